From an optimization exercise on the open Yosys and OpenROAD flow, aimed at small area; shortcuts taken in it are not production practice. RTL that was checked went through simulation tests only; none was proved equivalent to the original. The runs stand in the order in which they began. Some may have run side by side, so a run need not build on the results above it, and the first need not be the original design. Not every run is shown, and edits may drop behaviour that the tests do not exercise. No functional check of the RTL was part of runs 1 and 2.

===== config.mk =====
export PLATFORM = sky130hd
export DESIGN_NAME = data_shifter
export DESIGN_NICKNAME = data_shifter
export VERILOG_FILES = /design/flow/design.v
export SDC_FILE = /design/flow/constraint.sdc
export NUM_CORES = 4
export LEC_CHECK = 0
export CAP_MARGIN = 20
export CORE_MARGIN = 2
export CORE_UTILIZATION = 40
export PLACE_DENSITY = 0.6
export SLEW_MARGIN = 20

===== constraint.sdc =====
create_clock -name core_clock -period 6.0 [get_ports {mem_clk}]
set_input_delay 1.2000 -clock core_clock [delete_from_list [all_inputs] [get_ports {mem_clk}]]
set_output_delay 1.2000 -clock core_clock [all_outputs]
set_load 0.01 [all_outputs]

===== design.v =====
`timescale 1ns/1ps
module data_shifter
   (
   mem_clk,
   rst_n,
   mem_mr_xfer_valid,
   mem_mr_error,
   cont_wr_rd_req,
   mem_mr_xfer_wr_rd,
   mem_mr_xfer_btype,
   mem_mr_xfer_addr,
   mem_mr_xfer_len,
   mem_mr_wdata_valid,
   mem_mr_wdata,
   mem_mr_wlast,
   mem_mr_wstrb,
   mr8_bsize,
   xmittr_ack,
   mem_mr_xfer_ack,
   xmit_engn_wdata_ack,
   mem_mr_wdata_ack,
   spl_dpd_entry_valid,
   spl_dpd_exit_valid,
   spl_hs_entry_valid,
   spl_hs_exit_valid,
   spl_glbl_reset_valid,
   mem_spl_xfer_in_prgrs,
   mr_access_reg,
   mr_access,
   dpd_exit_cycle_cnt,
   hs_exit_cycle_cnt,
   mem_base_addr,
   mem_top_addr,
   cmd,
   mr8_btype,
   start_track,  
   wr_rd,        
   first_addr,   
   xfer_btype,
   xfer_mem_len,
   wr_tcem_pg_bndry_expired,
   wr_last_addr,
  mr8_rbx,
  prev_cmd,
  rd_done_reg,
  rd_pg_bndry_expired_sync,
  rd_last_addr,
  rd_cnt_sync,
  min_dqs_cnt_rch,
   rd_done,
   rd_stretch,
   dqs_timeout,
   almost_full_reg,
   pending_xfer,
   rcv_dq_fifo_flush_en,
   rcv_dq_fifo_flush_done,
   spl_instrn_dpd_exit_prgrs,
   spl_instrn_hs_exit_prgrs,
   spl_instrn_glbl_rst_prgrs,
   tcem_expired,
   tcph_expired,
   trc_expired,
   trst_expired,
   txhs_expired,
   txdpd_expired,
   sclk_en,
   ce_n_ip,
   dq_out_ip,
   dm_ip,
   dq_oe_ip,
   dm_oe_ip
   );
parameter AXI_DATA_WIDTH = 32;  
parameter FIFO_ADDR_WIDTH = 4;
localparam DQS_CNT_WIDTH = (AXI_DATA_WIDTH==32) ? 10: ((AXI_DATA_WIDTH==64) ? 11 : 12);
localparam INCR = 2'b01;
localparam WRAP = 2'b10;
parameter IDLE               = 4'd0;
parameter SEND_CMD                = 4'd1;
parameter ADDR               = 4'd2;
parameter TX_LATENCY         = 4'd3;
parameter TX_DATA            = 4'd4; 
parameter WAIT_TR_EXPIRY     = 4'd5;
parameter HS_EXIT            = 4'd6;
parameter DPD_EXIT           = 4'd7;
parameter RD_DATA            = 4'd8;
parameter RD_ERR_FINISH      = 4'd9;
parameter WR_ERR_FINISH      = 4'd10;
parameter WAIT_RCV_DQ_FIFO_FLUSH = 4'd11;
input                      mem_clk;
input                      rst_n;
input                      mem_mr_xfer_valid;
input [1:0]                mem_mr_error;
input                      cont_wr_rd_req;
input                      mem_mr_xfer_wr_rd;
input [1:0]                mem_mr_xfer_btype;
input [31:0]               mem_mr_xfer_addr;
input [DQS_CNT_WIDTH-1:0]  mem_mr_xfer_len;
input                      mem_mr_wdata_valid;
input [31:0]               mem_mr_wdata;
input [3:0]                mem_mr_wstrb;
input                      mem_mr_wlast;
output [1:0]               mr8_bsize;
output                     xmittr_ack;
input                      mem_mr_xfer_ack;
output                     xmit_engn_wdata_ack;
input                      mem_mr_wdata_ack;
input                      spl_dpd_entry_valid;
input                      spl_dpd_exit_valid;
input                      spl_hs_entry_valid;
input                      spl_hs_exit_valid;
input                      spl_glbl_reset_valid;
output                     mem_spl_xfer_in_prgrs;
output                     mr_access_reg;
input                      mr_access;
input [3:0]                dpd_exit_cycle_cnt;
input [3:0]                hs_exit_cycle_cnt;
input [24:0]               mem_base_addr;
input [24:0]               mem_top_addr;
input   [7:0]              cmd;
output                     start_track;  
output                     wr_rd;        
output  [31:0]             first_addr;   
output [1:0]               xfer_btype;
output [DQS_CNT_WIDTH-1:0] xfer_mem_len;
input                      wr_tcem_pg_bndry_expired;
input   [31:0]             wr_last_addr;
output                     mr8_rbx;
output  [7:0]              prev_cmd;
output                     rd_done_reg;
input                      rd_pg_bndry_expired_sync;
input  [31:0]              rd_last_addr;
input                      rd_cnt_sync;
input                      min_dqs_cnt_rch;
input tcem_expired;
input                      rd_done;
input                      rd_stretch;
input                      dqs_timeout;
input                      almost_full_reg;
output                     pending_xfer;
output                     rcv_dq_fifo_flush_en;
input                      rcv_dq_fifo_flush_done;
output                     mr8_btype;
output                     spl_instrn_dpd_exit_prgrs;
output                     spl_instrn_hs_exit_prgrs;
output                     spl_instrn_glbl_rst_prgrs;
input                      tcph_expired;
input                      trc_expired;
input                      trst_expired;
input                      txhs_expired;
input                      txdpd_expired;
output                     sclk_en;
output                     ce_n_ip;
output   [15:0]            dq_out_ip;
output   [1:0]             dm_ip;
output                     dq_oe_ip;
output                     dm_oe_ip;
reg [3:0]               pres_state, next_state;
reg [1:0]               mr8_bsize, next_mr8_bsize;                     
reg                     xmittr_ack, next_xmittr_ack;
reg                     xmit_engn_wdata_ack_int, next_xmit_engn_wdata_ack_int;
reg                     mem_spl_xfer_in_prgrs, next_mem_spl_xfer_in_prgrs;
reg                     rcv_dq_fifo_flush_en, next_rcv_dq_fifo_flush_en;
reg                     mr8_btype, next_mr8_btype;
reg                     cmd_ack, next_cmd_ack;
reg                     start_track, next_start_track;
reg                     wr_rd, next_wr_rd;
reg [31:0]              first_addr, next_first_addr;
reg [1:0]               xfer_btype, next_xfer_btype;
reg [DQS_CNT_WIDTH-1:0] xfer_mem_len, next_xfer_mem_len;
reg                     mr8_rbx, next_mr8_rbx;
reg                     sclk_en, next_sclk_en;
reg                     ce_n_ip, next_ce_n_ip;
reg [15:0]              dq_out_ip, next_dq_out_ip;
reg [1:0]               dm_ip, next_dm_ip;
reg                     dq_oe_ip, next_dq_oe_ip;
reg                     dm_oe_ip, next_dm_oe_ip;
reg                     rd_done_reg, next_rd_done_reg; 
reg [3:0]               ce_low_to_low_cntr, next_ce_low_to_low_cntr;
reg                     success_xfer, next_success_xfer;
reg [2:0]               mr4_wr_lat , next_mr4_wr_lat;
reg [7:0]               next_prev_cmd       , prev_cmd;
reg                     next_addr_cycle_cnt , addr_cycle_cnt;
reg [2:0]               next_wait_cntr      , wait_cntr;
reg [1:0]               next_addr_cntr             , addr_cntr             ;
reg                     tcem_expired_reg, next_tcem_expired_reg;
reg                     next_pending_xfer          , pending_xfer          ;
reg                     next_reg_1                  , reg_1                  ;
reg                     next_cnt                   , cnt                   ;
reg [36:0]              next_wr_data_reg0          , wr_data_reg0          ;
reg [36:0]              next_wr_data_reg1          , wr_data_reg1          ;
reg [1:0]               next_wdata_avail_cnt       , wdata_avail_cnt       ;
reg                     next_trc_expired_reg       , trc_expired_reg       ;
reg                     next_tcph_expired_reg      , tcph_expired_reg      ;
reg                     spl_instrn_hs_exit_prgrs, next_spl_instrn_hs_exit_prgrs;
reg                     spl_instrn_dpd_exit_prgrs, next_spl_instrn_dpd_exit_prgrs;
reg                     spl_instrn_glbl_rst_prgrs, next_spl_instrn_glbl_rst_prgrs;
reg                     wr_tcem_pg_bndry_expired_reg, next_wr_tcem_pg_bndry_expired_reg;
reg                     min_one_wr_xfer_cmplt, next_min_one_wr_xfer_cmplt;
reg odd_wrap_wr_xfer, next_odd_wrap_wr_xfer;
reg odd_wrap_wr_rem, next_odd_wrap_wr_rem;
reg [8:0] rem_wr_data, next_rem_wr_data;
reg mr_access_reg, next_mr_access_reg;
reg next_spl_dpd_exit_valid_reg     , spl_dpd_exit_valid_reg   ; 
reg next_spl_dpd_entry_valid_reg    , spl_dpd_entry_valid_reg   ;
reg next_spl_hs_exit_valid_reg      , spl_hs_exit_valid_reg     ;
reg next_spl_hs_entry_valid_reg     , spl_hs_entry_valid_reg    ;
reg next_spl_glbl_reset_valid_reg , spl_glbl_reset_valid_reg;
reg [31:0] wrap_wr_addr; 
reg pending_mr8_wr, next_pending_mr8_wr;
reg mr8_wr_complete, next_mr8_wr_complete;
wire [31:0]              first_addr_dur_rd_tcem_expiry;
wire last_xfer;
wire cont_wr_xfer_valid;
wire last_xfer_lsb;
wire [3:0]                mem_mr_wmask;
wire mem_boundary_cross;
assign first_addr_dur_rd_tcem_expiry = rd_last_addr + 1;
assign mem_boundary_cross = tcem_expired_reg ? ((first_addr_dur_rd_tcem_expiry < mem_base_addr) || (first_addr_dur_rd_tcem_expiry > mem_top_addr)) : 
                             ((first_addr < mem_base_addr) || (first_addr > mem_top_addr));
assign last_xfer          = reg_1 ? wr_data_reg1[36] : wr_data_reg0 [36];
assign cont_wr_xfer_valid = cont_wr_rd_req & mem_mr_xfer_valid & (!(|mem_mr_error)) & mem_mr_xfer_wr_rd;
assign last_xfer_lsb      = last_xfer && (reg_1 ? (&wr_data_reg1[35:34]) : (&wr_data_reg0[35:34]));
assign mem_mr_wmask = {!mem_mr_wstrb[3],!mem_mr_wstrb[2], !mem_mr_wstrb[1], !mem_mr_wstrb[0]};
assign xmit_engn_wdata_ack = wdata_avail_cnt==2 ? 1'b0 : xmit_engn_wdata_ack_int;
wire 			[6:0] 	req_in_wrap_size;
wire 			[6:0] 	ap_mem_wrap_size;
assign ap_mem_wrap_size= ('b10000) << mr8_bsize;
assign req_in_wrap_size  = mem_mr_xfer_len << 1;
always @ (posedge mem_clk or negedge rst_n)
begin
if(~rst_n)
begin
   pres_state                   <= IDLE;
   mr8_bsize                    <= 2'b01;
   xmittr_ack                   <= 1'b0;
   xmit_engn_wdata_ack_int      <= 1'b0;
   mem_spl_xfer_in_prgrs        <= 1'b0;
   mr8_btype                    <= 1'b1;
   rcv_dq_fifo_flush_en         <= 1'b0;
   cmd_ack                      <= 1'b0;
   start_track                  <= 1'b0;
   wr_rd                        <= 1'b0;
   first_addr                   <= 32'd0;
   xfer_btype                   <= 2'd0;
   xfer_mem_len                 <= {DQS_CNT_WIDTH{1'b0}};
   mr8_rbx                      <= 1'b0;  
   sclk_en                      <= 1'b0;
   ce_n_ip                      <= 1'b1;
   dq_out_ip                    <= 16'd0;
   dm_ip                        <= 2'd0;
   dq_oe_ip                     <= 1'b0;
   dm_oe_ip                     <= 1'b0; 
   rd_done_reg                  <= 1'b0;
   ce_low_to_low_cntr           <= 4'd0;
   success_xfer                 <= 1'b0;
   mr4_wr_lat                   <= 3'd5;
   prev_cmd                     <= 8'd0; 
   addr_cycle_cnt               <= 1'b0;
   wait_cntr                    <= 3'd0;
   addr_cntr                    <= 2'd0;
   tcem_expired_reg             <= 1'b0;
   pending_xfer                 <= 1'b0;
   reg_1                        <= 1'b0;
   cnt                          <= 1'b0;
   wr_data_reg0                 <= 37'd0;
   wr_data_reg1                 <= 37'd0;
   wdata_avail_cnt              <= 2'd0;
   trc_expired_reg              <= 1'b0;
   tcph_expired_reg             <= 1'b0;
   spl_instrn_hs_exit_prgrs     <= 1'b0; 
   spl_instrn_dpd_exit_prgrs    <= 1'b0; 
   spl_instrn_glbl_rst_prgrs    <= 1'b0;
   wr_tcem_pg_bndry_expired_reg <= 1'b0;
   min_one_wr_xfer_cmplt        <= 1'b0;
   odd_wrap_wr_xfer             <= 1'b0; 
   odd_wrap_wr_rem              <= 1'b0; 
   rem_wr_data                  <= 9'd0;
   mr_access_reg                <= 1'b1;
   spl_dpd_exit_valid_reg       <= 1'b0; 
   spl_dpd_entry_valid_reg      <= 1'b0;
   spl_hs_exit_valid_reg        <= 1'b0;
   spl_hs_entry_valid_reg       <= 1'b0;
   spl_glbl_reset_valid_reg     <= 1'b0;
pending_mr8_wr  <= 1'b0; 
mr8_wr_complete <= 1'b0; 
end
else
begin
   pres_state                <= next_state;
   mr8_bsize                 <= next_mr8_bsize;
   xmittr_ack                <= next_xmittr_ack           ;
   xmit_engn_wdata_ack_int   <= next_xmit_engn_wdata_ack_int  ;
   mem_spl_xfer_in_prgrs     <= next_mem_spl_xfer_in_prgrs;
   mr8_btype                 <= next_mr8_btype            ;
   rcv_dq_fifo_flush_en      <= next_rcv_dq_fifo_flush_en;
   cmd_ack                   <= next_cmd_ack              ;
   start_track               <= next_start_track          ;
   wr_rd                     <= next_wr_rd                ;
   first_addr                <= next_first_addr           ;
   xfer_btype                <= next_xfer_btype;
   xfer_mem_len              <= next_xfer_mem_len;
   mr8_rbx                   <= next_mr8_rbx              ;
   sclk_en                   <= next_sclk_en              ;
   ce_n_ip                   <= next_ce_n_ip              ;
   dq_out_ip                 <= next_dq_out_ip            ;
   dm_ip                     <= next_dm_ip                ;
   dq_oe_ip                  <= next_dq_oe_ip          ;
   dm_oe_ip                  <= next_dm_oe_ip          ;
   rd_done_reg                  <= next_rd_done_reg;
   ce_low_to_low_cntr           <= next_ce_low_to_low_cntr   ;
   success_xfer                 <= next_success_xfer         ;
   mr4_wr_lat                   <= next_mr4_wr_lat;
   prev_cmd                     <= next_prev_cmd;
   addr_cycle_cnt               <= next_addr_cycle_cnt;
   wait_cntr                    <= next_wait_cntr;     
   addr_cntr                    <= next_addr_cntr              ;
   tcem_expired_reg             <= next_tcem_expired_reg;
   pending_xfer                 <= next_pending_xfer           ;
   reg_1                        <= next_reg_1                   ;
   cnt                          <= next_cnt                    ;
   wr_data_reg0                 <= next_wr_data_reg0           ;
   wr_data_reg1                 <= next_wr_data_reg1           ;
   wdata_avail_cnt              <= next_wdata_avail_cnt        ;
   trc_expired_reg              <= next_trc_expired_reg        ;
   tcph_expired_reg             <= next_tcph_expired_reg       ;
   spl_instrn_hs_exit_prgrs     <= next_spl_instrn_hs_exit_prgrs;
   spl_instrn_dpd_exit_prgrs    <= next_spl_instrn_dpd_exit_prgrs;
   spl_instrn_glbl_rst_prgrs    <=  next_spl_instrn_glbl_rst_prgrs;
   wr_tcem_pg_bndry_expired_reg <= next_wr_tcem_pg_bndry_expired_reg;
   min_one_wr_xfer_cmplt        <= next_min_one_wr_xfer_cmplt;
   odd_wrap_wr_xfer             <= next_odd_wrap_wr_xfer;
   odd_wrap_wr_rem              <= next_odd_wrap_wr_rem;
   rem_wr_data                  <= next_rem_wr_data;     
   mr_access_reg                <= next_mr_access_reg;
   spl_dpd_exit_valid_reg       <= next_spl_dpd_exit_valid_reg   ; 
   spl_dpd_entry_valid_reg      <= next_spl_dpd_entry_valid_reg   ;
   spl_hs_exit_valid_reg        <= next_spl_hs_exit_valid_reg     ;
   spl_hs_entry_valid_reg       <= next_spl_hs_entry_valid_reg    ;
   spl_glbl_reset_valid_reg     <= next_spl_glbl_reset_valid_reg;
pending_mr8_wr  <=  next_pending_mr8_wr  ;
mr8_wr_complete <=  next_mr8_wr_complete ;
end                                                       
end                                                      
always @ *
begin
   case(mr8_bsize)
   'b00: wrap_wr_addr = &mem_mr_xfer_addr[3:0] ? {mem_mr_xfer_addr[31:4],4'd0} : mem_mr_xfer_addr + 32'd1;  
   'b01: wrap_wr_addr = &mem_mr_xfer_addr[4:0] ? {mem_mr_xfer_addr[31:5],5'd0} : mem_mr_xfer_addr + 32'd1;  
   'b10: wrap_wr_addr = &mem_mr_xfer_addr[5:0] ? {mem_mr_xfer_addr[31:6],6'd0} : mem_mr_xfer_addr + 32'd1;  
    default : wrap_wr_addr = mem_mr_xfer_addr;
   endcase
end
always @ *
begin
next_state                   = pres_state;
next_mr8_bsize               = mr8_bsize;            
next_xmittr_ack              = 1'b0;
next_mem_spl_xfer_in_prgrs   = mem_spl_xfer_in_prgrs;
next_mr8_btype               = mr8_btype;            
next_rcv_dq_fifo_flush_en    = 1'b0;
next_cmd_ack                 = 1'b0;
next_start_track             = wr_rd ? 1'b0 : start_track;
next_wr_rd                   = wr_rd;     
next_first_addr              = first_addr;
next_xfer_btype              = xfer_btype;
next_xfer_mem_len            = xfer_mem_len;
next_mr8_rbx                 = mr8_rbx;              
next_sclk_en                 = sclk_en;              
next_ce_n_ip                 = ce_n_ip;              
next_dq_out_ip               = dq_out_ip;
next_dm_ip                   = dm_ip;   
next_dq_oe_ip                = dq_oe_ip;          
next_dm_oe_ip                = dm_oe_ip;          
next_rd_done_reg             = rd_done ? 1'b1 : rd_done_reg;
next_ce_low_to_low_cntr      = ce_low_to_low_cntr;   
next_success_xfer            = success_xfer;
next_mr4_wr_lat              = mr4_wr_lat;           
next_prev_cmd                = prev_cmd;
next_addr_cycle_cnt          = addr_cycle_cnt;
next_wait_cntr               = wait_cntr;
next_addr_cntr               = addr_cntr; 
next_tcem_expired_reg        = tcem_expired_reg;
next_pending_xfer            = pending_xfer;
next_reg_1                   = reg_1;
next_cnt                     = cnt==0 && mem_mr_wdata_valid && xmit_engn_wdata_ack ? 1'b1 : cnt;
next_wr_data_reg0            = cnt==0 && mem_mr_wdata_valid && xmit_engn_wdata_ack ?{mem_mr_wlast,mem_mr_wmask,mem_mr_wdata} :wr_data_reg0;
next_wr_data_reg1            = cnt==1 && mem_mr_wdata_valid && xmit_engn_wdata_ack ?{mem_mr_wlast,mem_mr_wmask,mem_mr_wdata} :wr_data_reg1;
next_wdata_avail_cnt         = mem_mr_wdata_valid && xmit_engn_wdata_ack && success_xfer ? wdata_avail_cnt + 1 : wdata_avail_cnt;
next_xmit_engn_wdata_ack_int = cnt==0 && success_xfer ? 1'b1:
                               cnt==1 && success_xfer && (!reg_1) && mem_mr_wdata_valid ? 1'b0 : xmit_engn_wdata_ack_int && success_xfer; 
next_trc_expired_reg           = trc_expired ? 1'b1 : trc_expired_reg  ;
next_tcph_expired_reg          = tcph_expired ? 1'b1 : tcph_expired_reg;
next_spl_instrn_hs_exit_prgrs  = spl_instrn_hs_exit_prgrs;
next_spl_instrn_dpd_exit_prgrs = spl_instrn_dpd_exit_prgrs;
next_spl_instrn_glbl_rst_prgrs = spl_instrn_glbl_rst_prgrs;
next_wr_tcem_pg_bndry_expired_reg = wr_tcem_pg_bndry_expired ? 1'b1 : wr_tcem_pg_bndry_expired_reg;
next_min_one_wr_xfer_cmplt     = min_one_wr_xfer_cmplt;
next_xfer_btype                = mem_mr_xfer_ack ? mem_mr_xfer_btype : xfer_btype;
next_xfer_mem_len              = mem_mr_xfer_ack ? mem_mr_xfer_len : xfer_mem_len;
next_odd_wrap_wr_xfer          = odd_wrap_wr_xfer;
next_odd_wrap_wr_rem           = odd_wrap_wr_rem;
next_rem_wr_data               = rem_wr_data;
next_mr_access_reg             = mr_access_reg; 
next_spl_dpd_exit_valid_reg    = spl_dpd_exit_valid ? 1'b1 : spl_dpd_exit_valid_reg  ;
next_spl_dpd_entry_valid_reg   = spl_dpd_entry_valid ? 1'b1 : spl_dpd_entry_valid_reg ;
next_spl_hs_exit_valid_reg     = spl_hs_exit_valid ? 1'b1 : spl_hs_exit_valid_reg   ;
next_spl_hs_entry_valid_reg    = spl_hs_entry_valid? 1'b1 : spl_hs_entry_valid_reg  ;
next_spl_glbl_reset_valid_reg  = spl_glbl_reset_valid ? 1'b1 : spl_glbl_reset_valid_reg  ;
next_pending_mr8_wr  = pending_mr8_wr;
next_mr8_wr_complete = mr8_wr_complete;
case(pres_state)
IDLE:
begin
next_sclk_en = 1'b0;
next_ce_n_ip = 1'b1;
next_mem_spl_xfer_in_prgrs = 1'b0;
next_dq_oe_ip      = 1'b0;
next_dm_oe_ip         = 1'b0;
next_trc_expired_reg   = 1'b0;  
next_tcph_expired_reg  = 1'b0;  
   if(mem_mr_xfer_valid)
   begin
      if(|mem_mr_error)
      begin
         next_success_xfer = 1'b0; 
         next_xmittr_ack   = 1'b1;
         next_state        = mem_mr_xfer_wr_rd ? WR_ERR_FINISH : RD_ERR_FINISH;
      end
      else
      begin
        if(mem_mr_xfer_btype==WRAP && (|(req_in_wrap_size^ap_mem_wrap_size)) && (!pending_mr8_wr)) 
         begin
	 next_pending_mr8_wr = 1'b1;    
         next_mr8_btype     = 1'b1; 
         next_mr8_bsize     = (mem_mr_xfer_len[3] ? 2'b00 : mem_mr_xfer_len[4] ? 2'b01 : 2'b10);
         next_success_xfer  = 1'b0; 
         next_xmittr_ack    = 1'b0;
         next_mr_access_reg = 1'b1;
         next_start_track   = 1'b0;
         next_wr_rd         = 1'b1;
         next_first_addr    = {24'd0, 8'd8};  
         next_addr_cntr     = addr_cntr;  
         next_ce_n_ip       = 1'b0;
         next_state         = SEND_CMD;
         end
         else
         begin
         next_mr8_wr_complete = 1'b0;
         next_success_xfer  = 1'b1; 
         next_xmittr_ack    = 1'b1;
         next_mr_access_reg = mr_access ? 1'b1 : 1'b0;
         next_start_track   = mr_access ? 1'b0 : (mem_mr_xfer_wr_rd ? 1'b0: 1'b1) ;
         next_wr_rd         = mem_mr_xfer_wr_rd;         
         next_first_addr    = mr_access ? {mem_mr_xfer_addr[31:1],1'b0} : (mem_mr_xfer_btype==WRAP && mem_mr_xfer_wr_rd && mem_mr_xfer_addr[0]) ? 				  wrap_wr_addr : {mem_mr_xfer_addr[31:1],1'b0};
         next_addr_cntr        = {mem_mr_xfer_addr[1],1'b0};  
         next_odd_wrap_wr_xfer = mem_mr_xfer_btype==WRAP && mem_mr_xfer_wr_rd && mem_mr_xfer_addr[0];  
         next_ce_n_ip       = 1'b0;
         next_state         = SEND_CMD;
         end
      end
   end
   else if (spl_dpd_entry_valid || spl_hs_entry_valid || spl_glbl_reset_valid || 
            spl_dpd_entry_valid_reg || spl_hs_entry_valid_reg || spl_glbl_reset_valid_reg ) 
   begin
      next_mr_access_reg             = 1'b1;
      next_spl_dpd_entry_valid_reg   = 1'b0 ;
      next_spl_hs_entry_valid_reg    = 1'b0 ;
      next_spl_glbl_reset_valid_reg  = 1'b0 ;
      next_ce_n_ip                   = 1'b0;
      next_state                     = SEND_CMD;
      next_wr_rd                     = 1'b1;     
      next_mem_spl_xfer_in_prgrs     = 1'b1;
      next_first_addr                = {24'd0, 8'd6};  
      next_wr_data_reg0              = spl_dpd_entry_valid || spl_dpd_entry_valid_reg ? {wr_data_reg0 [36:8],8'hC0} : 
                                       spl_hs_entry_valid || spl_hs_entry_valid_reg ? {wr_data_reg0 [36:8],8'hF0} : wr_data_reg0;
      next_mr8_btype                 = spl_hs_entry_valid || spl_hs_entry_valid_reg ? mr8_btype  : 1'b1;   
      next_mr8_bsize                 = spl_hs_entry_valid || spl_hs_entry_valid_reg ? mr8_bsize  : 2'b01;
      next_mr8_rbx                   = spl_hs_entry_valid || spl_hs_entry_valid_reg ? mr8_rbx    : 1'b0; 
      next_mr4_wr_lat                = spl_hs_entry_valid || spl_hs_entry_valid_reg ? mr4_wr_lat : 3'd5;
      next_spl_instrn_glbl_rst_prgrs = spl_glbl_reset_valid || spl_glbl_reset_valid_reg ? 1'b1 : spl_instrn_glbl_rst_prgrs;
   end
   else if (spl_dpd_exit_valid || spl_dpd_exit_valid_reg)
   begin
      next_spl_dpd_exit_valid_reg    = 1'b0;
      next_ce_n_ip                   = 1'b0;
      next_state                     = DPD_EXIT;
      next_mem_spl_xfer_in_prgrs     = 1'b1;
      next_ce_low_to_low_cntr        = dpd_exit_cycle_cnt;
      next_spl_instrn_dpd_exit_prgrs = 1'b1;
   end
   else if(spl_hs_exit_valid || spl_hs_exit_valid_reg)
   begin
      next_spl_hs_exit_valid_reg    = 1'b0;
      next_ce_n_ip                  = 1'b0;
      next_state                    = HS_EXIT;
      next_mem_spl_xfer_in_prgrs    = 1'b1;
      next_ce_low_to_low_cntr       = hs_exit_cycle_cnt;
      next_spl_instrn_hs_exit_prgrs = 1'b1;
   end
   else
   begin
      next_state        = pres_state;
   end
end
SEND_CMD:
begin
next_addr_cycle_cnt    = 1'b0;
   if(pending_xfer)  
   begin
      next_pending_xfer = 1'b0; 
      next_sclk_en     = 1'b1;
      next_dq_oe_ip    = 1'b1;
      next_dm_oe_ip    = wr_rd ? 1'b1 : 1'b0;
      next_dq_out_ip   = (wr_rd ? {8'hA0,8'hA0} : {8'h20,8'h20});  
      next_dm_ip     = 2'b00;
      next_state     = ADDR;
      next_prev_cmd  =  wr_rd ? 8'hA0 : 8'h20;  
   end
   else
   begin
      next_sclk_en     = 1'b1;
      next_dq_oe_ip = 1'b1;
      next_dm_oe_ip    = wr_rd ? 1'b1 : 1'b0;
      next_cmd_ack   = pending_mr8_wr ? 1'b0 : 1'b1;
      next_dq_out_ip = pending_mr8_wr ? { 8'hC0, 8'hC0} : {cmd, cmd};
      next_dm_ip     = 2'b00;
      next_state     = ADDR;
      next_prev_cmd  = cmd;
   end
end
ADDR:
begin
   if(|addr_cycle_cnt)  
   begin
      next_addr_cycle_cnt = 1'b0;
      next_dq_out_ip      = {first_addr[7:0],first_addr[15:8]};
      next_dm_ip          = 2'b00;
      next_state          = mr_access_reg ? (wr_rd ? TX_DATA : RD_DATA) : (wr_rd ? TX_LATENCY : RD_DATA);
      next_wait_cntr      = (!mr_access_reg) && wr_rd ? mr4_wr_lat - 3'd1 : wait_cntr;
      next_start_track    = mr_access_reg ? 1'b0 : start_track;
   end
   else  
   begin
      next_addr_cycle_cnt = 1'b1;
      next_dq_out_ip      = {first_addr[23:16],first_addr[31:24]};
      next_dm_ip          = 2'b00;
      next_state          = pres_state;
   end
end
TX_LATENCY:
begin
   next_start_track = (wait_cntr==3'd2);  
   if(wait_cntr==3'd0)
   begin
      next_wait_cntr = 3'd0;
      if (|wdata_avail_cnt)
      begin
      next_min_one_wr_xfer_cmplt = 1'b1;
      next_sclk_en = odd_wrap_wr_xfer ? 1'b0 : 1'b1;
      next_rem_wr_data  = odd_wrap_wr_xfer ? (addr_cntr[1]   ? {wr_data_reg0[35],wr_data_reg0[31:24]} : 
                          {wr_data_reg0[33],wr_data_reg0[15:8]} ) : rem_wr_data;
      next_odd_wrap_wr_xfer = 1'b0;
      next_odd_wrap_wr_rem  = odd_wrap_wr_xfer ? 1'b1 : odd_wrap_wr_rem ;
         case(addr_cntr)       
            2'b00:
            begin
               next_dq_out_ip       = reg_1 ?  wr_data_reg1[15:0] : wr_data_reg0[15:0];
               next_dm_ip           = reg_1 ?  wr_data_reg1[33:32] : wr_data_reg0[33:32];
               next_addr_cntr       = last_xfer_lsb & cont_wr_xfer_valid ? {mem_mr_xfer_addr[1],1'b0} : 2'd2;
               next_state           = last_xfer_lsb ? 
			              (cont_wr_xfer_valid ? TX_DATA : WAIT_TR_EXPIRY) : pres_state;
               next_xmittr_ack      = last_xfer_lsb ? 
                                      cont_wr_xfer_valid : 1'b0;
               next_reg_1           = last_xfer_lsb ? 1'b0 : reg_1;
               next_cnt             = last_xfer_lsb ? 1'b0 : (cnt==0 && mem_mr_wdata_valid && xmit_engn_wdata_ack) || cnt;
               next_wdata_avail_cnt = last_xfer_lsb ? 2'd0 : (mem_mr_wdata_valid && xmit_engn_wdata_ack ?wdata_avail_cnt+1 : wdata_avail_cnt);
               next_pending_xfer  = last_xfer_lsb ? cont_wr_xfer_valid : 1'b1;
            end
            2'b10: 
            begin
               next_dq_out_ip       = reg_1 ?  wr_data_reg1[31:16] : wr_data_reg0[31:16];
               next_dm_ip           = reg_1 ?  wr_data_reg1[35:34] : wr_data_reg0[35:34];
               next_addr_cntr       = last_xfer & cont_wr_xfer_valid ? {mem_mr_xfer_addr[1],1'b0} : 2'd0;
               next_state           = last_xfer ? (cont_wr_xfer_valid ? TX_DATA : WAIT_TR_EXPIRY) : TX_DATA;
               next_xmittr_ack      = last_xfer ? cont_wr_xfer_valid : 1'b0;
               next_reg_1           = last_xfer ? 1'b0 : (reg_1 ? 1'b0: 1'b1);
               next_cnt             = last_xfer ? 1'b0 : (reg_1 ? ((cnt==0 && mem_mr_wdata_valid  && xmit_engn_wdata_ack) || cnt) : 1'b0);
               next_wdata_avail_cnt = last_xfer ? 2'd0 : (mem_mr_wdata_valid && xmit_engn_wdata_ack ? wdata_avail_cnt : wdata_avail_cnt-1); 
               next_pending_xfer  = last_xfer ? cont_wr_xfer_valid : 1'b1;
            end
         endcase
      end
      else
      begin
         next_state        = TX_DATA;
         next_reg_1        = 1'b0;  
         next_sclk_en      = 1'b0;
      end
   end
   else
   begin
      next_wait_cntr = wait_cntr - 3'd1;
      next_state     = pres_state;
   end
end
TX_DATA:
begin
   if(mem_spl_xfer_in_prgrs)  
   begin
      next_dq_out_ip = wr_data_reg0[15:0];  
      next_dm_ip         = 2'b10;
      next_state         = spl_instrn_glbl_rst_prgrs ? WAIT_TR_EXPIRY : IDLE;
   end
   else if(mr_access_reg)  
   begin
      if(|wdata_avail_cnt || pending_mr8_wr)
      begin
         next_pending_mr8_wr  = 1'b0;
         next_mr8_wr_complete = pending_mr8_wr;
         next_sclk_en         = 1'b1;
         next_addr_cntr       = 2'd0;
         next_state           = WAIT_TR_EXPIRY;
         next_reg_1            = 1'b0;
         next_cnt             = 1'b0;
         next_wdata_avail_cnt = 2'd0;
         next_dq_out_ip       = pending_mr8_wr ? {2{4'd0,mr8_rbx, mr8_btype, mr8_bsize}} : 
                                |first_addr[1:0]   ? wr_data_reg0[31:16] : {8'd0,wr_data_reg0[7:0]};
         next_dm_ip           = pending_mr8_wr ? 2'b00 : |first_addr[1:0]   ? wr_data_reg0[35:34] : {1'b1,wr_data_reg0[32]};
         case(first_addr[3:0])
         4'd8: 
         begin
            next_mr8_bsize  = pending_mr8_wr ? mr8_bsize: wr_data_reg0[1:0]; 
            next_mr8_btype  = pending_mr8_wr ? mr8_btype: wr_data_reg0[2]; 
            next_mr8_rbx    = pending_mr8_wr ? mr8_rbx  : wr_data_reg0[3]; 
         end
         4'd4:
         begin
            next_mr4_wr_lat = wr_data_reg0[7:5] ==3'd0 ? 3'd3 :
	          	      wr_data_reg0[7:5] ==3'd4 ? 3'd4 :
	          	      wr_data_reg0[7:5] ==3'd2 ? 3'd5 :
	          	      wr_data_reg0[7:5] ==3'd6 ? 3'd6 :
	          	      wr_data_reg0[7:5] ==3'd1 ? 3'd7 : 3'd5;
         end
         default;
         endcase
      end
      else
      begin
         next_state   = pres_state;
         next_sclk_en = 1'b0;
      end 
   end
   else  
   begin
      if(wr_tcem_pg_bndry_expired && ((xfer_btype==WRAP && sclk_en) || xfer_btype==INCR))
      begin
         next_sclk_en    = 1'b0;
         next_first_addr = sclk_en ? wr_last_addr : wr_last_addr-2;
         next_reg_1      = |wdata_avail_cnt ? reg_1 : 1'b0;  
         next_state      = WAIT_TR_EXPIRY; 
         next_pending_xfer  = min_one_wr_xfer_cmplt ? pending_xfer : 1'b1;
      end
      else if(|wdata_avail_cnt)
      begin
         next_sclk_en          = odd_wrap_wr_xfer ? 1'b0 : 1'b1;
         next_rem_wr_data      = odd_wrap_wr_xfer ? (addr_cntr[1]   ? {wr_data_reg0[35],wr_data_reg0[31:24]} : 
                                 {wr_data_reg0[33],wr_data_reg0[15:8]} ) : rem_wr_data;
         next_odd_wrap_wr_xfer = 1'b0;
         case(addr_cntr[1:0])
         2'b00:
         begin
         next_odd_wrap_wr_rem  = last_xfer_lsb ? 1'b0 : (odd_wrap_wr_xfer ? 1'b1 : odd_wrap_wr_rem);
         next_dq_out_ip    = last_xfer_lsb && odd_wrap_wr_rem ? 
                             (reg_1 ? {rem_wr_data[7:0],wr_data_reg1[7:0]} : {rem_wr_data[7:0],wr_data_reg0[7:0]}) :
			     (reg_1 ? wr_data_reg1[15:0] : wr_data_reg0[15:0]);
         next_dm_ip        = last_xfer_lsb && odd_wrap_wr_rem ?
                             (reg_1 ? {rem_wr_data[8],wr_data_reg1[32]} : {rem_wr_data[8],wr_data_reg0[32]}) :
   			     (reg_1 ? wr_data_reg1[33:32] : wr_data_reg0[33:32]); 
         next_addr_cntr    = last_xfer_lsb & cont_wr_xfer_valid ? {mem_mr_xfer_addr[1],1'b0} : 2'd2;
         next_state        = last_xfer_lsb ? 
	  	             (cont_wr_xfer_valid ? pres_state : WAIT_TR_EXPIRY) : pres_state;
         next_xmittr_ack   = last_xfer_lsb ? 
                                cont_wr_xfer_valid : 1'b0;
         next_reg_1        = last_xfer_lsb ? 1'b0 : reg_1;
         next_cnt          = last_xfer_lsb ? 1'b0 : (cnt==0 && mem_mr_wdata_valid && xmit_engn_wdata_ack) || cnt;
         next_wdata_avail_cnt = last_xfer_lsb ? 2'd0 : (mem_mr_wdata_valid && xmit_engn_wdata_ack ? wdata_avail_cnt+1 : wdata_avail_cnt);
         next_pending_xfer  = last_xfer_lsb ? cont_wr_xfer_valid : 1'b1;
         end
         2'b10:
         begin
         next_odd_wrap_wr_rem  = last_xfer ? 1'b0 : (odd_wrap_wr_xfer ? 1'b1 : odd_wrap_wr_rem);
         next_dq_out_ip    = last_xfer && odd_wrap_wr_rem ? 
                             (reg_1 ? {rem_wr_data[7:0],wr_data_reg1[23:16]} : {rem_wr_data[7:0],wr_data_reg0[23:16]}) :
			     (reg_1 ? wr_data_reg1[31:16] : wr_data_reg0[31:16]);
         next_dm_ip        = last_xfer && odd_wrap_wr_rem ?
                             (reg_1 ? {rem_wr_data[8],wr_data_reg1[34]} : {rem_wr_data[8],wr_data_reg0[34]}) :
   			     (reg_1 ? wr_data_reg1[35:34] : wr_data_reg0[35:34]); 
         next_addr_cntr    = last_xfer & cont_wr_xfer_valid ? {mem_mr_xfer_addr[1],1'b0} : 2'd0;
         next_state        = last_xfer ? (cont_wr_xfer_valid ? pres_state : WAIT_TR_EXPIRY) : pres_state;
         next_xmittr_ack   = last_xfer ? cont_wr_xfer_valid : 1'b0;
         next_reg_1        = last_xfer ? 1'b0 : (reg_1 ? 1'b0: 1'b1);
         next_cnt          = last_xfer ? 1'b0 : (reg_1 ? ((cnt==0 && mem_mr_wdata_valid  && xmit_engn_wdata_ack) || cnt) : 1'b0);
         next_wdata_avail_cnt = last_xfer ? 2'd0 : (mem_mr_wdata_valid && xmit_engn_wdata_ack ? wdata_avail_cnt : wdata_avail_cnt-1); 
         next_pending_xfer  = last_xfer ? cont_wr_xfer_valid : 1'b1;
         end
         default;
         endcase
      end
      else
      begin
         next_state   = pres_state;
         next_sclk_en = 1'b0;
         next_reg_1   = 1'b0;  
      end 
   end
end
HS_EXIT:
begin
   if(|ce_low_to_low_cntr)
   begin
      next_ce_low_to_low_cntr = ce_low_to_low_cntr - 1;
      next_state              = pres_state;      
   end
   else 
   begin
      next_ce_n_ip               = 1'b1;
      next_mem_spl_xfer_in_prgrs = txhs_expired ? 1'b0 : mem_spl_xfer_in_prgrs;
      next_spl_instrn_hs_exit_prgrs = txhs_expired ? 1'b0 : spl_instrn_hs_exit_prgrs;
      next_state                 = txhs_expired ? IDLE : pres_state;
   end
end
DPD_EXIT:
begin
   if(|ce_low_to_low_cntr)
   begin
      next_ce_low_to_low_cntr = ce_low_to_low_cntr - 1;
      next_state              = pres_state;      
   end
   else 
   begin
      next_ce_n_ip               = 1'b1;
      next_mem_spl_xfer_in_prgrs = txdpd_expired ? 1'b0 : mem_spl_xfer_in_prgrs;
      next_state                 = txdpd_expired ? IDLE : pres_state;
      next_spl_instrn_dpd_exit_prgrs = txdpd_expired ? 1'b0 : spl_instrn_dpd_exit_prgrs;
   end
end
RD_DATA:
begin
next_dq_oe_ip = 1'b0;
next_dm_oe_ip    = 1'b0;  
   if(dqs_timeout)  
   begin
      next_pending_xfer      = 1'b0;
      next_start_track       = 1'b0;
      next_rd_done_reg       = 1'b0;      
      next_state             = WAIT_RCV_DQ_FIFO_FLUSH;
      next_wait_cntr         = 3'd3;  
   end
   else if(rd_done || rd_done_reg) 
   begin
      next_sclk_en           = 1'b1;
      next_state             = start_track ? pres_state : (rd_cnt_sync ? pres_state : (rd_pg_bndry_expired_sync ? pres_state : WAIT_RCV_DQ_FIFO_FLUSH)) ; 
      next_start_track       = min_dqs_cnt_rch ? 1'b0 : start_track;
      next_rd_done_reg      = rd_done ? 1'b1 : rd_done_reg; 
      next_wait_cntr        = 3'd3;  
   end
   else if( tcem_expired || rd_pg_bndry_expired_sync) 
   begin
      next_tcem_expired_reg       = tcem_expired ? 1'b1 : tcem_expired_reg;
      next_pending_xfer           = 1'b1;
      next_first_addr             = tcem_expired ? first_addr :rd_last_addr + 1;  
      next_state                  = WAIT_TR_EXPIRY;         
      next_start_track            = min_dqs_cnt_rch ? 1'b0 : start_track;
      next_sclk_en                = 1'b1;
   end
   else if (rd_stretch)  
   begin
      next_sclk_en  = 1'b0;
      next_state    = pres_state;
   end
   else
   begin
      next_sclk_en              = 1'b1;
      next_state                = pres_state;
   end
end
WAIT_TR_EXPIRY:
begin
   if(spl_instrn_glbl_rst_prgrs)  
   begin
      next_mem_spl_xfer_in_prgrs = trst_expired ? 1'b0 : mem_spl_xfer_in_prgrs;
      next_sclk_en          = 1'b0;
      next_ce_n_ip          = sclk_en ? ce_n_ip : 1'b1;
      next_dq_oe_ip      = 1'b0;
      next_dm_oe_ip      = 1'b0;
      next_dm_ip         = 2'd0;
      next_spl_instrn_glbl_rst_prgrs = trst_expired ? 1'b0 : spl_instrn_glbl_rst_prgrs;
      next_state            = trst_expired ? IDLE : pres_state;
   end
   else  
   begin
      next_min_one_wr_xfer_cmplt = 1'b0;
      next_wr_tcem_pg_bndry_expired_reg = 1'b0;
      next_sclk_en       = wr_rd ? 1'b0 : (start_track ? sclk_en : (rd_cnt_sync ? 1'b1 : (rd_pg_bndry_expired_sync ? 1'b1 : 1'b0)));  
      next_ce_n_ip       = sclk_en ? ce_n_ip : 1'b1;
      next_dq_oe_ip      = 1'b0;
      next_dm_oe_ip      = 1'b0;
      next_dm_ip         = 2'd0;
      next_start_track   = min_dqs_cnt_rch ? 1'b0 : start_track;
      if(rd_done || rd_done_reg)
      begin
      next_pending_xfer  = 1'b0;
      next_state         = start_track ? pres_state : (rd_cnt_sync ? pres_state : (rd_pg_bndry_expired_sync ? pres_state : WAIT_RCV_DQ_FIFO_FLUSH)) ; 
      next_rd_done_reg   = 1'b1;
      next_wait_cntr     = 3'd3;  
      end
      else if((trc_expired || trc_expired_reg) && (tcph_expired || tcph_expired_reg) && (!almost_full_reg))
      begin
         next_trc_expired_reg  = 1'b0;
         next_tcph_expired_reg = 1'b0;
         next_tcem_expired_reg = 1'b0;
         next_first_addr       = mem_boundary_cross ? {7'd0,mem_base_addr} : wr_rd ? first_addr : rd_last_addr + 1;
         if(pending_xfer && ((!rd_done_reg) || (!rd_done)) )
         begin
            next_success_xfer    = success_xfer;  
            next_state           = SEND_CMD; 
            next_ce_n_ip         = 1'b0;
            next_start_track     = (wr_rd ? 1'b0: 1'b1) ;
            next_xfer_btype      = 2'd1;  
         end
         else
         begin
            next_rd_done_reg     = rd_done_reg || rd_done ? 1'b0 : rd_done_reg;
            next_success_xfer    = 1'b0;  
            next_state           = IDLE;
            next_ce_n_ip         = 1'b1;  
            next_cnt             = 1'b0;
            next_reg_1           = 1'b0;
            next_wdata_avail_cnt = 2'd0;
         end
      end      
      else
      begin
            next_state         = pres_state;
      end
   end
end
RD_ERR_FINISH:
begin
 next_rd_done_reg = 1'b0;
 next_state = rd_done ? IDLE : pres_state;  
end
WR_ERR_FINISH:
begin
 next_state = mem_mr_wdata_valid && mem_mr_wlast && mem_mr_wdata_ack ? IDLE : pres_state;
end
WAIT_RCV_DQ_FIFO_FLUSH:
begin
   next_sclk_en   = 1'b0;
   next_ce_n_ip   = sclk_en ? ce_n_ip : 1'b1;
   next_wait_cntr  = |wait_cntr ? wait_cntr-1 : wait_cntr; 
   next_rd_done_reg = wait_cntr==1 ? 1'b0 : rd_done_reg;
   next_rcv_dq_fifo_flush_en = wait_cntr==1 ? 1'b1 : 1'b0;
   next_state     = rcv_dq_fifo_flush_done ? WAIT_TR_EXPIRY :pres_state; 
end
endcase
end
endmodule

===== run.sh =====
#!/bin/bash
# synth_recipe.tcl (not shown) runs the flow's synth.tcl, then flattens the netlist and writes it again
# the make line also repeats each setting of config.mk as NAME=value (left out here)
make -C /OpenROAD-flow-scripts/flow DESIGN_CONFIG=/design/flow/config.mk WORK_HOME=/design/flow/orfs CLKGATE_MAP_FILE= SYNTH_SCRIPT=/design/flow/synth_recipe.tcl finish

==> results of run 1 <==
==> critical path: stages <==
cell and delay, ps:
clkdlybuf4s50_1 510, nand3_1 120, or4_1 600, nor2_1 210
and4_1 250, and3_1 180, xor2_1 280, ha_1 190
nand3_1 90, nor4_1 390, buf_4 180, a21oi_1 50
a211oi_1 170, o21ai_0 160, a2111oi_4 330, buf_4 190
o21ai_2 60, o21a_2 330, buf_4 230, nor2_1 100
a21oi_1 50
==> logic make-up (layout without fill, tap and decap cells) <==
kind of cell,Yosys count,after routing
AND/OR/NAND/NOR,732,732
AO/OA/AOI/OAI,541,541
flip-flops,207,207
buffers and inverters,190,541
multiplexers,123,123
adder cells (fa/ha/maj),110,110
XOR/XNOR,80,80
other,0,2
==> path summary, 6_finish.rpt <==
check | end | slack, ps
min | wr_data_reg1[32] | 480
max in group asynchronous | first_addr[25] | 3900
max | first_addr[31] | 520
max reg2reg | dq_out_ip[9] | 1890
min in group asynchronous | wr_data_reg1[21] | 760
min reg2reg | wr_data_reg1[32] | 480
==> per-layer routing <==
layer  share of wire [%]  up-vias  track usage, %
li1                    -     7974               -
met1                  42     8412            45.2
met5               0.018        -               0
met4                 4.6        2            14.2
met2                  46      850            55.4
met3                 7.4      155            3.82
==> stage by stage <==
stage,worst slack [ps],instance area (um2),hold slack [ps],instances,utilization (%)
global placement,100,20600,461,2822,50.6
finish,523,21500,482,2868,52.8
global route,166,21500,516,2868,52.8
detailed placement,19.8,20600,473,2822,50.6
CTS,559,21400,487,2866,52.8
floorplan,1100,16400,445,1983,-
==> placed cells by master (no fill, tap or decap), types with 7 or more instances in the layout <==
cell type / Yosys / final
nor4_1: 17 / 17
or3_1: 15 / 15
clkdlybuf4s50_1: 0 / 330
o221ai_1: 9 / 9
nor3_1: 49 / 47
nand2b_1: 23 / 23
a31oi_1: 33 / 33
and3_1: 19 / 19
a22oi_1: 7 / 7
mux2i_1: 51 / 51
nand2_1: 249 / 249
and2_1: 11 / 11
o31ai_1: 8 / 8
a221oi_1: 29 / 29
o211ai_1: 20 / 20
a222oi_1: 7 / 7
mux2_2: 54 / 54
nor2b_1: 14 / 13
dfrtp_1: 201 / 201
buf_4: 0 / 70
o21ai_0: 126 / 126
nand3b_1: 8 / 8
xor2_1: 40 / 40
a21o_1: 10 / 10
mux4_2: 18 / 18
a21oi_1: 154 / 153
a22o_1: 9 / 9
nand3_1: 68 / 68
inv_1: 93 / 93
a2111oi_0: 7 / 7
xnor2_1: 40 / 40
nor2_1: 202 / 202
o22ai_1: 29 / 29
o21a_1: 14 / 13
nand4_1: 25 / 25
ha_1: 110 / 110
a211oi_1: 22 / 22
clkbuf_16: 0 / 25
==> cell type report <==
type,instances,area (um2),share of cell area [%]
multi-input cells,1586,10500,48.8
clock inverters,13,204,0.951
clock buffers,31,688,3.21
flip-flops and latches,207,5190,24.2
inverters,94,353,1.64
well taps,532,666,3.10
repair buffers,403,3880,18.1
diodes,2,5.00,0.0233
==> flow_summary_export.csv, run 1 <==
group,metric,value,unit
cts,clock-sinks,207,
timing,grt_setup_unrepaired,"no",
global_routing,grt_pass1_vias,16800,
timing,setup_violations,0,
yosys,synth_xor_area_share,4.28,%
timing,slew_violations,0,
yosys,syn_nets,2335,
yosys,synth_area_leaders,"dfrtp_1 31%, ha_1 8.4%, nand2_1 5.7%, a21oi_1 4.7%, nor2_1 4.6%",
setup_path,setup.worst_path.class,"input port to flop",
floorplan,row_count,74,
cts,cts_setup_buffers,0,
timing,post-route-min-period,5480,ps
cts,clkTransAtPathRegs,60,ps
timing,fmax,183,MHz
drt,firstDrtPassIters,6,
yosys,synthAdderAreaFrac,8.41,%
drt,ant_nets,0,
timing,period_share,91.3,%
drt,wl_per_cell,25.5,um
drt,wirelength,73.0,mm
yosys,muxShareOfSynthArea,9.31,%
cts,cts_inserted_buffers,24,
global_routing,grt_pass1_wl,107,mm
yosys,synth_edf_count,0,
final_layout,nets,2668,
cts,cts_resized,0,
global_routing,track_usage,33.8,%
drt,drc,0,
place,io_buffers,331,
global_routing,antenna_found_initial,3,
yosys,async_flop_share,100,%
yosys,ys_types,80,
final_layout,area_delta_synth_final,31.0,%
setup_path,reg2regPathDepth,7,
yosys,ys_seq_area_share,31.7,%
floorplan,dieArea,42600,um2
cts,htreeDepth,1,
setup_path,cp-startpoint,"rd_last_addr[1]",
setup_path,worstPathArrival,5890,ps
timing,finalHoldViolCount,0,
final_layout,drive_gt1_share,9.13,%
place,place_hpwl,58.3,mm
worst_hold_path,hold_depth,2,
drt,drt_iter0_drc,1806,
final_layout,top_regs,"wr_data_reg0 (37), wr_data_reg1 (37), first_addr (32)",
timing,max_slew_margin,25.9,%
global_routing,grt_overflow,0,
yosys,yosysMostFrequentCell,"nand2_1",
yosys,synth_cells,1983,
drt,via_per_inst,6.06,
global_routing,grt_start_max_net_pins,116,
yosys,synth-simple-area-share,20.6,%
timing,finalSetupTns,0,ps
floorplan,core_area,40600,um2
place,routabilityCongestion,0.954,
yosys,syn_avg_cell_area,8.26,um2
yosys,netlist.top_cell.by_area,"dfrtp_1",
setup_path,cp-end-kind,"flop",
timing,tightestPinTransition,1110,ps
flow_run,drv_cap,0,
cts,cts_max_path_buffers,3,
setup_path,worstPathRequired,6410,ps
floorplan,initial_utilization,40.3,%
final_layout,fillers,3867,
timing,clock_skew,18.7,ps
cts,cts_tree,"done",
yosys,synth_top_area_share,30.7,%
floorplan,die_y,206,um
outcome,status,"finished clean",
floorplan,die_w,206,um
worst_hold_path,hold_path_class,"flop to flop",
setup_path,startpoint_type,"input port",
worst_hold_path,hold_start,"wr_data_reg1[32]",
yosys,synth_top_family_by_area,"compound AO/OA/AOI/OAI gates",
yosys,synth_ff_type,"dfrtp_1",
setup_path,crit-reg2reg-launch,"pres_state[1]",
drt,num_vias,17400,
cts,clock_latency,540,ps
yosys,syn_area,16400,um2
floorplan,io_pins,332,
setup_path,crit_fanout,20,
yosys,ys_seq_elements,207,
yosys,synth_compound_area_share,21.2,%
yosys,ys_warn_count,1,
cts,root_buffer,"clkbuf_16",
cts,hold_buffers,0,
yosys,synth_common_cells,"249 x nand2_1, 202 x nor2_1, 201 x dfrtp_1, 154 x a21oi_1, 126 x o21ai_0",
Power of run 1 is not shown: the default activity estimate is doubtful for this run.
==> run 2: changes to the inputs <==
==> flow/run.sh (new file) <==
#!/bin/bash
# Standard ORFS layout (standard.sh, unchanged synthesis) with port buffers
# made from the smallest buffer cell instead of the resizer's default choice.
set -euo pipefail
bash standard.sh "BUFFER_PORTS_ARGS=-buffer_cell sky130_fd_sc_hd__buf_1" finish > orfs_flow.log 2>&1
==> standard.sh (new file) <==
#!/bin/bash
# synth_recipe.tcl (not shown) runs the flow's synth.tcl, then flattens the netlist and writes it again
# the make line also repeats each setting of config.mk as NAME=value (left out here)
make -C /OpenROAD-flow-scripts/flow DESIGN_CONFIG=/design/flow/config.mk WORK_HOME=/design/flow/orfs CLKGATE_MAP_FILE= SYNTH_SCRIPT=/design/flow/synth_recipe.tcl "${@:-finish}"
--- a/config.mk
+++ b/config.mk
@@ -7,6 +7,9 @@
 export LEC_CHECK = 0
+export ABC_AREA = 1
 export CAP_MARGIN = 20
 export CORE_MARGIN = 2
-export CORE_UTILIZATION = 40
-export PLACE_DENSITY = 0.6
+export CORE_UTILIZATION = 60
+export CTS_BUF_LIST = sky130_fd_sc_hd__clkbuf_4 sky130_fd_sc_hd__clkbuf_8
+export GPL_TIMING_DRIVEN = 0
+export PLACE_DENSITY = 0.75
 export SLEW_MARGIN = 20
removed: run.sh
==> run 2 against run 1 <==
  * Still clean
  * Cell count increased by 21%
  * Register-to-register slack better by 410 ps
  * Sequential cell count unchanged
  * Core utilization rose by 18 points
  * Die area fell by 27%
  * Via count grew 25%
  * Hold slack worse by 8.3 ps
  * Area after synthesis is 8.1% higher
  * Clock-buffer cell count grew 25
  * First-iteration DRC count up 74%
  * Clock skew grew 10 ps
  * Maximum frequency rose by 5.7%
  * Critical path type unchanged
  * Critical endpoint is now first_addr[0]
  * Largest cell class unchanged
==> flow_summary_export.csv, run 2 <==
group,metric,value,unit
setup_path,slowest_stage,"nor4_1",
yosys,synth_area_leaders,"dfrtp_1 28%, nand2_1 12%, inv_1 7.9%, nor2_1 7.8%, ha_1 7.8%",
final_layout,nets,3425,
setup_path,cp-end-kind,"flop",
floorplan,initial_utilization,61.3,%
yosys,synth_top_area_share,28.4,%
final_layout,area_delta_synth_final,14.7,%
setup_path,setup.worst_path.class,"input port to flop",
setup_path,worstPathArrival,5620,ps
worst_hold_path,hold_path_class,"flop to flop",
setup_path,startpoint_type,"input port",
final_layout,final_common_cell,"nand2_1",
drt,wirelength,74.0,mm
drt,wl_per_cell,21.3,um
place,place_area,19500,um2
yosys,ys_seq_elements,207,
final_layout,finalNonFillerCells,3482,
cts,hold_buffers,0,
drt,drc,0,
global_routing,grt_overflow,0,
timing,setup_violations,0,
timing,post-route-min-period,5180,ps
setup_path,critPathBufInv,4,
drt,drt_iter0_drc,3137,
yosys,synth_edf_count,0,
cts,cts_resized,0,
cts,clock-sinks,207,
setup_path,worstPathRequired,6440,ps
outcome,status,"finished clean",
setup_path,path_cells,"buf_1 > ha_1 > nand2_1 > nor2_2 > nand2_1 > nor4_1 > nand2_1 > xor2_1 > inv_1 > ha_1 > nand4_1 > or3_1 > inv_1 > nand4_1 > nand2_1 > nand2_2 > nand3_4 > nand2_4 > nand3_2 > buf_2 > nand3_1 > nor2_1 > nor2_1",
drt,ant_nets,0,
flow_run,drv_cap,0,
global_routing,grt_pass1_wl,113,mm
yosys,synth_cells,2699,
floorplan,core_area,28900,um2
drt,firstDrtPassIters,8,
yosys,ys_types,63,
floorplan,io_pins,332,
yosys,async_flop_share,100,%
setup_path,crit_path_max_incr_delay,550,ps
timing,clock_skew,29.1,ps
yosys,yosysMostFrequentCell,"nand2_1",
timing,finalHoldViolCount,0,
timing,fmax,193,MHz
floorplan,dieArea,30900,um2
yosys,syn_area,17700,um2
cts,cts_inserted_buffers,36,
timing,tightestPinTransition,1250,ps
place,routabilityCongestion,1.07,
cts,htreeDepth,2,
timing,grt_setup_unrepaired,"no",
final_layout,layout_common_cells,"572 x nand2_1, 371 x inv_1, 368 x nor2_1",
yosys,synth_common_cells,"572 x nand2_1, 371 x inv_1, 368 x nor2_1, 242 x o21ai_0, 209 x nand3_1",
global_routing,grt_start_max_net_pins,35,
place,place_hpwl,59.6,mm
cts,cts_max_path_buffers,3,
drt,num_vias,21800,
setup_path,crit_fanout,10,
global_routing,antenna_found_initial,1,
place,dp.cells,3419,
global_routing,track_usage,47.1,%
floorplan,die_y,176,um
final_layout,stdcell_area,20300,um2
setup_path,path_delay_family,"simple AND/OR/NAND/NOR gates",
cts,cts_setup_buffers,0,
cts,clkTransAtPathRegs,60,ps
setup_path,cpMostUsedCell,"nand2_1",
yosys,ys_warn_count,1,
drt,via_per_inst,6.27,
cts,root_buffer,"clkbuf_8",
final_layout,postLayoutCoreUtil,70.3,%
timing,period_share,86.3,%
yosys,syn_nets,3051,
timing,finalSetupTns,0,ps
cts,cts_tree,"done",
yosys,netlist.top_cell.by_area,"dfrtp_1",
final_layout,fillers,2542,
cts,clock_latency,580,ps
floorplan,row_count,62,
place,io_buffers,330,
final_layout,top_regs,"wr_data_reg0 (37), wr_data_reg1 (37), first_addr (32)",
yosys,syn_avg_cell_area,6.55,um2
yosys,ys_seq_area_share,29.3,%
global_routing,grt_pass1_vias,20300,
timing,slew_violations,0,
yosys,synth_ff_type,"dfrtp_1",
timing,max_slew_margin,16.1,%
floorplan,die_w,176,um
final_layout,drive_gt1_share,4.75,%
-- run 2: final timing paths --
path / from / end / slack, ps / depth (start not counted)
worst max-delay path: rd_last_addr[0] / first_addr[0] / 820 / 23
worst min-delay path: xfer_mem_len[1] / xfer_mem_len[1] / 470 / 2
worst max register to register: addr_cntr[1] / dq_out_ip[0] / 2300 / 10
worst min register to register: xfer_mem_len[1] / xfer_mem_len[1] / 470 / 2
max in group asynchronous: rst_n / wr_data_reg0[10] / 4020 / 5
min in group asynchronous: rst_n / spl_instrn_glbl_rst_prgrs / 630 / 1
-- run 2: per-stage QoR --
| step | setup slack, ps | hold WS, ps |
|---|---|---|
| 2_1_floorplan | 1840 | 448 |
| 3_3_place_gp | -6150 | 454 |
| 3_5_place_dp | 422 | 459 |
| 4_1_cts | 956 | 474 |
| 5_1_grt | 503 | 503 |
| 6_report | 821 | 474 |
-- run 2: final cells by class --
cell class	count	area, um2	share of cell area [%]
diodes	1	2.50	0.0123
plain buffers	82	347	1.71
clock buffers	56	702	3.46
clock inverters	6	51.3	0.253
inverters	385	1450	7.14
multi-input cells	2025	10700	52.8
flip-flops and latches	207	5190	25.6
well taps	384	480	2.37
repair buffers	336	1360	6.70
-- run 2: worst register-to-register path, stage by stage (launching register included) --
cell,delay (ps)
dfrtp_1,320
clkbuf_1,380
clkinv_1,430
nor2_1,410
clkinv_1,330
o21ai_0,370
a211oi_1,130
o21ai_0,190
o22ai_1,130
a221oi_1,700
a31oi_1,150
-- run 2: kinds of logic (layout without fill, tap and decap cells) --
family	count (synthesis)	count (layout)	share of synthesized area, %
buffers and inverters	467	865	10.1
AO/OA/AOI/OAI	569	569	18.8
multiplexers	25	25	1.56
other	0	1	0
AND/OR/NAND/NOR	1284	1284	30.6
XOR/XNOR	37	37	1.83
flip-flops	207	207	29.3
adder cells (fa/ha/maj)	110	110	7.78
-- run 2: routing by layer --
layer  GRT usage, %  part of all wire [%]  up-vias
li1               -                     -     9792
met1           62.7                    37     9888
met2           69.8                    41     1783
met3           12.3                    15      350
met4           26.0                   6.6        2
met5              0                 0.018        -
Power of run 2 is not shown: the default activity estimate is doubtful for this run.
==> run 3: changes to the inputs <==
==> design.v (replaced) <==
`timescale 1ns/1ps
module data_shifter
   (
   mem_clk,
   rst_n,
   mem_mr_xfer_valid,
   mem_mr_error,
   cont_wr_rd_req,
   mem_mr_xfer_wr_rd,
   mem_mr_xfer_btype,
   mem_mr_xfer_addr,
   mem_mr_xfer_len,
   mem_mr_wdata_valid,
   mem_mr_wdata,
   mem_mr_wlast,
   mem_mr_wstrb,
   mr8_bsize,
   xmittr_ack,
   mem_mr_xfer_ack,
   xmit_engn_wdata_ack,
   mem_mr_wdata_ack,
   spl_dpd_entry_valid,
   spl_dpd_exit_valid,
   spl_hs_entry_valid,
   spl_hs_exit_valid,
   spl_glbl_reset_valid,
   mem_spl_xfer_in_prgrs,
   mr_access_reg,
   mr_access,
   dpd_exit_cycle_cnt,
   hs_exit_cycle_cnt,
   mem_base_addr,
   mem_top_addr,
   cmd,
   mr8_btype,
   start_track,  
   wr_rd,        
   first_addr,   
   xfer_btype,
   xfer_mem_len,
   wr_tcem_pg_bndry_expired,
   wr_last_addr,
  mr8_rbx,
  prev_cmd,
  rd_done_reg,
  rd_pg_bndry_expired_sync,
  rd_last_addr,
  rd_cnt_sync,
  min_dqs_cnt_rch,
   rd_done,
   rd_stretch,
   dqs_timeout,
   almost_full_reg,
   pending_xfer,
   rcv_dq_fifo_flush_en,
   rcv_dq_fifo_flush_done,
   spl_instrn_dpd_exit_prgrs,
   spl_instrn_hs_exit_prgrs,
   spl_instrn_glbl_rst_prgrs,
   tcem_expired,
   tcph_expired,
   trc_expired,
   trst_expired,
   txhs_expired,
   txdpd_expired,
   sclk_en,
   ce_n_ip,
   dq_out_ip,
   dm_ip,
   dq_oe_ip,
   dm_oe_ip
   );
parameter AXI_DATA_WIDTH = 32;  
parameter FIFO_ADDR_WIDTH = 4;
localparam DQS_CNT_WIDTH = (AXI_DATA_WIDTH==32) ? 10: ((AXI_DATA_WIDTH==64) ? 11 : 12);
localparam INCR = 2'b01;
localparam WRAP = 2'b10;
input                      mem_clk;
input                      rst_n;
input                      mem_mr_xfer_valid;
input [1:0]                mem_mr_error;
input                      cont_wr_rd_req;
input                      mem_mr_xfer_wr_rd;
input [1:0]                mem_mr_xfer_btype;
input [31:0]               mem_mr_xfer_addr;
input [DQS_CNT_WIDTH-1:0]  mem_mr_xfer_len;
input                      mem_mr_wdata_valid;
input [31:0]               mem_mr_wdata;
input [3:0]                mem_mr_wstrb;
input                      mem_mr_wlast;
output [1:0]               mr8_bsize;
output                     xmittr_ack;
input                      mem_mr_xfer_ack;
output                     xmit_engn_wdata_ack;
input                      mem_mr_wdata_ack;
input                      spl_dpd_entry_valid;
input                      spl_dpd_exit_valid;
input                      spl_hs_entry_valid;
input                      spl_hs_exit_valid;
input                      spl_glbl_reset_valid;
output                     mem_spl_xfer_in_prgrs;
output                     mr_access_reg;
input                      mr_access;
input [3:0]                dpd_exit_cycle_cnt;
input [3:0]                hs_exit_cycle_cnt;
input [24:0]               mem_base_addr;
input [24:0]               mem_top_addr;
input   [7:0]              cmd;
output                     start_track;  
output                     wr_rd;        
output  [31:0]             first_addr;   
output [1:0]               xfer_btype;
output [DQS_CNT_WIDTH-1:0] xfer_mem_len;
input                      wr_tcem_pg_bndry_expired;
input   [31:0]             wr_last_addr;
output                     mr8_rbx;
output  [7:0]              prev_cmd;
output                     rd_done_reg;
input                      rd_pg_bndry_expired_sync;
input  [31:0]              rd_last_addr;
input                      rd_cnt_sync;
input                      min_dqs_cnt_rch;
input tcem_expired;
input                      rd_done;
input                      rd_stretch;
input                      dqs_timeout;
input                      almost_full_reg;
output                     pending_xfer;
output                     rcv_dq_fifo_flush_en;
input                      rcv_dq_fifo_flush_done;
output                     mr8_btype;
output                     spl_instrn_dpd_exit_prgrs;
output                     spl_instrn_hs_exit_prgrs;
output                     spl_instrn_glbl_rst_prgrs;
input                      tcph_expired;
input                      trc_expired;
input                      trst_expired;
input                      txhs_expired;
input                      txdpd_expired;
output                     sclk_en;
output                     ce_n_ip;
output   [15:0]            dq_out_ip;
output   [1:0]             dm_ip;
output                     dq_oe_ip;
output                     dm_oe_ip;
localparam [3:0] IDLE                   = 4'd0;
localparam [3:0] SEND_CMD               = 4'd1;
localparam [3:0] ADDR                   = 4'd2;
localparam [3:0] TX_LATENCY             = 4'd3;
localparam [3:0] TX_DATA                = 4'd4;
localparam [3:0] WAIT_TR_EXPIRY         = 4'd5;
localparam [3:0] HS_EXIT                = 4'd6;
localparam [3:0] DPD_EXIT               = 4'd7;
localparam [3:0] RD_DATA                = 4'd8;
localparam [3:0] RD_ERR_FINISH          = 4'd9;
localparam [3:0] WR_ERR_FINISH          = 4'd10;
localparam [3:0] WAIT_RCV_DQ_FIFO_FLUSH = 4'd11;
localparam [3:0] ADDR2                  = 4'd12;  
reg [3:0]               pres_state, next_state;
reg [1:0]               mr8_bsize, next_mr8_bsize;
reg                     xmittr_ack, next_xmittr_ack;
reg                     xmit_engn_wdata_ack_int, next_xmit_engn_wdata_ack_int;
reg                     mem_spl_xfer_in_prgrs, next_mem_spl_xfer_in_prgrs;
reg                     rcv_dq_fifo_flush_en, next_rcv_dq_fifo_flush_en;
reg                     mr8_btype, next_mr8_btype;
reg                     start_track, next_start_track;
reg                     wr_rd, next_wr_rd;
reg [31:0]              first_addr, next_first_addr;
reg [1:0]               xfer_btype, next_xfer_btype;
reg [DQS_CNT_WIDTH-1:0] xfer_mem_len, next_xfer_mem_len;
reg                     mr8_rbx, next_mr8_rbx;
reg                     sclk_en, next_sclk_en;
reg                     ce_n_ip, next_ce_n_ip;
reg [15:0]              dq_out_ip, next_dq_out_ip;
reg [1:0]               dm_ip, next_dm_ip;
reg                     dq_oe_ip, next_dq_oe_ip;
reg                     rd_done_reg, next_rd_done_reg;
reg [3:0]               cntr, next_cntr;
reg                     success_xfer, next_success_xfer;
reg [2:0]               wr_lat_m1, next_wr_lat_m1;  
reg [7:0]               prev_cmd, next_prev_cmd;
reg [1:0]               addr_cntr, next_addr_cntr;
reg                     tcem_expired_reg, next_tcem_expired_reg;
reg                     pending_xfer, next_pending_xfer;
reg                     reg_1, next_reg_1;
reg                     cnt, next_cnt;
reg [36:0]              wr_data_reg0, next_wr_data_reg0;
reg [36:0]              wr_data_reg1, next_wr_data_reg1;
reg [1:0]               wdata_avail_cnt, next_wdata_avail_cnt;
reg                     trc_expired_reg, next_trc_expired_reg;
reg                     tcph_expired_reg, next_tcph_expired_reg;
reg                     spl_instrn_glbl_rst_prgrs, next_spl_instrn_glbl_rst_prgrs;
reg                     min_one_wr_xfer_cmplt, next_min_one_wr_xfer_cmplt;
reg                     odd_wrap_wr_xfer, next_odd_wrap_wr_xfer;
reg                     odd_wrap_wr_rem, next_odd_wrap_wr_rem;
reg [8:0]               rem_wr_data, next_rem_wr_data;
reg                     mr_access_reg, next_mr_access_reg;
reg                     spl_dpd_exit_valid_reg, next_spl_dpd_exit_valid_reg;
reg                     spl_dpd_entry_valid_reg, next_spl_dpd_entry_valid_reg;
reg                     spl_hs_exit_valid_reg, next_spl_hs_exit_valid_reg;
reg                     spl_hs_entry_valid_reg, next_spl_hs_entry_valid_reg;
reg                     spl_glbl_reset_valid_reg, next_spl_glbl_reset_valid_reg;
reg                     pending_mr8_wr, next_pending_mr8_wr;
assign dm_oe_ip = dq_oe_ip & wr_rd;
assign spl_instrn_hs_exit_prgrs  = (pres_state == HS_EXIT);
assign spl_instrn_dpd_exit_prgrs = (pres_state == DPD_EXIT);
wire [31:0] first_addr_dur_rd_tcem_expiry = rd_last_addr + 32'd1;
wire [31:0] bndry_chk_addr = tcem_expired_reg ? first_addr_dur_rd_tcem_expiry : first_addr;
wire mem_boundary_cross = (bndry_chk_addr < {7'd0, mem_base_addr}) || (bndry_chk_addr > {7'd0, mem_top_addr});
wire [36:0] sel_data      = reg_1 ? wr_data_reg1 : wr_data_reg0;
wire        last_xfer     = sel_data[36];
wire        last_xfer_lsb = last_xfer && (&sel_data[35:34]);
wire        cont_wr_xfer_valid = cont_wr_rd_req & mem_mr_xfer_valid & (!(|mem_mr_error)) & mem_mr_xfer_wr_rd;
wire [36:0] wbeat = {mem_mr_wlast, ~mem_mr_wstrb, mem_mr_wdata};
assign xmit_engn_wdata_ack = wdata_avail_cnt==2 ? 1'b0 : xmit_engn_wdata_ack_int;
wire        wr_acc = mem_mr_wdata_valid && xmit_engn_wdata_ack;
wire [6:0] req_in_wrap_size = mem_mr_xfer_len << 1;
wire [6:0] ap_mem_wrap_size = 7'b10000 << mr8_bsize;
wire [5:1] wa = mem_mr_xfer_addr[5:1];
wire [5:1] wa_inc = wa + 5'd1;
reg  [5:0] wrap_lo;
always @ *
begin
   case(mr8_bsize)
   2'b00: wrap_lo = {wa[5:4], wa_inc[3:1], 1'b0};
   2'b01: wrap_lo = {wa[5], wa_inc[4:1], 1'b0};
   2'b10: wrap_lo = {wa_inc[5:1], 1'b0};
   default: wrap_lo = {wa[5:1], 1'b1};
   endcase
end
wire odd_wrap_wr = mem_mr_xfer_btype==WRAP && mem_mr_xfer_wr_rd && mem_mr_xfer_addr[0];
wire [31:0] idle_first_addr = {mem_mr_xfer_addr[31:6], (odd_wrap_wr && !mr_access) ? wrap_lo : {mem_mr_xfer_addr[5:1], 1'b0}};
always @ (posedge mem_clk or negedge rst_n)
begin
if(~rst_n)
begin
   pres_state                   <= IDLE;
   mr8_bsize                    <= 2'b01;
   xmittr_ack                   <= 1'b0;
   xmit_engn_wdata_ack_int      <= 1'b0;
   mem_spl_xfer_in_prgrs        <= 1'b0;
   mr8_btype                    <= 1'b1;
   rcv_dq_fifo_flush_en         <= 1'b0;
   start_track                  <= 1'b0;
   wr_rd                        <= 1'b0;
   first_addr                   <= 32'd0;
   xfer_btype                   <= 2'd0;
   xfer_mem_len                 <= {DQS_CNT_WIDTH{1'b0}};
   mr8_rbx                      <= 1'b0;
   sclk_en                      <= 1'b0;
   ce_n_ip                      <= 1'b1;
   dq_out_ip                    <= 16'd0;
   dm_ip                        <= 2'd0;
   dq_oe_ip                     <= 1'b0;
   rd_done_reg                  <= 1'b0;
   cntr                         <= 4'd0;
   success_xfer                 <= 1'b0;
   wr_lat_m1                    <= 3'd4;
   prev_cmd                     <= 8'd0;
   addr_cntr                    <= 2'd0;
   tcem_expired_reg             <= 1'b0;
   pending_xfer                 <= 1'b0;
   reg_1                        <= 1'b0;
   cnt                          <= 1'b0;
   wr_data_reg0                 <= 37'd0;
   wr_data_reg1                 <= 37'd0;
   wdata_avail_cnt              <= 2'd0;
   trc_expired_reg              <= 1'b0;
   tcph_expired_reg             <= 1'b0;
   spl_instrn_glbl_rst_prgrs    <= 1'b0;
   min_one_wr_xfer_cmplt        <= 1'b0;
   odd_wrap_wr_xfer             <= 1'b0;
   odd_wrap_wr_rem              <= 1'b0;
   rem_wr_data                  <= 9'd0;
   mr_access_reg                <= 1'b1;
   spl_dpd_exit_valid_reg       <= 1'b0;
   spl_dpd_entry_valid_reg      <= 1'b0;
   spl_hs_exit_valid_reg        <= 1'b0;
   spl_hs_entry_valid_reg       <= 1'b0;
   spl_glbl_reset_valid_reg     <= 1'b0;
   pending_mr8_wr               <= 1'b0;
end
else
begin
   pres_state                   <= next_state;
   mr8_bsize                    <= next_mr8_bsize;
   xmittr_ack                   <= next_xmittr_ack;
   xmit_engn_wdata_ack_int      <= next_xmit_engn_wdata_ack_int;
   mem_spl_xfer_in_prgrs        <= next_mem_spl_xfer_in_prgrs;
   mr8_btype                    <= next_mr8_btype;
   rcv_dq_fifo_flush_en         <= next_rcv_dq_fifo_flush_en;
   start_track                  <= next_start_track;
   wr_rd                        <= next_wr_rd;
   first_addr                   <= next_first_addr;
   xfer_btype                   <= next_xfer_btype;
   xfer_mem_len                 <= next_xfer_mem_len;
   mr8_rbx                      <= next_mr8_rbx;
   sclk_en                      <= next_sclk_en;
   ce_n_ip                      <= next_ce_n_ip;
   dq_out_ip                    <= next_dq_out_ip;
   dm_ip                        <= next_dm_ip;
   dq_oe_ip                     <= next_dq_oe_ip;
   rd_done_reg                  <= next_rd_done_reg;
   cntr                         <= next_cntr;
   success_xfer                 <= next_success_xfer;
   wr_lat_m1                    <= next_wr_lat_m1;
   prev_cmd                     <= next_prev_cmd;
   addr_cntr                    <= next_addr_cntr;
   tcem_expired_reg             <= next_tcem_expired_reg;
   pending_xfer                 <= next_pending_xfer;
   reg_1                        <= next_reg_1;
   cnt                          <= next_cnt;
   wr_data_reg0                 <= next_wr_data_reg0;
   wr_data_reg1                 <= next_wr_data_reg1;
   wdata_avail_cnt              <= next_wdata_avail_cnt;
   trc_expired_reg              <= next_trc_expired_reg;
   tcph_expired_reg             <= next_tcph_expired_reg;
   spl_instrn_glbl_rst_prgrs    <= next_spl_instrn_glbl_rst_prgrs;
   min_one_wr_xfer_cmplt        <= next_min_one_wr_xfer_cmplt;
   odd_wrap_wr_xfer             <= next_odd_wrap_wr_xfer;
   odd_wrap_wr_rem              <= next_odd_wrap_wr_rem;
   rem_wr_data                  <= next_rem_wr_data;
   mr_access_reg                <= next_mr_access_reg;
   spl_dpd_exit_valid_reg       <= next_spl_dpd_exit_valid_reg;
   spl_dpd_entry_valid_reg      <= next_spl_dpd_entry_valid_reg;
   spl_hs_exit_valid_reg        <= next_spl_hs_exit_valid_reg;
   spl_hs_entry_valid_reg       <= next_spl_hs_entry_valid_reg;
   spl_glbl_reset_valid_reg     <= next_spl_glbl_reset_valid_reg;
   pending_mr8_wr               <= next_pending_mr8_wr;
end
end
always @ *
begin
next_state                   = pres_state;
next_mr8_bsize               = mr8_bsize;
next_xmittr_ack              = 1'b0;
next_mem_spl_xfer_in_prgrs   = mem_spl_xfer_in_prgrs;
next_mr8_btype               = mr8_btype;
next_rcv_dq_fifo_flush_en    = 1'b0;
next_start_track             = wr_rd ? 1'b0 : start_track;
next_wr_rd                   = wr_rd;
next_first_addr              = first_addr;
next_mr8_rbx                 = mr8_rbx;
next_sclk_en                 = sclk_en;
next_ce_n_ip                 = ce_n_ip;
next_dq_out_ip               = dq_out_ip;
next_dm_ip                   = dm_ip;
next_dq_oe_ip                = dq_oe_ip;
next_rd_done_reg             = rd_done ? 1'b1 : rd_done_reg;
next_cntr                    = |cntr ? cntr - 4'd1 : cntr;
next_success_xfer            = success_xfer;
next_wr_lat_m1               = wr_lat_m1;
next_prev_cmd                = prev_cmd;
next_addr_cntr               = addr_cntr;
next_tcem_expired_reg        = tcem_expired_reg;
next_pending_xfer            = pending_xfer;
next_reg_1                   = reg_1;
next_cnt                     = cnt==0 && wr_acc ? 1'b1 : cnt;
next_wr_data_reg0            = cnt==0 && wr_acc ? wbeat : wr_data_reg0;
next_wr_data_reg1            = cnt==1 && wr_acc ? wbeat : wr_data_reg1;
next_wdata_avail_cnt         = wr_acc && success_xfer ? wdata_avail_cnt + 2'd1 : wdata_avail_cnt;
next_xmit_engn_wdata_ack_int = cnt==0 && success_xfer ? 1'b1 :
                               cnt==1 && success_xfer && (!reg_1) && mem_mr_wdata_valid ? 1'b0 : xmit_engn_wdata_ack_int && success_xfer;
next_trc_expired_reg           = trc_expired ? 1'b1 : trc_expired_reg;
next_tcph_expired_reg          = tcph_expired ? 1'b1 : tcph_expired_reg;
next_spl_instrn_glbl_rst_prgrs = spl_instrn_glbl_rst_prgrs;
next_min_one_wr_xfer_cmplt     = min_one_wr_xfer_cmplt;
next_xfer_btype                = mem_mr_xfer_ack ? mem_mr_xfer_btype : xfer_btype;
next_xfer_mem_len              = mem_mr_xfer_ack ? mem_mr_xfer_len : xfer_mem_len;
next_odd_wrap_wr_xfer          = odd_wrap_wr_xfer;
next_odd_wrap_wr_rem           = odd_wrap_wr_rem;
next_rem_wr_data               = rem_wr_data;
next_mr_access_reg             = mr_access_reg;
next_spl_dpd_exit_valid_reg    = spl_dpd_exit_valid ? 1'b1 : spl_dpd_exit_valid_reg;
next_spl_dpd_entry_valid_reg   = spl_dpd_entry_valid ? 1'b1 : spl_dpd_entry_valid_reg;
next_spl_hs_exit_valid_reg     = spl_hs_exit_valid ? 1'b1 : spl_hs_exit_valid_reg;
next_spl_hs_entry_valid_reg    = spl_hs_entry_valid ? 1'b1 : spl_hs_entry_valid_reg;
next_spl_glbl_reset_valid_reg  = spl_glbl_reset_valid ? 1'b1 : spl_glbl_reset_valid_reg;
next_pending_mr8_wr            = pending_mr8_wr;
case(pres_state)
IDLE:
begin
next_sclk_en           = 1'b0;
next_ce_n_ip           = 1'b1;
next_mem_spl_xfer_in_prgrs = 1'b0;
next_dq_oe_ip          = 1'b0;
next_trc_expired_reg   = 1'b0;
next_tcph_expired_reg  = 1'b0;
next_cntr              = (spl_dpd_exit_valid || spl_dpd_exit_valid_reg) ? dpd_exit_cycle_cnt : hs_exit_cycle_cnt;
   if(mem_mr_xfer_valid)
   begin
      if(|mem_mr_error)
      begin
         next_success_xfer = 1'b0;
         next_xmittr_ack   = 1'b1;
         next_state        = mem_mr_xfer_wr_rd ? WR_ERR_FINISH : RD_ERR_FINISH;
      end
      else
      begin
        if(mem_mr_xfer_btype==WRAP && (|(req_in_wrap_size^ap_mem_wrap_size)) && (!pending_mr8_wr))
         begin
         next_pending_mr8_wr = 1'b1;
         next_mr8_btype     = 1'b1;
         next_mr8_bsize     = (mem_mr_xfer_len[3] ? 2'b00 : mem_mr_xfer_len[4] ? 2'b01 : 2'b10);
         next_success_xfer  = 1'b0;
         next_mr_access_reg = 1'b1;
         next_start_track   = 1'b0;
         next_wr_rd         = 1'b1;
         next_first_addr    = {24'd0, 8'd8};  
         next_ce_n_ip       = 1'b0;
         next_state         = SEND_CMD;
         end
         else
         begin
         next_success_xfer  = 1'b1;
         next_xmittr_ack    = 1'b1;
         next_mr_access_reg = mr_access;
         next_start_track   = !mr_access && !mem_mr_xfer_wr_rd;
         next_wr_rd         = mem_mr_xfer_wr_rd;
         next_first_addr    = idle_first_addr;
         next_addr_cntr     = {mem_mr_xfer_addr[1],1'b0};
         next_odd_wrap_wr_xfer = odd_wrap_wr;
         next_ce_n_ip       = 1'b0;
         next_state         = SEND_CMD;
         end
      end
   end
   else if (spl_dpd_entry_valid || spl_hs_entry_valid || spl_glbl_reset_valid ||
            spl_dpd_entry_valid_reg || spl_hs_entry_valid_reg || spl_glbl_reset_valid_reg )
   begin
      next_mr_access_reg             = 1'b1;
      next_spl_dpd_entry_valid_reg   = 1'b0 ;
      next_spl_hs_entry_valid_reg    = 1'b0 ;
      next_spl_glbl_reset_valid_reg  = 1'b0 ;
      next_ce_n_ip                   = 1'b0;
      next_state                     = SEND_CMD;
      next_wr_rd                     = 1'b1;
      next_mem_spl_xfer_in_prgrs     = 1'b1;
      next_first_addr                = {24'd0, 8'd6};  
      next_wr_data_reg0              = spl_dpd_entry_valid || spl_dpd_entry_valid_reg ? {wr_data_reg0 [36:8],8'hC0} :
                                       spl_hs_entry_valid || spl_hs_entry_valid_reg ? {wr_data_reg0 [36:8],8'hF0} : wr_data_reg0;
      next_mr8_btype                 = spl_hs_entry_valid || spl_hs_entry_valid_reg ? mr8_btype  : 1'b1;
      next_mr8_bsize                 = spl_hs_entry_valid || spl_hs_entry_valid_reg ? mr8_bsize  : 2'b01;
      next_mr8_rbx                   = spl_hs_entry_valid || spl_hs_entry_valid_reg ? mr8_rbx    : 1'b0;
      next_wr_lat_m1                 = spl_hs_entry_valid || spl_hs_entry_valid_reg ? wr_lat_m1  : 3'd4;
      next_spl_instrn_glbl_rst_prgrs = spl_glbl_reset_valid || spl_glbl_reset_valid_reg ? 1'b1 : spl_instrn_glbl_rst_prgrs;
   end
   else if (spl_dpd_exit_valid || spl_dpd_exit_valid_reg)
   begin
      next_spl_dpd_exit_valid_reg    = 1'b0;
      next_ce_n_ip                   = 1'b0;
      next_state                     = DPD_EXIT;
      next_mem_spl_xfer_in_prgrs     = 1'b1;
   end
   else if(spl_hs_exit_valid || spl_hs_exit_valid_reg)
   begin
      next_spl_hs_exit_valid_reg    = 1'b0;
      next_ce_n_ip                  = 1'b0;
      next_state                    = HS_EXIT;
      next_mem_spl_xfer_in_prgrs    = 1'b1;
   end
end
SEND_CMD:
begin
   next_sclk_en     = 1'b1;
   next_dq_oe_ip    = 1'b1;
   next_dm_ip       = 2'b00;
   next_state       = ADDR;
   if(pending_xfer)
   begin
      next_pending_xfer = 1'b0;
      next_dq_out_ip   = (wr_rd ? {8'hA0,8'hA0} : {8'h20,8'h20});
      next_prev_cmd    = wr_rd ? 8'hA0 : 8'h20;
   end
   else
   begin
      next_dq_out_ip = pending_mr8_wr ? { 8'hC0, 8'hC0} : {cmd, cmd};
      next_prev_cmd  = cmd;
   end
end
ADDR:  
begin
   next_cntr       = {1'b0, wr_lat_m1};
   next_dq_out_ip  = {first_addr[23:16],first_addr[31:24]};
   next_dm_ip      = 2'b00;
   next_state      = ADDR2;
end
ADDR2:  
begin
   next_cntr        = {1'b0, wr_lat_m1};
   next_dq_out_ip   = {first_addr[7:0],first_addr[15:8]};
   next_dm_ip       = 2'b00;
   next_state       = mr_access_reg ? (wr_rd ? TX_DATA : RD_DATA) : (wr_rd ? TX_LATENCY : RD_DATA);
   next_start_track = mr_access_reg ? 1'b0 : start_track;
end
TX_LATENCY:
begin
   next_start_track = (cntr==4'd2);
   if(cntr==4'd0)
   begin
      if (|wdata_avail_cnt)
      begin
      next_min_one_wr_xfer_cmplt = 1'b1;
      next_sclk_en = odd_wrap_wr_xfer ? 1'b0 : 1'b1;
      next_rem_wr_data  = odd_wrap_wr_xfer ? (addr_cntr[1] ? {wr_data_reg0[35],wr_data_reg0[31:24]} :
                          {wr_data_reg0[33],wr_data_reg0[15:8]} ) : rem_wr_data;
      next_odd_wrap_wr_xfer = 1'b0;
      next_odd_wrap_wr_rem  = odd_wrap_wr_xfer ? 1'b1 : odd_wrap_wr_rem ;
         case(addr_cntr)
            2'b00:
            begin
               next_dq_out_ip       = sel_data[15:0];
               next_dm_ip           = sel_data[33:32];
               next_addr_cntr       = last_xfer_lsb & cont_wr_xfer_valid ? {mem_mr_xfer_addr[1],1'b0} : 2'd2;
               next_state           = last_xfer_lsb ? (cont_wr_xfer_valid ? TX_DATA : WAIT_TR_EXPIRY) : pres_state;
               next_xmittr_ack      = last_xfer_lsb ? cont_wr_xfer_valid : 1'b0;
               next_reg_1           = last_xfer_lsb ? 1'b0 : reg_1;
               next_cnt             = last_xfer_lsb ? 1'b0 : (cnt==0 && wr_acc) || cnt;
               next_wdata_avail_cnt = last_xfer_lsb ? 2'd0 : (wr_acc ? wdata_avail_cnt+2'd1 : wdata_avail_cnt);
               next_pending_xfer    = last_xfer_lsb ? cont_wr_xfer_valid : 1'b1;
            end
            2'b10:
            begin
               next_dq_out_ip       = sel_data[31:16];
               next_dm_ip           = sel_data[35:34];
               next_addr_cntr       = last_xfer & cont_wr_xfer_valid ? {mem_mr_xfer_addr[1],1'b0} : 2'd0;
               next_state           = last_xfer ? (cont_wr_xfer_valid ? TX_DATA : WAIT_TR_EXPIRY) : TX_DATA;
               next_xmittr_ack      = last_xfer ? cont_wr_xfer_valid : 1'b0;
               next_reg_1           = last_xfer ? 1'b0 : !reg_1;
               next_cnt             = last_xfer ? 1'b0 : (reg_1 ? ((cnt==0 && wr_acc) || cnt) : 1'b0);
               next_wdata_avail_cnt = last_xfer ? 2'd0 : (wr_acc ? wdata_avail_cnt : wdata_avail_cnt-2'd1);
               next_pending_xfer    = last_xfer ? cont_wr_xfer_valid : 1'b1;
            end
            default;
         endcase
      end
      else
      begin
         next_state        = TX_DATA;
         next_reg_1        = 1'b0;
         next_sclk_en      = 1'b0;
      end
   end
end
TX_DATA:
begin
   if(mem_spl_xfer_in_prgrs)  
   begin
      next_dq_out_ip     = wr_data_reg0[15:0];
      next_dm_ip         = 2'b10;
      next_state         = spl_instrn_glbl_rst_prgrs ? WAIT_TR_EXPIRY : IDLE;
   end
   else if(mr_access_reg)  
   begin
      if(|wdata_avail_cnt || pending_mr8_wr)
      begin
         next_pending_mr8_wr  = 1'b0;
         next_sclk_en         = 1'b1;
         next_addr_cntr       = 2'd0;
         next_state           = WAIT_TR_EXPIRY;
         next_reg_1           = 1'b0;
         next_cnt             = 1'b0;
         next_wdata_avail_cnt = 2'd0;
         next_dq_out_ip       = pending_mr8_wr ? {2{4'd0,mr8_rbx, mr8_btype, mr8_bsize}} :
                                |first_addr[1:0] ? wr_data_reg0[31:16] : {8'd0,wr_data_reg0[7:0]};
         next_dm_ip           = pending_mr8_wr ? 2'b00 : |first_addr[1:0] ? wr_data_reg0[35:34] : {1'b1,wr_data_reg0[32]};
         case(first_addr[3:0])
         4'd8:
         begin
            next_mr8_bsize  = pending_mr8_wr ? mr8_bsize: wr_data_reg0[1:0];
            next_mr8_btype  = pending_mr8_wr ? mr8_btype: wr_data_reg0[2];
            next_mr8_rbx    = pending_mr8_wr ? mr8_rbx  : wr_data_reg0[3];
         end
         4'd4:
         begin
            next_wr_lat_m1 = wr_data_reg0[7:5] ==3'd0 ? 3'd2 :
                             wr_data_reg0[7:5] ==3'd4 ? 3'd3 :
                             wr_data_reg0[7:5] ==3'd2 ? 3'd4 :
                             wr_data_reg0[7:5] ==3'd6 ? 3'd5 :
                             wr_data_reg0[7:5] ==3'd1 ? 3'd6 : 3'd4;
         end
         default;
         endcase
      end
      else
      begin
         next_sclk_en = 1'b0;
      end
   end
   else  
   begin
      if(wr_tcem_pg_bndry_expired && ((xfer_btype==WRAP && sclk_en) || xfer_btype==INCR))
      begin
         next_sclk_en    = 1'b0;
         next_first_addr = sclk_en ? wr_last_addr : wr_last_addr-32'd2;
         next_reg_1      = |wdata_avail_cnt ? reg_1 : 1'b0;
         next_state      = WAIT_TR_EXPIRY;
         next_pending_xfer  = min_one_wr_xfer_cmplt ? pending_xfer : 1'b1;
      end
      else if(|wdata_avail_cnt)
      begin
         next_sclk_en          = odd_wrap_wr_xfer ? 1'b0 : 1'b1;
         next_rem_wr_data      = odd_wrap_wr_xfer ? (addr_cntr[1] ? {wr_data_reg0[35],wr_data_reg0[31:24]} :
                                 {wr_data_reg0[33],wr_data_reg0[15:8]} ) : rem_wr_data;
         next_odd_wrap_wr_xfer = 1'b0;
         case(addr_cntr[1:0])
         2'b00:
         begin
         next_odd_wrap_wr_rem  = last_xfer_lsb ? 1'b0 : (odd_wrap_wr_xfer ? 1'b1 : odd_wrap_wr_rem);
         next_dq_out_ip    = last_xfer_lsb && odd_wrap_wr_rem ? {rem_wr_data[7:0],sel_data[7:0]} : sel_data[15:0];
         next_dm_ip        = last_xfer_lsb && odd_wrap_wr_rem ? {rem_wr_data[8],sel_data[32]} : sel_data[33:32];
         next_addr_cntr    = last_xfer_lsb & cont_wr_xfer_valid ? {mem_mr_xfer_addr[1],1'b0} : 2'd2;
         next_state        = last_xfer_lsb ? (cont_wr_xfer_valid ? pres_state : WAIT_TR_EXPIRY) : pres_state;
         next_xmittr_ack   = last_xfer_lsb ? cont_wr_xfer_valid : 1'b0;
         next_reg_1        = last_xfer_lsb ? 1'b0 : reg_1;
         next_cnt          = last_xfer_lsb ? 1'b0 : (cnt==0 && wr_acc) || cnt;
         next_wdata_avail_cnt = last_xfer_lsb ? 2'd0 : (wr_acc ? wdata_avail_cnt+2'd1 : wdata_avail_cnt);
         next_pending_xfer  = last_xfer_lsb ? cont_wr_xfer_valid : 1'b1;
         end
         2'b10:
         begin
         next_odd_wrap_wr_rem  = last_xfer ? 1'b0 : (odd_wrap_wr_xfer ? 1'b1 : odd_wrap_wr_rem);
         next_dq_out_ip    = last_xfer && odd_wrap_wr_rem ? {rem_wr_data[7:0],sel_data[23:16]} : sel_data[31:16];
         next_dm_ip        = last_xfer && odd_wrap_wr_rem ? {rem_wr_data[8],sel_data[34]} : sel_data[35:34];
         next_addr_cntr    = last_xfer & cont_wr_xfer_valid ? {mem_mr_xfer_addr[1],1'b0} : 2'd0;
         next_state        = last_xfer ? (cont_wr_xfer_valid ? pres_state : WAIT_TR_EXPIRY) : pres_state;
         next_xmittr_ack   = last_xfer ? cont_wr_xfer_valid : 1'b0;
         next_reg_1        = last_xfer ? 1'b0 : !reg_1;
         next_cnt          = last_xfer ? 1'b0 : (reg_1 ? ((cnt==0 && wr_acc) || cnt) : 1'b0);
         next_wdata_avail_cnt = last_xfer ? 2'd0 : (wr_acc ? wdata_avail_cnt : wdata_avail_cnt-2'd1);
         next_pending_xfer  = last_xfer ? cont_wr_xfer_valid : 1'b1;
         end
         default;
         endcase
      end
      else
      begin
         next_sclk_en = 1'b0;
         next_reg_1   = 1'b0;
      end
   end
end
HS_EXIT:
begin
   if(~|cntr)
   begin
      next_ce_n_ip               = 1'b1;
      next_mem_spl_xfer_in_prgrs = txhs_expired ? 1'b0 : mem_spl_xfer_in_prgrs;
      next_state                 = txhs_expired ? IDLE : pres_state;
   end
end
DPD_EXIT:
begin
   if(~|cntr)
   begin
      next_ce_n_ip               = 1'b1;
      next_mem_spl_xfer_in_prgrs = txdpd_expired ? 1'b0 : mem_spl_xfer_in_prgrs;
      next_state                 = txdpd_expired ? IDLE : pres_state;
   end
end
RD_DATA:
begin
next_dq_oe_ip = 1'b0;
next_cntr     = 4'd3;
   if(dqs_timeout)
   begin
      next_pending_xfer      = 1'b0;
      next_start_track       = 1'b0;
      next_rd_done_reg       = 1'b0;
      next_state             = WAIT_RCV_DQ_FIFO_FLUSH;
   end
   else if(rd_done || rd_done_reg)
   begin
      next_sclk_en           = 1'b1;
      next_state             = start_track ? pres_state : (rd_cnt_sync ? pres_state : (rd_pg_bndry_expired_sync ? pres_state : WAIT_RCV_DQ_FIFO_FLUSH)) ;
      next_start_track       = min_dqs_cnt_rch ? 1'b0 : start_track;
   end
   else if( tcem_expired || rd_pg_bndry_expired_sync)
   begin
      next_tcem_expired_reg       = tcem_expired ? 1'b1 : tcem_expired_reg;
      next_pending_xfer           = 1'b1;
      next_first_addr             = tcem_expired ? first_addr : first_addr_dur_rd_tcem_expiry;
      next_state                  = WAIT_TR_EXPIRY;
      next_start_track            = min_dqs_cnt_rch ? 1'b0 : start_track;
      next_sclk_en                = 1'b1;
   end
   else
   begin
      next_sclk_en              = !rd_stretch;
   end
end
WAIT_TR_EXPIRY:
begin
   next_sclk_en          = 1'b0;
   next_dq_oe_ip         = 1'b0;
   next_dm_ip            = 2'd0;
   next_ce_n_ip          = sclk_en ? ce_n_ip : 1'b1;
   next_cntr             = 4'd3;
   if(spl_instrn_glbl_rst_prgrs)  
   begin
      next_mem_spl_xfer_in_prgrs = trst_expired ? 1'b0 : mem_spl_xfer_in_prgrs;
      next_spl_instrn_glbl_rst_prgrs = trst_expired ? 1'b0 : spl_instrn_glbl_rst_prgrs;
      next_state            = trst_expired ? IDLE : pres_state;
   end
   else
   begin
      next_min_one_wr_xfer_cmplt = 1'b0;
      next_sclk_en       = wr_rd ? 1'b0 : (start_track ? sclk_en : (rd_cnt_sync ? 1'b1 : (rd_pg_bndry_expired_sync ? 1'b1 : 1'b0)));
      next_start_track   = min_dqs_cnt_rch ? 1'b0 : start_track;
      if(rd_done || rd_done_reg)
      begin
      next_pending_xfer  = 1'b0;
      next_state         = start_track ? pres_state : (rd_cnt_sync ? pres_state : (rd_pg_bndry_expired_sync ? pres_state : WAIT_RCV_DQ_FIFO_FLUSH)) ;
      next_rd_done_reg   = 1'b1;
      end
      else if((trc_expired || trc_expired_reg) && (tcph_expired || tcph_expired_reg) && (!almost_full_reg))
      begin
         next_trc_expired_reg  = 1'b0;
         next_tcph_expired_reg = 1'b0;
         next_tcem_expired_reg = 1'b0;
         next_first_addr       = mem_boundary_cross ? {7'd0,mem_base_addr} : wr_rd ? first_addr : first_addr_dur_rd_tcem_expiry;
         if(pending_xfer)
         begin
            next_state           = SEND_CMD;
            next_ce_n_ip         = 1'b0;
            next_start_track     = !wr_rd;
            next_xfer_btype      = 2'd1;
         end
         else
         begin
            next_success_xfer    = 1'b0;
            next_state           = IDLE;
            next_ce_n_ip         = 1'b1;
            next_cnt             = 1'b0;
            next_reg_1           = 1'b0;
            next_wdata_avail_cnt = 2'd0;
         end
      end
   end
end
RD_ERR_FINISH:
begin
 next_rd_done_reg = 1'b0;
 next_state = rd_done ? IDLE : pres_state;
end
WR_ERR_FINISH:
begin
 next_state = mem_mr_wdata_valid && mem_mr_wlast && mem_mr_wdata_ack ? IDLE : pres_state;
end
WAIT_RCV_DQ_FIFO_FLUSH:
begin
   next_sclk_en   = 1'b0;
   next_ce_n_ip   = sclk_en ? ce_n_ip : 1'b1;
   next_rd_done_reg = cntr==4'd1 ? 1'b0 : rd_done_reg;
   next_rcv_dq_fifo_flush_en = cntr==4'd1;
   next_state     = rcv_dq_fifo_flush_done ? WAIT_TR_EXPIRY : pres_state;
end
default: ;
endcase
end
endmodule
==> flow/run.sh (replaced) <==
#!/bin/bash
# Layout flow: the standard ORFS flow (standard.sh) with two changes:
#  - synthesis is the standard flow's own script, except that the one technology-mapping
#    call to ABC uses the area-oriented ABC script flow/abc_area.script
#    (registers are not touched by ABC, so they are the standard synthesis's);
#  - port buffers use the smallest buffer cell.
# Each tool's output goes to a log file in the folder the flow runs in.
set -euo pipefail
W=$PWD
export MY_ABC_SCRIPT=$W/flow/abc_area.script
{
  cat <<'TCL'
proc abc {args} {
  set i [lsearch -exact $args -script]
  if { $i >= 0 } { lset args [expr {$i + 1}] $::env(MY_ABC_SCRIPT) }
  yosys abc {*}$args
}
TCL
  cat $W/synth_recipe.tcl
} > $W/area_synth.tcl
bash standard.sh "SYNTH_SCRIPT=$W/area_synth.tcl" "BUFFER_PORTS_ARGS=-buffer_cell sky130_fd_sc_hd__buf_1" finish > orfs_flow.log 2>&1
==> flow/abc_area.script (new file) <==
strash
&get -n
&deepsyn -T 90
&put
dch -f
amap
buffer -c
upsize -D 4800
dnsize -D 4800
topo
stime -c
--- a/config.mk
+++ b/config.mk
@@ -7,3 +7,2 @@
 export LEC_CHECK = 0
-export ABC_AREA = 1
 export CAP_MARGIN = 20
==> run 3 against run 2 <==
  * The run now fails in 5_1_grt
  * Synthesized cell count is 40% lower
  * Area after synthesis is 28% lower
==> flow_summary_export.csv, run 3 <==
group,metric,value,unit
outcome,status,"aborted with a tool error",
outcome,haltStage,"5_1_grt",
outcome,stop_error,"[ERROR GRT-0232] Routing congestion too high. Check the congestion heatmap in the GUI.",
yosys,ys_seq_area_share,39.3,%
yosys,synth_ff_type,"dfrtp_1",
floorplan,initial_utilization,60.8,%
yosys,syn_avg_cell_area,7.90,um2
cts,cts_max_path_buffers,2,
cts,cts_inserted_buffers,17,
yosys,synth_common_cells,"261 x inv_1, 256 x nor2_1, 195 x dfrtp_1, 121 x a21oi_1",
floorplan,die_w,150,um
place,place_hpwl,42.7,mm
yosys,synth_area_leaders,"dfrtp_1 38%, inv_1 7.7%, nor2_1 7.5%, ha_1 5.6%, a21oi_1 4.7%",
global_routing,track_usage,68.6,%
yosys,syn_nets,1914,
floorplan,die_y,150,um
cts,clock-sinks,200,
yosys,netlist.top_cell.by_area,"dfrtp_1",
yosys,ys_warn_count,1,
cts,htreeDepth,4,
floorplan,io_pins,332,
global_routing,grt_overflow,11,
yosys,syn_area,12800,um2
place,routabilityCongestion,1.06,
yosys,yosysMostFrequentCell,"inv_1",
yosys,ys_types,59,
yosys,async_flop_share,100,%
yosys,ys_seq_elements,200,
global_routing,grt_start_max_net_pins,34,
place,io_buffers,331,
cts,root_buffer,"clkbuf_8",
floorplan,row_count,53,
yosys,synth_top_area_share,38.3,%
yosys,synth_edf_count,0,
yosys,synth_cells,1615,
-- run 3: changes by cell type after synthesis, sizes merged, moves of 51 or more --
cell	before	now
nand2	577	91
ha	110	57
o22ai	22	91
inv	377	262
o21ai	243	83
nor2	382	256
nand3	211	24
o22a	0	51
-- run 3: worst min-delay path by stage --
stage | startpoint | to | slack, ps | cells after the start
after floorplan | spl_hs_exit_valid_reg | spl_hs_exit_valid_reg | 450 | 2
after global placement | spl_hs_exit_valid_reg | spl_hs_exit_valid_reg | 460 | 2
after detailed placement | dq_out_ip[6] | dq_out_ip[6] | 470 | 2
after CTS | dq_out_ip[8] | dq_out_ip[8] | 500 | 2
-- run 3: metrics by stage --
step                      cells  hold WS, ps  area, um2  TNS [ps]  setup slack [ps]
after floorplan            1615          450      13200    -18720              -564
after global placement     2221          463      14800  -1288430             -6140
after detailed placement   2228          473      14900    -87260             -2310
after CTS                  2378          500      16800    -32510              -845
-- run 3: cells by family after synthesis --
group,count (synthesis),share of synthesized area [%]
buffers and inverters,321,9.62
adders and majority gates,57,5.59
AOI/OAI and AO/OA,514,27.1
DFF,200,39.3
and+or+nand+nor,523,18.4
-- run 3: repair_timing --
item / CTS
gates resized for setup: 107
hold endpoints to repair: 0
setup buffers: 115
pin swaps: 24
gates cloned: 4
endpoints found under the setup margin: 43
hold buffers: 0
-- run 3: routing by layer --
| metal | GRT usage [%] | GRT overflow |
|---|---|---|
| met1 | 72.7 | 0 |
| met2 | 86.2 | 9 |
| met3 | 50.1 | 0 |
| met4 | 60.9 | 2 |
| met5 | 23.4 | 0 |
==> run 4: changes to the inputs <==
==> flow/run.sh (replaced) <==
#!/bin/bash
# Standard ORFS layout (standard.sh, unchanged synthesis) with port buffers
# made from the smallest buffer cell instead of the resizer's default choice.
set -euo pipefail
bash standard.sh "BUFFER_PORTS_ARGS=-buffer_cell sky130_fd_sc_hd__buf_1" finish > orfs_flow.log 2>&1
--- a/config.mk
+++ b/config.mk
@@ -9,6 +9,4 @@
 export CORE_MARGIN = 2
-export CORE_UTILIZATION = 60
-export CTS_BUF_LIST = sky130_fd_sc_hd__clkbuf_4 sky130_fd_sc_hd__clkbuf_8
-export GPL_TIMING_DRIVEN = 0
-export PLACE_DENSITY = 0.75
+export CORE_UTILIZATION = 55
+export PLACE_DENSITY = 0.7
 export SLEW_MARGIN = 20
removed: flow/abc_area.script
==> run 4 against run 3 <==
  * The run now finishes clean
  * Synthesized cell count grew 13%
  * Area after synthesis increased by 16%
==> flow_summary_export.csv, run 4 <==
group,metric,value,unit
global_routing,grt_overflow,0,
global_routing,met1_usage,57.3,%
cts,cts_setup_buffers,0,
yosys,ys_seq_elements,200,
cts,hold_buffers,0,
yosys,async_flop_share,100,%
cts,clock-sinks,200,
timing,max_slew_margin,24.3,%
setup_path,critPathBufInv,2,
outcome,status,"finished clean",
drt,firstDrtPassIters,9,
timing,post-route-min-period,5380,ps
drt,wl_per_cell,24.2,um
final_layout,multi_input_area,9110,um2
setup_path,worstPathArrival,5720,ps
yosys,netlist.top_cell.by_area,"dfrtp_1",
setup_path,path_delay_family,"simple AND/OR/NAND/NOR gates",
floorplan,core_area,26700,um2
cts,cts_resized,0,
final_layout,top_regs,"wr_data_reg0 (37), wr_data_reg1 (37), first_addr (32)",
drt,drt_iter0_drc,2042,
timing,grt_setup_unrepaired,"no",
yosys,syn_area,14800,um2
cts,clkTransAtPathRegs,80,ps
global_routing,use_met2,62.5,%
yosys,synth_cells,1820,
drt,drc,0,
timing,tightestPinTransition,1130,ps
setup_path,cp-end-kind,"flop",
timing,finalSetupTns,0,ps
floorplan,initial_utilization,55.4,%
yosys,synth_area_leaders,"dfrtp_1 33%, nand2_1 5.9%, nor2_1 5.6%, ha_1 4.8%, o21ai_0 4.3%",
setup_path,slowest_stage,"or3_1",
yosys,ys_types,82,
final_layout,layout_common_cells,"330 x buf_1, 234 x nand2_1, 217 x nor2_1",
timing,clock_skew,19.5,ps
yosys,synth_edf_count,0,
yosys,syn_nets,2119,
setup_path,crit_fanout,7,
timing,setup_violations,0,
flow_run,drv_cap,0,
final_layout,drive_gt1_share,7.50,%
cts,cts_tree,"done",
final_layout,area_delta_synth_final,14.7,%
cts,htreeDepth,4,
floorplan,die_y,168,um
timing,period_share,89.7,%
setup_path,cpMostUsedCell,"nor2_1",
setup_path,worstPathRequired,6340,ps
place,place_hpwl,45.7,mm
cts,root_buffer,"clkbuf_16",
floorplan,dieArea,28300,um2
global_routing,grt_pass1_wl,89.4,mm
yosys,yosysMostFrequentCell,"nand2_1",
timing,finalHoldViolCount,0,
drt,via_per_inst,6.57,
global_routing,grt_start_max_net_pins,93,
yosys,synth_ff_type,"dfrtp_1",
yosys,synth_common_cells,"234 x nand2_1, 220 x nor2_1, 195 x dfrtp_1, 126 x o21ai_0, 120 x a21oi_1",
final_layout,seq_area,5010,um2
cts,clock_latency,470,ps
global_routing,antenna_found_initial,1,
setup_path,startpoint_type,"input port",
drt,wirelength,59.3,mm
timing,slew_violations,0,
floorplan,die_w,168,um
timing,fmax,186,MHz
final_layout,diodes,0,
drt,ant_nets,0,
drt,num_vias,16100,
floorplan,io_pins,332,
final_layout,fillers,2457,
place,io_buffers,331,
cts,cts_inserted_buffers,17,
floorplan,row_count,60,
setup_path,crit_path_max_incr_delay,470,ps
final_layout,nets,2394,
place,routabilityCongestion,1.02,
final_layout,final_common_cell,"buf_1",
global_routing,grtUsageMet3,9.52,%
cts,cts_max_path_buffers,2,
global_routing,grt_pass1_vias,15000,
global_routing,gr-max-usage-layer,"met2",
worst_hold_path,hold_path_class,"flop to flop",
yosys,ys_seq_area_share,33.8,%
yosys,syn_avg_cell_area,8.14,um2
setup_path,path_cells,"buf_1 > nand3_2 > or3_1 > nor2_1 > nand3_1 > nor3_1 > xor2_1 > nor2_1 > nor2_1 > ha_1 > nand4_1 > a21oi_1 > o31ai_1 > nand3_1 > o221ai_1 > nand3_1 > nor2_1 > buf_4 > nor3_1 > o32a_1",
setup_path,setup.worst_path.class,"input port to flop",
yosys,ys_warn_count,1,
yosys,synth_top_area_share,32.9,%
global_routing,track_usage,41.4,%
run 4: cell count changes after synthesis, sizes merged, moves of 52 or more:
| cell | before | now |
|---|---|---|
| mux2 | 0 | 52 |
| nand2 | 91 | 235 |
| inv | 262 | 71 |
| o21ai | 83 | 136 |
| o22ai | 91 | 18 |
run 4: routing by layer:
metal | routed length [um] | part of all wire (%)
met2 | 25200 | 42
met3 | 7150 | 12
met5 | 14 | 0.024
met1 | 23900 | 40
met4 | 3050 | 5.1
run 4: path summary, 6_finish.rpt:
path	start	end	slack, ps	depth (start not counted)
worst max-delay path	rd_last_addr[0]	first_addr[14]	620	20
worst min-delay path	dq_out_ip[7]	dq_out_ip[7]	480	1
worst max register to register	tcem_expired_reg	first_addr[23]	1950	13
worst min register to register	dq_out_ip[7]	dq_out_ip[7]	480	1
max in group asynchronous	rst_n	first_addr[15]	3830	2
min in group asynchronous	rst_n	xfer_mem_len[7]	880	1
run 4: cell families after synthesis:
logic type                 count (synthesis)  share of synthesized area, %
adders and majority gates                 57                          4.81
AOI/OAI and AO/OA                        498                          21.8
xor gates and xnor gates                  66                          3.90
buffers and inverters                    180                          4.87
muxes                                    107                          8.51
and+or+nand+nor                          712                          22.2
DFF                                      200                          33.8
run 4: area by class of cell:
cell class                 instances  share of cell area, %
timing repair buffer             364                   8.98
tap                              341                   2.51
inverter                          72                   1.59
clock buffer                      17                   2.50
multi-input combinational       1440                   53.6
sequential                       200                   29.5
clock inverter                    15                   1.34
run 4: per-stage QoR:
stage	utilization [%]	instances	setup WS [ps]	hold WS [ps]	area [um2]
3_3_place_gp	61.1	2416	385	462	16300
4_1_cts	63.6	2449	689	486	17000
3_5_place_dp	61.2	2417	246	468	16300
6_report	63.6	2449	616	481	17000
2_1_floorplan	-	1820	1250	445	14800
5_1_grt	63.6	2449	303	511	17000
Power of run 4 is not shown: the default activity estimate is doubtful for this run.
==> run 5: changes to the inputs <==
==> flow/run.sh (replaced) <==
#!/bin/bash
# Layout flow: the standard ORFS flow (standard.sh) with these changes:
#  - synthesis is the standard flow's own script, except that the one technology-mapping
#    call to ABC uses the area-oriented ABC script flow/abc_area.script
#    (registers are not touched by ABC, so they are the standard synthesis's);
#  - port buffers use the smallest buffer cell.
# Each tool's output goes to a log file in the folder the flow runs in.
set -euo pipefail
W=$PWD
export MY_ABC_SCRIPT=$W/flow/abc_area.script
{
  cat <<'TCL'
proc abc {args} {
  set i [lsearch -exact $args -script]
  if { $i >= 0 } { lset args [expr {$i + 1}] $::env(MY_ABC_SCRIPT) }
  yosys abc {*}$args
}
TCL
  cat $W/synth_recipe.tcl
} > $W/area_synth.tcl
bash standard.sh "SYNTH_SCRIPT=$W/area_synth.tcl" "BUFFER_PORTS_ARGS=-buffer_cell sky130_fd_sc_hd__buf_1" finish > orfs_flow.log 2>&1
==> flow/abc_area.script (new file) <==
strash
&get -n
&deepsyn -T 60
&st
&syn2
&if -g -K 6
&synch2
&nf
&st
&syn2
&if -g -K 6
&synch2
&nf
&put
buffer -c
upsize -D 3500
dnsize -D 3500
topo
stime -c
==> run 5 against run 4 <==
  * Hold slack improved by 3.2 ps
  * Routed wire length decreased by 9.6%
  * Via count decreased by 9.6%
  * Synthesized cell count decreased by 12%
  * First-iteration DRC count decreased by 24%
  * Register-to-register slack got worse by 520 ps
  * Sequential share of layout area increased by 2.4 points
  * Global-route usage decreased by 0.13 points
  * Critical path depth decreased by 3
  * Worst setup slack improved by 13 ps
  * Die area decreased by 9.3%
  * Critical endpoint is now first_addr[27]
==> flow_summary_export.csv, run 5 <==
group,metric,value,unit
setup_path,r2r_slack,1430,ps
yosys,netlist.top_cell.by_area,"dfrtp_1",
setup_path,cp-end-kind,"flop",
yosys,syn_nets,1892,
yosys,muxShareOfSynthArea,6.31,%
setup_path,worstPathRequired,6310,ps
setup_path,reg2regPathDepth,9,
floorplan,initial_utilization,55.6,%
yosys,synth_cells,1593,
setup_path,critPathBufInv,1,
worst_hold_path,hold_end,"prev_cmd[7]",
global_routing,grt_pass1_wl,81.4,mm
timing,fmax,186,MHz
yosys,ys_seq_elements,200,
place,routabilityCongestion,1.00,
floorplan,die_y,160,um
drt,via_per_inst,6.52,
yosys,synth_top_area_share,36.4,%
setup_path,startpoint_type,"input port",
timing,setup_violations,0,
floorplan,io_pins,332,
timing,max_slew_margin,30.5,%
global_routing,grt_overflow,0,
yosys,synth_compound_area_share,20.9,%
yosys,ys_types,68,
timing,slew_violations,0,
yosys,syn_area,13400,um2
final_layout,final_common_cell,"buf_1",
setup_path,rr_endpoint,"rem_wr_data[1]",
yosys,ys_warn_count,1,
cts,cts_setup_buffers,0,
floorplan,dieArea,25600,um2
flow_run,drv_cap,0,
timing,finalSetupTns,0,ps
cts,clock_latency,470,ps
timing,finalHoldViolCount,0,
final_layout,nets,2192,
cts,cts_tree,"done",
global_routing,grt_start_max_net_pins,142,
final_layout,top_regs,"wr_data_reg0 (37), wr_data_reg1 (37), first_addr (32)",
timing,period_share,89.5,%
global_routing,antenna_found_initial,2,
cts,cts_inserted_buffers,17,
yosys,synth_xor_area_share,4.51,%
cts,clkTransAtPathRegs,90,ps
final_layout,fillers,2157,
cts,cts_resized,0,
yosys,async_flop_share,100,%
setup_path,crit-reg2reg-launch,"pres_state[3]",
setup_path,worstPathArrival,5680,ps
worst_hold_path,hold_start,"prev_cmd[7]",
yosys,synth_ff_type,"dfrtp_1",
setup_path,crit_fanout,25,
setup_path,crit_path_max_incr_delay,740,ps
worst_hold_path,hold_path_class,"flop to flop",
cts,cts_max_path_buffers,2,
final_layout,area_delta_synth_final,17.2,%
setup_path,path_cells,"buf_1 > nand4_1 > or4b_2 > nor2_1 > nand2_1 > xor2_1 > a21oi_1 > ha_1 > a211oi_1 > o21ai_0 > o211a_1 > o31ai_1 > a21oi_1 > o41ai_1 > nor4_1 > o21ai_4 > o21ai_0",
worst_hold_path,hold_depth,2,
outcome,status,"finished clean",
drt,firstDrtPassIters,8,
global_routing,grt_pass1_vias,14100,
yosys,synth_edf_count,0,
final_layout,layout_common_cells,"329 x buf_1, 248 x nand2_1, 195 x dfrtp_1",
yosys,synth_area_leaders,"dfrtp_1 36%, nand2_1 6.9%, ha_1 5.3%, mux2_2 4.2%, nor2_1 3.8%",
timing,post-route-min-period,5370,ps
place,io_buffers,331,
drt,num_vias,14500,
floorplan,die_w,160,um
place,place_hpwl,41.0,mm
yosys,yosysMostFrequentCell,"nand2_1",
cts,htreeDepth,4,
timing,grt_setup_unrepaired,"no",
floorplan,core_area,24100,um2
final_layout,drive_gt1_share,7.35,%
yosys,synth_common_cells,"248 x nand2_1, 195 x dfrtp_1, 137 x nor2_1, 95 x o21ai_0, 93 x a21oi_1",
setup_path,slowest_stage,"or4b_2",
yosys,syn_avg_cell_area,8.41,um2
drt,drt_iter0_drc,1556,
yosys,synthAdderAreaFrac,5.32,%
setup_path,path_delay_family,"compound AO/OA/AOI/OAI gates",
cts,root_buffer,"clkbuf_16",
setup_path,setup.worst_path.class,"input port to flop",
cts,hold_buffers,0,
drt,wl_per_cell,24.0,um
yosys,synth-simple-area-share,21.1,%
timing,tightestPinTransition,1040,ps
timing,clock_skew,22.5,ps
global_routing,track_usage,41.3,%
yosys,ys_seq_area_share,37.4,%
yosys,synth_top_family_by_area,"simple AND/OR/NAND/NOR gates",
drt,ant_nets,0,
cts,clock-sinks,200,
drt,wirelength,53.6,mm
floorplan,row_count,57,
drt,drc,0,
[run 5: changes by cell type after synthesis, sizes merged, moves of 14 or more]
| cell | change |
|---|---|
| o211ai | +16 |
| o21ai | -39 |
| mux2i | -19 |
| clkbuf | -14 |
| a222oi | +14 |
| nor2 | -83 |
| a21oi | -29 |
[run 5: metrics by stage]
stage | hold slack [ps] | instance area, um2 | instances | util (%) | setup WS [ps]
after floorplan | 445 | 13400 | 1593 | - | 931
after global routing | 498 | 15700 | 2231 | 65.1 | 249
after CTS | 489 | 15700 | 2230 | 65.1 | 704
after detailed placement | 467 | 15000 | 2198 | 62.3 | 261
final | 485 | 15700 | 2231 | 65.1 | 629
after global placement | 458 | 15000 | 2198 | 62.3 | 91.5
[run 5: worst max path at each step]
stage                    start        endpoint  slack, ps  cells after the start
2_1_floorplan  rd_last_addr[0]   first_addr[3]        930                     17
3_3_place_gp   rd_last_addr[5]  first_addr[29]         90                     17
3_5_place_dp   rd_last_addr[6]  first_addr[27]        260                     17
4_1_cts        rd_last_addr[6]  first_addr[29]        700                     17
5_1_grt        rd_last_addr[6]  first_addr[25]        250                     17
6_report       rd_last_addr[6]  first_addr[27]        630                     17
[run 5: final cells by class]
class | count | area [um2] | share of cell area (%)
multi-input combinational | 1235 | 7830 | 49.9
sequential | 200 | 5010 | 31.9
timing repair buffer | 362 | 1490 | 9.51
clock buffer | 17 | 425 | 2.71
tap | 324 | 405 | 2.58
inverter | 77 | 289 | 1.84
clock inverter | 15 | 241 | 1.54
antenna | 1 | 2.50 | 0.0159
[run 5: routing by layer]
metal  vias up  track usage, %  wire length, um
met5         -               0               13
met3       206            8.62             5370
met2       965            67.0            24600
li1       6397               -                -
met4         2            20.1             2980
met1      6968            52.8            20600
[run 5: logic make-up after synthesis]
family / Yosys count
XOR/XNOR: 69
multiplexers: 77
AND/OR/NAND/NOR: 614
adder cells (fa/ha/maj): 57
buffers and inverters: 158
flip-flops: 200
AO/OA/AOI/OAI: 418
[run 5: worst min-delay path: stages, from the launching register on]
cell	delay, ps
dfrtp_1	350
nand2_1	40
o21ai_0	60
Power of run 5 is not shown: the default activity estimate is doubtful for this run.
==> run 6: changes to the inputs <==
--- a/flow/run.sh
+++ b/flow/run.sh
@@ -5,3 +5,4 @@
 #    (registers are not touched by ABC, so they are the standard synthesis's);
-#  - port buffers use the smallest buffer cell.
+#  - port buffers use the smallest buffer cell;
+#  - clock tree synthesis inserts no dummy loads and uses larger sink clusters.
 # Each tool's output goes to a log file in the folder the flow runs in.
@@ -20,2 +21,4 @@
 } > $W/area_synth.tcl
-bash standard.sh "SYNTH_SCRIPT=$W/area_synth.tcl" "BUFFER_PORTS_ARGS=-buffer_cell sky130_fd_sc_hd__buf_1" finish > orfs_flow.log 2>&1
+bash standard.sh "SYNTH_SCRIPT=$W/area_synth.tcl" "BUFFER_PORTS_ARGS=-buffer_cell sky130_fd_sc_hd__buf_1" \
+  "CTS_ARGS=-sink_clustering_enable -repair_clock_nets -dont_use_dummy_load -sink_clustering_size 40 -sink_clustering_max_diameter 100" \
+  finish > orfs_flow.log 2>&1
==> run 6 against run 5 <==
  * Still clean on timing, DRC and antenna
  * Area after synthesis unchanged
  * Via count down 0.43%
  * Clock skew up 29 ps
  * Largest cell class unchanged
==> flow_summary_export.csv, run 6 <==
group,metric,value,unit
outcome,status,"finished clean",
yosys,syn_avg_cell_area,8.41,um2
yosys,synth_cells,1593,
worst_hold_path,hold_depth,2,
drt,drt_iter0_drc,1658,
yosys,synth_top_area_share,36.4,%
setup_path,worstPathArrival,5640,ps
floorplan,die_w,160,um
yosys,synth_ff_type,"dfrtp_1",
timing,slew_violations,0,
drt,wl_per_cell,24.1,um
cts,hold_buffers,0,
cts,root_buffer,"clkbuf_16",
yosys,synth_compound_area_share,20.9,%
yosys,synth_xor_area_share,4.51,%
timing,setup_violations,0,
place,routabilityCongestion,1.00,
setup_path,startpoint_type,"input port",
cts,clock_latency,460,ps
yosys,netlist.top_cell.by_area,"dfrtp_1",
place,place_hpwl,41.0,mm
setup_path,path_cells,"buf_1 > nand4_1 > or4b_2 > nor2_1 > nand2_1 > xor2_1 > a21oi_1 > ha_1 > a211oi_1 > o21ai_0 > o211a_1 > o31ai_1 > a21oi_1 > o41ai_1 > nor4_1 > o21ai_4 > o21ai_0",
timing,grt_setup_unrepaired,"no",
timing,fmax,187,MHz
yosys,synth_area_leaders,"dfrtp_1 36%, nand2_1 6.9%, ha_1 5.3%, mux2_2 4.2%, nor2_1 3.8%",
timing,layout_setup_ws,654,ps
final_layout,drive_gt1_share,6.61,%
floorplan,row_count,57,
yosys,yosysMostFrequentCell,"nand2_1",
cts,clkTransAtPathRegs,80,ps
setup_path,crit_path_max_incr_delay,740,ps
worst_hold_path,hold_path_class,"flop to flop",
floorplan,initial_utilization,55.6,%
yosys,ys_seq_elements,200,
timing,clock_skew,51.3,ps
yosys,synth_common_cells,"248 x nand2_1, 195 x dfrtp_1, 137 x nor2_1, 95 x o21ai_0, 93 x a21oi_1",
final_layout,layout_common_cells,"329 x buf_1, 248 x nand2_1, 195 x dfrtp_1",
cts,clock-sinks,200,
flow_run,drv_cap,0,
cts,cts_setup_buffers,0,
place,dpl_worst_slack,261,ps
drt,firstDrtPassIters,9,
global_routing,grt_pass1_wl,81.0,mm
yosys,synthAdderAreaFrac,5.32,%
global_routing,grt_pass1_vias,14000,
timing,hold_slack,477,ps
final_layout,final_common_cell,"buf_1",
setup_path,critPathBufInv,1,
global_routing,antenna_found_initial,2,
timing,finalHoldViolCount,0,
drt,wirelength,53.4,mm
drt,drc,0,
final_layout,multi_input_area,7830,um2
global_routing,track_usage,41.1,%
drt,via_per_inst,6.53,
yosys,muxShareOfSynthArea,6.31,%
yosys,synth_top_family_by_area,"simple AND/OR/NAND/NOR gates",
timing,post-route-min-period,5350,ps
floorplan,io_pins,332,
timing,finalSetupTns,0,ps
cts,cts_inserted_buffers,17,
place,io_buffers,331,
drt,num_vias,14500,
setup_path,setup.worst_path.class,"input port to flop",
global_routing,grt_start_max_net_pins,142,
floorplan,dieArea,25600,um2
final_layout,fillers,2200,
yosys,ys_warn_count,1,
cts,cts_tree,"done",
final_layout,postLayoutCoreUtil,64.1,%
setup_path,worstSetupPathDepth,17,
setup_path,crit_fanout,25,
cts,cts_max_path_buffers,2,
yosys,syn_area,13400,um2
setup_path,reg2regPathDepth,9,
setup_path,path_delay_family,"compound AO/OA/AOI/OAI gates",
timing,period_share,89.1,%
final_layout,seq_area,5010,um2
drt,ant_nets,0,
timing,tightestPinTransition,1100,ps
final_layout,nets,2192,
yosys,synth-simple-area-share,21.1,%
cts,cts_resized,0,
yosys,async_flop_share,100,%
setup_path,slowest_stage,"or4b_2",
setup_path,cp-end-kind,"flop",
cts,htreeDepth,4,
setup_path,worstPathRequired,6300,ps
floorplan,core_area,24100,um2
final_layout,area_delta_synth_final,15.4,%
final_layout,top_regs,"wr_data_reg0 (37), wr_data_reg1 (37), first_addr (32)",
timing,max_slew_margin,26.6,%
yosys,ys_seq_area_share,37.4,%
global_routing,grt_overflow,0,
floorplan,die_y,160,um
yosys,syn_nets,1892,
yosys,ys_types,68,
yosys,synth_edf_count,0,
## run 6: tightest hold or removal path, cell delays in order, from the launching register on
cell,delay [ps]
dfrtp_1,340
nand2_1,50
o21ai_0,60
## run 6: kinds of logic after synthesis
kind of cell / Yosys count
adders and majority gates: 57
DFF: 200
and+or+nand+nor: 614
AOI/OAI and AO/OA: 418
muxes: 77
buffers and inverters: 158
xor gates and xnor gates: 69
## run 6: through the flow
stage,instance area (um2),std cells
3_5_place_dp,15000,2198
6_report,15500,2216
3_3_place_gp,15000,2198
2_1_floorplan,13400,1593
4_1_cts,15500,2215
5_1_grt,15500,2216
## run 6: final timing paths
kind                       slack, ps            start              end
max                              650  rd_last_addr[6]   first_addr[27]
min                              480      prev_cmd[2]      prev_cmd[2]
max reg2reg                     1370    pres_state[3]   rem_wr_data[1]
min reg2reg                      480      prev_cmd[2]      prev_cmd[2]
max in group asynchronous       3800            rst_n  wr_data_reg0[3]
min in group asynchronous        890            rst_n          cntr[0]
## run 6: cell type report
cell class              count  area share, %
flip-flops and latches    200           32.4
clock buffers              17           2.75
diodes                      1         0.0162
repair buffers            362           9.66
well taps                 324           2.62
inverters                  77           1.87
multi-input cells        1235           50.7
## run 6: layer usage
layer  up-vias  track usage (%)  part of all wire, %
met5         -                0                0.024
met4         2             18.7                  5.1
met1      6958             52.9                   39
met3       184             8.83                   10
met2       950             66.7                   46
li1       6381                -                    -
Power of run 6 is not shown: the default activity estimate is doubtful for this run.
==> run 7: changes to the inputs <==
--- a/design.v
+++ b/design.v
@@ -208,3 +208,15 @@
 wire [31:0] bndry_chk_addr = tcem_expired_reg ? first_addr_dur_rd_tcem_expiry : first_addr;
-wire mem_boundary_cross = (bndry_chk_addr < {7'd0, mem_base_addr}) || (bndry_chk_addr > {7'd0, mem_top_addr});
+reg bc_lt, bc_gt;
+integer k;
+always @ *
+begin
+   bc_lt = 1'b0;
+   bc_gt = 1'b0;
+   for (k = 0; k < 25; k = k + 1)
+   begin
+      bc_lt = (~bndry_chk_addr[k] & mem_base_addr[k]) | (~bndry_chk_addr[k] & bc_lt) | (mem_base_addr[k] & bc_lt);
+      bc_gt = (bndry_chk_addr[k] & ~mem_top_addr[k]) | (bndry_chk_addr[k] & bc_gt) | (~mem_top_addr[k] & bc_gt);
+   end
+end
+wire mem_boundary_cross = (|bndry_chk_addr[31:25]) | bc_lt | bc_gt;
 wire [36:0] sel_data      = reg_1 ? wr_data_reg1 : wr_data_reg0;
--- a/flow/run.sh
+++ b/flow/run.sh
@@ -6,3 +6,3 @@
 #  - port buffers use the smallest buffer cell;
-#  - clock tree synthesis inserts no dummy loads and uses larger sink clusters.
+#  - clock tree synthesis inserts no dummy loads.
 # Each tool's output goes to a log file in the folder the flow runs in.
@@ -22,3 +22,3 @@
 bash standard.sh "SYNTH_SCRIPT=$W/area_synth.tcl" "BUFFER_PORTS_ARGS=-buffer_cell sky130_fd_sc_hd__buf_1" \
-  "CTS_ARGS=-sink_clustering_enable -repair_clock_nets -dont_use_dummy_load -sink_clustering_size 40 -sink_clustering_max_diameter 100" \
+  "CTS_ARGS=-sink_clustering_enable -repair_clock_nets -dont_use_dummy_load" \
   finish > orfs_flow.log 2>&1
==> flow/abc_area.script (replaced) <==
strash
&get -n
&deepsyn -T 180
&put
dch -f
map -D 3500
buffer -c
upsize -D 3500
dnsize -D 3500
topo
stime -c
==> run 7 against run 6 <==
  * Global-route usage shrank 2.1 points
  * Still clean
  * Critical path depth up 11
  * Worst setup slack worse by 210 ps
  * Sequential share of layout area rose by 2.0 points
  * Sequential cell count unchanged
  * Area after synthesis is 7.2% lower
  * Largest cell class unchanged
  * Via count down 4.1%
  * Register-to-register slack got worse by 280 ps
  * Design area down 5.9%
  * First-iteration DRC count shrank 3.1%
  * Synthesized cell count grew 3.8%
==> flow_summary_export.csv, run 7 <==
group,metric,value,unit
yosys,netlist.top_cell.by_area,"dfrtp_1",
setup_path,cp-startpoint,"rd_last_addr[0]",
floorplan,dieArea,23800,um2
drt,num_vias,13900,
place,io_buffers,331,
outcome,status,"finished clean",
flow_run,drv_cap,0,
timing,clock_skew,46.6,ps
place,routabilityCongestion,1.01,
final_layout,stdcell_area,14500,um2
drt,firstDrtPassIters,6,
yosys,synth_area_leaders,"dfrtp_1 39%, nand2_1 8.8%, inv_1 6.9%, o21ai_0 6.7%, nor2_1 6.5%",
final_layout,top_regs,"wr_data_reg0 (37), wr_data_reg1 (37), first_addr (32)",
drt,wirelength,47.2,mm
yosys,syn_avg_cell_area,7.52,um2
drt,drt_iter0_drc,1606,
floorplan,die_w,154,um
yosys,ys_warn_count,1,
timing,finalSetupTns,0,ps
final_layout,nets,2232,
cts,clkTransAtPathRegs,60,ps
drt,drc,0,
yosys,async_flop_share,100,%
setup_path,startpoint_type,"input port",
global_routing,grt_pass1_wl,72.3,mm
setup_path,reg2regPathDepth,23,
final_layout,multi_input_area,6360,um2
place,dpl_worst_slack,-68.8,ps
yosys,yosysMostFrequentCell,"nand2_1",
cts,htreeDepth,4,
floorplan,io_pins,332,
cts,cts_tree,"done",
yosys,ys_seq_elements,200,
yosys,synth_top_area_share,39.3,%
timing,period_share,92.5,%
drt,wl_per_cell,20.8,um
yosys,synth_common_cells,"291 x nand2_1, 229 x inv_1, 216 x nor2_1, 195 x dfrtp_1, 167 x o21ai_0",
final_layout,diodes,0,
timing,tightestPinTransition,1090,ps
floorplan,row_count,55,
worst_hold_path,hold_depth,2,
yosys,ys_seq_area_share,40.3,%
cts,root_buffer,"clkbuf_16",
cts,cts_inserted_buffers,17,
setup_path,crit_fanout,28,
floorplan,core_area,22400,um2
setup_path,crit-reg2reg-launch,"sclk_en",
yosys,synth_cells,1653,
global_routing,grt_start_max_net_pins,178,
global_routing,track_usage,39.0,%
final_layout,layout_common_cells,"330 x buf_1, 290 x nand2_1, 229 x inv_1",
yosys,ys_types,72,
final_layout,fillers,2096,
cts,clock_latency,450,ps
timing,layout_setup_ws,447,ps
yosys,syn_area,12400,um2
cts,cts_max_path_buffers,2,
yosys,synth_ff_type,"dfrtp_1",
drt,ant_nets,0,
final_layout,seq_area,5010,um2
cts,hold_buffers,0,
floorplan,die_y,154,um
timing,post-route-min-period,5550,ps
setup_path,rr_endpoint,"first_addr[31]",
timing,setup_violations,0,
timing,grt_setup_unrepaired,"no",
worst_hold_path,hold_start,"wr_data_reg1[5]",
setup_path,r2r_slack,1090,ps
setup_path,cp-end-kind,"flop",
worst_hold_path,hold_path_class,"flop to flop",
timing,finalHoldViolCount,0,
setup_path,worstPathRequired,6320,ps
place,place_area,14100,um2
yosys,synth_edf_count,0,
worst_hold_path,hold_end,"wr_data_reg1[5]",
floorplan,initial_utilization,55.4,%
setup_path,setup.worst_path.class,"input port to flop",
place,place_hpwl,36.9,mm
setup_path,worstPathArrival,5870,ps
timing,max_slew_margin,27.6,%
yosys,syn_nets,1903,
global_routing,antenna_found_initial,0,
timing,fmax,180,MHz
final_layout,area_delta_synth_final,17.0,%
timing,slew_violations,0,
global_routing,grt_pass1_vias,13000,
final_layout,drive_gt1_share,5.05,%
global_routing,grt_overflow,0,
cts,clock-sinks,200,
final_layout,final_common_cell,"buf_1",
drt,via_per_inst,6.13,
run 7: cell count changes after synthesis, moves of 25 or more:
cell and change:
mux2i_1 -25, nor2_1 +79, ha_1 -49, inv_1 +152, xnor2_1 -26, o21ai_0 +72
a21oi_1 -33, nand2_1 +43, a22oi_1 +62, nor3_1 -26, mux2_2 -41, clkbuf_1 -38
run 7: how the worst max path moves through the flow:
stage | to | slack [ps] | cells after the start
5_1_grt | first_addr[30] | 10 | 29
2_1_floorplan | mr8_bsize[1] | 1100 | 29
3_5_place_dp | first_addr[25] | -70 | 29
3_3_place_gp | first_addr[25] | 160 | 29
4_1_cts | first_addr[25] | 360 | 29
6_report | first_addr[26] | 450 | 28
run 7: kinds of logic (layout without fill, tap and decap cells):
logic type	after synthesis	in the layout	synth area share, %
simple gates	646	646	22.0
compound gates	470	470	24.6
buf+inv	283	610	8.86
flops	200	200	40.3
xor+xnor	35	35	2.47
mux	10	10	0.896
fa+ha+maj	9	9	0.886
run 7: layout make-up:
type,instances,share of cell area (%)
Multi-Input combinational cell,1170,43.7
Sequential cell,200,34.5
Timing Repair Buffer,361,10.4
Inverter,232,6.04
Clock buffer,17,2.93
Tap cell,285,2.45
run 7: metrics by stage:
step | std cells | util (%) | hold slack [ps]
6_report | 2265 | 64.8 | 487
3_5_place_dp | 2246 | 62.7 | 473
3_3_place_gp | 2246 | 62.7 | 467
4_1_cts | 2263 | 64.6 | 488
5_1_grt | 2265 | 64.8 | 508
2_1_floorplan | 1653 | - | 436
run 7: critical path, stage by stage:
cell and delay, ps:
buf_1 180, ha_1 200, nand3_1 130, nor3_2 180
nand3_1 220, xor2_1 220, nand2_1 70, o21ai_0 170
a22oi_1 180, o21ai_0 110, a21oi_1 150, a211oi_1 70
a221oi_1 260, nor2_1 90, a221oi_1 230, o22ai_1 100
a21oi_1 140, a221oi_1 60, o21ai_0 220, a21oi_1 100
o221a_2 260, o2111ai_4 300, nor2_2 70, nand2_2 90
nand2_4 150, inv_8 250, nand2_4 170, o311ai_0 300
run 7: per-layer routing:
metal | up-vias | wire (um) | global-route usage [%]
li1 | 6338 | - | -
met1 | 6523 | 19700 | 54.4
met2 | 899 | 21100 | 60.8
met3 | 124 | 4790 | 8.55
met4 | 0 | 1650 | 13.3
met5 | - | 0 | 0
run 7: repair_timing:
item,CTS,global route
resized for setup,0,9
setup endpoints to repair,0,22
endpoints found under the hold margin,0,0
setup buffers,0,2
Power of run 7 is not shown: the default activity estimate is doubtful for this run.
==> run 8: changes to the inputs <==
--- a/config.mk
+++ b/config.mk
@@ -9,4 +9,4 @@
 export CORE_MARGIN = 2
-export CORE_UTILIZATION = 55
-export PLACE_DENSITY = 0.7
+export CORE_UTILIZATION = 62
+export PLACE_DENSITY = 0.75
 export SLEW_MARGIN = 20
==> run 8 against run 7 <==
  * Global-route usage up 5.2 points
  * Register-to-register slack worse by 160 ps
  * Die area decreased by 11%
  * Area after synthesis did not move
  * Clock skew decreased by 3.6 ps
  * Design area barely moved
  * Non-clock buffer count rose by 1
  * Core utilization up 9.5 points
  * Critical endpoint is now first_addr[0]
==> flow_summary_export.csv, run 8 <==
group,metric,value,unit
cts,cts_tree,"done",
yosys,synth-simple-area-share,22.0,%
yosys,ys_types,72,
global_routing,gr-max-usage-layer,"met2",
final_layout,stdcell_area,14600,um2
timing,clock_skew,42.9,ps
place,place_area,14000,um2
yosys,synth_common_cells,"291 x nand2_1, 229 x inv_1, 216 x nor2_1, 195 x dfrtp_1, 167 x o21ai_0",
yosys,synth_compound_area_share,24.6,%
cts,cts_max_path_buffers,2,
yosys,synth_area_leaders,"dfrtp_1 39%, nand2_1 8.8%, inv_1 6.9%, o21ai_0 6.7%, nor2_1 6.5%",
timing,slew_violations,0,
setup_path,startpoint_type,"input port",
timing,finalHoldViolCount,0,
floorplan,initial_utilization,63.4,%
cts,clock_latency,460,ps
place,routabilityCongestion,1.01,
global_routing,grt_pass1_vias,13500,
final_layout,area_delta_synth_final,17.1,%
timing,period_share,94.1,%
setup_path,setup.worst_path.class,"input port to flop",
cts,clock-sinks,200,
outcome,status,"finished clean",
setup_path,slowest_stage,"a221oi_2",
final_layout,diodes,0,
final_layout,top_regs,"wr_data_reg0 (37), wr_data_reg1 (37), first_addr (32)",
floorplan,die_w,146,um
cts,clkTransAtPathRegs,60,ps
yosys,ys_seq_elements,200,
worst_hold_path,hold_depth,2,
drt,firstDrtPassIters,8,
timing,setup_violations,0,
final_layout,drive_gt1_share,5.50,%
yosys,synthAdderAreaFrac,0.886,%
yosys,netlist.top_cell.by_area,"dfrtp_1",
drt,ant_nets,0,
cts,root_buffer,"clkbuf_16",
yosys,synth_top_family_by_area,"compound AO/OA/AOI/OAI gates",
final_layout,nets,2233,
yosys,synth_top_area_share,39.3,%
global_routing,antenna_found_initial,0,
worst_hold_path,hold_path_class,"flop to flop",
global_routing,grt_overflow,0,
timing,post-route-min-period,5640,ps
yosys,muxShareOfSynthArea,0.896,%
place,place_hpwl,37.2,mm
setup_path,worstPathArrival,5980,ps
yosys,synth_xor_area_share,2.47,%
setup_path,crit_fanout,6,
floorplan,core_area,19600,um2
global_routing,grt_pass1_wl,73.4,mm
global_routing,use_met2,69.4,%
yosys,synth_cells,1653,
timing,fmax,177,MHz
yosys,yosysMostFrequentCell,"nand2_1",
yosys,syn_avg_cell_area,7.52,um2
setup_path,crit_path_max_incr_delay,330,ps
drt,num_vias,14500,
final_layout,fillers,1562,
drt,drt_iter0_drc,2079,
yosys,ys_seq_area_share,40.3,%
final_layout,layout_common_cells,"329 x buf_1, 290 x nand2_1, 229 x inv_1",
floorplan,row_count,51,
yosys,ys_warn_count,1,
drt,wl_per_cell,21.5,um
final_layout,final_common_cell,"buf_1",
floorplan,die_y,146,um
global_routing,met1_usage,59.4,%
global_routing,grtUsageMet3,9.18,%
global_routing,track_usage,44.3,%
drt,wirelength,48.4,mm
yosys,synth_edf_count,0,
setup_path,reg2regPathDepth,26,
setup_path,cp-end-kind,"flop",
floorplan,io_pins,332,
floorplan,dieArea,21200,um2
flow_run,drv_cap,0,
yosys,synth_ff_type,"dfrtp_1",
yosys,async_flop_share,100,%
yosys,syn_area,12400,um2
timing,tightestPinTransition,1180,ps
cts,hold_buffers,0,
timing,max_slew_margin,20.4,%
drt,drc,0,
cts,htreeDepth,4,
setup_path,worstPathRequired,6340,ps
place,io_buffers,331,
global_routing,grt_start_max_net_pins,174,
drt,via_per_inst,6.45,
yosys,syn_nets,1903,
cts,cts_inserted_buffers,17,
## run 8: cells by family (layout without fill, tap and decap cells)
group	count (synthesis)	in the layout
simple gates	646	646
compound gates	470	470
buf+inv	283	611
flops	200	200
xor+xnor	35	35
mux	10	10
fa+ha+maj	9	9
## run 8: what timing repair did
| action | 4_1_cts | 5_1_grt |
|---|---|---|
| setup endpoints to repair | 0 | 36 |
| hold endpoints to repair | 0 | 0 |
| gates resized for setup | 0 | 23 |
| setup buffers | 0 | 6 |
## run 8: path summary, 6_finish.rpt
check                                         to              from  slack [ps]
max                                first_addr[0]   rd_last_addr[2]         360
min                              wr_data_reg1[6]   wr_data_reg1[6]         490
max reg2reg                        first_addr[0]  tcem_expired_reg         930
min reg2reg                      wr_data_reg1[6]   wr_data_reg1[6]         490
max in group asynchronous  mem_spl_xfer_in_prgrs             rst_n        3870
min in group asynchronous         first_addr[17]             rst_n         750
## run 8: cell type report
type	count	area, um2	area share [%]
Inverter	232	881	6.05
Tap cell	265	332	2.28
Clock buffer	17	425	2.92
Multi-Input combinational cell	1170	6410	44.0
Timing Repair Buffer	362	1500	10.3
Sequential cell	200	5010	34.4
## run 8: critical path, delay by kind of cell
kind | cells | cell delay [ps]
buf+inv | 3 | 590
xor+xnor | 1 | 230
compound gates | 12 | 1930
simple gates | 13 | 2020
## run 8: stage by stage
| stage | hold WS [ps] | util, % | instances | setup WS, ps | TNS (ps) |
|---|---|---|---|---|---|
| finish | 490 | 74.3 | 2246 | 356 | 0 |
| global route | 511 | 74.3 | 2246 | -13.0 | -14.2 |
| CTS | 491 | 73.6 | 2240 | 350 | 0 |
| detailed placement | 474 | 71.4 | 2223 | -75.2 | -442 |
| global placement | 466 | 71.4 | 2223 | 84.8 | 0 |
| floorplan | 436 | - | 1653 | 1100 | 0 |
## run 8: metal layers
metal / up-vias / part of all wire, %
met3: 227 / 13
met4: 0 / 5.7
met2: 1228 / 44
met1: 6689 / 37
met5: - / 0
li1: 6348 / -
Power of run 8 is not shown: the default activity estimate is doubtful for this run.
==> run 9: changes to the inputs <==
==> flow/abc_area.script (replaced) <==
strash
&get -n
&deepsyn -T 300
&put
dch -f
map -D 3500
buffer -c
dnsize -D 3500
topo
stime -c
--- a/config.mk
+++ b/config.mk
@@ -9,4 +9,4 @@
 export CORE_MARGIN = 2
-export CORE_UTILIZATION = 62
-export PLACE_DENSITY = 0.75
+export CORE_UTILIZATION = 55
+export PLACE_DENSITY = 0.7
 export SLEW_MARGIN = 20
==> run 9 against run 8 <==
  * Still clean
  * Area after synthesis shrank 2.0%
  * First-iteration DRC count shrank 22%
  * Routed wire length grew 4.0%
  * Maximum frequency shrank 0.57%
  * Global-route usage shrank 2.2 points
  * Via count shrank 1.9%
  * Design area grew 1.7%
  * Die area grew 10%
  * Core utilization shrank 6.2 points
  * Critical path type unchanged
  * Highest routed layer is now met5
==> flow_summary_export.csv, run 9 <==
group,metric,value,unit
outcome,status,"finished clean",
setup_path,setup.worst_path.class,"input port to flop",
setup_path,worstPathRequired,6290,ps
timing,tightestPinTransition,1010,ps
global_routing,grt_pass1_wl,76.3,mm
drt,num_vias,14200,
cts,clkTransAtPathRegs,60,ps
yosys,yosysMostFrequentCell,"nand2_1",
final_layout,fillers,1970,
yosys,synth_ff_type,"dfrtp_1",
global_routing,grt_overflow,0,
setup_path,cp-end-kind,"flop",
worst_hold_path,hold_end,"prev_cmd[7]",
cts,clock-sinks,200,
drt,wirelength,50.3,mm
timing,max_slew_margin,32.4,%
yosys,ys_types,48,
cts,htreeDepth,4,
worst_hold_path,hold_start,"prev_cmd[7]",
timing,setup_violations,0,
drt,wl_per_cell,22.0,um
final_layout,layout_common_cells,"329 x buf_1, 290 x nand2_1, 245 x inv_1",
cts,clock_latency,450,ps
cts,root_buffer,"clkbuf_16",
global_routing,track_usage,42.0,%
global_routing,grt_start_max_net_pins,157,
drt,wl_met2,23.0,mm
yosys,synth_area_leaders,"dfrtp_1 40%, nand2_1 9.0%, inv_1 7.6%, nor2_1 6.6%, o21ai_0 6.5%",
final_layout,top_regs,"wr_data_reg0 (37), wr_data_reg1 (37), first_addr (32)",
final_layout,nets,2260,
setup_path,crit-reg2reg-launch,"tcem_expired_reg",
yosys,synth_cells,1638,
setup_path,worstPathArrival,5970,ps
floorplan,initial_utilization,56.0,%
yosys,async_flop_share,100,%
final_layout,area_delta_synth_final,21.5,%
setup_path,slowest_stage,"or2_2",
setup_path,reg2regPathDepth,26,
floorplan,core_area,21800,um2
drt,drc,0,
cts,cts_inserted_buffers,17,
drt,via_per_inst,6.21,
timing,fmax,176,MHz
timing,period_share,94.6,%
timing,post-route-min-period,5680,ps
setup_path,rr_endpoint,"first_addr[27]",
yosys,synth_common_cells,"293 x nand2_1, 247 x inv_1, 213 x nor2_1, 195 x dfrtp_1, 159 x o21ai_0",
drt,ant_nets,0,
yosys,synth_edf_count,0,
place,routabilityCongestion,1.03,
drt,firstDrtPassIters,6,
place,io_buffers,331,
setup_path,crit_path_max_incr_delay,310,ps
cts,cts_max_path_buffers,2,
setup_path,crit_fanout,28,
timing,slew_violations,0,
setup_path,critPathBufInv,6,
worst_hold_path,hold_path_class,"flop to flop",
floorplan,row_count,54,
setup_path,r2r_slack,450,ps
global_routing,grt_pass1_vias,13800,
floorplan,dieArea,23400,um2
floorplan,die_y,153,um
timing,layout_setup_ws,323,ps
cts,hold_buffers,0,
yosys,ys_seq_elements,200,
timing,clock_skew,36.6,ps
drt,wl_met1,18.3,mm
flow_run,drv_cap,0,
place,place_hpwl,39.2,mm
timing,finalHoldViolCount,0,
floorplan,die_w,153,um
floorplan,io_pins,332,
yosys,syn_area,12200,um2
cts,cts_tree,"done",
yosys,syn_nets,1888,
setup_path,startpoint_type,"input port",
setup_path,path_delay_family,"simple AND/OR/NAND/NOR gates",
final_layout,diodes,0,
yosys,syn_avg_cell_area,7.44,um2
drt,drt_iter0_drc,1627,
yosys,ys_seq_area_share,41.1,%
yosys,synth_top_area_share,40.0,%
setup_path,cpMostUsedCell,"nand2_1",
yosys,netlist.top_cell.by_area,"dfrtp_1",
drt,highest_layer,"met5",
global_routing,antenna_found_initial,1,
yosys,ys_warn_count,1,
final_layout,drive_gt1_share,7.62,%
place,dpl_worst_slack,-316,ps
drt,wl_met3,5.92,mm
worst_hold_path,hold_depth,2,
final_layout,final_common_cell,"buf_1",
run 9: worst max-delay path by stage:
stage	startpoint	to	slack [ps]	cells after the start
floorplan	rd_last_addr[0]	first_addr[21]	240	30
global placement	rd_last_addr[0]	first_addr[25]	-90	33
detailed placement	rd_last_addr[0]	first_addr[25]	-320	33
CTS	rd_last_addr[0]	first_addr[25]	110	33
global route	rd_last_addr[1]	first_addr[7]	-30	31
finish	rd_last_addr[1]	first_addr[27]	320	33
run 9: final cells by class:
cell class	count	area (um2)	area share [%]
clock buffers	17	425	2.87
inverters	249	935	6.31
multi-input cells	1142	6260	42.3
flip-flops and latches	200	5010	33.8
well taps	280	350	2.37
repair buffers	400	1830	12.3
run 9: logic make-up after synthesis:
family	count (synthesis)	share of synthesized area (%)
simple gates	610	20.3
compound gates	479	25.2
buf+inv	296	9.14
flops	200	41.1
xor+xnor	36	2.59
mux	9	0.832
fa+ha+maj	8	0.821
run 9: metrics by stage:
step	utilization [%]	cells	cell area [um2]	setup TNS (ps)	hold slack, ps
after detailed placement	65.2	2269	14200	-6970	467
final	68.1	2288	14800	0	484
after floorplan	-	1638	12200	0	449
after CTS	67.1	2286	14600	0	480
after global placement	65.2	2269	14200	-977	463
after global routing	68.1	2288	14800	-155	508
run 9: per-layer routing:
metal,global-route usage (%),vias to the layer above
li1,-,6348
met1,52.7,6599
met2,67.3,1045
met3,10.0,220
met4,23.2,2
met5,0,-
run 9: timing repair:
| action | 4_1_cts | 5_1_grt |
|---|---|---|
| resized for setup | 0 | 51 |
| setup endpoints to repair | 0 | 43 |
| buffers inserted | 0 | 2 |
| hold endpoints to repair | 0 | 0 |
run 9: worst register-to-register path: cells and delay by family, from the launching register on:
| family | cells | cell delay [ps] |
|---|---|---|
| compound gates | 18 | 2970 |
| simple gates | 5 | 780 |
| flops | 1 | 910 |
| buf+inv | 3 | 770 |
Power of run 9 is not shown: the default activity estimate is doubtful for this run.
==> run 10: changes to the inputs <==
==> flow/abc_area.script (replaced) <==
strash
&get -n
&deepsyn -T 300
&put
dch -f
map -D 3500
buffer -c
upsize -D 3500
dnsize -D 3500
topo
stime -c
==> run 10 against run 9 <==
  * Still clean on timing, DRC and antenna
  * Routed wire length fell by 1.1%
  * Critical path depth fell by 2
  * Worst setup slack improved by 40 ps
  * Clock skew fell by 4.3 ps
  * Sequential share of layout area rose by 0.60 points
  * Core utilization fell by 1.8 points
  * Non-clock buffer count fell by 33
  * Cell count fell by 1.4%
  * Clock-buffer cell count did not move
  * Design area fell by 1.7%
  * Sequential cell count did not move
  * First-iteration DRC count fell by 1.4%
  * Critical endpoint is now first_addr[11]
  * Largest cell class unchanged
==> flow_summary_export.csv, run 10 <==
group,metric,value,unit
final_layout,drive_gt1_share,5.77,%
setup_path,worstPathArrival,5930,ps
cts,root_buffer,"clkbuf_16",
yosys,synth_cells,1638,
drt,drt_iter0_drc,1605,
yosys,ys_seq_area_share,40.5,%
final_layout,final_common_cell,"buf_1",
yosys,synth_ff_type,"dfrtp_1",
setup_path,crit_fanout,14,
global_routing,antenna_found_initial,1,
timing,tightestPinTransition,934,ps
yosys,synth_top_area_share,39.4,%
floorplan,dieArea,23700,um2
timing,post-route-min-period,5640,ps
yosys,synth_common_cells,"290 x nand2_1, 244 x inv_1, 204 x nor2_1, 195 x dfrtp_1, 156 x o21ai_0",
place,io_buffers,331,
timing,slew_violations,0,
flow_run,drv_cap,0,
place,routabilityCongestion,1.03,
drt,ant_nets,0,
setup_path,startpoint_type,"input port",
setup_path,r2r_slack,960,ps
final_layout,seq_area,5010,um2
final_layout,nets,2227,
drt,num_vias,14000,
final_layout,fillers,1936,
timing,fmax,177,MHz
yosys,netlist.top_cell.by_area,"dfrtp_1",
place,dp.cells,2237,
yosys,ys_seq_elements,200,
cts,cts_inserted_buffers,17,
drt,wl_per_cell,22.1,um
global_routing,grt_start_max_net_pins,149,
floorplan,initial_utilization,56.4,%
timing,period_share,93.9,%
setup_path,slowest_stage,"or2_1",
timing,clock_skew,32.3,ps
yosys,async_flop_share,100,%
yosys,syn_area,12400,um2
setup_path,setup.worst_path.class,"input port to flop",
worst_hold_path,hold_depth,2,
cts,cts_tree,"done",
setup_path,crit_path_max_incr_delay,310,ps
timing,max_slew_margin,36.1,%
final_layout,postLayoutCoreUtil,66.2,%
final_layout,area_delta_synth_final,17.5,%
final_layout,finalNonFillerCells,2256,
setup_path,cp-end-kind,"flop",
yosys,syn_avg_cell_area,7.56,um2
place,dpl_worst_slack,19.1,ps
floorplan,row_count,54,
timing,grt_setup_unrepaired,"yes",
cts,clkTransAtPathRegs,60,ps
drt,drc,0,
place,place_hpwl,39.3,mm
floorplan,die_y,154,um
drt,firstDrtPassIters,5,
global_routing,grt_pass1_wl,75.1,mm
drt,via_per_inst,6.20,
yosys,syn_nets,1888,
timing,finalHoldViolCount,0,
yosys,ys_warn_count,1,
cts,clock-sinks,200,
setup_path,reg2regPathDepth,27,
yosys,synth_area_leaders,"dfrtp_1 39%, nand2_1 8.8%, inv_1 7.4%, o21ai_0 6.3%, nor2_1 6.2%",
final_layout,top_regs,"wr_data_reg0 (37), wr_data_reg1 (37), first_addr (32)",
worst_hold_path,hold_path_class,"flop to flop",
timing,layout_setup_ws,364,ps
timing,setup_violations,0,
setup_path,cpMostUsedCell,"a21oi_1",
cts,cts_max_path_buffers,2,
floorplan,die_w,154,um
global_routing,grt_overflow,0,
yosys,ys_types,66,
final_layout,layout_common_cells,"330 x buf_1, 289 x nand2_1, 244 x inv_1",
final_layout,multi_input_area,6280,um2
outcome,status,"finished clean",
floorplan,io_pins,332,
cts,htreeDepth,4,
floorplan,core_area,22000,um2
drt,wirelength,49.8,mm
cts,clock_latency,450,ps
global_routing,track_usage,41.4,%
global_routing,grt_pass1_vias,13200,
yosys,synth_edf_count,0,
yosys,yosysMostFrequentCell,"nand2_1",
setup_path,worstPathRequired,6290,ps
cts,hold_buffers,0,
[run 10: final timing paths]
check | endpoint | startpoint
hold reg to reg | prev_cmd[7] | prev_cmd[7]
max in group asynchronous | first_addr[3] | rst_n
setup / recovery | first_addr[11] | rd_last_addr[0]
min in group asynchronous | cntr[2] | rst_n
setup reg to reg | first_addr[11] | tcem_expired_reg
hold / removal | prev_cmd[7] | prev_cmd[7]
[run 10: cell families after synthesis]
family | synth area share, %
AOI/OAI and AO/OA | 25.2
xor gates and xnor gates | 2.55
adders and majority gates | 0.809
buffers and inverters | 9.18
DFF | 40.5
muxes | 0.819
and+or+nand+nor | 21.0
[run 10: cell type report]
type,count,area share [%]
well taps,280,2.41
inverters,249,6.46
diodes,1,0.0172
repair buffers,367,10.6
flip-flops and latches,200,34.4
multi-input cells,1142,43.1
clock buffers,17,2.92
[run 10: per-stage QoR]
step / cell area, um2 / setup TNS, ps / hold WS (ps)
2_1_floorplan: 12400 / 0 / 449
3_3_place_gp: 14100 / 0 / 467
3_5_place_dp: 14100 / 0 / 474
4_1_cts: 14500 / 0 / 488
5_1_grt: 14500 / -63.9 / 515
6_report: 14500 / 0 / 483
[run 10: what timing repair did]
action                                  CTS  global route
hold endpoints to repair                  0             0
endpoints found under the setup margin    0            33
gates resized for setup                   0             9
setup buffers                             0             1
[run 10: worst max-delay path: cells and delay by family]
| kind | cells | cell delay [ps] |
|---|---|---|
| simple gates | 14 | 2180 |
| compound gates | 11 | 1690 |
| buf+inv | 6 | 860 |
[run 10: routing by layer]
| layer | share of wire (%) | track usage (%) | vias to the layer above |
|---|---|---|---|
| li1 | - | - | 6282 |
| met1 | 38 | 52.9 | 6524 |
| met2 | 46 | 66.7 | 988 |
| met3 | 11 | 8.99 | 183 |
| met4 | 5.8 | 21.0 | 0 |
| met5 | 0 | 0 | - |
Power of run 10 is not shown: the default activity estimate is doubtful for this run.
==> run 11: changes to the inputs <==
==> flow/abc_area.script (replaced) <==
strash
&get -n
&deepsyn -T 180
&put
dch -f
map -D 3500
buffer -c
upsize -D 3500
dnsize -D 3500
topo
stime -c
--- a/config.mk
+++ b/config.mk
@@ -10,2 +10,3 @@
 export CORE_UTILIZATION = 55
+export GPL_TIMING_DRIVEN = 0
 export PLACE_DENSITY = 0.7
==> run 11 against run 10 <==
  * Global-route usage down 0.25 points
  * Routed wire length rose by 0.54%
  * Synthesized cell count grew 0.92%
  * Worst setup slack got worse by 98 ps
  * Design area increased by 1.3%
  * Register-to-register slack worse by 480 ps
  * Die area up 0.38%
  * Non-clock buffer count up 27
  * Critical path type unchanged
  * Largest cell class unchanged
==> flow_summary_export.csv, run 11 <==
group,metric,value,unit
outcome,status,"finished clean",
place,io_buffers,330,
yosys,synth_cells,1653,
timing,post-route-min-period,5730,ps
yosys,netlist.top_cell.by_area,"dfrtp_1",
yosys,synthAdderAreaFrac,0.886,%
timing,finalHoldViolCount,0,
cts,hold_buffers,0,
setup_path,setup.worst_path.class,"input port to flop",
yosys,muxShareOfSynthArea,0.896,%
timing,slew_violations,0,
setup_path,crit_fanout,10,
yosys,synth_area_leaders,"dfrtp_1 39%, nand2_1 8.8%, inv_1 6.9%, o21ai_0 6.7%, nor2_1 6.5%",
floorplan,die_w,154,um
yosys,syn_nets,1903,
cts,cts_inserted_buffers,17,
yosys,synth_top_family_by_area,"compound AO/OA/AOI/OAI gates",
setup_path,cpMostUsedCell,"nand2_1",
yosys,synth_top_area_share,39.3,%
final_layout,area_delta_synth_final,18.6,%
final_layout,diodes,0,
drt,ant_nets,0,
global_routing,grt_pass1_vias,13200,
yosys,ys_seq_elements,200,
setup_path,cp-end-kind,"flop",
setup_path,worstPathArrival,6010,ps
cts,clock_latency,460,ps
setup_path,crit_path_max_incr_delay,360,ps
global_routing,antenna_found_initial,0,
setup_path,startpoint_type,"input port",
final_layout,layout_common_cells,"328 x buf_1, 291 x nand2_1, 229 x inv_1",
floorplan,initial_utilization,55.4,%
drt,num_vias,14400,
cts,cts_max_path_buffers,2,
cts,cts_tree,"done",
timing,fmax,174,MHz
yosys,async_flop_share,100,%
yosys,yosysMostFrequentCell,"nand2_1",
floorplan,io_pins,332,
drt,via_per_inst,6.27,
final_layout,top_regs,"wr_data_reg0 (37), wr_data_reg1 (37), first_addr (32)",
yosys,synth_compound_area_share,24.6,%
final_layout,fillers,2055,
final_layout,final_common_cell,"buf_1",
global_routing,grt_overflow,0,
yosys,syn_avg_cell_area,7.52,um2
yosys,ys_types,72,
timing,period_share,95.6,%
place,place_hpwl,39.4,mm
setup_path,worstPathRequired,6280,ps
cts,clock-sinks,200,
timing,setup_violations,0,
yosys,synth-simple-area-share,22.0,%
timing,tightestPinTransition,844,ps
global_routing,grt_pass1_wl,75.2,mm
timing,finalSetupTns,0,ps
timing,clock_skew,50.4,ps
global_routing,grt_start_max_net_pins,34,
place,routabilityCongestion,1.03,
floorplan,row_count,55,
worst_hold_path,hold_path_class,"flop to flop",
cts,htreeDepth,4,
yosys,syn_area,12400,um2
yosys,synth_xor_area_share,2.47,%
cts,clkTransAtPathRegs,60,ps
drt,wl_per_cell,21.8,um
timing,max_slew_margin,42.3,%
setup_path,slowest_stage,"a221oi_2",
drt,drc,0,
yosys,synth_ff_type,"dfrtp_1",
final_layout,drive_gt1_share,5.22,%
floorplan,dieArea,23800,um2
floorplan,die_y,154,um
cts,root_buffer,"clkbuf_16",
yosys,ys_seq_area_share,40.3,%
yosys,synth_common_cells,"291 x nand2_1, 229 x inv_1, 216 x nor2_1, 195 x dfrtp_1, 167 x o21ai_0",
drt,wirelength,50.0,mm
yosys,ys_warn_count,1,
drt,drt_iter0_drc,1831,
yosys,synth_edf_count,0,
drt,firstDrtPassIters,6,
global_routing,track_usage,41.2,%
final_layout,nets,2265,
floorplan,core_area,22400,um2
flow_run,drv_cap,0,
==> run 11: changes by cell type after synthesis, sizes merged, moves of 7 or more <==
| cell | change |
|---|---|
| o21ai | +12 |
| a21oi | -15 |
| nand4 | +12 |
| inv | -19 |
| a41oi | -7 |
| nand3 | +19 |
| buf | +7 |
| nor2 | +7 |
| o211ai | -10 |
==> run 11: final timing paths <==
| kind | start | to | slack, ps | cells after the start |
|---|---|---|---|---|
| min in group asynchronous | rst_n | first_addr[5] | 830 | 1 |
| min reg2reg | wr_lat_m1[0] | wr_lat_m1[0] | 480 | 2 |
| max in group asynchronous | rst_n | wr_data_reg1[6] | 4080 | 4 |
| max reg2reg | pres_state[3] | dq_out_ip[12] | 480 | 14 |
| max | rd_last_addr[0] | first_addr[15] | 270 | 30 |
| min | wr_lat_m1[0] | wr_lat_m1[0] | 480 | 2 |
==> run 11: final cells by class <==
cell class	instances	area, um2	share of cell area (%)
Clock buffer	17	425	2.89
Multi-Input combinational cell	1170	6380	43.3
Sequential cell	200	5010	34.0
Inverter	232	878	5.96
Timing Repair Buffer	343	1440	9.79
Buffer	51	244	1.66
Tap cell	285	357	2.42
==> run 11: worst max-delay path, delay by kind of cell <==
kind	cells	cell delay, ps
and+or+nand+nor	18	2600
adders and majority gates	1	200
buffers and inverters	3	530
AOI/OAI and AO/OA	8	1440
==> run 11: metal layers <==
metal  part of all wire (%)  GRT usage (%)
met3                     11           8.13
met2                     44           64.9
met4                    3.7           14.0
met5                      0              0
met1                     40           57.4
==> run 11: logic make-up after synthesis <==
| family | Yosys count |
|---|---|
| simple gates | 646 |
| compound gates | 470 |
| buf+inv | 283 |
| flops | 200 |
| xor+xnor | 35 |
| mux | 10 |
| fa+ha+maj | 9 |
==> run 11: timing repair <==
action | 4_1_cts | 5_1_grt
setup endpoints to repair | 3 | 42
setup buffers | 1 | 5
pin swaps | 0 | 2
hold endpoints to repair | 0 | 0
resized for setup | 1 | 28
==> run 11: metrics by stage <==
stage                     area [um2]  hold slack, ps  worst slack, ps  std cells  utilization, %
after floorplan                12400             436             1100       1653               -
after global placement         14000             454            -6080       2268            62.5
after detailed placement       14200             462             -422       2275            63.2
after CTS                      14600             478             16.8       2293            65.2
after global routing           14700             509            -43.7       2298            65.7
final                          14700             475              266       2298            65.7
Power of run 11 is not shown: the default activity estimate is doubtful for this run.

port drivers added, routing unchanged:
No port has a modelled driver above. Below, the same layouts with a new extraction and two added sets of constraints.
Step 1 assumes that a clkbuf_16 drives the clock port and a buf_2 every other input.
Step 2 moves the port delays by t, midway between the first and last clock arrival at a register: inputs arrive t later, outputs are due t later. That takes back most of the time a late clock gives input paths.
Three values: no drivers, after step 1, after step 2; two values: the first two.
| run | t, ns | setup WS [ns] | worst hold slack (ns) | worst setup path at the end |
|---|---|---|---|---|
| run 1 | 0.591 | 0.523 / 0.554 / -0.037 | 0.482 / 0.482 / 0.482 | input to register |
| run 2 | 0.617 | 0.821 / 0.850 / 0.232 | 0.474 / 0.474 / 0.474 | input to register |
| run 4 | 0.508 | 0.616 / 0.606 / 0.099 | 0.481 / 0.481 / 0.481 | input to register |
| run 5 | 0.503 | 0.629 / 0.652 / 0.149 | 0.485 / 0.485 / 0.485 | input to register |
| run 6 | 0.488 | 0.654 / 0.680 / 0.192 | 0.477 / 0.477 / 0.477 | input to register |
| run 7 | 0.475 | 0.447 / 0.466 / -0.009 | 0.487 / 0.487 / 0.487 | input to register |
| run 8 | 0.490 | 0.356 / 0.381 / -0.109 | 0.490 / 0.490 / 0.490 | input to register |
| run 9 | 0.480 | 0.323 / 0.348 / -0.132 | 0.484 / 0.484 / 0.484 | input to register |
| run 10 | 0.483 | 0.364 / 0.386 / -0.096 | 0.483 / 0.483 / 0.483 | input to register |
| run 11 | 0.486 | 0.266 / 0.267 / -0.219 | 0.475 / 0.475 / 0.475 | input to register |
With both steps, setup timing fails in 6 of these runs, where it was met with ideal ports. For run 2, which loses most, drivers alone change the setup slack by +0.029 ns; drivers and shift together by -0.589 ns.
